Background: an optimization exercise with open tools, aiming at small area. Do not read the settings as production practice.
In this exercise RTL edits were held to simulation tests only and were not proved equivalent to the original.
The runs stand in the order in which they began. Some may have run side by side, so a run need not build on the results above it, and the first need not be the original design.
Not every run is shown, and edits may drop behaviour that the tests do not exercise.
Power and IR drop assume default switching activity.

## flow/config.mk

```make
export PLATFORM = sky130hd
export DESIGN_NAME = ddk_core
export DESIGN_NICKNAME = ddk_core
export VERILOG_FILES = /design/flow/design.v
export SDC_FILE = /design/flow/constraint.sdc
export NUM_CORES = 4
export LEC_CHECK = 0
export CAP_MARGIN = 20
export CORE_MARGIN = 2
export CORE_UTILIZATION = 40
export PLACE_DENSITY = 0.6
export SLEW_MARGIN = 20
```

## flow/constraint.sdc

```tcl
create_clock -name core_clock -period 6.0 [get_ports {SysClk}]
set_input_delay 1.2000 -clock core_clock [delete_from_list [all_inputs] [get_ports {SysClk}]]
set_output_delay 1.2000 -clock core_clock [all_outputs]
set_load 0.01 [all_outputs]
```

## flow/design.v

```verilog
module edge_detect (input async_sig,
                    input clk,
                    output reg rise,
                    output reg fall);
  reg [1:3] resync;
  always @(posedge clk)
  begin
    rise <= resync[2] & !resync[3];
    fall <= resync[3] & !resync[2];
    resync <= {async_sig , resync[1:2]};
  end
endmodule
module clk_counter(
    input wire          clk_in,
    input wire          rst,
    input wire          start,
    input wire          stop,
    output reg          state,
    output reg [31:0]   count
);
always @ (posedge clk_in)
begin
    if(rst)
    begin
        state <= 1'b0;
        count <= 32'b0;
    end
    else
    begin
        state <= state;
        count <= count;
        case (state)
            1'b0:
            begin
                if (start)
                begin
                    count <= 32'b0;
                    state <= 1'b1;
                end
            end
            1'b1:
            begin
                count <= count + 1;
                if (stop)
                begin
                    state <= 1'b0;
                end
            end
        endcase
    end
end
endmodule
module clk_counter_wb(
    input wire          clk_i,
    input wire          rst_i,
    output reg          ack_o,
    input wire [7:0]    dat_i,
    input wire [3:0]    adr_i,
    output reg [7:0]    dat_o,
    input wire          stb_i,
    input wire          we_i,
    input wire          clk_in,
    input wire [5:0]    ch_in
);
wire ch_start, ch_stop;
assign ch_start = ch_in[0];
assign ch_stop = ch_in[1];
wire start, stop;
edge_detect startedge(
    .clk(clk_in),
    .async_sig(ch_start),
    .fall(start)
);
edge_detect stopedge(
    .clk(clk_in),
    .async_sig(ch_stop),
    .fall(stop)
);
wire [31:0] count;
wire state;
reg force_rst;
wire clk_counter_rst;
assign clk_counter_rst = (rst_i || force_rst);
clk_counter clk_counteri(
    .clk_in(clk_in),
    .rst(clk_counter_rst),
    .start(start),
    .stop(stop),
    .count(count),
    .state(state)
);
always @ (posedge clk_i)
begin
    if(rst_i)
    begin
        force_rst <= 1'b0;
    end
    else
    begin
        ack_o <= 1'b0;
        dat_o <= 8'b0;
        if (stb_i)
        begin
            case(adr_i)
                8'h00:
                begin
                    if (we_i)
                    begin
                        force_rst <= dat_i[0];
                        ack_o <= 1'b1;
                    end
                    else
                    begin
                        dat_o[0] <= clk_counter_rst;
                        ack_o <= 1'b1;
                    end
                end
                8'h01:
                begin
                    begin
                        dat_o[7:0] <= count[07:00];
                        ack_o <= 1'b1;
                    end
                end
                8'h02:
                begin
                    begin
                        dat_o[7:0] <= count[15:08];
                        ack_o <= 1'b1;
                    end
                end
                8'h03:
                begin
                    begin
                        dat_o[7:0] <= count[23:16];
                        ack_o <= 1'b1;
                    end
                end
                8'h04:
                begin
                    begin
                        dat_o[7:0] <= count[31:24];
                        ack_o <= 1'b1;
                    end
                end
            endcase
        end
    end
end
endmodule
module  clk_gen(
    input wire        clk_i,
    input wire        rst_i,
    output reg        ack_o,
    input wire [7:0]  dat_i,
    input wire [3:0]  adr_i,
    output reg [7:0]  dat_o,
    input wire        stb_i,
    input wire        we_i,
    output wire       clk_posedge,
    output wire       clk_out);
reg          en;
reg          div_clk;
reg [7:0]    div;
reg [7:0]    periods;
assign clk_out = div_clk && en;
assign clk_posedge = (periods == 8'd0) && div_clk && en;
always @ (posedge clk_i)
begin
  if(rst_i)
  begin
    div <= 8'd0;
    en <= 1'b0;
    div_clk <= 1'b0;
    periods <= 8'd0;
    dat_o <= 8'd0;
  end
  else
  begin
    en <= en;
    div <= div;
    periods <= (periods + 1);
    div_clk <= div_clk;
    ack_o <= 1'b0;
    dat_o <= 8'd0;
    if(periods == div)
    begin
      periods <= 8'd0;
      div_clk <= ~div_clk;
    end
    if(stb_i)
    begin
      case(adr_i)
        4'h0:
        begin
          if(we_i)  
          begin
            en <= dat_i[0];
            ack_o <= 1'b1;
          end
          else  
          begin
            dat_o[0] <= en;
            ack_o <= 1'b1;
          end
        end
        4'h1:
        begin
          if(we_i)  
          begin
            div <= dat_i;
            periods <= 8'd0;
            ack_o <= 1'b1;
          end
          else  
          begin
            dat_o <= div;
            ack_o <= 1'b1;
          end
        end
      endcase
    end
  end
end
endmodule
module  krake_port(
    input wire        clk_i,
    input wire        rst_i,
    output reg        ack_o,
    input wire [7:0]  dat_i,
    input wire [3:0]  adr_i,
    output reg [7:0]  dat_o,
    input wire        stb_i,
    input wire        we_i,
    input wire [5:0]  ch_in,
    output reg [5:0]  ch_out,
    output reg [5:0]  ch_oe,
    input wire        clka,
    input wire        clkb,
    input wire        clkc,
    input wire        clkd);
reg [4:0] clk_conf [5:0];
reg [5:0] ch_data;
integer i;
always @ (posedge clk_i)
begin
  if(rst_i)
  begin
    ch_data <= 6'd0;
    ch_oe <= 6'd0;
    for(i = 0; i < 6; i = i + 1)
    begin
      clk_conf[i] <= 5'd0;
    end
  end
  else
  begin
    ack_o <= 1'b0;
    dat_o <= 8'd0;
    ch_oe <= ch_oe;
    if(stb_i)
    begin
      case(adr_i)
        4'h0:
        begin
          if(we_i)  
          begin
            ch_data <= dat_i[5:0];
            ack_o <= 1'b1;
          end
          else  
          begin
            dat_o[5:0] <= ch_in;
            ack_o <= 1'b1;
          end
        end
        4'h1:
        begin
          if(we_i)  
          begin
            ch_oe <= dat_i[5:0];
            ack_o <= 1'b1;
          end
          else  
          begin
            dat_o[5:0] <= ch_oe;
            ack_o <= 1'b1;
          end
        end
        4'h2:
        begin
          if(we_i)  
          begin
            clk_conf[0] <= dat_i[4:0];
            ack_o <= 1'b1;
          end
          else  
          begin
            dat_o[4:0] <= clk_conf[0];
            ack_o <= 1'b1;
          end
        end
        4'h3:
        begin
          if(we_i)  
          begin
            clk_conf[1] <= dat_i[4:0];
            ack_o <= 1'b1;
          end
          else  
          begin
            dat_o[4:0] <= clk_conf[1];
            ack_o <= 1'b1;
          end
        end
        4'h4:
        begin
          if(we_i)  
          begin
            clk_conf[2] <= dat_i[4:0];
            ack_o <= 1'b1;
          end
          else  
          begin
            dat_o[4:0] <= clk_conf[2];
            ack_o <= 1'b1;
          end
        end
        4'h5:
        begin
          if(we_i)  
          begin
            clk_conf[3] <= dat_i[4:0];
            ack_o <= 1'b1;
          end
          else  
          begin
            dat_o[4:0] <= clk_conf[3];
            ack_o <= 1'b1;
          end
        end
        4'h6:
        begin
          if(we_i)  
          begin
            clk_conf[4] <= dat_i[4:0];
            ack_o <= 1'b1;
          end
          else  
          begin
            dat_o[4:0] <= clk_conf[4];
            ack_o <= 1'b1;
          end
        end
        4'h7:
        begin
          if(we_i)  
          begin
            clk_conf[5] <= dat_i[4:0];
            ack_o <= 1'b1;
          end
          else  
          begin
            dat_o[4:0] <= clk_conf[5];
            ack_o <= 1'b1;
          end
        end
      endcase
    end
  end
end
always @ (*)
begin
  ch_out <= ch_data;
  for(i = 0; i < 6; i = i + 1)
  begin
    if(clk_conf[i][4] == 1'b1)
      ch_out[i] <= 1'b0;  
    else if(clk_conf[i][3] == 1'b1)
      ch_out[i] <= clkd;
    else if(clk_conf[i][2] == 1'b1)
      ch_out[i] <= clkc;
    else if(clk_conf[i][1] == 1'b1)
      ch_out[i] <= clkb;
    else if(clk_conf[i][0] == 1'b1)
      ch_out[i] <= clka;
  end
end
endmodule
module  uart_tx(
    input wire         clk,
    input wire         rst,
    output reg         dout,
    input wire [7:0]   data_out,
    input wire         en,
    output wire        rdy);
reg  [7:0]  data;
reg [1:0]  state;
reg [2:0] bit_cnt;
reg [8:0]  etu_cnt;
wire etu_full;
assign etu_full = (etu_cnt == (26'd50000000/115200));
assign rdy = (state == 2'b00);
always  @ (posedge clk)
begin
  if (rst)
  begin
    state <= 2'b00;
    dout <= 1'b1;
  end
  else
  begin
    etu_cnt <= (etu_cnt + 1);
    dout <= dout;
    data <= data;
    state <= state;
    bit_cnt <= bit_cnt;
    case(state)
      2'b00:
      begin
        if(en == 1)
        begin
          dout <= 1'b0;
          data <= data_out;
          state <= 2'b01;
          etu_cnt <= 9'd0;
          bit_cnt <= 3'd0;
        end
      end
      2'b01:
      if(etu_full)
      begin
        etu_cnt <= 9'd0;
        bit_cnt <= (bit_cnt + 1);
        dout <= data[0];
        data <= {data[0], data[7:1]};
        if(bit_cnt == 3'd7)
        begin
          state <= 2'b10;
        end
      end
      2'b10:
      if(etu_full)
      begin
        etu_cnt <= 9'd0;
        dout <= 1'b1;
        state <= 2'b11;
      end
      2'b11:
      if(etu_full)
      begin
        etu_cnt <= 9'd0;
        state <= 2'b00;
      end
      default:
        ;  
    endcase
  end
end
endmodule
module  read_ctl(
    input wire        clk_i,
    input wire        rst_i,
    input wire        ack_i,
    input wire [7:0]  dat_i,
    input wire [7:0]  adr_o,
    input wire        stb_o,
    input wire        we_o,
    output reg        valid,
    output reg        read_ack,
    output reg [7:0]  read_adr,
    output reg [7:0]  read_dat);
  reg [7:0] adr;
  reg read;
  always@(posedge clk_i)
  begin
    if(rst_i)
    begin
      valid <= 1'b0;
      read <= 1'b0;
    end  
    else
    begin
      read <= 1'b0;
      valid <= 1'b0;
      adr <= adr_o;  
      if(!we_o && stb_o)
        read <= 1'b1;
      if(read)
      begin
        valid <= 1'b1;
        read_dat <= dat_i;
        read_ack <= ack_i;
        read_adr <= adr;
      end
    end  
  end
endmodule
module p3_fifo #(
    parameter DEPTH_LOG2 = 5
)(
    input  wire [16:0] DATA,
    output reg  [16:0] Q,
    input  wire        WE,
    input  wire        RE,
    input  wire        WCLOCK,
    input  wire        RCLOCK,
    output wire        FULL,
    output wire        EMPTY,
    input  wire        RESET
);
localparam DEPTH = (1 << DEPTH_LOG2);
reg [16:0]         mem [0:DEPTH-1];
reg [DEPTH_LOG2:0] wptr;
reg [DEPTH_LOG2:0] rptr;
assign EMPTY = (wptr == rptr);
assign FULL  = (wptr[DEPTH_LOG2-1:0] == rptr[DEPTH_LOG2-1:0]) &&
               (wptr[DEPTH_LOG2] != rptr[DEPTH_LOG2]);
always @(posedge WCLOCK)
begin
  if(WE && !FULL)
    mem[wptr[DEPTH_LOG2-1:0]] <= DATA;
end
always @(posedge WCLOCK)
begin
  if(RESET)
  begin
    wptr <= 0;
    rptr <= 0;
  end
  else
  begin
    if(WE && !FULL)
      wptr <= wptr + 1'b1;
    if(RE && !EMPTY)
    begin
      rptr <= rptr + 1'b1;
      Q <= mem[rptr[DEPTH_LOG2-1:0]];
    end
  end
end
endmodule
module  read_fifo(
    input wire        clk_i,
    input wire        rst_i,
    input wire        ack_i,
    input wire [7:0]  dat_i,
    input wire [7:0]  adr_o,
    input wire        stb_o,
    input wire        we_o,
    output wire       dout);
reg [1:0] state;
wire       rd_valid;
wire       rd_ack;
wire [7:0] rd_adr;
wire [7:0] rd_dat;
reg       tx_en;
reg [7:0] tx_data;
wire      tx_rdy;
wire        fifo_empty;
wire [16:0] fifo_q;
wire        fifo_re;
wire [16:0] fifo_data;
assign fifo_re = (state == 0 && !fifo_empty);
assign fifo_data = {rd_ack,rd_adr,rd_dat};
wire       ack = fifo_q[16];
wire [7:0] adr = fifo_q[15:8];
wire [7:0] dat = fifo_q[7:0];
read_ctl rdi(
    .clk_i(clk_i),
    .rst_i(rst_i),
    .ack_i(ack_i),
    .dat_i(dat_i),
    .adr_o(adr_o),
    .stb_o(stb_o),
    .we_o(we_o),
    .valid(rd_valid),
    .read_ack(rd_ack),
    .read_adr(rd_adr),
    .read_dat(rd_dat));
p3_fifo fifoi(
    .WCLOCK(clk_i),
    .RCLOCK(clk_i),
    .RESET(rst_i),
    .DATA(fifo_data),
    .WE(rd_valid),
    .Q(fifo_q),
    .RE(fifo_re),
    .FULL(),
    .EMPTY(fifo_empty));
uart_tx txi(
    .clk(clk_i),
    .rst(rst_i),
    .dout(dout),
    .data_out(tx_data),
    .en(tx_en),
    .rdy(tx_rdy));
always @(posedge clk_i)
begin
  if(rst_i)
  begin
    state <= 0;
    tx_en <= 1'b0;
  end
  else
  begin
    state <= state;
    tx_data <= tx_data;
    tx_en <= 1'b0;
    case(state)
      0:
      begin
        if(fifo_re)
        begin
          state <= 1;
        end
      end
      1:
      begin
        if(!tx_en && tx_rdy)
        begin
          tx_data <= {7'd0, ack};
          tx_en <= 1'b1;
          state <= 2;
        end
      end
      2:
      begin
        if(!tx_en && tx_rdy)
        begin
          tx_data <= adr;
          tx_en <= 1'b1;
          state <= 3;
        end
      end
      3:
      begin
        if(!tx_en && tx_rdy)
        begin
          tx_data <= dat;
          tx_en <= 1'b1;
          state <= 0;
        end
      end
    endcase
  end
end
endmodule
module  krake_bus(
      input wire         clk_i,     
      input wire         rst_i,     
      input wire [15:0]  data,      
      input wire         data_clk,  
      input wire         we,        
      output reg         stb_o,     
      output reg [7:0]   adr_o,     
      output reg [7:0]   dat_o,     
      output reg         we_o);     
reg  clean;  
reg  dirty;  
always  @ (posedge clk_i)
begin
  stb_o <= 1'b0;
  dirty <= data_clk;
  clean <= dirty;
  we_o <= we;  
  adr_o <= data[15:8];  
  dat_o <= data[7:0];  
  if(clean ^ dirty)
    stb_o <= 1'b1;
end
endmodule
module ddk_core(
        input   wire  SysClk,             
        input   wire  SysRst,             
        output  wire  RX1,                
        input   wire  DataClk,            
        input   wire  DataWe,             
        input   wire  [15:0]  DATA,       
        input   wire  [5:0]    CH3_IN,    
        output  wire  [5:0]    CH3_OUT,   
        output  wire  [5:0]    CH3_OE,    
        input   wire  [5:0]    CH4_IN,    
        output  wire  [5:0]    CH4_OUT,   
        output  wire  [5:0]    CH4_OE,    
        input   wire  [5:0]    CH5_IN,    
        output  wire  [5:0]    CH5_OUT,   
        output  wire  [5:0]    CH5_OE,    
        input   wire  [5:0]    CH6_IN,    
        output  wire  [5:0]    CH6_OUT,   
        output  wire  [5:0]    CH6_OE,    
        input   wire  [5:0]    CH7_IN,    
        output  wire  [5:0]    CH7_OUT,   
        output  wire  [5:0]    CH7_OE,    
        input   wire  [5:0]    CH8_IN);   
wire         clk_o;
wire         rst_o;
wire         stb_o;
wire         we_o;
wire [7:0]   adr_o;
wire [7:0]   dat_o;
reg  [7:0]   dat_i;
reg          ack_i;
assign clk_o = SysClk;
assign rst_o = SysRst;
wire         ch1_stb_i;  
wire [7:0]   ch1_dat_o;  
wire         ch1_ack_o;  
wire         ch2_stb_i;  
wire [7:0]   ch2_dat_o;  
wire         ch2_ack_o;  
wire         ch3_stb_i;  
wire [7:0]   ch3_dat_o;  
wire         ch3_ack_o;  
wire         ch4_stb_i;  
wire [7:0]   ch4_dat_o;  
wire         ch4_ack_o;  
wire         ch5_stb_i;  
wire [7:0]   ch5_dat_o;  
wire         ch5_ack_o;  
wire         ch6_stb_i;  
wire [7:0]   ch6_dat_o;  
wire         ch6_ack_o;  
wire         ch7_stb_i;  
wire [7:0]   ch7_dat_o;  
wire         ch7_ack_o;  
wire         ch8_stb_i;  
wire [7:0]   ch8_dat_o;  
wire         ch8_ack_o;  
wire         clka_stb_i;  
wire [7:0]   clka_dat_o;  
wire         clka_ack_o;  
wire         clkb_stb_i;  
wire [7:0]   clkb_dat_o;  
wire         clkb_ack_o;  
wire         clkc_stb_i;  
wire [7:0]   clkc_dat_o;  
wire         clkc_ack_o;  
wire         clkd_stb_i;  
wire [7:0]   clkd_dat_o;  
wire         clkd_ack_o;  
wire clka_posedge;
wire clka;
wire clkb_posedge;
wire clkb;
wire clkc_posedge;
wire clkc;
wire clkd_posedge;
wire clkd;
krake_bus ext_bus(
    .clk_i(clk_o),
    .rst_i(rst_o),
    .data(DATA),
    .data_clk(DataClk),
    .we(DataWe),
    .stb_o(stb_o),
    .adr_o(adr_o),
    .dat_o(dat_o),
    .we_o(we_o));
read_fifo fifoi(
    .clk_i(clk_o),
    .rst_i(rst_o),
    .ack_i(ack_i),
    .dat_i(dat_i),
    .adr_o(adr_o),
    .stb_o(stb_o),
    .we_o(we_o),
    .dout(RX1));
assign ch1_dat_o  = 8'd0;
assign ch1_ack_o  = 1'b0;
assign ch2_dat_o  = 8'd0;
assign ch2_ack_o  = 1'b0;
assign clkb_dat_o = 8'd0;
assign clkb_ack_o = 1'b0;
assign clkc_dat_o = 8'd0;
assign clkc_ack_o = 1'b0;
assign clkd_dat_o = 8'd0;
assign clkd_ack_o = 1'b0;
assign clkb = 1'b0;
assign clkc = 1'b0;
assign clkd = 1'b0;
krake_port ch3(
    .clk_i(clk_o),
    .rst_i(rst_o),
    .ack_o(ch3_ack_o),
    .dat_i(dat_o),
    .adr_i(adr_o[3:0]),
    .dat_o(ch3_dat_o),
    .stb_i(ch3_stb_i),
    .we_i(we_o),
    .ch_in(CH3_IN),
    .ch_out(CH3_OUT),
    .ch_oe(CH3_OE),
    .clka(clka),
    .clkb(clkb),
    .clkc(clkc),
    .clkd(clkd));
krake_port ch4(
    .clk_i(clk_o),
    .rst_i(rst_o),
    .ack_o(ch4_ack_o),
    .dat_i(dat_o),
    .adr_i(adr_o[3:0]),
    .dat_o(ch4_dat_o),
    .stb_i(ch4_stb_i),
    .we_i(we_o),
    .ch_in(CH4_IN),
    .ch_out(CH4_OUT),
    .ch_oe(CH4_OE),
    .clka(clka),
    .clkb(clkb),
    .clkc(clkc),
    .clkd(clkd));
krake_port ch5(
    .clk_i(clk_o),
    .rst_i(rst_o),
    .ack_o(ch5_ack_o),
    .dat_i(dat_o),
    .adr_i(adr_o[3:0]),
    .dat_o(ch5_dat_o),
    .stb_i(ch5_stb_i),
    .we_i(we_o),
    .ch_in(CH5_IN),
    .ch_out(CH5_OUT),
    .ch_oe(CH5_OE),
    .clka(clka),
    .clkb(clkb),
    .clkc(clkc),
    .clkd(clkd));
krake_port ch6(
    .clk_i(clk_o),
    .rst_i(rst_o),
    .ack_o(ch6_ack_o),
    .dat_i(dat_o),
    .adr_i(adr_o[3:0]),
    .dat_o(ch6_dat_o),
    .stb_i(ch6_stb_i),
    .we_i(we_o),
    .ch_in(CH6_IN),
    .ch_out(CH6_OUT),
    .ch_oe(CH6_OE),
    .clka(clka),
    .clkb(clkb),
    .clkc(clkc),
    .clkd(clkd));
krake_port ch7(
    .clk_i(clk_o),
    .rst_i(rst_o),
    .ack_o(ch7_ack_o),
    .dat_i(dat_o),
    .adr_i(adr_o[3:0]),
    .dat_o(ch7_dat_o),
    .stb_i(ch7_stb_i),
    .we_i(we_o),
    .ch_in(CH7_IN),
    .ch_out(CH7_OUT),
    .ch_oe(CH7_OE),
    .clka(clka),
    .clkb(clkb),
    .clkc(clkc),
    .clkd(clkd));
clk_counter_wb ci(
    .clk_i(clk_o),
    .rst_i(rst_o),
    .ack_o(ch8_ack_o),
    .dat_i(dat_o),
    .adr_i(adr_o[3:0]),
    .dat_o(ch8_dat_o),
    .stb_i(ch8_stb_i),
    .we_i(we_o),
    .clk_in(clk_o),
    .ch_in(CH8_IN)
);
clk_gen clk_gena(
    .clk_i(clk_o),
    .rst_i(rst_o),
    .ack_o(clka_ack_o),
    .dat_i(dat_o),
    .adr_i(adr_o[3:0]),
    .dat_o(clka_dat_o),
    .stb_i(clka_stb_i),
    .we_i(we_o),
    .clk_posedge(clka_posedge),
    .clk_out(clka));
assign ch1_stb_i  = (stb_o && (adr_o[7:4] == 4'h0));
assign ch2_stb_i  = (stb_o && (adr_o[7:4] == 4'h1));
assign ch3_stb_i  = (stb_o && (adr_o[7:4] == 4'h2));
assign ch4_stb_i  = (stb_o && (adr_o[7:4] == 4'h3));
assign ch5_stb_i  = (stb_o && (adr_o[7:4] == 4'h4));
assign ch6_stb_i  = (stb_o && (adr_o[7:4] == 4'h5));
assign ch7_stb_i  = (stb_o && (adr_o[7:4] == 4'h6));
assign ch8_stb_i  = (stb_o && (adr_o[7:4] == 4'h7));
assign clka_stb_i = (stb_o && (adr_o[7:4] == 4'h8));
assign clkb_stb_i = (stb_o && (adr_o[7:4] == 4'h9));
assign clkc_stb_i = (stb_o && (adr_o[7:4] == 4'hA));
assign clkd_stb_i = (stb_o && (adr_o[7:4] == 4'hB));
always @ (
  adr_o or
  ch1_dat_o    or ch1_ack_o or
  ch2_dat_o    or ch2_ack_o or
  ch3_dat_o    or ch3_ack_o or
  ch4_dat_o    or ch4_ack_o or
  ch5_dat_o    or ch5_ack_o or
  ch6_dat_o    or ch6_ack_o or
  ch7_dat_o    or ch7_ack_o or
  ch8_dat_o    or ch8_ack_o or
  clka_dat_o   or clka_ack_o or
  clkb_dat_o   or clkb_ack_o or
  clkc_dat_o   or clkc_ack_o or
  clkd_dat_o   or clkd_ack_o)
begin
  dat_i <= ch1_dat_o;
  ack_i <= ch1_ack_o;
  case(adr_o[7:4])
    4'h1:
    begin
      dat_i <= ch2_dat_o;
      ack_i <= ch2_ack_o;
    end
    4'h2:
    begin
      dat_i <= ch3_dat_o;
      ack_i <= ch3_ack_o;
    end
    4'h3:
    begin
      dat_i <= ch4_dat_o;
      ack_i <= ch4_ack_o;
    end
    4'h4:
    begin
      dat_i <= ch5_dat_o;
      ack_i <= ch5_ack_o;
    end
    4'h5:
    begin
      dat_i <= ch6_dat_o;
      ack_i <= ch6_ack_o;
    end
    4'h6:
    begin
      dat_i <= ch7_dat_o;
      ack_i <= ch7_ack_o;
    end
    4'h7:
    begin
      dat_i <= ch8_dat_o;
      ack_i <= ch8_ack_o;
    end
    4'h8:
    begin
      dat_i <= clka_dat_o;
      ack_i <= clka_ack_o;
    end
    4'h9:
    begin
      dat_i <= clkb_dat_o;
      ack_i <= clkb_ack_o;
    end
    4'hA:
    begin
      dat_i <= clkc_dat_o;
      ack_i <= clkc_ack_o;
    end
    4'hB:
    begin
      dat_i <= clkd_dat_o;
      ack_i <= clkd_ack_o;
    end
  endcase
end
endmodule
```

## flow/run.sh

```bash
#!/bin/bash
# synth_recipe.tcl (not shown) runs the flow's synth.tcl, then flattens the netlist and writes it again
# the make line also repeats each setting of config.mk as NAME=value (left out here)
make -C /OpenROAD-flow-scripts/flow DESIGN_CONFIG=/design/flow/config.mk WORK_HOME=/design/flow/orfs CLKGATE_MAP_FILE= SYNTH_SCRIPT=/design/flow/synth_recipe.tcl finish
```

==> results of run 1 <==
flip-flops by register name, indices dropped and copies added (netlist names), 9 cells and up:
signal	cells
ch3.clk_conf	30
ch4.clk_conf	30
ch5.clk_conf	30
ch6.clk_conf	30
ch7.clk_conf	30
ci.clk_counteri.count	32
fifoi.fifoi.Q	17
fifoi.fifoi.mem	544
fifoi.txi.etu_cnt	9
cell type report:
cell class	instances	area, µm²
Inverter	17	63.81
Sequential cell	977	26170
Clock inverter	53	615.6
Tap cell	1276	1597
Multi-Input combinational cell	1554	12170
Timing Repair Buffer	186	1788
Clock buffer	135	2779
Fill cell	8301	51670
synth_stat cells (22+ instances only):
| master | number | share of area, % |
|---|---|---|
| edfxtp_1 | 659 | 51 |
| nor2_1 | 353 | 3.4 |
| dfxtp_1 | 318 | 16 |
| mux2i_1 | 306 | 7.8 |
| a22oi_1 | 113 | 2.2 |
| clkbuf_1 | 105 | 1.0 |
| mux4_2 | 103 | 5.9 |
| a21oi_1 | 75 | 0.96 |
| nand2_1 | 68 | 0.65 |
| o22ai_1 | 51 | 0.82 |
| nand3_1 | 49 | 0.63 |
| buf_2 | 40 | 0.51 |
| a22o_1 | 33 | 0.74 |
| or4_1 | 31 | 0.59 |
| a221oi_1 | 28 | 0.63 |
| a31oi_1 | 26 | 0.42 |
| xnor2_1 | 24 | 0.54 |
| ha_1 | 22 | 0.70 |
worst max path at each step:
stage	startpoint	to	slack (ns)	cells after the start
floorplan	SysRst	fifoi.fifoi.Q[0]	2.32	3
global placement	clk_gena.en	CH7_OUT[3]	2.63	4
detailed placement	clk_gena.en	CH7_OUT[3]	2.57	4
CTS	clk_gena.en	CH7_OUT[3]	1.86	4
global route	clk_gena.div_clk	CH7_OUT[3]	1.86	4
finish	clk_gena.en	CH7_OUT[0]	1.97	4
through the flow:
| stage | hold slack [ns] | instance area [µm²] | worst slack, ns |
|---|---|---|---|
| after global routing | 0.3355 | 45180 | 1.864 |
| after global placement | 0.3145 | 41650 | 2.625 |
| final | 0.3253 | 45180 | 1.969 |
| after floorplan | 0.3096 | 39110 | 2.322 |
| after detailed placement | 0.3121 | 41690 | 2.566 |
| after CTS | 0.3263 | 45080 | 1.863 |
metal layers:
metal  part of all wire (%)  global-route usage, %
met1                     42                  26.49
met2                     49                  33.70
met3                    5.7                  2.909
met4                    2.9                  6.132
met5                      0                      0
kinds of logic after synthesis:
logic type,count (synthesis)
fa+ha+maj,22
flops,977
mux,427
compound gates,382
xor+xnor,41
simple gates,682
buf+inv,195
power by group:
group / internal (mW) / total (mW) / leakage [nW] / switching (mW)
logic: 0.774 / 1.63 / 4.78 / 0.857
clock network: 3.67 / 6.31 / 1.66 / 2.64
registers: 7.32 / 7.45 / 8.57 / 0.127
total: 11.8 / 15.4 / 15.0 / 3.63
worst reg2reg max path: stages, from the launching register on:
cell and delay, ns:
dfxtp_1 0.69, nor2b_1 0.64, nand3_1 0.55, nor2_2 0.64, mux2i_1 0.26, nor2_1 0.06
==> summary.txt, run 1 <==
Placed design
The detailed-placement wirelength estimate is 62670 µm. Including well taps, the total number of placed cells is 4005. The congestion estimate from routability-driven global placement came to 0.8732. The count of input and output buffers is 112.

Final layout
The most common cell after layout, fill and taps aside is edfxtp_1. Cells fill 46.65% of the core in the end. Relative to the synthesized area, the layout overhead comes to 15.52%.

At the end of the flow, the number of nets in the layout was 2913. The number of diodes added for antenna fixing is 0. Leaving out filler cells and counting taps, the final layout contains 4198. The library cells used most frequently in the layout, excluding fill and tap cells, are edfxtp_1, nor2_1, dfxtp_1. Cells with a size suffix above 1 make up 14.03% of the layout.

Floorplan
The region available for standard cell placement spans 0.09685 mm². The die covers 0.1003 mm². The floorplan step set the die height to 316.7 µm. In this run the core area contains 114 standard-cell rows.

117 I/O pins were placed. The horizontal extent of the die is 316.7 µm. For this configuration, the core starts out at a cell density of 40.39%.

Drt
The first detailed-routing pass ran for 6 iterations. The via-per-instance ratio is 5.638. The per-cell routed wire length is 23.93 µm.

The number of vias after detailed routing is 23670. The post-detailed-route DRC marker count is 0. For this block, the routed nets add up to 100400 µm of wire. For this block, the initial DRC count from the detailed router was 2049. The number of routed nets with antenna violations is 0.

Clocking
The library cell used as clock root buffer is clkbuf_16. TritonCTS built the clock tree. The clock latency reported for the late side of the worst-skew pair is 0.68 ns.

The number of clock buffers inserted by TritonCTS is 99. Gates resized during post-CTS repair numbered 0. The count of H-tree levels built during CTS is 3. Buffers added to address setup during post-CTS repair amount to 0. The register clock-pin slew on the reported worst setup and hold paths is 0.06 ns. The number of buffers on the longest clock path is 3. The TritonCTS sink count is 977.

The hold-fix buffer count after cts is 0.

Timing
For the pin with the worst max-slew slack, the measured transition is 1.043 ns. The worst relative slew slack is 30.45%. For the final database, setup skew stands at 0.04233 ns. The final count of pins violating max slew is 0. After routing, the total negative slack on setup checks comes to 0 ns. The post-route minimum period is 4.031 ns. The number of setup violations in the final report is 0. The share of the clock period used by the worst path after layout is 67.19%.

Setup repair after global routing left no endpoint under its margin. The number of hold violations in the final report came to 0. Derived from the worst setup path, the maximum achievable clock frequency is 0.2481 GHz.

Run status
The flow ran to the end and the layout has no timing, DRC or antenna violations.

Setup path
The signal on the critical path passes through and2_2, mux2i_1, nor2_1, clkdlybuf4s50_1. The number of cells on the worst reg-to-reg path is 5. STA classifies the critical path startpoint as a flip-flop. The cell type group with the largest total delay on the critical path is simple AND/OR/NAND/NOR gates.

The worst register-to-register path begins at ext_bus.adr_o[6]. The worst setup path is of the flip-flop to output port kind. The reg-to-reg setup timing slack is 3.04 ns. The maximum fanout count along the critical path is 30. The data arrival time of the worst path is 2.83 ns.

The worst flop-to-flop path endpoint is ch5.ch_data[1]. The cell at the slowest stage of the critical path is and2_2. The capturing element type of the critical path is an output port. Together, buffers and inverters on the worst path number 1. The largest single stage delay on the critical path is 0.73 ns. At the worst endpoint, the required time is 4.80 ns.

Global routing
Global routing used 19.89% of the available tracks. After global routing the overflow that remains totals 0. The initial antenna violation count is 3. Entering global routing, the biggest net connects 211 pins.

The first global-routing pass estimated 150200 µm of wire. The number of global-route vias before repair is 23830.

Yosys
The most used flip-flop cell after synthesis is edfxtp_1. The synthesized design contains 977 register bits. The share of synthesized registers carrying an async set or reset is 0%. Summing the sequential cell areas from Yosys gives 66.87% of the chip area. The combinational family with the most area after synthesis is multiplexers.

In this run the mean area of a mapped cell was 14.35 µm². The count of cell types in the netlist is 68. The simple-gate share of the synthesized area is 8.323%. The total number of yosys warnings is 12. The count of mapped cells out of synthesis is 2726.

The multiplexer share of the synthesized area is 14.28%. The total nets after synthesis is 2804. Summing the areas of all compound-gate instances in the mapped netlist gives 6.737% of the synthesized area. The count of flip-flops with a built-in enable after synthesis is 659. The post-synthesis xor/xnor area fraction is 0.9181%. After Yosys synthesis, full adders, half adders and majority gates account for 0.7038% of the synthesized area.

The synthesized area is 0.03911 mm².

Job
The tool flagged a number of max-cap violations equal to 0.

Pwr
The leakage power summed over all cells is 15.01 nW. The ratio of total power to cell area is 340.6 mW/mm². The design draws 15.39 mW.

VDD sags by at most 344.4 µV.

Worst hold path
The startpoint of the tightest hold check path is ci.startedge.resync[1]. The tightest min-delay check is of the flip-flop to flip-flop type. The worst-case hold path end point is ci.startedge.resync[2]. The worst hold path was traced through 0 stages.
==> run 2: changes to the inputs <==
==> flow/design.v (replaced) <==
module ddk_core(
        input   wire  SysClk,
        input   wire  SysRst,
        output  reg   RX1,
        input   wire  DataClk,
        input   wire  DataWe,
        input   wire  [15:0]  DATA,
        input   wire  [5:0]    CH3_IN,
        output  wire  [5:0]    CH3_OUT,
        output  wire  [5:0]    CH3_OE,
        input   wire  [5:0]    CH4_IN,
        output  wire  [5:0]    CH4_OUT,
        output  wire  [5:0]    CH4_OE,
        input   wire  [5:0]    CH5_IN,
        output  wire  [5:0]    CH5_OUT,
        output  wire  [5:0]    CH5_OE,
        input   wire  [5:0]    CH6_IN,
        output  wire  [5:0]    CH6_OUT,
        output  wire  [5:0]    CH6_OE,
        input   wire  [5:0]    CH7_IN,
        output  wire  [5:0]    CH7_OUT,
        output  wire  [5:0]    CH7_OE,
        input   wire  [5:0]    CH8_IN);
reg dirty, clean, stb;
always @(posedge SysClk) begin
  dirty <= DataClk;
  clean <= dirty;
  stb   <= clean ^ dirty;
end
wire [7:0] adr  = DATA[15:8];
wire [7:0] wdat = DATA[7:0];
wire [3:0] hi   = adr[7:4];
wire [3:0] lo   = adr[3:0];
wire       wr   = stb & DataWe;
reg rd1, valid;
always @(posedge SysClk) begin
  if (SysRst) begin
    rd1   <= 1'b0;
    valid <= 1'b0;
  end else begin
    rd1   <= stb & ~DataWe;
    valid <= rd1;
  end
end
reg       cg_en;
reg       div_clk;
reg [7:0] div;
reg [7:0] periods;
wire      clka = div_clk & cg_en;
always @(posedge SysClk) begin
  if (SysRst) begin
    div     <= 8'd0;
    cg_en   <= 1'b0;
    div_clk <= 1'b0;
    periods <= 8'd0;
  end else begin
    periods <= periods + 1'b1;
    if (periods == div) begin
      periods <= 8'd0;
      div_clk <= ~div_clk;
    end
    if (wr && hi == 4'h8 && lo == 4'h0)
      cg_en <= wdat[0];
    if (wr && hi == 4'h8 && lo == 4'h1) begin
      div     <= wdat;
      periods <= 8'd0;
    end
  end
end
reg  [29:0]  ch_data;
reg  [29:0]  ch_oe;
reg  [149:0] conf;
wire [29:0]  ch_in  = {CH7_IN, CH6_IN, CH5_IN, CH4_IN, CH3_IN};
wire [29:0]  ch_out;
genvar p, q;
generate
  for (p = 0; p < 5; p = p + 1) begin : g_port
    wire sel = wr && hi == (p + 2);
    always @(posedge SysClk) begin
      if (SysRst) begin
        ch_data[p*6 +: 6]  <= 6'd0;
        ch_oe[p*6 +: 6]    <= 6'd0;
        conf[p*30 +: 30]   <= 30'd0;
      end else if (sel) begin
        if (lo == 4'h0) ch_data[p*6 +: 6] <= wdat[5:0];
        if (lo == 4'h1) ch_oe[p*6 +: 6]   <= wdat[5:0];
        if (lo == 4'h2) conf[p*30 +  0 +: 5] <= wdat[4:0];
        if (lo == 4'h3) conf[p*30 +  5 +: 5] <= wdat[4:0];
        if (lo == 4'h4) conf[p*30 + 10 +: 5] <= wdat[4:0];
        if (lo == 4'h5) conf[p*30 + 15 +: 5] <= wdat[4:0];
        if (lo == 4'h6) conf[p*30 + 20 +: 5] <= wdat[4:0];
        if (lo == 4'h7) conf[p*30 + 25 +: 5] <= wdat[4:0];
      end
    end
    for (q = 0; q < 6; q = q + 1) begin : g_pin
      wire [4:0] c = conf[p*30 + q*5 +: 5];
      assign ch_out[p*6 + q] = (c[4:1] != 4'd0) ? 1'b0 :
                               c[0] ? clka : ch_data[p*6 + q];
    end
  end
endgenerate
assign {CH7_OUT, CH6_OUT, CH5_OUT, CH4_OUT, CH3_OUT} = ch_out;
assign {CH7_OE,  CH6_OE,  CH5_OE,  CH4_OE,  CH3_OE}  = ch_oe;
reg  [1:3] rs_start, rs_stop;
reg        start, stop;
reg        force_rst;
reg        cnt_state;
reg [31:0] count;
wire       cnt_rst = SysRst | force_rst;
always @(posedge SysClk) begin
  start    <= rs_start[3] & ~rs_start[2];
  stop     <= rs_stop[3]  & ~rs_stop[2];
  rs_start <= {CH8_IN[0], rs_start[1:2]};
  rs_stop  <= {CH8_IN[1], rs_stop[1:2]};
end
always @(posedge SysClk) begin
  if (SysRst)
    force_rst <= 1'b0;
  else if (wr && hi == 4'h7 && lo == 4'h0)
    force_rst <= wdat[0];
end
always @(posedge SysClk) begin
  if (cnt_rst) begin
    cnt_state <= 1'b0;
    count     <= 32'd0;
  end else if (!cnt_state) begin
    if (start) begin
      count     <= 32'd0;
      cnt_state <= 1'b1;
    end
  end else begin
    count <= count + 1'b1;
    if (stop)
      cnt_state <= 1'b0;
  end
end
reg [7:0] rdat;
integer k;
always @(*) begin
  rdat = 8'd0;
  for (k = 0; k < 5; k = k + 1) begin
    if (hi == k + 2 && !lo[3]) begin
      case (lo[2:0])
        3'd0: rdat[5:0] = ch_in[k*6 +: 6];
        3'd1: rdat[5:0] = ch_oe[k*6 +: 6];
        3'd2: rdat[4:0] = conf[k*30 +  0 +: 5];
        3'd3: rdat[4:0] = conf[k*30 +  5 +: 5];
        3'd4: rdat[4:0] = conf[k*30 + 10 +: 5];
        3'd5: rdat[4:0] = conf[k*30 + 15 +: 5];
        3'd6: rdat[4:0] = conf[k*30 + 20 +: 5];
        default: rdat[4:0] = conf[k*30 + 25 +: 5];
      endcase
    end
  end
  if (hi == 4'h7) begin
    case (lo)
      4'h0: rdat[0] = cnt_rst;
      4'h1: rdat = count[7:0];
      4'h2: rdat = count[15:8];
      4'h3: rdat = count[23:16];
      4'h4: rdat = count[31:24];
      default: rdat = 8'd0;
    endcase
  end
  if (hi == 4'h8) begin
    if (lo == 4'h0) rdat[0] = cg_en;
    if (lo == 4'h1) rdat = div;
  end
end
function [11:0] enc;
  input [7:0] a;
  input [7:0] d;
  reg [3:0] h, l;
  begin
    h = a[7:4];
    l = a[3:0];
    if (h >= 4'h2 && h <= 4'h6 && !l[3]) begin
      if (l[2:1] == 2'b00)
        enc = {2'b10, h[2:0], l[0], d[5:0]};
      else if (h == 4'h6)
        enc = {2'b11, l[2:1], 2'b00, l[0], d[4:0]};
      else
        enc = {2'b11, h[2], h[0], l[2:0], d[4:0]};
    end else if (h == 4'h7 && l <= 4'h4)
      enc = {1'b0, l[2:0], d};
    else if (h == 4'h8 && l[3:1] == 3'b000)
      enc = {1'b0, 2'b11, l[0], d};
    else
      enc = {1'b0, 3'b101, a};
  end
endfunction
function [16:0] dec;    
  input [11:0] e;
  reg [4:0] c;
  begin
    c = e[9:5];
    if (e[11:10] == 2'b11) begin
      if (c[2:1] == 2'b00)
        dec = {1'b1, 4'h6, 1'b0, c[4:3], c[0], 3'b000, e[4:0]};
      else
        dec = {1'b1, 1'b0, c[4], ~c[4], c[3], 1'b0, c[2:0], 3'b000, e[4:0]};
    end else if (e[11:10] == 2'b10)
      dec = {1'b1, 1'b0, e[9:7], 3'b000, e[6], 2'b00, e[5:0]};
    else if (e[10:8] == 3'b101)
      dec = {1'b0, e[7:0], 8'd0};
    else if (e[10:9] == 2'b11)
      dec = {1'b1, 4'h8, 3'b000, e[8], e[7:0]};
    else
      dec = {1'b1, 4'h7, 1'b0, e[10:8], e[7:0]};
  end
endfunction
reg [11:0] mem [0:31];
reg [5:0]  wptr, rptr;
reg [11:0] qe;
reg [1:0]  rf_state;
wire empty = (wptr == rptr);
wire full  = (wptr[4:0] == rptr[4:0]) && (wptr[5] != rptr[5]);
wire fifo_re = (rf_state == 2'd0) && !empty;
wire fifo_we = valid && !full;
reg [11:0] rd_e;
always @(posedge SysClk)
  if (stb)
    rd_e <= enc(adr, rdat);
always @(posedge SysClk)
  if (fifo_we)
    mem[wptr[4:0]] <= rd_e;
always @(posedge SysClk) begin
  if (SysRst) begin
    wptr <= 6'd0;
    rptr <= 6'd0;
  end else begin
    if (fifo_we)
      wptr <= wptr + 1'b1;
    if (fifo_re) begin
      rptr <= rptr + 1'b1;
      qe   <= mem[rptr[4:0]];
    end
  end
end
wire [16:0] qd = dec(qe);
reg  tx_en;
wire tx_rdy;
always @(posedge SysClk) begin
  if (SysRst) begin
    rf_state <= 2'd0;
    tx_en    <= 1'b0;
  end else begin
    tx_en <= 1'b0;
    case (rf_state)
      2'd0: if (fifo_re) rf_state <= 2'd1;
      default:
        if (!tx_en && tx_rdy) begin
          tx_en    <= 1'b1;
          rf_state <= rf_state + 1'b1;
        end
    endcase
  end
end
wire [7:0] tx_byte = (rf_state == 2'd2) ? {7'd0, qd[16]} :
                     (rf_state == 2'd3) ? qd[15:8] : qd[7:0];
reg [7:0] tx_sh;
reg [1:0] u_state;
reg [2:0] bit_cnt;
reg [8:0] etu_cnt;
wire      etu_full = (etu_cnt == 9'd434);
assign    tx_rdy = (u_state == 2'd0);
always @(posedge SysClk) begin
  if (SysRst) begin
    u_state <= 2'd0;
    RX1     <= 1'b1;
  end else begin
    etu_cnt <= etu_cnt + 1'b1;
    case (u_state)
      2'd0:
        if (tx_en) begin
          RX1     <= 1'b0;
          tx_sh   <= tx_byte;
          u_state <= 2'd1;
          etu_cnt <= 9'd0;
          bit_cnt <= 3'd0;
        end
      2'd1:
        if (etu_full) begin
          etu_cnt <= 9'd0;
          bit_cnt <= bit_cnt + 1'b1;
          RX1     <= tx_sh[0];
          tx_sh   <= {tx_sh[0], tx_sh[7:1]};
          if (bit_cnt == 3'd7)
            u_state <= 2'd2;
        end
      2'd2:
        if (etu_full) begin
          etu_cnt <= 9'd0;
          RX1     <= 1'b1;
          u_state <= 2'd3;
        end
      default:
        if (etu_full) begin
          etu_cnt <= 9'd0;
          u_state <= 2'd0;
        end
    endcase
  end
end
endmodule
==> run 2 against run 1 <==
  * Via count decreased by 9.9%
  * Critical path depth rose by 1
  * Setup slack worse by 0.41 ns
  * Synthesized cell count decreased by 5.8%
  * Final area decreased by 20%
  * Clock-buffer cell count decreased by 22
  * Power is 22% lower
  * Utilization hardly changed
  * Wire length is 17% lower
  * Flip-flop and latch count decreased by 256
  * Maximum frequency shrank 9.2%
  * Non-clock buffer count is 17 lower
==> summary.txt, run 2 <==
Run status
Run status: timing/DRC/antenna clean (unchanged).

Yosys
Synth top cells by count: edfxtp_1, dfxtp_1, nand2_1 (was edfxtp_1, nor2_1, dfxtp_1). Leading cell types by total area after synthesis: edfxtp_1, dfxtp_1, mux4_2 (was edfxtp_1, dfxtp_1, mux2i_1). The synthesized area was 0.03141 mm² (was 0.03911 mm²). The fraction of post-synthesis cell area in the top cell type by area is 40.92% (was 50.59%). The total of flip-flops plus latches after synthesis is 721 (was 977). The most used flip-flop cell after synthesis is edfxtp_1 (unchanged). The count of mapped cells out of synthesis came to 2569 (was 2726). The most common cell in the synthesized netlist was edfxtp_1 (unchanged). The total nets after synthesis is 2644 (was 2804).

The count of flip-flops with a built-in enable after synthesis is 428 (was 659). The share of synthesized registers carrying an async set or reset is 0% (unchanged). The most area-hungry cell type in the Yosys netlist is edfxtp_1 (unchanged).

The average footprint of a synthesized cell is 12.23 µm² (was 14.35 µm²). The count of cell types in the netlist came to 76 (was 68). The total number of yosys warnings was 1 (was 12). The part of the Yosys area used for sequential elements is 59.60% (was 66.87%).

Drt
The per-cell routed wire length came to 22.27 µm (was 23.93 µm). The number of vias after detailed routing is 21330 (was 23670). The first-pass detailed-route iteration total is 6 (unchanged). The number of routed nets with antenna violations is 0 (unchanged). The number of DRC markers after the initial detailed-route iteration is 1986 (was 2049). The routed wire length is 83060 µm (was 100400 µm). The via-per-instance ratio is 5.718 (was 5.638). The post-detailed-route DRC marker count is 0 (unchanged).

Placed design
The instance count after placement with tap cells included came to 3574 (was 4005). The routability congestion estimate is 0.9238 (was 0.8732). The detailed-placement wirelength estimate is 52950 µm (was 62670 µm). The count of input and output buffers is 112 (unchanged).

Timing
The worst relative slew slack is 21.61% (was 30.45%). The final-layout worst hold slack is 0.3254 ns (was 0.3253 ns). The share of the clock period used by the worst path after layout was 74.00% (was 67.19%). Setup repair after global routing missed its margin: no (unchanged). The number of setup violations in the final report was 0 (unchanged). The final clock skew was 0.03907 ns (was 0.04233 ns). The aggregate negative setup slack came to 0 ns (unchanged). The final count of pins violating max slew is 0 (unchanged). The highest clock frequency the design can meet is 0.2252 GHz (was 0.2481 GHz). The transition time at the pin with the least slew margin is 1.176 ns (was 1.043 ns). The post-route minimum period is 4.440 ns (was 4.031 ns). The number of hold violations in the final report came to 0 (unchanged).

Setup path
The critical path startpoint is cg_en (was clk_gena.en). The data arrival time of the worst path is 3.24 ns (was 2.83 ns). The startpoint of the worst register-to-register path is rptr[0] (was ext_bus.adr_o[6]).

The capturing element type of the critical path is an output port (unchanged). The maximum fanout count along the critical path was 19 (was 30). The end point of the critical path is CH7_OUT[4] (was CH7_OUT[0]).

The worst flop-to-flop path endpoint is mem[29][5] (was ch5.ch_data[1]). The required time of the critical path is 4.80 ns (about the same). The number of cells on the worst reg-to-reg path was 5 (unchanged). The reg-to-reg setup timing slack is 2.65 ns (was 3.04 ns).

The classification of the worst setup path is flip-flop to output port (unchanged). The nature of the critical path startpoint was a flip-flop (unchanged).

Final layout
The most common cell after layout, fill and taps aside is edfxtp_1 (unchanged). The flip-flop count of the largest register after layout was 384 (was 544). The fraction of final layout cells with drive strength greater than 1 came to 15.43% (was 14.03%). The final core utilization is 46.67% (was 46.65%).

The relative area change from synthesis to final layout is 15.31% (was 15.52%). The count of nets after finishing was 2701 (was 2913). The area taken by flip-flops and latches is 0.01873 mm² (was 0.02617 mm²). The post-route non-filler standard cell count came to 3730 (was 4198). Commonest cells after routing, fill and taps aside: edfxtp_1, dfxtp_1, nand2_1 (was edfxtp_1, nor2_1, dfxtp_1).

The area used by multi-input combinational logic was 0.01189 mm² (was 0.01217 mm²). The number of fill cells in the layout was 6970 (was 8301).

Clocking
The clock tree from TritonCTS is done (unchanged). The register clock-pin slew on the reported worst setup and hold paths is 0.06 ns (about the same). The number of buffers on the longest clock path is 3 (unchanged). The number of clock buffers inserted by TritonCTS came to 78 (was 99). The count of buffers added by post-CTS timing repair for setup is 0 (unchanged). The number of instances resized during post-cts repair is 0 (unchanged). The hold-fix buffer count after cts is 0 (unchanged). The count of H-tree levels built during CTS came to 3 (unchanged). The library cell used as clock root buffer was clkbuf_16 (unchanged). The TritonCTS sink count is 721 (was 977). The clock latency reported for the late side of the worst-skew pair is 0.64 ns (was 0.68 ns).

Pwr
The overall power is 12.01 mW (was 15.39 mW). The ratio of total power to cell area is 331.6 mW/mm² (was 340.6 mW/mm²). The leakage power summed over all cells came to 11.34 nW (was 15.01 nW). The peak supply drop is 209.1 µV (was 344.4 µV).

Floorplan
The die outline area came to 0.08077 mm² (was 0.1003 mm²). The site row count is 102 (was 114). The die span in y is 284.2 µm (was 316.7 µm). The initial standard-cell utilization of the core is 40.48% (was 40.39%). The horizontal extent of the die is 284.2 µm (was 316.7 µm).

The total I/O pin count is 117 (unchanged). The area inside the core boundary is 0.07759 mm² (was 0.09685 mm²).

Job
The max-capacitance violation count is 0 (unchanged).

Global routing
The total congestion overflow was 0 (unchanged). The total track usage was 20.25% (was 19.89%). The largest net degree at the start of global routing is 87 (was 211). The global-route wire length before repair is 126400 µm (was 150200 µm). The initial antenna violation count came to 3 (unchanged). The number of global-route vias before repair is 20880 (was 23830).

Worst hold path
The worst hold path class is flip-flop to flip-flop (unchanged).
-- run 2: how the worst min path moves through the flow --
stage           startpoint           to  slack [ns]  depth (start not counted)
6_report       rs_start[1]  rs_start[2]        0.33                          0
5_1_grt        rs_start[1]  rs_start[2]        0.33                          0
4_1_cts        rs_start[1]  rs_start[2]        0.33                          0
3_5_place_dp   rs_start[1]  rs_start[2]        0.31                          0
3_3_place_gp    rs_stop[1]   rs_stop[2]        0.32                          0
2_1_floorplan  rs_start[1]  rs_start[2]        0.31                          0
-- run 2: where the power goes --
part | total (mW) | internal (mW) | switching [mW]
sequential | 5.64 | 5.41 | 0.223
clock | 4.82 | 2.85 | 1.97
combinational | 1.55 | 0.756 | 0.792
total | 12.0 | 9.02 | 2.99
-- run 2: through the flow --
stage / setup slack (ns) / cell area, µm²
finish: 1.560 / 36210
global route: 1.476 / 36210
CTS: 1.539 / 36000
detailed placement: 1.594 / 33430
global placement: 1.751 / 33330
floorplan: 3.004 / 31410
-- run 2: worst max-delay path, stage by stage (launching register included) --
cell and delay (ns):
dfxtp_1 0.36, and2_1 0.92, buf_4 0.37, mux2i_1 0.12
nor2_1 0.26, clkdlybuf4s50_1 0.60
-- run 2: layout make-up --
cell class | count | share of cell area [%]
Antenna cell | 1 | 0.006910
Clock buffer | 113 | 6.029
Clock inverter | 30 | 1.081
Inverter | 19 | 0.1969
Multi-Input combinational cell | 1637 | 32.84
Sequential cell | 721 | 51.71
Tap cell | 1040 | 3.593
Timing Repair Buffer | 169 | 4.547
-- run 2: routing by layer --
layer,track usage (%),wire length (µm),up-vias
met5,0,16,-
li1,-,-,9750
met4,7.368,2800,2
met3,3.981,5186,174
met2,32.59,39510,757
met1,27.23,35540,10640
-- run 2: cell families after synthesis --
family / count (synthesis) / share of synthesized area [%]
fa+ha+maj: 19 / 0.7569
simple gates: 860 / 13.11
buf+inv: 211 / 2.848
flops: 721 / 59.60
mux: 273 / 14.05
compound gates: 443 / 8.462
xor+xnor: 42 / 1.171
==> run 3: changes to the inputs <==
--- a/flow/design.v
+++ b/flow/design.v
@@ -211,3 +211,2 @@
 endfunction
-reg [11:0] mem [0:31];
 reg [5:0]  wptr, rptr;
@@ -215,2 +214,4 @@
 reg [1:0]  rf_state;
+reg [1:0]  rot;
+reg        pw, pr;
 wire empty = (wptr == rptr);
@@ -219,2 +220,7 @@
 wire fifo_we = valid && !full;
+wire [4:0] ws = wptr[4:0] - 1'b1;    
+wire [4:0] rs = rptr[4:0] - 1'b1;    
+wire ins    = pw && (rot + ws[4:3] == 2'd3);
+wire ld     = pr && (rot + rs[4:3] == 2'd3);
+wire bypass = pw && (ws == rptr[4:0]);
 reg [11:0] rd_e;
@@ -223,5 +229,17 @@
     rd_e <= enc(adr, rdat);
+reg [95:0] r0, r1, r2, r3;
+genvar b;
+generate
+  for (b = 0; b < 8; b = b + 1) begin : g_bank
+    always @(posedge SysClk) begin
+      r0[b*12 +: 12] <= (ins && ws[2:0] == b) ? rd_e : r3[b*12 +: 12];
+      r1[b*12 +: 12] <= r0[b*12 +: 12];
+      r2[b*12 +: 12] <= r1[b*12 +: 12];
+      r3[b*12 +: 12] <= r2[b*12 +: 12];
+    end
+  end
+endgenerate
+wire [11:0] tap = r3[rs[2:0]*12 +: 12];
 always @(posedge SysClk)
-  if (fifo_we)
-    mem[wptr[4:0]] <= rd_e;
+  rot <= rot + 1'b1;
 always @(posedge SysClk) begin
@@ -230,8 +248,21 @@
     rptr <= 6'd0;
+    pw   <= 1'b0;
+    pr   <= 1'b0;
   end else begin
-    if (fifo_we)
+    if (ins)
+      pw <= 1'b0;
+    if (fifo_we) begin
       wptr <= wptr + 1'b1;
+      pw   <= 1'b1;
+    end
+    if (ld) begin
+      pr <= 1'b0;
+      qe <= tap;
+    end
     if (fifo_re) begin
       rptr <= rptr + 1'b1;
-      qe   <= mem[rptr[4:0]];
+      if (bypass)
+        qe <= rd_e;
+      else
+        pr <= 1'b1;
     end
@@ -258,3 +289,3 @@
 end
-wire [7:0] tx_byte = (rf_state == 2'd2) ? {7'd0, qd[16]} :
+wire [7:0] tx_byte = (rf_state == 2'd2) ? 8'd0 :
                      (rf_state == 2'd3) ? qd[15:8] : qd[7:0];
@@ -285,3 +316,3 @@
           bit_cnt <= bit_cnt + 1'b1;
-          RX1     <= tx_sh[0];
+          RX1     <= (rf_state == 2'd2 && bit_cnt == 3'd0) ? qd[16] : tx_sh[0];
           tx_sh   <= {tx_sh[0], tx_sh[7:1]};
==> run 3 against run 2 <==
  * Maximum frequency grew 19%
  * Clock power shrank 7.7%
  * Still clean
  * Via count shrank 6.5%
  * Utilization grew 0.19 points
  * Final area shrank 14%
  * Power shrank 11%
  * Sequential share of layout area shrank 3.4 points
  * Critical endpoint is now CH3_OUT[4]
==> summary.txt, run 3 <==
Run status
Run status: timing/DRC/antenna clean (unchanged).

Final layout
The number of fill cells in the layout is 6096 (was 6970). The fraction of final layout cells with drive strength greater than 1 is 13.48% (was 15.43%). Commonest cells after routing, fill and taps aside: dfxtp_1, nand2_1, a21oi_1 (was edfxtp_1, dfxtp_1, nand2_1).

The count of nets after finishing came to 2766 (was 2701). The relative area change from synthesis to final layout is 15.43% (was 15.31%). The flip-flop count of the largest register after layout is 150 (was 384). The most common cell after layout, fill and taps aside is dfxtp_1 (was edfxtp_1).

Drt
The via-per-instance ratio is 5.526 (was 5.718). The number of routed nets with antenna violations came to 0 (unchanged). The per-cell routed wire length is 20.37 µm (was 22.27 µm). The routed wire length is 73530 µm (was 83060 µm).

The number of DRC markers after the initial detailed-route iteration came to 1321 (was 1986). The number of vias after detailed routing is 19950 (was 21330). The first-pass detailed-route iteration total was 5 (was 6). The post-detailed-route DRC marker count is 0 (unchanged).

Pwr
The leakage power summed over all cells came to 11.26 nW (was 11.34 nW). The switching share of power is 25.38% (was 24.90%). The ratio of total power to cell area is 343.4 mW/mm² (was 331.6 mW/mm²). The overall power is 10.64 mW (was 12.01 mW). The logic gate share of total power is 9.3% (was 12.9%). The peak supply drop was 222.4 µV (was 209.1 µV). The internal power came to 7.936 mW (was 9.018 mW).

The part of the total power dissipated in the clock network is 41.8% (was 40.2%). The power spent charging and discharging nets is 2.700 mW (was 2.990 mW). The sequential power share is 48.8% (was 46.9%).

Global routing
The largest net degree at the start of global routing was 113 (was 87). The total congestion overflow was 0 (unchanged). The total track usage is 20.75% (was 20.25%).

The initial antenna violation count is 5 (was 3). The number of global-route vias before repair is 19730 (was 20880). The global-route wire length before repair is 113600 µm (was 126400 µm).

Setup path
The data arrival time of the worst path was 2.54 ns (was 3.24 ns). The reg-to-reg setup timing slack is 2.61 ns (was 2.65 ns). The classification of the worst setup path is flip-flop to output port (unchanged). The maximum fanout count along the critical path is 30 (was 19). The required time of the critical path is 4.80 ns (about the same). The nature of the critical path startpoint is a flip-flop (unchanged). The capturing element type of the critical path is an output port (unchanged).

Clocking
The number of instances resized during post-cts repair was 0 (unchanged). The number of clock buffers inserted by TritonCTS is 73 (was 78). The hold-fix buffer count after cts is 0 (unchanged). The clock latency reported for the late side of the worst-skew pair came to 0.63 ns (was 0.64 ns). The count of H-tree levels built during CTS is 3 (unchanged).

The library cell used as clock root buffer is clkbuf_16 (unchanged). The count of buffers added by post-CTS timing repair for setup is 0 (unchanged). The register clock-pin slew on the reported worst setup and hold paths is 0.06 ns (about the same). The TritonCTS sink count was 725 (was 721).

The clock tree from TritonCTS is done (unchanged). The number of buffers on the longest clock path is 3 (unchanged).

Yosys
The share of synthesized registers carrying an async set or reset came to 0% (unchanged). The part of the Yosys area used for sequential elements is 55.73% (was 59.60%). The synthesized area was 0.02683 mm² (was 0.03141 mm²). The most area-hungry cell type in the Yosys netlist is dfxtp_1 (was edfxtp_1). The total of flip-flops plus latches after synthesis is 725 (was 721). The total number of yosys warnings is 1 (unchanged). The count of flip-flops with a built-in enable after synthesis is 44 (was 428). Synth top cells by count: dfxtp_1, nand2_1, a21oi_1 (was edfxtp_1, dfxtp_1, nand2_1). The most used flip-flop cell after synthesis is dfxtp_1 (was edfxtp_1). The count of mapped cells out of synthesis is 2642 (was 2569). The most common cell in the synthesized netlist is dfxtp_1 (was edfxtp_1). The count of cell types in the netlist was 71 (was 76). The fraction of post-synthesis cell area in the top cell type by area came to 50.81% (was 40.92%). The average footprint of a synthesized cell came to 10.16 µm² (was 12.23 µm²). Leading cell types by total area after synthesis: dfxtp_1, mux2_2, edfxtp_1 (was edfxtp_1, dfxtp_1, mux4_2).

The total nets after synthesis is 2722 (was 2644).

Timing
The share of the clock period used by the worst path after layout was 62.41% (was 74.00%). The transition time at the pin with the least slew margin is 1.214 ns (was 1.176 ns). The final clock skew is 0.02331 ns (was 0.03907 ns). The number of hold violations in the final report is 0 (unchanged). Setup repair after global routing missed its margin: no (unchanged). The worst relative slew slack came to 19.08% (was 21.61%). The highest clock frequency the design can meet is 0.2671 GHz (was 0.2252 GHz). The final count of pins violating max slew came to 0 (unchanged).

The number of setup violations in the final report is 0 (unchanged). The aggregate negative setup slack is 0 ns (unchanged). The post-route minimum period is 3.744 ns (was 4.440 ns).

Floorplan
The horizontal extent of the die was 263.0 µm (was 284.2 µm). The area inside the core boundary is 0.06610 mm² (was 0.07759 mm²). The initial standard-cell utilization of the core is 40.60% (was 40.48%). The die outline area came to 0.06917 mm² (was 0.08077 mm²).

The total I/O pin count is 117 (unchanged). The die span in y is 263.0 µm (was 284.2 µm). The site row count came to 94 (was 102).

Job
The max-capacitance violation count came to 0 (unchanged).

Placed design
The detailed-placement wirelength estimate came to 47310 µm (was 52950 µm). The count of input and output buffers came to 112 (unchanged). The routability congestion estimate came to 0.8965 (was 0.9238).

Worst hold path
The worst hold path class is flip-flop to flip-flop (unchanged).
run 3: changes by cell type after synthesis, sizes merged, moves of 12 or more:
cell	change
xor2	+12
mux2	+112
buf	-15
or3	-14
dfxtp	+388
mux4	-103
o21ai	+48
edfxtp	-384
a21oi	+23
nand3	-29
run 3: cells by family (layout without fill, tap and decap cells):
logic type                 Yosys count  count (layout)  share of synthesized area, %
AOI/OAI and AO/OA                  521             521                         11.46
xor gates and xnor gates            56              56                         1.879
adders and majority gates           24              24                         1.119
buffers and inverters              212             315                         3.185
DFF                                725             725                         55.73
muxes                              281             281                         12.46
other                                0               1                             0
and+or+nand+nor                    823             823                         14.16
run 3: area by class of cell:
class                           instances  area, µm²  area share, %
Sequential cell                       725      14960          48.28
Multi-Input combinational cell       1705      11050          35.67
Clock buffer                          106       2052          6.625
Timing Repair Buffer                  151       1408          4.544
Tap cell                              864       1081          3.490
Clock inverter                         28      314.1          1.014
Inverter                               30      112.6         0.3635
Antenna cell                            1      2.502       0.008079
run 3: metrics by stage:
step                      utilization, %  worst slack (ns)  hold WS [ns]  cells  instance area [µm²]
after global placement             43.22             1.834        0.3100   3474                28570
after global routing               46.86             2.159        0.3243   3610                30970
final                              46.86             2.256        0.3124   3610                30970
after CTS                          46.80             2.248        0.3159   3608                30940
after floorplan                        -             2.571        0.3096   2642                26830
after detailed placement           43.23             1.772        0.3121   3474                28570
run 3: metal layers:
| layer | up-vias | GRT usage (%) | wire (µm) |
|---|---|---|---|
| met4 | 8 | 8.278 | 2293 |
| met3 | 175 | 4.116 | 4664 |
| li1 | 9422 | - | - |
| met5 | - | 0 | 44 |
| met1 | 9681 | 26.43 | 31460 |
| met2 | 664 | 34.56 | 35070 |
run 3: critical path, cell delays in order (launching register included):
cell,delay (ns)
dfxtp_1,0.35
and2_1,0.13
buf_4,0.43
mux2i_1,0.15
nor2_1,0.23
clkdlybuf4s50_1,0.59
run 3: worst paths after layout:
path / start / end / cells past startpoint
setup reg to reg: wptr[0] / r0[72] / 9
setup / recovery: cg_en / CH3_OUT[4] / 5
hold / removal: r0[21] / r1[21] / 0
hold reg to reg: r0[21] / r1[21] / 0
run 3: power by group through the flow:
stage                     Combinational (mW)  Sequential [mW]  Clock, mW
final                                  0.994             5.19       4.45
after global routing                    1.08             5.21       4.75
after CTS                              0.994             5.20       4.54
after detailed placement               0.991             5.30          0
after global placement                 0.971             5.29          0
after floorplan                        0.715             5.23          0
==> run 4: changes to the inputs <==
--- a/flow/config.mk
+++ b/flow/config.mk
@@ -10,2 +10,3 @@
 export CORE_UTILIZATION = 40
+export CTS_BUF_LIST = sky130_fd_sc_hd__clkbuf_4
 export PLACE_DENSITY = 0.6
==> run 4 against run 3 <==
  * Power is 3.5% lower
  * Non-clock buffer count stayed put
  * Hold slack worse by 0.034 ns
  * Flip-flop and latch count stayed put
  * Synthesized area stayed put
  * Clock power is 8.3% lower
  * Global-route usage is 0.47 points higher
  * Wire length is 2.0% higher
  * Critical path depth stayed put
  * Critical endpoint is now CH3_OUT[5]
  * Largest power group unchanged
==> summary.txt, run 4 <==
Clocking
The register clock-pin slew on the reported worst setup and hold paths is 0.07 ns (was 0.06 ns). The clock tree from TritonCTS is done (unchanged). The library cell used as clock root buffer is clkbuf_4 (was clkbuf_16). The number of instances resized during post-cts repair is 0 (unchanged). The number of clock buffers inserted by TritonCTS is 181 (was 73).

The number of buffers on the longest clock path is 3 (unchanged). The clock latency reported for the late side of the worst-skew pair came to 1.03 ns (was 0.63 ns). The hold-fix buffer count after cts came to 0 (unchanged).

The TritonCTS sink count is 725 (unchanged). The count of H-tree levels built during CTS is 4 (was 3). The count of buffers added by post-CTS timing repair for setup is 0 (unchanged).

Yosys
The multiplexer share of the synthesized area is 12.46% (unchanged). The total number of yosys warnings is 1 (unchanged). The total of flip-flops plus latches after synthesis is 725 (unchanged).

Synth top cells by count: dfxtp_1, nand2_1, a21oi_1 (unchanged). The count of flip-flops with a built-in enable after synthesis is 44 (unchanged). The part of the Yosys area used for sequential elements was 55.73% (unchanged). The most common cell in the synthesized netlist is dfxtp_1 (unchanged). The count of cell types in the netlist is 71 (unchanged).

The most area-hungry cell type in the Yosys netlist was dfxtp_1 (unchanged). The count of mapped cells out of synthesis was 2642 (unchanged). The share of the synthesized area in compound gates (AO/OA/AOI/OAI) was 11.46% (unchanged). The most used flip-flop cell after synthesis is dfxtp_1 (unchanged). The total nets after synthesis came to 2722 (unchanged). The share of synthesized registers carrying an async set or reset is 0% (unchanged). The adder and majority gate portion of the synthesized area was 1.119% (unchanged).

The average footprint of a synthesized cell is 10.16 µm² (unchanged). The simple-gate share of the synthesized area is 14.16% (unchanged). The synthesized area came to 0.02683 mm² (unchanged). The combinational family with the most area after synthesis is simple AND/OR/NAND/NOR gates (unchanged).

The fraction of post-synthesis cell area in the top cell type by area is 50.81% (unchanged). Leading cell types by total area after synthesis: dfxtp_1, mux2_2, edfxtp_1 (unchanged). The post-synthesis xor/xnor area fraction is 1.879% (unchanged).

Final layout
The most common cell after layout, fill and taps aside is dfxtp_1 (unchanged). The fraction of final layout cells with drive strength greater than 1 is 18.89% (was 13.48%). The relative area change from synthesis to final layout is 15.17% (was 15.43%).

The post-route non-filler standard cell count was 3798 (was 3610). The area used by multi-input combinational logic was 0.01105 mm² (unchanged). The flip-flop count of the largest register after layout was 150 (unchanged). The final instance area is 0.03090 mm² (was 0.03097 mm²). The area taken by flip-flops and latches is 0.01496 mm² (unchanged). Commonest cells after routing, fill and taps aside: dfxtp_1, nand2_1, clkbuf_4 (was dfxtp_1, nand2_1, a21oi_1). The final core utilization is 46.76% (was 46.86%).

The count of nets after finishing is 2874 (was 2766). The number of fill cells in the layout is 6228 (was 6096).

Timing
The highest clock frequency the design can meet is 0.2399 GHz (was 0.2671 GHz). The share of the clock period used by the worst path after layout is 69.48% (was 62.41%). Setup repair after global routing missed its margin: no (unchanged). The final count of pins violating max slew is 0 (unchanged).

The post-route minimum period is 4.169 ns (was 3.744 ns). The number of hold violations in the final report is 0 (unchanged). The number of setup violations in the final report came to 0 (unchanged). The transition time at the pin with the least slew margin is 1.247 ns (was 1.214 ns). The aggregate negative setup slack is 0 ns (unchanged). The worst relative slew slack was 16.88% (was 19.08%). The final clock skew is 0.05992 ns (was 0.02331 ns).

Setup path
The number of cells on the worst reg-to-reg path is 9 (unchanged). The nature of the critical path startpoint is a flip-flop (unchanged). The capturing element type of the critical path is an output port (unchanged). The required time of the critical path is 4.80 ns (about the same). The data arrival time of the worst path is 2.97 ns (was 2.54 ns). The maximum fanout count along the critical path was 30 (unchanged).

The classification of the worst setup path was flip-flop to output port (unchanged).

Pwr
The overall power is 10.27 mW (was 10.64 mW). The leakage power summed over all cells came to 11.47 nW (was 11.26 nW). The peak supply drop is 179.0 µV (was 222.4 µV). The ratio of total power to cell area is 332.2 mW/mm² (was 343.4 mW/mm²).

Drt
The via-per-instance ratio was 5.458 (was 5.526). The number of routed nets with antenna violations came to 0 (unchanged). The first-pass detailed-route iteration total is 5 (unchanged).

The per-cell routed wire length is 19.76 µm (was 20.37 µm). The routed wire length came to 75040 µm (was 73530 µm). The number of DRC markers after the initial detailed-route iteration is 1271 (was 1321). The post-detailed-route DRC marker count is 0 (unchanged).

The number of vias after detailed routing is 20730 (was 19950).

Global routing
The initial antenna violation count is 7 (was 5). The global-route wire length before repair came to 115600 µm (was 113600 µm). The met3 track demand over resource came to 5.238% (was 4.116%). The met1 routing resource usage after global routing is 26.24% (was 26.43%).

The largest net degree at the start of global routing is 113 (unchanged). The total track usage was 21.21% (was 20.75%). The total congestion overflow was 0 (unchanged). The number of global-route vias before repair is 20630 (was 19730). The met2 usage is 34.70% (was 34.56%). The peak-usage layer in the global routing report is met2 (unchanged).

Floorplan
The total I/O pin count was 117 (unchanged). The horizontal extent of the die is 263.0 µm (unchanged). The site row count is 94 (unchanged). The die span in y is 263.0 µm (unchanged).

The initial standard-cell utilization of the core is 40.60% (unchanged). The die outline area is 0.06917 mm² (unchanged). The area inside the core boundary is 0.06610 mm² (unchanged).

Run status
Run status: timing/DRC/antenna clean (unchanged).

Placed design
The count of input and output buffers is 112 (unchanged). The instance count after placement with tap cells included was 3474 (unchanged). The area after detailed placement is 0.02857 mm² (unchanged). The routability congestion estimate came to 0.8965 (unchanged). The detailed-placement wirelength estimate came to 47310 µm (unchanged).

Job
The max-capacitance violation count is 0 (unchanged).

Worst hold path
The worst hold path cell count is 0 (unchanged). The worst hold path class is flip-flop to flip-flop (unchanged).
run 4: cell counts after synthesis:
No cell type changed its count.
run 4: layer usage:
metal  part of all wire [%]  routed length (µm)  vias up
li1                       -                   -     9773
met1                     42               31790     9987
met2                     47               35640      781
met3                    6.9                5196      182
met4                    3.1                2351        8
met5                  0.071                  53        -
run 4: final timing paths:
| path | from | endpoint | slack, ns |
|---|---|---|---|
| max | div_clk | CH3_OUT[5] | 1.83 |
| min | r0[14] | r1[14] | 0.28 |
| max reg2reg | wptr[0] | r0[48] | 2.62 |
| min reg2reg | r0[14] | r1[14] | 0.28 |
run 4: logic make-up (layout without fill, tap and decap cells):
kind of cell,count (synthesis),in the layout
AOI/OAI and AO/OA,521,521
xor gates and xnor gates,56,56
adders and majority gates,24,24
buffers and inverters,212,497
DFF,725,725
muxes,281,281
other,0,7
and+or+nand+nor,823,823
run 4: critical path, stage by stage, from the launching register on:
cell             delay (ns)
dfxtp_1                0.34
and2_1                 0.12
buf_4                  0.45
mux2i_1                0.14
nor2_1                 0.27
clkdlybuf4s50_1        0.60
run 4: cell type report:
cell class	count	share of cell area, %
multi-input combinational	1705	35.75
clock buffer	272	6.607
inverter	30	0.3644
timing repair buffer	151	4.555
tap	864	3.498
clock inverter	44	0.7733
sequential	725	48.39
antenna	7	0.05668
run 4: through the flow:
step | hold slack (ns) | setup WS, ns
finish | 0.2779 | 1.831
CTS | 0.2675 | 1.806
detailed placement | 0.3121 | 1.772
global placement | 0.3100 | 1.834
global route | 0.2695 | 1.730
floorplan | 0.3096 | 2.571
run 4: report_power, final:
part | switching, mW | internal [mW] | leakage (nW) | total, mW
Combinational | 0.594 | 0.402 | 4.18 | 0.997
Sequential | 0.138 | 5.06 | 5.92 | 5.19
Clock | 1.99 | 2.08 | 1.37 | 4.08
==> run 5: changes to the inputs <==
--- a/flow/config.mk
+++ b/flow/config.mk
@@ -10,3 +10,4 @@
 export CORE_UTILIZATION = 40
-export CTS_BUF_LIST = sky130_fd_sc_hd__clkbuf_4
+export CTS_BUF_LIST = sky130_fd_sc_hd__clkbuf_8
+export CTS_CLUSTER_SIZE = 20
 export PLACE_DENSITY = 0.6
==> run 5 against run 4 <==
  * Critical path type unchanged
  * Largest cell class unchanged
  * Final area is 0.14% lower
  * Critical path depth did not move
  * Synthesized cell count unchanged
  * First-iteration DRC count barely moved
  * Clock-buffer cell count shrank 132
  * Via count down 2.7%
  * Setup slack better by 0.34 ns
  * Sequential power about the same
  * Clock skew fell by 0.020 ns
  * Non-clock buffer count did not move
  * Global-route usage shrank 0.44 points
  * Clock power hardly changed
==> summary.txt, run 5 <==
Run status
Run status: timing/DRC/antenna clean (unchanged).

Pwr
The internal power came to 7.646 mW (was 7.540 mW). The power spent charging and discharging nets is 2.627 mW (was 2.727 mW). The peak supply drop is 209.8 µV (was 179.0 µV). The leakage power summed over all cells was 11.40 nW (was 11.47 nW).

The ratio of total power to cell area is 332.9 mW/mm² (was 332.2 mW/mm²). The overall power was 10.27 mW (about the same). The sequential power share is 50.6% (about the same).

The part of the total power dissipated in the clock network is 39.8% (was 39.7%). The logic gate share of total power is 9.7% (about the same). The switching share of power is 25.57% (was 26.56%).

Setup path
The nature of the critical path startpoint is a flip-flop (unchanged). The reg-to-reg setup timing slack is 2.63 ns (was 2.62 ns). The data arrival time of the worst path is 2.63 ns (was 2.97 ns). The maximum fanout count along the critical path is 30 (unchanged). The classification of the worst setup path is flip-flop to output port (unchanged). The required time of the critical path is 4.80 ns (about the same). The capturing element type of the critical path is an output port (unchanged).

The number of cells on the worst reg-to-reg path came to 9 (unchanged).

Clocking
The TritonCTS sink count is 725 (unchanged). The number of clock buffers inserted by TritonCTS came to 111 (was 181). The clock latency reported for the late side of the worst-skew pair is 0.73 ns (was 1.03 ns). The library cell used as clock root buffer is clkbuf_8 (was clkbuf_4). The register clock-pin slew on the reported worst setup and hold paths is 0.06 ns (was 0.07 ns). The number of buffers on the longest clock path was 3 (unchanged). The clock tree from TritonCTS is done (unchanged). The hold-fix buffer count after cts is 0 (unchanged).

The count of buffers added by post-CTS timing repair for setup came to 0 (unchanged). The number of instances resized during post-cts repair is 0 (unchanged). The count of H-tree levels built during CTS was 3 (was 4).

Drt
The per-cell routed wire length is 20.07 µm (was 19.76 µm). The via-per-instance ratio is 5.494 (was 5.458). The first-pass detailed-route iteration total is 6 (was 5).

The number of DRC markers after the initial detailed-route iteration is 1272 (was 1271). The post-detailed-route DRC marker count was 0 (unchanged). The number of routed nets with antenna violations is 0 (unchanged). The number of vias after detailed routing came to 20170 (was 20730). The routed wire length is 73690 µm (was 75040 µm).

Floorplan
The horizontal extent of the die is 263.0 µm (unchanged). The area inside the core boundary was 0.06610 mm² (unchanged). The site row count is 94 (unchanged). The total I/O pin count came to 117 (unchanged). The die span in y came to 263.0 µm (unchanged). The initial standard-cell utilization of the core is 40.60% (unchanged). The die outline area was 0.06917 mm² (unchanged).

Timing
The aggregate negative setup slack is 0 ns (unchanged). The post-route minimum period is 3.833 ns (was 4.169 ns). The final-layout worst hold slack is 0.3172 ns (was 0.2779 ns).

The share of the clock period used by the worst path after layout is 63.88% (was 69.48%). The transition time at the pin with the least slew margin is 1.242 ns (was 1.247 ns). Setup repair after global routing missed its margin: no (unchanged). The number of setup violations in the final report is 0 (unchanged).

The minimum setup slack in the final design is 2.167 ns (was 1.831 ns). The worst relative slew slack is 17.19% (was 16.88%). The number of hold violations in the final report is 0 (unchanged).

The final clock skew is 0.04029 ns (was 0.05992 ns). The final count of pins violating max slew is 0 (unchanged). The highest clock frequency the design can meet is 0.2609 GHz (was 0.2399 GHz).

Worst hold path
The worst hold path cell count came to 0 (unchanged). The worst hold path class was flip-flop to flip-flop (unchanged).

Yosys
The most common cell in the synthesized netlist is dfxtp_1 (unchanged). The count of mapped cells out of synthesis came to 2642 (unchanged). The count of flip-flops with a built-in enable after synthesis came to 44 (unchanged). The part of the Yosys area used for sequential elements is 55.73% (unchanged). The total nets after synthesis came to 2722 (unchanged). The synthesized area was 0.02683 mm² (unchanged). Leading cell types by total area after synthesis: dfxtp_1, mux2_2, edfxtp_1 (unchanged). The share of synthesized registers carrying an async set or reset was 0% (unchanged). Synth top cells by count: dfxtp_1, nand2_1, a21oi_1 (unchanged).

The most used flip-flop cell after synthesis is dfxtp_1 (unchanged). The total number of yosys warnings is 1 (unchanged). The fraction of post-synthesis cell area in the top cell type by area is 50.81% (unchanged). The average footprint of a synthesized cell is 10.16 µm² (unchanged).

The count of cell types in the netlist came to 71 (unchanged). The total of flip-flops plus latches after synthesis is 725 (unchanged). The most area-hungry cell type in the Yosys netlist is dfxtp_1 (unchanged).

Global routing
The total congestion overflow came to 0 (unchanged). The initial antenna violation count is 5 (was 7). The global-route wire length before repair is 114100 µm (was 115600 µm). The number of global-route vias before repair is 20070 (was 20630). The total track usage came to 20.77% (was 21.21%). The largest net degree at the start of global routing is 113 (unchanged).

Final layout
The count of nets after finishing is 2804 (was 2874). The area used by multi-input combinational logic is 0.01105 mm² (unchanged). The area taken by flip-flops and latches is 0.01496 mm² (unchanged). The relative area change from synthesis to final layout is 15.01% (was 15.17%). The final core utilization came to 46.69% (was 46.76%). The most common cell after layout, fill and taps aside is dfxtp_1 (unchanged). The fraction of final layout cells with drive strength greater than 1 is 14.93% (was 18.89%).

The number of fill cells in the layout is 6170 (was 6228). Commonest cells after routing, fill and taps aside: dfxtp_1, nand2_1, a21oi_1 (was dfxtp_1, nand2_1, clkbuf_4). The flip-flop count of the largest register after layout is 150 (unchanged).

Placed design
The minimum setup slack after placement is 1.772 ns (unchanged). The detailed-placement wirelength estimate is 47310 µm (unchanged). The routability congestion estimate was 0.8965 (unchanged).

The count of input and output buffers is 112 (unchanged).

Job
The max-capacitance violation count is 0 (unchanged).
[run 5: changes by cell type in the layout (fill, tap and decap cells not counted), sizes merged]
cell / previous run / this run
bufinv: 0 / 2
clkbuf: 272 / 140
inv: 37 / 69
clkinvlp: 3 / 2
clkinv: 34 / 12
diode: 7 / 1
[run 5: per-layer routing]
| metal | vias to the layer above | share of wire, % | global-route usage (%) |
|---|---|---|---|
| li1 | 9505 | - | - |
| met1 | 9688 | 43 | 26.40 |
| met2 | 749 | 47 | 34.33 |
| met3 | 217 | 6.8 | 4.275 |
| met4 | 8 | 3.6 | 8.788 |
| met5 | - | 0.066 | 0 |
[run 5: logic make-up after synthesis]
kind of cell	count (synthesis)	share of synthesized area, %
flops	725	55.73
mux	281	12.46
simple gates	823	14.16
xor+xnor	56	1.879
fa+ha+maj	24	1.119
compound gates	521	11.46
buf+inv	212	3.185
[run 5: final cells by class]
| class | count | area share, % |
|---|---|---|
| Tap cell | 864 | 3.503 |
| Antenna cell | 1 | 0.008108 |
| Sequential cell | 725 | 48.46 |
| Multi-Input combinational cell | 1705 | 35.80 |
| Clock inverter | 55 | 1.058 |
| Clock buffer | 140 | 6.243 |
| Inverter | 30 | 0.3649 |
| Timing Repair Buffer | 151 | 4.561 |
[run 5: power groups by stage]
stage                     combinational (mW)  sequential [mW]  clock, mW
after floorplan                        0.715             5.23          0
after global placement                 0.971             5.29          0
after detailed placement               0.991             5.30          0
after CTS                              0.993             5.20       4.18
after global routing                    1.08             5.22       4.41
final                                  0.992             5.20       4.08
[run 5: critical path, stage by stage, from the launching register on]
cell and delay [ns]:
dfxtp_1 0.35, and2_1 0.13, buf_4 0.45, mux2i_1 0.14, nor2_1 0.25, clkdlybuf4s50_1 0.60
[run 5: through the flow]
step	instances	area, µm²
4_1_cts	3669	30820
3_3_place_gp	3474	28570
3_5_place_dp	3474	28570
5_1_grt	3671	30860
6_report	3671	30860
2_1_floorplan	2642	26830
[run 5: worst paths after layout]
check,startpoint,to
max,cg_en,CH3_OUT[5]
min,r2[15],r3[15]
max reg2reg,wptr[0],r0[48]
min reg2reg,r2[15],r3[15]
==> run 6: changes to the inputs <==
--- a/flow/config.mk
+++ b/flow/config.mk
@@ -10,4 +10,4 @@
 export CORE_UTILIZATION = 40
-export CTS_BUF_LIST = sky130_fd_sc_hd__clkbuf_8
-export CTS_CLUSTER_SIZE = 20
+export CTS_BUF_LIST = sky130_fd_sc_hd__clkbuf_16
+export CTS_CLUSTER_SIZE = 30
 export PLACE_DENSITY = 0.6
==> run 6 against run 5 <==
  * Global-route usage about the same
  * Clock power is 5.6% higher
  * Flip-flop and latch count unchanged
  * Setup slack improved by 0.079 ns
  * Clock skew shrank 0.016 ns
  * Sequential power is essentially flat
  * Wire length down 0.34%
  * Clock-buffer cell count decreased by 66
  * Critical path depth unchanged
  * Largest cell class unchanged
  * Maximum frequency is 2.1% higher
  * Die area stayed put
  * Largest power group unchanged
==> summary.txt, run 6 <==
Run status
Run status: timing/DRC/antenna clean (unchanged).

Yosys
The simple-gate share of the synthesized area is 14.16% (unchanged). Leading cell types by total area after synthesis: dfxtp_1, mux2_2, edfxtp_1 (unchanged). Synth top cells by count: dfxtp_1, nand2_1, a21oi_1 (unchanged).

The share of the synthesized area in compound gates (AO/OA/AOI/OAI) is 11.46% (unchanged). The combinational family with the most area after synthesis is simple AND/OR/NAND/NOR gates (unchanged). The count of cell types in the netlist is 71 (unchanged). The most area-hungry cell type in the Yosys netlist was dfxtp_1 (unchanged). The fraction of post-synthesis cell area in the top cell type by area came to 50.81% (unchanged). The total number of yosys warnings is 1 (unchanged). The part of the Yosys area used for sequential elements is 55.73% (unchanged). The count of mapped cells out of synthesis came to 2642 (unchanged). The post-synthesis xor/xnor area fraction was 1.879% (unchanged). The most used flip-flop cell after synthesis was dfxtp_1 (unchanged). The total of flip-flops plus latches after synthesis is 725 (unchanged). The total nets after synthesis is 2722 (unchanged). The share of synthesized registers carrying an async set or reset is 0% (unchanged). The adder and majority gate portion of the synthesized area came to 1.119% (unchanged).

The synthesized area is 0.02683 mm² (unchanged). The multiplexer share of the synthesized area is 12.46% (unchanged). The count of flip-flops with a built-in enable after synthesis is 44 (unchanged). The most common cell in the synthesized netlist is dfxtp_1 (unchanged). The average footprint of a synthesized cell was 10.16 µm² (unchanged).

Floorplan
The horizontal extent of the die is 263.0 µm (unchanged). The initial standard-cell utilization of the core was 40.60% (unchanged). The die span in y came to 263.0 µm (unchanged). The total I/O pin count is 117 (unchanged). The site row count is 94 (unchanged). The die outline area is 0.06917 mm² (unchanged). The area inside the core boundary came to 0.06610 mm² (unchanged).

Pwr
The peak supply drop is 221.6 µV (was 209.8 µV). The part of the total power dissipated in the clock network was 41.0% (was 39.8%). The internal power is 7.792 mW (was 7.646 mW). The sequential power share is 49.5% (was 50.6%).

The power spent charging and discharging nets was 2.701 mW (was 2.627 mW). The overall power is 10.49 mW (was 10.27 mW). The leakage power summed over all cells came to 11.31 nW (was 11.40 nW). The switching share of power is 25.74% (was 25.57%). The logic gate share of total power is 9.5% (was 9.7%). The ratio of total power to cell area is 339.7 mW/mm² (was 332.9 mW/mm²).

Placed design
The count of input and output buffers is 112 (unchanged). The instance count after placement with tap cells included is 3474 (unchanged). The routability congestion estimate is 0.8965 (unchanged). The detailed-placement wirelength estimate was 47310 µm (unchanged). The area after detailed placement is 0.02857 mm² (unchanged).

The minimum setup slack after placement was 1.772 ns (unchanged).

Timing
The final clock skew is 0.02432 ns (was 0.04029 ns). The share of the clock period used by the worst path after layout is 62.57% (was 63.88%). The minimum setup slack in the final design is 2.246 ns (was 2.167 ns). The transition time at the pin with the least slew margin is 1.240 ns (was 1.242 ns). The aggregate negative setup slack is 0 ns (unchanged). The number of setup violations in the final report is 0 (unchanged). The post-route minimum period is 3.754 ns (was 3.833 ns).

The highest clock frequency the design can meet is 0.2664 GHz (was 0.2609 GHz). The number of hold violations in the final report is 0 (unchanged). The final-layout worst hold slack is 0.3142 ns (was 0.3172 ns). The final count of pins violating max slew came to 0 (unchanged). Setup repair after global routing missed its margin: no (unchanged). The worst relative slew slack is 17.36% (was 17.19%).

Global routing
The largest net degree at the start of global routing was 113 (unchanged). The total congestion overflow is 0 (unchanged). The global-route wire length before repair came to 113500 µm (was 114100 µm).

The number of global-route vias before repair is 19690 (was 20070). The initial antenna violation count was 5 (unchanged). The total track usage is 20.73% (was 20.77%).

Setup path
The data arrival time of the worst path is 2.55 ns (was 2.63 ns). The required time of the critical path is 4.80 ns (about the same). The classification of the worst setup path was flip-flop to output port (unchanged). The maximum fanout count along the critical path is 30 (unchanged). The capturing element type of the critical path is an output port (unchanged). The nature of the critical path startpoint is a flip-flop (unchanged).

Clocking
The count of H-tree levels built during CTS is 3 (unchanged). The library cell used as clock root buffer was clkbuf_16 (was clkbuf_8). The register clock-pin slew on the reported worst setup and hold paths is 0.06 ns (about the same). The number of instances resized during post-cts repair came to 0 (unchanged). The TritonCTS sink count is 725 (unchanged). The number of buffers on the longest clock path is 3 (unchanged). The count of buffers added by post-CTS timing repair for setup is 0 (unchanged). The hold-fix buffer count after cts is 0 (unchanged). The number of clock buffers inserted by TritonCTS is 73 (was 111). The clock latency reported for the late side of the worst-skew pair is 0.64 ns (was 0.73 ns).

The clock tree from TritonCTS is done (unchanged).

Final layout
The flip-flop count of the largest register after layout was 150 (unchanged). The final instance area is 0.03089 mm² (was 0.03086 mm²). The final core utilization is 46.74% (was 46.69%). The most common cell after layout, fill and taps aside was dfxtp_1 (unchanged). The post-route non-filler standard cell count is 3610 (was 3671). Commonest cells after routing, fill and taps aside: dfxtp_1, nand2_1, a21oi_1 (unchanged). The count of nets after finishing is 2766 (was 2804).

The fraction of final layout cells with drive strength greater than 1 is 13.19% (was 14.93%). The relative area change from synthesis to final layout is 15.14% (was 15.01%).

Drt
The number of routed nets with antenna violations was 0 (unchanged). The via-per-instance ratio is 5.539 (was 5.494). The number of DRC markers after the initial detailed-route iteration is 1388 (was 1272).

The first-pass detailed-route iteration total is 5 (was 6). The number of vias after detailed routing came to 20000 (was 20170). The post-detailed-route DRC marker count is 0 (unchanged). The routed wire length is 73440 µm (was 73690 µm).

The per-cell routed wire length is 20.34 µm (was 20.07 µm).

Job
The max-capacitance violation count is 0 (unchanged).

Worst hold path
The worst hold path class is flip-flop to flip-flop (unchanged).
==> run 6: cell counts after synthesis <==
No cell type changed its count.
==> run 6: cell families (layout without fill, tap and decap cells) <==
group                      after synthesis  in the layout
muxes                                  281            281
xor gates and xnor gates                56             56
and+or+nand+nor                        823            823
adders and majority gates               24             24
buffers and inverters                  212            315
other                                    0              1
DFF                                    725            725
AOI/OAI and AO/OA                      521            521
==> run 6: worst paths after layout <==
check	to	startpoint	depth (start not counted)	slack, ns
min	r1[21]	r0[21]	0	0.31
min reg2reg	r1[21]	r0[21]	0	0.31
max reg2reg	r0[72]	wptr[0]	9	2.62
max	CH3_OUT[5]	cg_en	5	2.25
==> run 6: power by group through the flow <==
stage / sequential [mW] / combinational, mW / clock (mW)
after global routing: 5.21 / 1.08 / 4.61
after detailed placement: 5.30 / 0.991 / 0
final: 5.19 / 0.995 / 4.31
after CTS: 5.20 / 0.994 / 4.40
after floorplan: 5.23 / 0.715 / 0
after global placement: 5.29 / 0.971 / 0
==> run 6: per-layer routing <==
metal | track usage, % | up-vias | part of all wire, %
li1 | - | 9434 | -
met3 | 4.181 | 175 | 6.4
met5 | 0 | - | 0.060
met4 | 8.154 | 8 | 3.1
met2 | 34.53 | 679 | 48
met1 | 26.40 | 9699 | 43
==> run 6: worst max-delay path, stage by stage, from the launching register on <==
cell,delay [ns]
dfxtp_1,0.35
and2_1,0.13
buf_4,0.43
mux2i_1,0.14
nor2_1,0.27
clkdlybuf4s50_1,0.61
==> run 6: layout make-up <==
| class | instances | area, µm² |
|---|---|---|
| inverter | 30 | 112.6 |
| tap | 864 | 1081 |
| clock buffer | 74 | 1852 |
| clock inverter | 60 | 434.2 |
| sequential | 725 | 14960 |
| timing repair buffer | 151 | 1408 |
| fill | 6113 | 35200 |
| antenna | 1 | 2.502 |
| multi-input combinational | 1705 | 11050 |
==> run 7: changes to the inputs <==
--- a/flow/config.mk
+++ b/flow/config.mk
@@ -11,2 +11,3 @@
 export CTS_BUF_LIST = sky130_fd_sc_hd__clkbuf_16
+export CTS_CLUSTER_DIAMETER = 100
 export CTS_CLUSTER_SIZE = 30
==> run 7 against run 6 <==
  * Still clean
  * Sequential power about the same
  * Flip-flop and latch count unchanged
  * First-iteration DRC count down 0.58%
  * Clock power down 42%
  * Via count down 1.6%
  * Synthesized cell count unchanged
  * Clock skew up 0.0014 ns
  * Wire length down 1.6%
  * Synthesized area unchanged
  * Final area down 4.4%
  * Non-clock buffer count unchanged
==> summary.txt, run 7 <==
Run status
Run status: timing/DRC/antenna clean (unchanged).

Floorplan
The initial standard-cell utilization of the core was 40.60% (unchanged). The die span in y was 263.0 µm (unchanged). The site row count is 94 (unchanged).

The area inside the core boundary is 0.06610 mm² (unchanged). The horizontal extent of the die is 263.0 µm (unchanged). The total I/O pin count is 117 (unchanged).

The die outline area is 0.06917 mm² (unchanged).

Setup path
The cell type group with the largest total delay on the critical path is buffers and inverters (unchanged). The buffer and inverter count on the worst path is 2 (unchanged). Critical Path, Cell by Cell: and2_1, buf_4, mux2i_1, nor2_1, clkdlybuf4s50_1 (unchanged). The data arrival time of the worst path is 2.62 ns (was 2.55 ns). The nature of the critical path startpoint was a flip-flop (unchanged). The capturing element type of the critical path is an output port (unchanged). The reg-to-reg setup timing slack was 2.64 ns (was 2.62 ns). The startpoint of the worst register-to-register path is wptr[0] (unchanged). The worst flop-to-flop path endpoint is r0[59] (was r0[72]). The classification of the worst setup path was flip-flop to output port (unchanged). The required time of the critical path is 4.80 ns (about the same). The cell at the slowest stage of the critical path was clkdlybuf4s50_1 (unchanged).

The maximum fanout count along the critical path came to 30 (unchanged). The stage delay of the slowest cell on the critical path was 0.59 ns (was 0.61 ns). The depth of the critical timing path with buffers and inverters included was 5 (unchanged). The number of cells on the worst reg-to-reg path is 9 (unchanged).

Yosys
The average footprint of a synthesized cell is 10.16 µm² (unchanged). Synth top cells by count: dfxtp_1, nand2_1, a21oi_1 (unchanged). The adder and majority gate portion of the synthesized area came to 1.119% (unchanged). The share of the synthesized area in compound gates (AO/OA/AOI/OAI) is 11.46% (unchanged). The post-synthesis xor/xnor area fraction was 1.879% (unchanged).

The count of flip-flops with a built-in enable after synthesis is 44 (unchanged). The part of the Yosys area used for sequential elements came to 55.73% (unchanged). The share of synthesized registers carrying an async set or reset is 0% (unchanged). The most common cell in the synthesized netlist is dfxtp_1 (unchanged). The most area-hungry cell type in the Yosys netlist was dfxtp_1 (unchanged). Leading cell types by total area after synthesis: dfxtp_1, mux2_2, edfxtp_1 (unchanged). The fraction of post-synthesis cell area in the top cell type by area was 50.81% (unchanged). The combinational family with the most area after synthesis was simple AND/OR/NAND/NOR gates (unchanged).

The total of flip-flops plus latches after synthesis is 725 (unchanged). The count of cell types in the netlist was 71 (unchanged). The synthesized area is 0.02683 mm² (unchanged). The count of mapped cells out of synthesis came to 2642 (unchanged).

The total number of yosys warnings is 1 (unchanged). The most used flip-flop cell after synthesis is dfxtp_1 (unchanged). The multiplexer share of the synthesized area is 12.46% (unchanged).

The simple-gate share of the synthesized area came to 14.16% (unchanged). The total nets after synthesis is 2722 (unchanged).

Final layout
The count of nets after finishing was 2723 (was 2766). The number of fill cells in the layout was 6241 (was 6113). Commonest cells after routing, fill and taps aside: dfxtp_1, nand2_1, a21oi_1 (unchanged).

The most common cell after layout, fill and taps aside is dfxtp_1 (unchanged). The flip-flop count of the largest register after layout is 150 (unchanged). The post-route non-filler standard cell count is 3523 (was 3610).

The final core utilization is 44.67% (was 46.74%). The final instance area came to 0.02952 mm² (was 0.03089 mm²). The fraction of final layout cells with drive strength greater than 1 is 11.25% (was 13.19%). The area taken by flip-flops and latches was 0.01496 mm² (unchanged). The relative area change from synthesis to final layout is 10.03% (was 15.14%). The area used by multi-input combinational logic is 0.01105 mm² (unchanged).

Clocking
The library cell used as clock root buffer is clkbuf_16 (unchanged). The number of buffers on the longest clock path is 3 (unchanged). The count of H-tree levels built during CTS came to 1 (was 3). The TritonCTS sink count is 725 (unchanged). The clock tree from TritonCTS is done (unchanged). The number of clock buffers inserted by TritonCTS is 30 (was 73).

The register clock-pin slew on the reported worst setup and hold paths is 0.12 ns (was 0.06 ns). The clock latency reported for the late side of the worst-skew pair is 0.65 ns (was 0.64 ns). The number of instances resized during post-cts repair came to 0 (unchanged). The count of buffers added by post-CTS timing repair for setup is 0 (unchanged). The hold-fix buffer count after cts is 0 (unchanged).

Worst hold path
The worst-case hold path end point is r1[88] (was r1[21]). The worst hold path class is flip-flop to flip-flop (unchanged). The startpoint of the tightest hold check path was r0[88] (was r0[21]). The worst hold path cell count was 0 (unchanged).

Timing
The transition time at the pin with the least slew margin is 1.239 ns (was 1.240 ns). The final-layout worst hold slack was 0.3245 ns (was 0.3142 ns). The highest clock frequency the design can meet is 0.2615 GHz (was 0.2664 GHz).

The post-route minimum period is 3.823 ns (was 3.754 ns). The share of the clock period used by the worst path after layout is 63.72% (was 62.57%). The number of hold violations in the final report is 0 (unchanged). The final clock skew was 0.02573 ns (was 0.02432 ns). The minimum setup slack in the final design is 2.177 ns (was 2.246 ns). The aggregate negative setup slack was 0 ns (unchanged).

The number of setup violations in the final report is 0 (unchanged). The final count of pins violating max slew is 0 (unchanged). Setup repair after global routing missed its margin: no (unchanged). The worst relative slew slack is 17.43% (was 17.36%).

Global routing
The peak-usage layer in the global routing report is met2 (unchanged). The global-route wire length before repair is 111300 µm (was 113500 µm). The met1 routing resource usage after global routing came to 26.36% (was 26.40%). The total congestion overflow is 0 (unchanged). The largest net degree at the start of global routing came to 113 (unchanged). The initial antenna violation count is 5 (unchanged). The total track usage is 20.09% (was 20.73%).

The met3 track demand over resource is 2.881% (was 4.181%). The met2 usage is 34.13% (was 34.53%). The number of global-route vias before repair is 19120 (was 19690).

Placed design
The instance count after placement with tap cells included is 3474 (unchanged). The count of input and output buffers was 112 (unchanged). The area after detailed placement came to 0.02857 mm² (unchanged). The routability congestion estimate came to 0.8965 (unchanged). The detailed-placement wirelength estimate is 47310 µm (unchanged).

The minimum setup slack after placement is 1.772 ns (unchanged).

Drt
The routed wire length is 72290 µm (was 73440 µm). The post-detailed-route DRC marker count is 0 (unchanged). The per-cell routed wire length came to 20.52 µm (was 20.34 µm). The via-per-instance ratio is 5.586 (was 5.539).

The number of DRC markers after the initial detailed-route iteration is 1380 (was 1388). The number of vias after detailed routing came to 19680 (was 20000). The number of routed nets with antenna violations is 0 (unchanged). The first-pass detailed-route iteration total is 5 (unchanged).

Pwr
The peak supply drop is 235.2 µV (was 221.6 µV). The leakage power summed over all cells is 10.58 nW (was 11.31 nW). The overall power is 8.697 mW (was 10.49 mW). The ratio of total power to cell area is 294.6 mW/mm² (was 339.7 mW/mm²).

Job
The max-capacitance violation count was 0 (unchanged).
==> run 7: area by class of cell <==
cell class,instances,share of cell area (%)
Antenna cell,1,0.008476
Clock buffer,30,2.543
Multi-Input combinational cell,1705,37.43
Inverter,30,0.3814
Clock inverter,17,0.5552
Tap cell,864,3.662
Sequential cell,725,50.66
Timing Repair Buffer,151,4.768
==> run 7: metal layers <==
layer	vias up	share of wire, %
met3	139	6.0
li1	9289	-
met4	8	3.0
met5	-	0.061
met1	9585	43
met2	660	47
==> run 7: worst max path at each step <==
stage	start	endpoint	slack, ns
after floorplan	rptr[0]	qe[1]	2.57
after global placement	DATA[14]	periods[4]	1.83
after detailed placement	DATA[14]	periods[5]	1.77
after CTS	cg_en	CH3_OUT[2]	2.20
after global routing	cg_en	CH3_OUT[2]	2.12
final	cg_en	CH3_OUT[4]	2.18
==> run 7: kinds of logic (layout without fill, tap and decap cells) <==
logic type               after synthesis  in the layout
multiplexers                         281            281
XOR/XNOR                              56             56
AO/OA/AOI/OAI                        521            521
other                                  0              1
adder cells (fa/ha/maj)               24             24
AND/OR/NAND/NOR                      823            823
flip-flops                           725            725
buffers and inverters                212            228
==> run 7: report_power, final <==
part           internal [mW]  switching (mW)
Combinational          0.402           0.591
Sequential              5.05           0.137
Clock                  0.959            1.55
Total                   6.41            2.28
==> run 8: changes to the inputs <==
==> flow/flow/run.sh (new file) <==
#!/bin/bash
# Standard ORFS layout, with the combinational logic of the standard synthesis re-mapped
# by ABC for area (registers untouched) and the smallest buffer on the ports.
set -euo pipefail
W=$(pwd)
R=$W/orfs/results/$FLOW_PLATFORM/ddk_core/base
export LIB=$FLOW_HOME/platforms/$FLOW_PLATFORM/lib/sky130_fd_sc_hd__tt_025C_1v80.lib

# 1. standard synthesis
bash standard.sh synth > $W/1_synth_standard.log 2>&1
cp $R/1_2_yosys.v $W/1_2_yosys_standard.v

# 2. area re-mapping of the combinational logic
python3 flow/comb_lib.py $LIB $W/comb.lib > $W/comb_lib.log 2>&1
export COMB_LIB=$W/comb.lib NETLIST_IN=$W/1_2_yosys_standard.v NETLIST_OUT=$W/1_2_yosys_remap.v STAT_OUT=$W/remap_stat.txt
DU=""
for c in $(sed -n '/DONT_USE_CELLS/,/^$/p' $FLOW_HOME/platforms/$FLOW_PLATFORM/config.mk | grep -o 'sky130_fd_sc_hd__[a-z0-9_]*'); do DU="$DU -dont_use $c"; done
export DONT_USE_ARGS="$DU"
yosys -c flow/remap.tcl > $W/remap.log 2>&1
cp $W/1_2_yosys_remap.v $R/1_2_yosys.v
touch $R/1_2_yosys.v

# 3. the rest of the standard flow on the re-mapped netlist
export BUFFER_PORTS_ARGS="-buffer_cell sky130_fd_sc_hd__buf_1"
bash standard.sh finish > $W/2_to_6_standard.log 2>&1
==> flow/flow/comb_lib.py (new file) <==
# Writes a copy of a liberty file with only its combinational cells (no ff, latch or
# statetable groups), so Yosys can read their functions while flip-flops stay black boxes.
import re, sys
lib = open(sys.argv[1]).read()
parts = re.split(r'(\n\s*cell\s*\()', lib)
keep = [parts[0]]
for i in range(1, len(parts), 2):
    c = parts[i] + parts[i + 1]
    if not re.search(r'\bff\s*\(|\blatch\s*\(|statetable', c):
        keep.append(c)
txt = ''.join(keep)
txt += '}\n' * (txt.count('{') - txt.count('}'))
open(sys.argv[2], 'w').write(txt)
==> flow/flow/remap.tcl (new file) <==
# Re-map the combinational logic of the standard synthesis netlist for area. Flip-flops are
# black boxes here, so every register keeps its instance name, cell type and connections.
yosys read_liberty -lib $::env(LIB)
yosys read_liberty -overwrite -ignore_miss_func $::env(COMB_LIB)
yosys read_verilog $::env(NETLIST_IN)
yosys hierarchy -top $::env(FLOW_TOP)
yosys flatten
yosys opt_clean
yosys abc -liberty $::env(LIB) {*}$::env(DONT_USE_ARGS) -script "+strash;dch;map -a;topo"
yosys read_liberty -lib -overwrite $::env(LIB)
yosys opt_clean -purge
yosys setundef -zero
yosys splitnets
yosys opt_clean -purge
yosys hilomap -singleton -hicell sky130_fd_sc_hd__conb_1 HI -locell sky130_fd_sc_hd__conb_1 LO
yosys insbuf -buf sky130_fd_sc_hd__buf_4 A X
yosys check -assert -mapped
yosys tee -o $::env(STAT_OUT) stat -liberty $::env(LIB)
yosys write_verilog -noattr -nohex -nodec $::env(NETLIST_OUT)
==> flow/standard.sh (new file) <==
#!/bin/bash
# synth_recipe.tcl (not shown) runs the flow's synth.tcl, then flattens the netlist and writes it again
# the make line also repeats each setting of config.mk as NAME=value (left out here)
make -C /OpenROAD-flow-scripts/flow DESIGN_CONFIG=/design/flow/config.mk WORK_HOME=/design/flow/orfs CLKGATE_MAP_FILE= SYNTH_SCRIPT=/design/flow/synth_recipe.tcl "${@:-finish}"
--- a/flow/config.mk
+++ b/flow/config.mk
@@ -10,5 +10,2 @@
 export CORE_UTILIZATION = 40
-export CTS_BUF_LIST = sky130_fd_sc_hd__clkbuf_16
-export CTS_CLUSTER_DIAMETER = 100
-export CTS_CLUSTER_SIZE = 30
 export PLACE_DENSITY = 0.6
removed: flow/run.sh
==> run 8 against run 7 <==
  * Flip-flop and latch count stayed put
  * Utilization is 2.3 points higher
  * Setup slack worse by 0.72 ns
  * Clock skew is 0.0047 ns higher
  * Sequential share of layout area is 0.90 points higher
==> summary.txt, run 8 <==
Floorplan
The horizontal extent of the die is 254.0 µm (was 263.0 µm). The die span in y is 254.0 µm (was 263.0 µm). The total I/O pin count is 117 (unchanged). The initial standard-cell utilization of the core was 40.51% (was 40.60%).

The site row count came to 91 (was 94). The area inside the core boundary is 0.06171 mm² (was 0.06610 mm²). The die outline area was 0.06451 mm² (was 0.06917 mm²).

Final layout
The number of fill cells in the layout is 5893 (was 6241). The area taken by flip-flops and latches was 0.01495 mm² (was 0.01496 mm²). The count of nets after finishing came to 2970 (was 2723).

The fraction of final layout cells with drive strength greater than 1 is 6.218% (was 11.25%). The relative area change from synthesis to final layout was 16.04% (was 10.03%). The area used by multi-input combinational logic is 0.008463 mm² (was 0.01105 mm²).

The flip-flop count of the largest register after layout is 150 (unchanged). The most common cell after layout, fill and taps aside is dfxtp_1 (unchanged). The post-route non-filler standard cell count was 3814 (was 3523). Commonest cells after routing, fill and taps aside: dfxtp_1, nor2_1, o21ai_0 (was dfxtp_1, nand2_1, a21oi_1).

Setup path
The data arrival time of the worst path was 5.03 ns (was 2.62 ns). The worst flop-to-flop path endpoint is count[25] (was r0[59]). The nature of the critical path startpoint is an input port (was flip-flop). The required time of the critical path is 6.49 ns (was 4.80 ns). The number of cells on the worst reg-to-reg path came to 16 (was 9).

The capturing element type of the critical path is a flip-flop (was output port). The maximum fanout count along the critical path is 13 (was 30). The classification of the worst setup path was input port to flip-flop (was flip-flop to output port). The reg-to-reg setup timing slack is 2.63 ns (was 2.64 ns). The startpoint of the worst register-to-register path is cnt_state (was wptr[0]).

Pwr
The switching share of power is 25.45% (was 26.25%). The peak supply drop came to 250.6 µV (was 235.2 µV). The internal power is 8.122 mW (was 6.413 mW). The ratio of total power to cell area is 375.6 mW/mm² (was 294.6 mW/mm²). The sequential power share is 47.7% (was 59.7%). The logic gate share of total power is 8.1% (was 11.4%). The part of the total power dissipated in the clock network is 44.2% (was 28.9%). The leakage power summed over all cells was 10.08 nW (was 10.58 nW). The power spent charging and discharging nets was 2.773 mW (was 2.283 mW).

Drt
The per-cell routed wire length came to 20.42 µm (was 20.52 µm). The via-per-instance ratio came to 5.433 (was 5.586). The number of vias after detailed routing is 20720 (was 19680). The number of routed nets with antenna violations is 0 (unchanged). The first-pass detailed-route iteration total came to 6 (was 5). The routed wire length is 77880 µm (was 72290 µm).

The post-detailed-route DRC marker count is 0 (unchanged). The number of DRC markers after the initial detailed-route iteration is 1874 (was 1380).

Job
The max-capacitance violation count is 0 (unchanged).

Global routing
The global-route wire length before repair is 117400 µm (was 111300 µm). The total track usage is 23.91% (was 20.09%). The number of global-route vias before repair was 19850 (was 19120). The largest net degree at the start of global routing is 123 (was 113). The total congestion overflow is 0 (unchanged). The initial antenna violation count is 3 (was 5).

Timing
The highest clock frequency the design can meet was 0.2203 GHz (was 0.2615 GHz). The worst relative slew slack is 19.60% (was 17.43%). The transition time at the pin with the least slew margin is 1.206 ns (was 1.239 ns). The post-route minimum period was 4.540 ns (was 3.823 ns). The aggregate negative setup slack is 0 ns (unchanged). The final count of pins violating max slew is 0 (unchanged). Setup repair after global routing missed its margin: no (unchanged). The number of hold violations in the final report is 0 (unchanged). The final clock skew is 0.03044 ns (was 0.02573 ns). The share of the clock period used by the worst path after layout is 75.66% (was 63.72%). The number of setup violations in the final report is 0 (unchanged).

Run status
Run status: timing/DRC/antenna clean (unchanged).

Clocking
The count of H-tree levels built during CTS came to 3 (was 1). The hold-fix buffer count after cts is 0 (unchanged). The number of instances resized during post-cts repair is 0 (unchanged). The library cell used as clock root buffer is clkbuf_16 (unchanged). The clock tree from TritonCTS is done (unchanged). The number of clock buffers inserted by TritonCTS came to 75 (was 30).

The count of buffers added by post-CTS timing repair for setup is 0 (unchanged). The TritonCTS sink count is 725 (unchanged). The register clock-pin slew on the reported worst setup and hold paths is 0.06 ns (was 0.12 ns). The clock latency reported for the late side of the worst-skew pair is 0.64 ns (was 0.65 ns). The number of buffers on the longest clock path is 3 (unchanged).

Placed design
The count of input and output buffers came to 112 (unchanged). The routability congestion estimate is 0.9724 (was 0.8965). The instance count after placement with tap cells included is 3674 (was 3474).

The detailed-placement wirelength estimate was 51200 µm (was 47310 µm).

Yosys
The total nets after synthesis came to 2800 (was 2722). The synthesized area is 0.02500 mm² (was 0.02683 mm²). The total number of yosys warnings is 1 (unchanged). The count of mapped cells out of synthesis was 2744 (was 2642). The average footprint of a synthesized cell is 9.110 µm² (was 10.16 µm²).

Worst hold path
The worst hold path class is flip-flop to flip-flop (unchanged). The startpoint of the tightest hold check path is r1[77] (was r0[88]). The worst hold path cell count is 0 (unchanged). The worst-case hold path end point is r2[77] (was r1[88]).
[run 8: area by class of cell]
cell class	count	share of cell area (%)
sequential	725	51.55
timing repair buffer	153	2.562
antenna	2	0.01725
clock inverter	28	1.216
clock buffer	110	7.833
tap	837	3.610
inverter	311	4.033
multi-input combinational	1648	29.18
[run 8: metal layers]
layer  wire length, µm  track usage (%)
met1             33190            31.02
met2             35060            38.26
met3              5689            4.271
met4              3917            12.02
met5                25                0
[run 8: worst max-delay path by stage]
stage / startpoint / end / slack [ns] / cells after the start
after floorplan: SysRst / etu_cnt[0] / 1.62 / 1
after global placement: DATA[8] / periods[6] / 1.19 / 13
after detailed placement: DATA[8] / periods[6] / 1.02 / 13
after CTS: DATA[8] / periods[6] / 1.65 / 13
after global routing: DATA[8] / periods[7] / 1.34 / 13
final: DATA[8] / periods[7] / 1.46 / 13
[run 8: power groups by stage]
| stage | sequential [mW] | combinational [mW] | clock, mW |
|---|---|---|---|
| 2_1_floorplan | 5.26 | 0.518 | 0 |
| 3_3_place_gp | 5.30 | 0.859 | 0 |
| 3_5_place_dp | 5.31 | 0.876 | 0 |
| 4_1_cts | 5.20 | 0.879 | 4.90 |
| 5_1_grt | 5.22 | 0.973 | 5.09 |
| 6_report | 5.20 | 0.884 | 4.81 |
[run 8: critical path, cell delays in order]
cell and delay [ns]:
buf_1 0.15, clkinv_1 0.44, buf_4 0.38, nor2_1 0.15, clkinv_1 0.11, nor2_1 0.20
clkinv_1 0.46, nor2_1 0.51, clkinv_1 0.29, nor2_1 0.35, clkinv_1 0.37, nand2_1 0.32
nor2_1 0.09
[run 8: stage by stage]
step	cell area, µm²	power, mW	setup slack, ns	utilization [%]	hold WS, ns
finish	29010	10.90	1.460	47.01	0.3089
global route	29000	11.29	1.335	47.00	0.3107
CTS	29000	10.98	1.651	46.99	0.3079
detailed placement	26370	6.181	1.016	42.73	0.3121
global placement	26360	6.160	1.187	42.71	0.3096
floorplan	25000	5.776	1.618	-	0.3096
==> run 9: changes to the inputs <==
--- a/flow/design.v
+++ b/flow/design.v
@@ -23,2 +23,14 @@
         input   wire  [5:0]    CH8_IN);
+function [31:0] inc32;
+  input [31:0] v;
+  integer i;
+  reg c;
+  begin
+    c = 1'b1;
+    for (i = 0; i < 32; i = i + 1) begin
+      inc32[i] = v[i] ^ c;
+      c = c & v[i];
+    end
+  end
+endfunction
 reg dirty, clean, stb;
@@ -56,3 +68,3 @@
   end else begin
-    periods <= periods + 1'b1;
+    periods <= inc32({24'd0, periods});
     if (periods == div) begin
@@ -131,3 +143,3 @@
   end else begin
-    count <= count + 1'b1;
+    count <= inc32(count);
     if (stop)
--- a/flow/flow/run.sh
+++ b/flow/flow/run.sh
@@ -2,3 +2,4 @@
 # Standard ORFS layout, with the combinational logic of the standard synthesis re-mapped
-# by ABC for area (registers untouched) and the smallest buffer on the ports.
+# by ABC for area (registers untouched; the smallest of a few ABC scripts is kept) and the
+# smallest buffer on the ports.
 set -euo pipefail
@@ -14,9 +15,27 @@
 python3 flow/comb_lib.py $LIB $W/comb.lib > $W/comb_lib.log 2>&1
-export COMB_LIB=$W/comb.lib NETLIST_IN=$W/1_2_yosys_standard.v NETLIST_OUT=$W/1_2_yosys_remap.v STAT_OUT=$W/remap_stat.txt
 DU=""
 for c in $(sed -n '/DONT_USE_CELLS/,/^$/p' $FLOW_HOME/platforms/$FLOW_PLATFORM/config.mk | grep -o 'sky130_fd_sc_hd__[a-z0-9_]*'); do DU="$DU -dont_use $c"; done
-export DONT_USE_ARGS="$DU"
-yosys -c flow/remap.tcl > $W/remap.log 2>&1
-cp $W/1_2_yosys_remap.v $R/1_2_yosys.v
+export DONT_USE_ARGS="$DU" COMB_LIB=$W/comb.lib NETLIST_IN=$W/1_2_yosys_standard.v
+SCRIPTS=(
+  "strash;dch;map -a;topo"
+  "strash;dch;map -a;strash;dch;map -a"
+  "strash;dch;map -a;strash;dch;map -a;strash;dch;map -a"
+  "strash;dc2;dc2;dc2;dch -f;map -a"
+  "strash;dch -f;amap"
+)
+best=""; best_area=""
+for i in "${!SCRIPTS[@]}"; do
+  export ABC_SCRIPT="${SCRIPTS[$i]}" NETLIST_OUT=$W/remap_$i.v STAT_OUT=$W/remap_stat_$i.txt
+  if yosys -c flow/remap.tcl > $W/remap_$i.log 2>&1; then
+    a=$(grep -i "chip area" $STAT_OUT | grep -o '[0-9.]*$')
+    echo "script $i ($ABC_SCRIPT): $a" >> $W/remap_choice.log
+    if [[ -z "$best" ]] || python3 -c "import sys; sys.exit(0 if $a < $best_area else 1)"; then
+      best=$i; best_area=$a
+    fi
+  fi
+done
+echo "chosen: $best ($best_area)" >> $W/remap_choice.log
+cp $W/remap_$best.v $R/1_2_yosys.v
 touch $R/1_2_yosys.v
+rm -f $W/comb.lib
 
--- a/flow/flow/remap.tcl
+++ b/flow/flow/remap.tcl
@@ -7,4 +7,6 @@
 yosys flatten
+# names made from the flattened cells' pins are internal, so nets keep their netlist names
+yosys rename -hide w:*.*
 yosys opt_clean
-yosys abc -liberty $::env(LIB) {*}$::env(DONT_USE_ARGS) -script "+strash;dch;map -a;topo"
+yosys abc -liberty $::env(LIB) {*}$::env(DONT_USE_ARGS) -script "+$::env(ABC_SCRIPT)"
 yosys read_liberty -lib -overwrite $::env(LIB)
--- a/flow/config.mk
+++ b/flow/config.mk
@@ -10,2 +10,5 @@
 export CORE_UTILIZATION = 40
+export CTS_BUF_LIST = sky130_fd_sc_hd__clkbuf_16
+export CTS_CLUSTER_DIAMETER = 100
+export CTS_CLUSTER_SIZE = 24
 export PLACE_DENSITY = 0.6
==> run 9 against run 8 <==
  * Critical path depth down 1
  * Synthesized cell count down 8.9%
  * Flip-flop and latch count unchanged
  * Clock power down 45%
  * Largest cell class unchanged
==> summary.txt, run 9 <==
Drt
The via-per-instance ratio was 5.607 (was 5.433). The first-pass detailed-route iteration total is 5 (was 6). The number of DRC markers after the initial detailed-route iteration is 1937 (was 1874). The post-detailed-route DRC marker count is 0 (unchanged). The per-cell routed wire length is 20.87 µm (was 20.42 µm).

The number of vias after detailed routing is 19570 (was 20720). The routed wire length is 72850 µm (was 77880 µm). The number of routed nets with antenna violations is 0 (unchanged).

Final layout
The relative area change from synthesis to final layout came to 11.87% (was 16.04%). The area used by multi-input combinational logic was 0.008294 mm² (was 0.008463 mm²). The flip-flop count of the largest register after layout was 150 (unchanged). The fraction of final layout cells with drive strength greater than 1 was 4.713% (was 6.218%). The final core utilization came to 45.26% (was 47.01%). Commonest cells after routing, fill and taps aside: dfxtp_1, o21ai_0, a21oi_1 (was dfxtp_1, nor2_1, o21ai_0).

The most common cell after layout, fill and taps aside is dfxtp_1 (unchanged). The count of nets after finishing is 2760 (was 2970). The post-route non-filler standard cell count is 3490 (was 3814). The number of fill cells in the layout is 5629 (was 5893).

The area taken by flip-flops and latches is 0.01495 mm² (unchanged).

Timing
The final count of pins violating max slew came to 0 (unchanged). The aggregate negative setup slack came to 0 ns (unchanged). The share of the clock period used by the worst path after layout is 67.33% (was 75.66%).

The worst relative slew slack is 30.42% (was 19.60%). Setup repair after global routing missed its margin: no (unchanged). The final clock skew is 0.02463 ns (was 0.03044 ns).

The number of hold violations in the final report was 0 (unchanged). The highest clock frequency the design can meet is 0.2475 GHz (was 0.2203 GHz). The number of setup violations in the final report came to 0 (unchanged). The transition time at the pin with the least slew margin is 1.040 ns (was 1.206 ns).

The post-route minimum period is 4.040 ns (was 4.540 ns).

Yosys
The total number of yosys warnings is 1 (unchanged). The total nets after synthesis was 2556 (was 2800). The average footprint of a synthesized cell is 9.532 µm² (was 9.110 µm²). The synthesized area is 0.02383 mm² (was 0.02500 mm²). The count of mapped cells out of synthesis is 2500 (was 2744).

Floorplan
The initial standard-cell utilization of the core is 40.45% (was 40.51%). The total I/O pin count came to 117 (unchanged). The site row count is 89 (was 91). The die outline area is 0.06154 mm² (was 0.06451 mm²). The horizontal extent of the die is 248.1 µm (was 254.0 µm).

The area inside the core boundary is 0.05891 mm² (was 0.06171 mm²). The die span in y is 248.1 µm (was 254.0 µm).

Global routing
The initial antenna violation count came to 1 (was 3). The total congestion overflow is 0 (unchanged). The global-route wire length before repair is 110700 µm (was 117400 µm). The number of global-route vias before repair is 18790 (was 19850).

The largest net degree at the start of global routing is 154 (was 123). The total track usage is 23.42% (was 23.91%).

Clocking
The register clock-pin slew on the reported worst setup and hold paths is 0.10 ns (was 0.06 ns). The number of instances resized during post-cts repair is 0 (unchanged). The TritonCTS sink count came to 725 (unchanged). The number of buffers on the longest clock path is 3 (unchanged). The library cell used as clock root buffer was clkbuf_16 (unchanged). The number of clock buffers inserted by TritonCTS is 36 (was 75).

The count of H-tree levels built during CTS is 2 (was 3). The count of buffers added by post-CTS timing repair for setup is 0 (unchanged). The clock latency reported for the late side of the worst-skew pair is 0.60 ns (was 0.64 ns).

The clock tree from TritonCTS was done (unchanged). The hold-fix buffer count after cts is 0 (unchanged).

Worst hold path
The worst hold path class is flip-flop to flip-flop (unchanged). The worst hold path cell count was 0 (unchanged).

Setup path
The maximum fanout count along the critical path is 11 (was 13). The required time of the critical path is 6.53 ns (was 6.49 ns). The data arrival time of the worst path is 4.57 ns (was 5.03 ns). The capturing element type of the critical path is a flip-flop (unchanged).

The nature of the critical path startpoint is an input port (unchanged). The number of cells on the worst reg-to-reg path is 13 (was 16). The classification of the worst setup path is input port to flip-flop (unchanged).

Pwr
The logic gate share of total power is 9.6% (was 8.1%). The internal power came to 6.300 mW (was 8.122 mW). The switching share of power is 26.05% (was 25.45%). The overall power is 8.519 mW (was 10.90 mW). The part of the total power dissipated in the clock network came to 31.2% (was 44.2%). The ratio of total power to cell area is 319.6 mW/mm² (was 375.6 mW/mm²).

The leakage power summed over all cells is 9.431 nW (was 10.08 nW). The power spent charging and discharging nets is 2.219 mW (was 2.773 mW). The peak supply drop is 348.4 µV (was 250.6 µV). The sequential power share came to 59.3% (was 47.7%).

Run status
Run status: timing/DRC/antenna clean (unchanged).

Placed design
The count of input and output buffers is 112 (unchanged). The routability congestion estimate is 0.9693 (was 0.9724). The instance count after placement with tap cells included is 3438 (was 3674). The detailed-placement wirelength estimate is 47590 µm (was 51200 µm).

Job
The max-capacitance violation count came to 0 (unchanged).
==> run 9: power by group through the flow <==
stage / Combinational (mW) / Sequential (mW) / Clock [mW]
finish: 0.814 / 5.05 / 2.66
global route: 0.891 / 5.06 / 2.89
CTS: 0.809 / 5.05 / 2.72
detailed placement: 0.805 / 5.16 / 0
global placement: 0.793 / 5.16 / 0
floorplan: 0.468 / 5.14 / 0
==> run 9: per-layer routing <==
metal  vias up  wire length, µm  GRT usage [%]
met4         0             3570          11.13
li1       9319                -              -
met5         -                0              0
met2       801            33000          38.10
met1      9258            30810          30.23
met3       190             5470          4.072
==> run 9: worst paths after layout <==
check / start / to / slack, ns
worst max-delay path: DATA[10] / conf[42] / 1.96
worst min-delay path: r0[82] / r1[82] / 0.32
worst max register to register: count[0] / count[31] / 2.66
worst min register to register: r0[82] / r1[82] / 0.32
==> run 9: layout make-up <==
cell class	instances	share of cell area [%]
flip-flops and latches	725	56.09
repair buffers	166	3.088
inverters	163	2.314
well taps	773	3.628
diodes	1	0.009387
clock inverters	14	0.3755
multi-input cells	1612	31.11
clock buffers	36	3.379
==> run 9: stage by stage <==
stage	setup slack [ns]	hold WS, ns	cell area, µm²
final	1.960	0.3189	26660
after detailed placement	1.551	0.3121	25650
after CTS	2.172	0.3243	26650
after floorplan	0.9768	0.3096	23830
after global placement	1.634	0.3096	25650
after global routing	1.760	0.3262	26660
==> run 9: critical path, cell delays in order <==
cell and delay, ns:
buf_1 0.11, clkinv_1 0.06, buf_4 0.20, nor2_1 0.15
clkinv_1 0.28, nor2_1 0.67, clkinv_1 0.14, nor2_1 0.21
clkinv_1 0.55, nor2_1 0.66, o21ai_0 0.15, a21oi_1 0.17
==> run 10: changes to the inputs <==
--- a/flow/config.mk
+++ b/flow/config.mk
@@ -9,3 +9,3 @@
 export CORE_MARGIN = 2
-export CORE_UTILIZATION = 40
+export CORE_UTILIZATION = 60
 export CTS_BUF_LIST = sky130_fd_sc_hd__clkbuf_16
@@ -13,3 +13,3 @@
 export CTS_CLUSTER_SIZE = 24
-export PLACE_DENSITY = 0.6
+export PLACE_DENSITY = 0.75
 export SLEW_MARGIN = 20
==> run 10 against run 9 <==
  * Still clean
  * Wire length decreased by 4.3%
  * Non-clock buffer count shrank 7
  * Synthesized area stayed put
  * Utilization rose by 22 points
  * Sequential share of layout area increased by 0.62 points
  * Clock power is 3% higher
  * Maximum frequency decreased by 2.1%
  * Power increased by 0.57%
  * Flip-flop and latch count unchanged
  * Clock skew rose by 0.0085 ns
  * Largest cell class unchanged
  * Largest power group unchanged
  * Highest routed layer unchanged
==> summary.txt, run 10 <==
Clocking
The clock tree from TritonCTS is done (unchanged). The number of instances resized during post-cts repair is 0 (unchanged). The library cell used as clock root buffer was clkbuf_16 (unchanged). The count of buffers added by post-CTS timing repair for setup is 0 (unchanged). The hold-fix buffer count after cts came to 0 (unchanged). The number of buffers on the longest clock path is 3 (unchanged). The count of H-tree levels built during CTS was 2 (unchanged).

The TritonCTS sink count is 725 (unchanged). The register clock-pin slew on the reported worst setup and hold paths is 0.10 ns (about the same). The clock latency reported for the late side of the worst-skew pair is 0.60 ns (about the same).

The number of clock buffers inserted by TritonCTS was 36 (unchanged).

Setup path
The nature of the critical path startpoint is a flip-flop (was input port). The classification of the worst setup path is flip-flop to output port (was input port to flip-flop). The number of cells on the worst reg-to-reg path is 11 (was 13). The end point of the critical path was CH3_OUT[4] (was conf[42]). The required time of the critical path was 4.80 ns (was 6.53 ns). The reg-to-reg setup timing slack is 2.18 ns (was 2.66 ns). The startpoint of the worst register-to-register path is wptr[1] (was count[0]). The data arrival time of the worst path was 2.93 ns (was 4.57 ns). The maximum fanout count along the critical path is 16 (was 11). The capturing element type of the critical path is an output port (was flip-flop). The worst flop-to-flop path endpoint is r0[91] (was count[31]). The critical path startpoint is div_clk (was DATA[10]).

Yosys
The average footprint of a synthesized cell was 9.532 µm² (unchanged). The total number of yosys warnings is 1 (unchanged). The total nets after synthesis is 2556 (unchanged). The synthesized area is 0.02383 mm² (unchanged). The count of mapped cells out of synthesis is 2500 (unchanged).

Pwr
The part of the total power dissipated in the clock network is 31.8% (was 31.2%). The ratio of total power to cell area is 324.9 mW/mm² (was 319.6 mW/mm²). The switching share of power was 25.57% (was 26.05%).

The internal power is 6.377 mW (was 6.300 mW). The power spent charging and discharging nets is 2.191 mW (was 2.219 mW). The leakage power summed over all cells came to 9.439 nW (was 9.431 nW). The sequential power share is 58.8% (was 59.3%). The logic gate share of total power was 9.4% (was 9.6%). The peak supply drop is 193.0 µV (was 348.4 µV). The overall power is 8.568 mW (was 8.519 mW).

Global routing
The largest net degree at the start of global routing came to 110 (was 154). The initial antenna violation count came to 1 (unchanged). The global-route wire length before repair came to 106800 µm (was 110700 µm).

The number of global-route vias before repair was 19040 (was 18790). The total track usage was 33.22% (was 23.42%). The total congestion overflow is 0 (unchanged).

Placed design
The count of input and output buffers is 112 (unchanged). The detailed-placement wirelength estimate is 45530 µm (was 47590 µm). The routability congestion estimate came to 0.9904 (was 0.9693). The area after detailed placement was 0.02530 mm² (was 0.02565 mm²).

Timing
The final count of pins violating max slew came to 0 (unchanged). The post-route minimum period is 4.128 ns (was 4.040 ns). The share of the clock period used by the worst path after layout is 68.81% (was 67.33%). The worst relative slew slack is 19.64% (was 30.42%). The transition time at the pin with the least slew margin is 1.202 ns (was 1.040 ns). The aggregate negative setup slack is 0 ns (unchanged). The number of hold violations in the final report is 0 (unchanged). Setup repair after global routing missed its margin: no (unchanged). The highest clock frequency the design can meet came to 0.2422 GHz (was 0.2475 GHz). The final clock skew came to 0.03315 ns (was 0.02463 ns). The number of setup violations in the final report came to 0 (unchanged).

Drt
The first-pass detailed-route iteration total is 7 (was 5). The per-cell routed wire length was 21.51 µm (was 20.87 µm). The routed wire length is 69690 µm (was 72850 µm).

The number of vias after detailed routing is 19780 (was 19570). The via-per-instance ratio is 6.104 (was 5.607). The number of DRC markers after the initial detailed-route iteration is 1822 (was 1937).

The post-detailed-route DRC marker count was 0 (unchanged). The number of routed nets with antenna violations is 0 (unchanged).

Run status
Run status: timing/DRC/antenna clean (unchanged).

Job
The max-capacitance violation count is 0 (unchanged).

Final layout
The area used by multi-input combinational logic is 0.008299 mm² (was 0.008294 mm²). The final core utilization is 66.83% (was 45.26%). The flip-flop count of the largest register after layout is 150 (unchanged). The final instance area was 0.02637 mm² (was 0.02666 mm²). The count of nets after finishing is 2753 (was 2760). Commonest cells after routing, fill and taps aside: dfxtp_1, o21ai_0, a21oi_1 (unchanged). The area taken by flip-flops and latches is 0.01495 mm² (unchanged). The most common cell after layout, fill and taps aside is dfxtp_1 (unchanged). The number of fill cells in the layout was 3267 (was 5629). The fraction of final layout cells with drive strength greater than 1 was 4.679% (was 4.713%).

The relative area change from synthesis to final layout came to 10.65% (was 11.87%).

Worst hold path
The worst hold path class is flip-flop to flip-flop (unchanged).

Floorplan
The area inside the core boundary is 0.03946 mm² (was 0.05891 mm²). The horizontal extent of the die is 203.3 µm (was 248.1 µm). The site row count is 73 (was 89).

The initial standard-cell utilization of the core is 60.39% (was 40.45%). The die span in y is 203.3 µm (was 248.1 µm). The total I/O pin count is 117 (unchanged). The die outline area was 0.04133 mm² (was 0.06154 mm²).
[run 10: cell count changes in the layout (fill, tap and decap cells not counted), sizes merged]
cell	delta
bufinv	+1
inv	+3
buf	-7
clkbuf	+1
[run 10: power by group through the flow]
stage,registers (mW),logic (mW),clock network (mW)
global placement,5.15,0.769,0
finish,5.04,0.801,2.73
CTS,5.04,0.788,2.75
detailed placement,5.15,0.786,0
global route,5.05,0.871,2.92
floorplan,5.14,0.468,0
[run 10: worst min-delay path by stage]
| stage | to | from | slack, ns | cells past startpoint |
|---|---|---|---|---|
| finish | r3[22] | r2[22] | 0.32 | 0 |
| global route | r3[22] | r2[22] | 0.33 | 0 |
| CTS | r3[22] | r2[22] | 0.32 | 0 |
| detailed placement | r1[46] | r0[46] | 0.31 | 0 |
| global placement | r1[75] | r0[75] | 0.31 | 0 |
| floorplan | r1[0] | r0[0] | 0.31 | 0 |
[run 10: cell type report]
type                            instances  area share (%)
Antenna cell                            1        0.009490
Clock buffer                           37           3.511
Clock inverter                         18          0.5314
Inverter                              163           2.339
Multi-Input combinational cell       1612           31.47
Sequential cell                       725           56.71
Tap cell                              525           2.491
Timing Repair Buffer                  159           2.932
[run 10: stage by stage]
step           instances  hold slack, ns  setup slack (ns)
3_3_place_gp        3184          0.3095             1.617
5_1_grt             3239          0.3268             1.836
3_5_place_dp        3184          0.3121             1.577
2_1_floorplan       2500          0.3096            0.9768
6_report            3240          0.3240             1.872
4_1_cts             3239          0.3226             1.988
[run 10: critical path, stage by stage, from the launching register on]
cell       delay, ns
dfxtp_1         0.39
nand2_1         0.54
buf_4           0.47
a2111oi_0       0.72
buf_1           0.22
[run 10: layer usage]
layer	GRT usage, %	vias to the layer above	share of wire (%)
met1	41.79	9272	40
met2	53.78	948	45
met4	17.36	0	5.5
met3	7.335	236	8.7
li1	-	9321	-
met5	0	-	0
==> run 11: changes to the inputs <==
--- a/flow/config.mk
+++ b/flow/config.mk
@@ -7,5 +7,5 @@
 export LEC_CHECK = 0
-export CAP_MARGIN = 20
+export CAP_MARGIN = 0
 export CORE_MARGIN = 2
-export CORE_UTILIZATION = 60
+export CORE_UTILIZATION = 40
 export CTS_BUF_LIST = sky130_fd_sc_hd__clkbuf_16
@@ -13,3 +13,3 @@
 export CTS_CLUSTER_SIZE = 24
-export PLACE_DENSITY = 0.75
-export SLEW_MARGIN = 20
+export PLACE_DENSITY = 0.6
+export SLEW_MARGIN = 0
==> run 11 against run 10 <==
  * Combinational power rose by 2%
  * Synthesized cell count stayed put
  * Critical path depth is 8 higher
  * Critical path type is now input port to flip-flop
  * Die area is 49% higher
  * Final area rose by 1.1%
  * Largest cell class unchanged
==> summary.txt, run 11 <==
Yosys
The average footprint of a synthesized cell is 9.532 µm² (unchanged). The synthesized area came to 0.02383 mm² (unchanged). The total number of yosys warnings is 1 (unchanged). The count of mapped cells out of synthesis was 2500 (unchanged). The total nets after synthesis is 2556 (unchanged).

Timing
The aggregate negative setup slack came to 0 ns (unchanged). The post-route minimum period is 4.004 ns (was 4.128 ns). Setup repair after global routing missed its margin: no (unchanged). The final count of pins violating max slew is 0 (unchanged).

The transition time at the pin with the least slew margin came to 1.131 ns (was 1.202 ns). The share of the clock period used by the worst path after layout is 66.73% (was 68.81%). The number of hold violations in the final report was 0 (unchanged). The number of setup violations in the final report was 0 (unchanged).

The final clock skew came to 0.02635 ns (was 0.03315 ns). The worst relative slew slack is 24.61% (was 19.64%). The highest clock frequency the design can meet came to 0.2498 GHz (was 0.2422 GHz).

Clocking
The count of H-tree levels built during CTS is 2 (unchanged). The TritonCTS sink count was 725 (unchanged). The hold-fix buffer count after cts came to 0 (unchanged). The register clock-pin slew on the reported worst setup and hold paths is 0.10 ns (about the same). The library cell used as clock root buffer is clkbuf_16 (unchanged).

The clock tree from TritonCTS is done (unchanged). The number of buffers on the longest clock path is 3 (unchanged). The clock latency reported for the late side of the worst-skew pair was 0.60 ns (about the same). The number of clock buffers inserted by TritonCTS was 36 (unchanged).

The number of instances resized during post-cts repair is 0 (unchanged). The count of buffers added by post-CTS timing repair for setup is 0 (unchanged).

Setup path
The capturing element type of the critical path is a flip-flop (was output port). The maximum fanout count along the critical path came to 11 (was 16). The number of cells on the worst reg-to-reg path was 13 (was 11). The cell at the slowest stage of the critical path is nor2_1 (was a2111oi_0).

The end point of the critical path is conf[40] (was CH3_OUT[4]). The stage delay of the slowest cell on the critical path is 0.65 ns (was 0.72 ns). The classification of the worst setup path is input port to flip-flop (was flip-flop to output port). Critical Path, Cell by Cell: buf_1, clkinv_1, buf_4, nor2_1, clkinv_1, nor2_1, clkinv_1, nor2_1, clkinv_1, nor2_1, o21ai_0, a21oi_1 (was nand2_1, buf_4, a2111oi_0, buf_1). The worst flop-to-flop path endpoint is count[31] (was r0[91]). The nature of the critical path startpoint is an input port (was flip-flop).

The data arrival time of the worst path is 4.53 ns (was 2.93 ns). The startpoint of the worst register-to-register path is count[0] (was wptr[1]). The required time of the critical path was 6.53 ns (was 4.80 ns). The critical path startpoint was DATA[10] (was div_clk). The reg-to-reg setup timing slack is 2.65 ns (was 2.18 ns).

Pwr
The ratio of total power to cell area was 319.9 mW/mm² (was 324.9 mW/mm²). The part of the total power dissipated in the clock network is 31.2% (was 31.8%). The overall power is 8.526 mW (was 8.568 mW).

The sequential power share is 59.2% (was 58.8%). The leakage power summed over all cells was 9.425 nW (was 9.439 nW). The peak supply drop is 348.3 µV (was 193.0 µV). The logic gate share of total power is 9.5% (was 9.4%).

The internal power came to 6.299 mW (was 6.377 mW). The power spent charging and discharging nets is 2.227 mW (was 2.191 mW). The switching share of power is 26.12% (was 25.57%).

Final layout
The flip-flop count of the largest register after layout came to 150 (unchanged). Commonest cells after routing, fill and taps aside: dfxtp_1, o21ai_0, a21oi_1 (unchanged). The fraction of final layout cells with drive strength greater than 1 was 4.678% (was 4.679%). The relative area change from synthesis to final layout is 11.85% (was 10.65%). The count of nets after finishing is 2759 (was 2753). The final core utilization is 45.25% (was 66.83%). The most common cell after layout, fill and taps aside is dfxtp_1 (unchanged).

Placed design
The detailed-placement wirelength estimate is 47590 µm (was 45530 µm). The count of input and output buffers is 112 (unchanged). The routability congestion estimate was 0.9693 (was 0.9904).

Floorplan
The area inside the core boundary is 0.05891 mm² (was 0.03946 mm²). The horizontal extent of the die was 248.1 µm (was 203.3 µm). The site row count is 89 (was 73). The total I/O pin count came to 117 (unchanged). The initial standard-cell utilization of the core came to 40.45% (was 60.39%). The die outline area was 0.06154 mm² (was 0.04133 mm²).

The die span in y is 248.1 µm (was 203.3 µm).

Run status
Run status: timing/DRC/antenna clean (unchanged).

Drt
The routed wire length is 72950 µm (was 69690 µm). The number of vias after detailed routing was 19590 (was 19780). The top metal layer carrying routed signals is met4 (unchanged). The per-cell routed wire length is 20.91 µm (was 21.51 µm).

The first-pass detailed-route iteration total is 5 (was 7). The number of DRC markers after the initial detailed-route iteration is 1961 (was 1822). The via-per-instance ratio is 5.615 (was 6.104). The length of routed wiring on met1 came to 31150 µm (was 28220 µm). The routed length on met2 came to 32970 µm (was 31560 µm).

The number of routed nets with antenna violations came to 0 (unchanged). The routed wire length on met3 was 5287 µm (was 6045 µm). The post-detailed-route DRC marker count is 0 (unchanged).

Global routing
The number of global-route vias before repair is 18790 (was 19040). The total track usage was 23.42% (was 33.22%). The largest net degree at the start of global routing is 154 (was 110). The global-route wire length before repair was 110700 µm (was 106800 µm). The initial antenna violation count is 1 (unchanged).

The total congestion overflow is 0 (unchanged).

Worst hold path
The worst hold path class is flip-flop to flip-flop (unchanged).

Job
The max-capacitance violation count is 0 (unchanged).
## run 11: power groups by stage
stage                     Clock [mW]  Sequential, mW  Combinational [mW]
after floorplan                    0            5.14               0.468
after CTS                       2.72            5.05               0.809
after global placement             0            5.16               0.793
after global routing            2.89            5.06               0.888
after detailed placement           0            5.16               0.805
final                           2.66            5.05               0.814
## run 11: worst max-delay path: cells and delay by family
family	cells	cell delay, ns
AOI/OAI and AO/OA	2	0.32
and+or+nand+nor	4	1.66
buffers and inverters	6	1.36
## run 11: layer usage
metal / up-vias / GRT usage, %
met2: 802 / 38.10
met4: 0 / 11.13
met3: 191 / 4.072
li1: 9325 / -
met1: 9271 / 30.23
met5: - / 0
## run 11: layout make-up
class / count / area [µm²]
Inverter: 163 / 616.8
Clock buffer: 36 / 900.9
Sequential cell: 725 / 14950
Antenna cell: 1 / 2.502
Timing Repair Buffer: 165 / 818.3
Clock inverter: 14 / 100.1
Multi-Input combinational cell: 1612 / 8294
Tap cell: 773 / 967.2
Fill cell: 5629 / 32250
## run 11: worst min-delay path by stage
stage	startpoint	endpoint	slack (ns)	cells past startpoint
global placement	r0[51]	r1[51]	0.31	0
detailed placement	r2[75]	r3[75]	0.31	0
finish	r0[82]	r1[82]	0.32	0
CTS	r2[20]	r3[20]	0.32	0
global route	r0[82]	r1[82]	0.33	0
floorplan	r0[0]	r1[0]	0.31	0
## run 11: stage by stage
step	instance area, µm²	hold WS (ns)	instances	setup slack, ns
after floorplan	23830	0.3096	2500	0.9768
after global placement	25650	0.3096	3438	1.634
after detailed placement	25650	0.3121	3438	1.551
after CTS	26650	0.3243	3488	2.172
after global routing	26650	0.3262	3489	1.760
final	26650	0.3171	3489	1.996
==> run 12: changes to the inputs <==
--- a/flow/config.mk
+++ b/flow/config.mk
@@ -7,6 +7,6 @@
 export LEC_CHECK = 0
-export CAP_MARGIN = 0
+export CAP_MARGIN = 20
 export CORE_MARGIN = 2
 export CORE_UTILIZATION = 40
-export CTS_BUF_LIST = sky130_fd_sc_hd__clkbuf_16
+export CTS_BUF_LIST = sky130_fd_sc_hd__clkbuf_16 sky130_fd_sc_hd__clkbuf_8
 export CTS_CLUSTER_DIAMETER = 100
@@ -14,2 +14,2 @@
 export PLACE_DENSITY = 0.6
-export SLEW_MARGIN = 0
+export SLEW_MARGIN = 20
==> run 12 against run 11 <==
  * Cell count hardly changed
  * Register-to-register slack hardly changed
  * Still clean on timing, DRC and antenna
  * Sequential share of layout area barely moved
  * Synthesized area stayed put
  * Hold slack better by 0.0018 ns
  * Largest cell class unchanged
  * Die area unchanged
==> summary.txt, run 12 <==
Run status
Run status: timing/DRC/antenna clean (unchanged).

Global routing
The global-route wire length before repair was 110700 µm (unchanged). The peak-usage layer in the global routing report is met2 (unchanged). The total congestion overflow was 0 (unchanged).

The met1 routing resource usage after global routing was 30.23% (unchanged). The total track usage is 23.42% (unchanged). The met3 track demand over resource is 4.072% (unchanged). The initial antenna violation count was 1 (unchanged).

The number of global-route vias before repair is 18790 (unchanged). The met2 usage is 38.10% (unchanged). The largest net degree at the start of global routing is 154 (unchanged).

Clocking
The TritonCTS sink count is 725 (unchanged). The hold-fix buffer count after cts is 0 (unchanged). The library cell used as clock root buffer is clkbuf_16 (unchanged). The number of clock buffers inserted by TritonCTS is 36 (unchanged).

The number of buffers on the longest clock path is 3 (unchanged). The clock latency reported for the late side of the worst-skew pair is 0.60 ns (about the same). The clock tree from TritonCTS is done (unchanged). The register clock-pin slew on the reported worst setup and hold paths is 0.10 ns (about the same).

The count of buffers added by post-CTS timing repair for setup was 0 (unchanged). The count of H-tree levels built during CTS was 2 (unchanged). The number of instances resized during post-cts repair came to 0 (unchanged).

Floorplan
The total I/O pin count is 117 (unchanged). The area inside the core boundary was 0.05891 mm² (unchanged). The die span in y came to 248.1 µm (unchanged).

The horizontal extent of the die is 248.1 µm (unchanged). The site row count is 89 (unchanged). The initial standard-cell utilization of the core is 40.45% (unchanged).

The die outline area is 0.06154 mm² (unchanged).

Yosys
The total number of yosys warnings came to 1 (unchanged). The total nets after synthesis is 2556 (unchanged). The count of mapped cells out of synthesis was 2500 (unchanged). The synthesized area is 0.02383 mm² (unchanged). The average footprint of a synthesized cell is 9.532 µm² (unchanged).

Timing
The aggregate negative setup slack came to 0 ns (unchanged). Setup repair after global routing missed its margin: no (unchanged). The minimum setup slack in the final design is 1.960 ns (was 1.996 ns). The share of the clock period used by the worst path after layout is 67.33% (was 66.73%). The final count of pins violating max slew is 0 (unchanged).

The number of hold violations in the final report is 0 (unchanged). The final clock skew came to 0.02463 ns (was 0.02635 ns). The number of setup violations in the final report is 0 (unchanged). The transition time at the pin with the least slew margin is 1.040 ns (was 1.131 ns). The worst relative slew slack is 30.42% (was 24.61%). The highest clock frequency the design can meet came to 0.2475 GHz (was 0.2498 GHz). The post-route minimum period was 4.040 ns (was 4.004 ns).

Worst hold path
The worst hold path cell count is 0 (unchanged). The startpoint of the tightest hold check path is r0[82] (unchanged). The worst hold path class is flip-flop to flip-flop (unchanged).

The worst-case hold path end point was r1[82] (unchanged).

Drt
The number of vias after detailed routing came to 19570 (was 19590). The routed wire length is 72850 µm (was 72950 µm). The post-detailed-route DRC marker count is 0 (unchanged). The number of routed nets with antenna violations came to 0 (unchanged).

The via-per-instance ratio is 5.607 (was 5.615). The first-pass detailed-route iteration total is 5 (unchanged). The number of DRC markers after the initial detailed-route iteration is 1937 (was 1961). The per-cell routed wire length came to 20.87 µm (was 20.91 µm).

Placed design
The routability congestion estimate is 0.9693 (unchanged). The area after detailed placement is 0.02565 mm² (unchanged). The detailed-placement wirelength estimate is 47590 µm (unchanged). The minimum setup slack after placement is 1.551 ns (unchanged).

The count of input and output buffers was 112 (unchanged).

Setup path
The capturing element type of the critical path is a flip-flop (unchanged). The worst flop-to-flop path endpoint is count[31] (unchanged). The nature of the critical path startpoint is an input port (unchanged). The startpoint of the worst register-to-register path is count[0] (unchanged). The critical path startpoint was DATA[10] (unchanged). The reg-to-reg setup timing slack is 2.66 ns (was 2.65 ns). The required time of the critical path is 6.53 ns (about the same). The number of cells on the worst reg-to-reg path is 13 (unchanged). The maximum fanout count along the critical path was 11 (unchanged).

The classification of the worst setup path is input port to flip-flop (unchanged). The data arrival time of the worst path is 4.57 ns (was 4.53 ns).

Final layout
The count of nets after finishing is 2760 (was 2759). The most common cell after layout, fill and taps aside is dfxtp_1 (unchanged). The fraction of final layout cells with drive strength greater than 1 is 4.713% (was 4.678%). The relative area change from synthesis to final layout came to 11.87% (was 11.85%). Commonest cells after routing, fill and taps aside: dfxtp_1, o21ai_0, a21oi_1 (unchanged). The flip-flop count of the largest register after layout is 150 (unchanged). The final instance area is 0.02666 mm² (was 0.02665 mm²).

Pwr
The peak supply drop is 348.4 µV (was 348.3 µV). The leakage power summed over all cells was 9.431 nW (was 9.425 nW). The ratio of total power to cell area was 319.6 mW/mm² (was 319.9 mW/mm²).

Job
The max-capacitance violation count is 0 (unchanged).
run 12: worst max-delay path by stage:
stage          slack, ns  cells after the start          to
5_1_grt             1.76                     12    conf[44]
6_report            1.96                     12    conf[42]
2_1_floorplan       0.98                      1  etu_cnt[0]
4_1_cts             2.17                     12   conf[104]
3_3_place_gp        1.63                     12    conf[71]
3_5_place_dp        1.55                     12   conf[104]
run 12: layer usage:
layer	share of wire, %	vias up
li1	-	9319
met1	42	9258
met2	45	801
met3	7.5	190
met4	4.9	0
met5	0	-
run 12: metrics by stage:
step | hold slack, ns | util (%) | cells | power (mW)
after floorplan | 0.3096 | - | 2500 | 5.603
after global placement | 0.3096 | 43.54 | 3438 | 5.953
after detailed placement | 0.3121 | 43.54 | 3438 | 5.967
after CTS | 0.3243 | 45.24 | 3488 | 8.577
after global routing | 0.3262 | 45.26 | 3490 | 8.843
final | 0.3189 | 45.26 | 3490 | 8.519
run 12: final cells by class:
| type | instances | area, µm² |
|---|---|---|
| Fill cell | 5629 | 32250 |
| Sequential cell | 725 | 14950 |
| Multi-Input combinational cell | 1612 | 8294 |
| Tap cell | 773 | 967.2 |
| Clock buffer | 36 | 900.9 |
| Timing Repair Buffer | 166 | 823.3 |
| Inverter | 163 | 616.8 |
| Clock inverter | 14 | 100.1 |
| Antenna cell | 1 | 2.502 |
run 12: worst max-delay path, cell delays in order:
cell and delay [ns]:
buf_1 0.11, clkinv_1 0.06, buf_4 0.20, nor2_1 0.15
clkinv_1 0.28, nor2_1 0.67, clkinv_1 0.14, nor2_1 0.21
clkinv_1 0.55, nor2_1 0.66, o21ai_0 0.15, a21oi_1 0.17
run 12: power breakdown:
part	leakage (nW)	internal (mW)	switching [mW]	total, mW
combinational	2.99	0.208	0.606	0.814
clock	0.524	1.11	1.54	2.66
sequential	5.92	4.98	0.0705	5.05
==> run 13: changes to the inputs <==
--- a/flow/config.mk
+++ b/flow/config.mk
@@ -9,7 +9,8 @@
 export CORE_MARGIN = 2
-export CORE_UTILIZATION = 40
-export CTS_BUF_LIST = sky130_fd_sc_hd__clkbuf_16 sky130_fd_sc_hd__clkbuf_8
+export CORE_UTILIZATION = 50
+export CTS_BUF_LIST = sky130_fd_sc_hd__clkbuf_16
 export CTS_CLUSTER_DIAMETER = 100
-export CTS_CLUSTER_SIZE = 24
-export PLACE_DENSITY = 0.6
+export CTS_CLUSTER_SIZE = 28
+export GPL_TIMING_DRIVEN = 0
+export PLACE_DENSITY = 0.7
 export SLEW_MARGIN = 20
==> run 13 against run 12 <==
  * Sequential power hardly changed
  * Maximum frequency is 31% lower
  * First-iteration DRC count decreased by 3.9%
  * Critical path depth down 3
  * Synthesized area is the same
  * Die area down 20%
  * Power decreased by 2.2%
  * Critical path type unchanged
==> summary.txt, run 13 <==
Timing
The share of the clock period used by the worst path after layout is 97.54% (was 67.33%). Setup repair after global routing missed its margin: no (unchanged). The minimum setup slack in the final design is 0.1478 ns (was 1.960 ns). The final clock skew is 0.03170 ns (was 0.02463 ns). The worst relative slew slack came to 18.50% (was 30.42%). The post-route minimum period was 5.852 ns (was 4.040 ns). The highest clock frequency the design can meet was 0.1709 GHz (was 0.2475 GHz).

The number of hold violations in the final report is 0 (unchanged). The transition time at the pin with the least slew margin came to 1.213 ns (was 1.040 ns). The final count of pins violating max slew is 0 (unchanged). The number of setup violations in the final report is 0 (unchanged).

Final layout
The number of diodes added for antenna fixing is 0 (was 1). The count of nets after finishing is 2721 (was 2760). Commonest cells after routing, fill and taps aside: dfxtp_1, o21ai_0, a21oi_1 (unchanged). The fraction of final layout cells with drive strength greater than 1 is 3.960% (was 4.713%). The most common cell after layout, fill and taps aside is dfxtp_1 (unchanged). The flip-flop count of the largest register after layout was 150 (unchanged). The final instance area is 0.02636 mm² (was 0.02666 mm²).

The relative area change from synthesis to final layout is 10.61% (was 11.87%).

Worst hold path
The worst hold path class is flip-flop to flip-flop (unchanged). The worst hold path cell count is 0 (unchanged).

Pwr
The ratio of total power to cell area is 316.1 mW/mm² (was 319.6 mW/mm²). The peak supply drop is 196.1 µV (was 348.4 µV). The leakage power summed over all cells is 9.304 nW (was 9.431 nW).

Drt
The via-per-instance ratio is 5.978 (was 5.607). The number of vias after detailed routing is 19630 (was 19570). The post-detailed-route DRC marker count was 0 (unchanged). The routed wire length came to 69300 µm (was 72850 µm). The number of routed nets with antenna violations is 0 (unchanged). The first-pass detailed-route iteration total came to 6 (was 5). The number of DRC markers after the initial detailed-route iteration came to 1861 (was 1937).

The per-cell routed wire length came to 21.10 µm (was 20.87 µm).

Global routing
The largest net degree at the start of global routing is 113 (was 154). The number of global-route vias before repair came to 18550 (was 18790). The total congestion overflow is 0 (unchanged). The total track usage is 27.13% (was 23.42%). The global-route wire length before repair came to 105600 µm (was 110700 µm). The initial antenna violation count was 0 (was 1).

Placed design
The detailed-placement wirelength estimate is 46440 µm (was 47590 µm). The routability congestion estimate is 0.9757 (was 0.9693). The count of input and output buffers is 112 (unchanged).

The minimum setup slack after placement was -0.8419 ns (was 1.551 ns). The area after detailed placement is 0.02546 mm² (was 0.02565 mm²).

Yosys
The total nets after synthesis came to 2556 (unchanged). The count of mapped cells out of synthesis is 2500 (unchanged). The synthesized area is 0.02383 mm² (unchanged). The average footprint of a synthesized cell is 9.532 µm² (unchanged). The total number of yosys warnings is 1 (unchanged).

Clocking
The register clock-pin slew on the reported worst setup and hold paths came to 0.12 ns (was 0.10 ns). The clock tree from TritonCTS is done (unchanged). The number of instances resized during post-cts repair came to 1 (was 0). The number of clock buffers inserted by TritonCTS was 30 (was 36). The count of buffers added by post-CTS timing repair for setup is 0 (unchanged). The library cell used as clock root buffer is clkbuf_16 (unchanged). The hold-fix buffer count after cts came to 0 (unchanged). The clock latency reported for the late side of the worst-skew pair is 0.66 ns (was 0.60 ns).

The TritonCTS sink count is 725 (unchanged). The number of buffers on the longest clock path was 3 (unchanged). The count of H-tree levels built during CTS is 1 (was 2).

Setup path
The required time of the critical path is 6.58 ns (was 6.53 ns). The depth of the critical timing path with buffers and inverters included was 9 (was 12). The data arrival time of the worst path is 6.43 ns (was 4.57 ns).

The stage delay of the slowest cell on the critical path is 0.95 ns (was 0.67 ns). Critical Path, Cell by Cell: buf_1, clkinv_1, nor2_1, clkinv_1, nor2_1, clkinv_1, nor2_1, o21ai_0, a21oi_1 (was buf_1, clkinv_1, buf_4, nor2_1, clkinv_1, nor2_1, clkinv_1, nor2_1, clkinv_1, nor2_1, o21ai_0, a21oi_1). The cell type group with the largest total delay on the critical path is buffers and inverters (was simple AND/OR/NAND/NOR gates). The buffer and inverter count on the worst path came to 4 (was 6).

The number of cells on the worst reg-to-reg path is 11 (was 13). The nature of the critical path startpoint was an input port (unchanged). The capturing element type of the critical path is a flip-flop (unchanged).

The maximum fanout count along the critical path is 14 (was 11). The cell at the slowest stage of the critical path is nor2_1 (unchanged). The classification of the worst setup path is input port to flip-flop (unchanged).

Floorplan
The die span in y was 222.3 µm (was 248.1 µm). The area inside the core boundary is 0.04675 mm² (was 0.05891 mm²). The site row count was 79 (was 89).

The total I/O pin count is 117 (unchanged). The initial standard-cell utilization of the core is 50.97% (was 40.45%). The die outline area came to 0.04942 mm² (was 0.06154 mm²). The horizontal extent of the die is 222.3 µm (was 248.1 µm).

Job
The max-capacitance violation count is 0 (unchanged).

Run status
Run status: timing/DRC/antenna clean (unchanged).
-- run 13: stage by stage --
| step | hold WS [ns] | std cells | power, mW | utilization (%) | setup TNS [ns] |
|---|---|---|---|---|---|
| finish | 0.3192 | 3284 | 8.331 | 56.38 | 0 |
| global route | 0.3208 | 3284 | 8.607 | 56.38 | 0 |
| CTS | 0.3235 | 3281 | 8.357 | 56.28 | 0 |
| detailed placement | 0.3121 | 3237 | 6.008 | 54.45 | -20.96 |
| global placement | 0.3098 | 3219 | 5.898 | 53.49 | -551.08 |
| floorplan | 0.3096 | 2500 | 5.603 | - | 0 |
-- run 13: layout make-up --
class                           count  area (µm²)
Sequential cell                   725       14950
Timing Repair Buffer              133       837.1
Clock buffer                       30       750.7
Inverter                          163       623.1
Clock inverter                     14       103.9
Multi-Input combinational cell   1612        8329
Tap cell                          607       759.5
Fill cell                        4209       20400
-- run 13: worst paths after layout --
kind | start | endpoint | slack (ns)
min reg2reg | r0[31] | r1[31] | 0.32
max | DATA[8] | ch_oe[29] | 0.15
min | r0[31] | r1[31] | 0.32
max reg2reg | wptr[1] | r0[67] | 2.26
-- run 13: report_power, final --
group / internal [mW] / switching, mW / total, mW
sequential: 4.98 / 0.0703 / 5.05
clock: 0.929 / 1.49 / 2.42
combinational: 0.253 / 0.607 / 0.860
-- run 13: layer usage --
| layer | up-vias | part of all wire (%) | GRT usage, % |
|---|---|---|---|
| met3 | 224 | 7.9 | 3.584 |
| met2 | 936 | 45 | 44.41 |
| met1 | 9221 | 41 | 35.18 |
| li1 | 9252 | - | - |
| met4 | 0 | 5.7 | 14.17 |
| met5 | - | 0 | 0 |
-- run 13: worst reg2reg max path: cells and delay by family (launching register included) --
family          cells  cell delay [ns]
simple gates        4             1.51
flops               1             0.37
compound gates      4             1.38
buf+inv             3             0.37
==> run 14: changes to the inputs <==
--- a/flow/design.v
+++ b/flow/design.v
@@ -226,3 +226,3 @@
 reg [1:0]  rf_state;
-reg [1:0]  rot;
+reg [4:0]  rot;
 reg        pw, pr;
@@ -234,4 +234,5 @@
 wire [4:0] rs = rptr[4:0] - 1'b1;    
-wire ins    = pw && (rot + ws[4:3] == 2'd3);
-wire ld     = pr && (rot + rs[4:3] == 2'd3);
+wire [4:0] wpos = ws + rot + 1'b1;   
+wire ld     = pr && (rs == ~rot);    
+wire ins    = pw && (wpos[1:0] == 2'd0) && !(pr && rs == ws && !ld);
 wire bypass = pw && (ws == rptr[4:0]);
@@ -239,13 +240,15 @@
 always @(posedge SysClk)
-  if (stb)
+  if (stb && (!pw || ins))
     rd_e <= enc(adr, rdat);
-reg [95:0] r0, r1, r2, r3;
+reg [383:0] ring;
 genvar b;
 generate
-  for (b = 0; b < 8; b = b + 1) begin : g_bank
-    always @(posedge SysClk) begin
-      r0[b*12 +: 12] <= (ins && ws[2:0] == b) ? rd_e : r3[b*12 +: 12];
-      r1[b*12 +: 12] <= r0[b*12 +: 12];
-      r2[b*12 +: 12] <= r1[b*12 +: 12];
-      r3[b*12 +: 12] <= r2[b*12 +: 12];
+  for (b = 0; b < 32; b = b + 1) begin : g_ring
+    if (b % 4 == 0) begin : g_ins
+      always @(posedge SysClk)
+        ring[b*12 +: 12] <= (ins && wpos[4:2] == b / 4) ? rd_e
+                                                        : ring[((b + 31) % 32)*12 +: 12];
+    end else begin : g_sh
+      always @(posedge SysClk)
+        ring[b*12 +: 12] <= ring[(b - 1)*12 +: 12];
     end
@@ -253,3 +256,2 @@
 endgenerate
-wire [11:0] tap = r3[rs[2:0]*12 +: 12];
 always @(posedge SysClk)
@@ -271,3 +273,3 @@
       pr <= 1'b0;
-      qe <= tap;
+      qe <= ring[31*12 +: 12];
     end
--- a/flow/flow/run.sh
+++ b/flow/flow/run.sh
@@ -18,15 +18,22 @@
 export DONT_USE_ARGS="$DU" COMB_LIB=$W/comb.lib NETLIST_IN=$W/1_2_yosys_standard.v
-SCRIPTS=(
-  "strash;dch;map -a;topo"
-  "strash;dch;map -a;strash;dch;map -a"
-  "strash;dch;map -a;strash;dch;map -a;strash;dch;map -a"
-  "strash;dc2;dc2;dc2;dch -f;map -a"
-  "strash;dch -f;amap"
-)
+P="strash;dch;map -a;strash;dch;map -a;strash;&get -n"
+SCRIPTS=()
+for s in 0 42 7 13 21 77 3 99; do
+  SCRIPTS+=("$P;&deepsyn -S $s -T 60;&put;dch;map -a")
+done
+SCRIPTS+=("strash;dch;map -a;strash;dch;map -a")
+# run the candidates 4 at a time
+for i in "${!SCRIPTS[@]}"; do
+  (
+    export ABC_SCRIPT="${SCRIPTS[$i]}" NETLIST_OUT=$W/remap_$i.v STAT_OUT=$W/remap_stat_$i.txt
+    yosys -c flow/remap.tcl > $W/remap_$i.log 2>&1 || true
+  ) &
+  if (( i % 4 == 3 )); then wait; fi
+done
+wait
 best=""; best_area=""
 for i in "${!SCRIPTS[@]}"; do
-  export ABC_SCRIPT="${SCRIPTS[$i]}" NETLIST_OUT=$W/remap_$i.v STAT_OUT=$W/remap_stat_$i.txt
-  if yosys -c flow/remap.tcl > $W/remap_$i.log 2>&1; then
-    a=$(grep -i "chip area" $STAT_OUT | grep -o '[0-9.]*$')
-    echo "script $i ($ABC_SCRIPT): $a" >> $W/remap_choice.log
+  if [[ -s $W/remap_$i.v && -s $W/remap_stat_$i.txt ]]; then
+    a=$(grep -i "chip area" $W/remap_stat_$i.txt | grep -o '[0-9.]*$')
+    echo "script $i (${SCRIPTS[$i]}): $a" >> $W/remap_choice.log
     if [[ -z "$best" ]] || python3 -c "import sys; sys.exit(0 if $a < $best_area else 1)"; then
--- a/flow/config.mk
+++ b/flow/config.mk
@@ -9,8 +9,7 @@
 export CORE_MARGIN = 2
-export CORE_UTILIZATION = 50
+export CORE_UTILIZATION = 40
 export CTS_BUF_LIST = sky130_fd_sc_hd__clkbuf_16
 export CTS_CLUSTER_DIAMETER = 100
-export CTS_CLUSTER_SIZE = 28
-export GPL_TIMING_DRIVEN = 0
-export PLACE_DENSITY = 0.7
+export CTS_CLUSTER_SIZE = 24
+export PLACE_DENSITY = 0.6
 export SLEW_MARGIN = 20
==> run 14 against run 13 <==
  * Still clean
  * Combinational power rose by 2.6%
  * Cell count rose by 1.3%
  * Critical endpoint is now count[31]
  * Highest routed layer unchanged
  * Flip-flop and latch count rose by 3
==> summary.txt, run 14 <==
Run status
Run status: timing/DRC/antenna clean (unchanged).

Clocking
The count of H-tree levels built during CTS is 2 (was 1). The number of instances resized during post-cts repair was 0 (was 1). The count of buffers added by post-CTS timing repair for setup is 0 (unchanged). The number of buffers on the longest clock path was 3 (unchanged). The clock latency reported for the late side of the worst-skew pair is 0.62 ns (was 0.66 ns). The number of clock buffers inserted by TritonCTS is 36 (was 30). The TritonCTS sink count came to 728 (was 725). The library cell used as clock root buffer was clkbuf_16 (unchanged).

The hold-fix buffer count after cts is 0 (unchanged). The register clock-pin slew on the reported worst setup and hold paths is 0.10 ns (was 0.12 ns). The clock tree from TritonCTS is done (unchanged).

Yosys
The average footprint of a synthesized cell is 9.610 µm² (was 9.532 µm²). The count of mapped cells out of synthesis is 2373 (was 2500). The total number of yosys warnings was 1 (unchanged). The total nets after synthesis is 2429 (was 2556). The synthesized area is 0.02281 mm² (was 0.02383 mm²).

Final layout
The flip-flop count of the largest register after layout is 384 (was 150). The fraction of final layout cells with drive strength greater than 1 came to 3.737% (was 3.960%). The count of nets after finishing is 2612 (was 2721). Commonest cells after routing, fill and taps aside: dfxtp_1, nand2_1, o21ai_0 (was dfxtp_1, o21ai_0, a21oi_1). The most common cell after layout, fill and taps aside is dfxtp_1 (unchanged). The number of fill cells in the layout is 5504 (was 4209). The relative area change from synthesis to final layout came to 11.56% (was 10.61%).

Setup path
The nature of the critical path startpoint is a flip-flop (was input port). The data arrival time of the worst path is 5.58 ns (was 6.43 ns). By instance count, the cell type seen most on the critical path is nand2_1. The maximum fanout count along the critical path was 4 (was 14). The capturing element type of the critical path is a flip-flop (unchanged). The stage delay of the slowest cell on the critical path came to 0.40 ns (was 0.95 ns). The cell at the slowest stage of the critical path is dfxtp_1 (was nor2_1).

The classification of the worst setup path is flip-flop to flip-flop (was input port to flip-flop). The required time of the critical path came to 6.50 ns (was 6.58 ns).

Timing
The minimum setup slack in the final design was 0.9232 ns (was 0.1478 ns). The aggregate negative setup slack is 0 ns (unchanged). The post-route minimum period came to 5.077 ns (was 5.852 ns). The transition time at the pin with the least slew margin was 1.188 ns (was 1.213 ns). The worst relative slew slack came to 20.61% (was 18.50%). The share of the clock period used by the worst path after layout is 84.61% (was 97.54%).

The final clock skew is 0.04455 ns (was 0.03170 ns). The highest clock frequency the design can meet is 0.1970 GHz (was 0.1709 GHz). Setup repair after global routing missed its margin: no (unchanged). The number of hold violations in the final report is 0 (unchanged).

The number of setup violations in the final report is 0 (unchanged). The final count of pins violating max slew was 0 (unchanged).

Drt
The per-cell routed wire length is 19.61 µm (was 21.10 µm). The first-pass detailed-route iteration total is 5 (was 6). The via-per-instance ratio came to 5.293 (was 5.978).

The routed wire length is 65220 µm (was 69300 µm). The number of routed nets with antenna violations is 0 (unchanged). The number of vias after detailed routing is 17600 (was 19630). The number of DRC markers after the initial detailed-route iteration came to 1605 (was 1861).

The post-detailed-route DRC marker count is 0 (unchanged).

Placed design
The count of input and output buffers is 112 (unchanged). The detailed-placement wirelength estimate is 44710 µm (was 46440 µm). The routability congestion estimate is 0.9957 (was 0.9757). The minimum setup slack after placement is 0.7467 ns (was -0.8419 ns).

Floorplan
The initial standard-cell utilization of the core is 40.45% (was 50.97%). The total I/O pin count was 117 (unchanged). The die outline area is 0.05894 mm² (was 0.04942 mm²). The area inside the core boundary is 0.05639 mm² (was 0.04675 mm²).

The horizontal extent of the die was 242.8 µm (was 222.3 µm). The site row count is 87 (was 79). The die span in y is 242.8 µm (was 222.3 µm).

Pwr
The ratio of total power to cell area is 355.2 mW/mm² (was 316.1 mW/mm²). The leakage power summed over all cells was 9.195 nW (was 9.304 nW). The peak supply drop is 242.9 µV (was 196.1 µV).

The overall power was 9.037 mW (was 8.331 mW).

Global routing
The largest net degree at the start of global routing is 41 (was 113). The total congestion overflow is 0 (unchanged). The number of global-route vias before repair is 16720 (was 18550). The global-route wire length before repair was 98690 µm (was 105600 µm). The initial antenna violation count is 1 (was 0). The total track usage was 21.69% (was 27.13%).

Job
The max-capacitance violation count was 0 (unchanged).

Worst hold path
The worst hold path class is flip-flop to flip-flop (unchanged).
[run 14: per-stage QoR]
stage,instances,utilization (%),hold WS (ns),cell area (µm²)
after floorplan,2373,-,0.3096,22810
after global placement,3273,43.29,0.3108,24410
after detailed placement,3273,43.30,0.3121,24420
after CTS,3324,45.08,0.3296,25420
after global routing,3326,45.12,0.3321,25440
final,3326,45.12,0.3184,25440
[run 14: power breakdown]
| group | total (mW) | internal, mW | switching, mW |
|---|---|---|---|
| sequential | 5.50 | 5.26 | 0.243 |
| combinational | 0.882 | 0.281 | 0.600 |
| clock | 2.65 | 1.11 | 1.54 |
[run 14: cell type report]
| class | instances | area, µm² | share of cell area [%] |
|---|---|---|---|
| Clock inverter | 15 | 102.6 | 0.4033 |
| Multi-Input combinational cell | 1487 | 7217 | 28.37 |
| Inverter | 158 | 593.1 | 2.331 |
| Timing Repair Buffer | 145 | 665.6 | 2.616 |
| Tap cell | 756 | 945.9 | 3.718 |
| Sequential cell | 728 | 15010 | 59.01 |
| Clock buffer | 36 | 900.9 | 3.541 |
| Antenna cell | 1 | 2.502 | 0.009836 |
[run 14: worst paths after layout]
check | to | depth (start not counted) | startpoint | slack, ns
worst min-delay path | ring[125] | 0 | ring[113] | 0.32
worst min register to register | ring[125] | 0 | ring[113] | 0.32
worst max register to register | count[31] | 37 | cnt_state | 0.92
worst max-delay path | count[31] | 37 | cnt_state | 0.92
[run 14: per-layer routing]
layer | part of all wire [%] | wire length (µm) | GRT usage (%)
met1 | 42 | 27180 | 27.50
met4 | 5.0 | 3261 | 10.86
met3 | 7.9 | 5160 | 4.401
met5 | 0 | 0 | 0
met2 | 45 | 29620 | 35.18
[run 14: critical path: cells and delay by family (launching register included)]
family                 cells  cell delay, ns
buffers and inverters      7            0.67
AO/OA/AOI/OAI              2            0.22
AND/OR/NAND/NOR           28            3.66
flip-flops                 1            0.40
==> run 15: changes to the inputs <==
--- a/flow/config.mk
+++ b/flow/config.mk
@@ -12,3 +12,3 @@
 export CTS_CLUSTER_DIAMETER = 100
-export CTS_CLUSTER_SIZE = 24
+export CTS_CLUSTER_SIZE = 20
 export PLACE_DENSITY = 0.6
==> run 15 against run 14 <==
  * First-iteration DRC count decreased by 6.0%
  * Clock skew down 0.0042 ns
  * Via count hardly changed
  * Sequential share of layout area fell by 0.41 points
  * Synthesized area is the same
  * Largest cell class unchanged
  * Hold slack got worse by 0.0014 ns
  * Die area unchanged
  * Clock-buffer cell count up 6
  * Flip-flop and latch count is the same
  * Largest power group unchanged
  * Still clean on timing, DRC and antenna
==> summary.txt, run 15 <==
Yosys
The average footprint of a synthesized cell is 9.610 µm² (unchanged). The synthesized area was 0.02281 mm² (unchanged). The total nets after synthesis is 2429 (unchanged). The total number of yosys warnings came to 1 (unchanged). The count of mapped cells out of synthesis was 2373 (unchanged).

Timing
Setup repair after global routing missed its margin: no (unchanged). The highest clock frequency the design can meet was 0.1983 GHz (was 0.1970 GHz). The minimum setup slack in the final design is 0.9560 ns (was 0.9232 ns).

The number of setup violations in the final report is 0 (unchanged). The worst relative slew slack is 23.25% (was 20.61%). The final-layout worst hold slack came to 0.3170 ns (was 0.3184 ns). The final clock skew is 0.04030 ns (was 0.04455 ns). The post-route minimum period is 5.044 ns (was 5.077 ns). The number of hold violations in the final report is 0 (unchanged). The aggregate negative setup slack was 0 ns (unchanged). The share of the clock period used by the worst path after layout is 84.07% (was 84.61%). The final count of pins violating max slew is 0 (unchanged).

The transition time at the pin with the least slew margin is 1.149 ns (was 1.188 ns).

Clocking
The clock latency reported for the late side of the worst-skew pair is 0.63 ns (was 0.62 ns). The register clock-pin slew on the reported worst setup and hold paths is 0.09 ns (was 0.10 ns). The clock tree from TritonCTS is done (unchanged). The TritonCTS sink count is 728 (unchanged).

The count of H-tree levels built during CTS is 2 (unchanged). The number of buffers on the longest clock path is 3 (unchanged). The number of clock buffers inserted by TritonCTS is 42 (was 36). The hold-fix buffer count after cts is 0 (unchanged).

The library cell used as clock root buffer is clkbuf_16 (unchanged).

Drt
The routed wire length was 65260 µm (was 65220 µm). The number of routed nets with antenna violations is 0 (unchanged). The number of vias after detailed routing is 17620 (was 17600). The first-pass detailed-route iteration total is 8 (was 5). The number of DRC markers after the initial detailed-route iteration is 1509 (was 1605). The per-cell routed wire length is 19.59 µm (was 19.61 µm). The post-detailed-route DRC marker count is 0 (unchanged). The via-per-instance ratio is 5.288 (was 5.293).

Job
The max-capacitance violation count was 0 (unchanged).

Global routing
The total track usage is 21.78% (was 21.69%). The number of global-route vias before repair is 16860 (was 16720). The initial antenna violation count was 1 (unchanged).

The global-route wire length before repair was 99440 µm (was 98690 µm). The largest net degree at the start of global routing is 41 (unchanged). The total congestion overflow came to 0 (unchanged).

Run status
Run status: timing/DRC/antenna clean (unchanged).

Worst hold path
The startpoint of the tightest hold check path is ring[147] (was ring[113]). The worst hold path class is flip-flop to flip-flop (unchanged). The worst hold path cell count is 0 (unchanged).

Setup path
The critical path startpoint is cnt_state (unchanged). The data arrival time of the worst path is 5.54 ns (was 5.58 ns). The classification of the worst setup path is flip-flop to flip-flop (unchanged). The maximum fanout count along the critical path is 4 (unchanged). The most repeated library cell on the critical path was nand2_1 (unchanged).

The number of cells on the worst reg-to-reg path is 37 (unchanged). The cell at the slowest stage of the critical path is dfxtp_1 (unchanged). The required time of the critical path is 6.50 ns (about the same). The nature of the critical path startpoint is a flip-flop (unchanged).

The capturing element type of the critical path is a flip-flop (unchanged). The startpoint of the worst register-to-register path was cnt_state (unchanged). The stage delay of the slowest cell on the critical path is 0.39 ns (was 0.40 ns).

Final layout
The relative area change from synthesis to final layout came to 12.34% (was 11.56%). The most common cell after layout, fill and taps aside is dfxtp_1 (unchanged). Commonest cells after routing, fill and taps aside: dfxtp_1, nand2_1, o21ai_0 (unchanged). The fraction of final layout cells with drive strength greater than 1 came to 4.002% (was 3.737%). The post-route non-filler standard cell count was 3331 (was 3326). The flip-flop count of the largest register after layout came to 384 (unchanged). The final core utilization is 45.44% (was 45.12%). The count of nets after finishing came to 2618 (was 2612).

Pwr
The leakage power summed over all cells came to 9.267 nW (was 9.195 nW). The ratio of total power to cell area was 361.8 mW/mm² (was 355.2 mW/mm²). The peak supply drop is 230.7 µV (was 242.9 µV).

Floorplan
The total I/O pin count is 117 (unchanged). The horizontal extent of the die came to 242.8 µm (unchanged). The area inside the core boundary is 0.05639 mm² (unchanged). The site row count came to 87 (unchanged). The die span in y came to 242.8 µm (unchanged).

The die outline area is 0.05894 mm² (unchanged). The initial standard-cell utilization of the core came to 40.45% (unchanged).

Placed design
The minimum setup slack after placement came to 0.7467 ns (unchanged). The routability congestion estimate is 0.9957 (unchanged). The detailed-placement wirelength estimate was 44710 µm (unchanged). The count of input and output buffers is 112 (unchanged). The instance count after placement with tap cells included was 3273 (unchanged).
-- run 15: power by group --
part           internal, mW  leakage, nW  total (mW)  switching (mW)
clock                  1.29        0.603        2.89            1.60
combinational         0.281         2.65       0.884           0.602
sequential             5.26         6.01        5.50           0.242
-- run 15: final cells by class --
cell class	count	area (µm²)
flip-flops and latches	728	15010
repair buffers	145	665.6
multi-input cells	1487	7217
clock inverters	14	130.1
well taps	756	945.9
clock buffers	42	1051
inverters	158	593.1
diodes	1	2.502
fillers	5467	30770
-- run 15: critical path, delay by kind of cell (launching register included) --
family | cells | cell delay, ns
AND/OR/NAND/NOR | 28 | 3.67
buffers and inverters | 7 | 0.66
flip-flops | 1 | 0.39
AO/OA/AOI/OAI | 2 | 0.22
-- run 15: what timing repair did --
action / CTS / global route
endpoints found under the setup margin: 0 / 2
endpoints found under the hold margin: 0 / 0
setup buffers: 0 / 0
gates resized for setup: 0 / 3
-- run 15: stage by stage --
| step | power [mW] | cell area, µm² |
|---|---|---|
| 6_report | 9.270 | 25620 |
| 5_1_grt | 9.661 | 25620 |
| 4_1_cts | 9.332 | 25600 |
| 3_5_place_dp | 6.480 | 24420 |
| 3_3_place_gp | 6.452 | 24410 |
| 2_1_floorplan | 6.082 | 22810 |
-- run 15: layer usage --
layer  GRT usage [%]  wire length [µm]
met1           27.88             27040
met2           35.34             29590
met3           4.124              5322
met4           10.74              3308
met5               0                 0
-- run 15: path summary, 6_finish.rpt --
check / to / slack (ns)
hold reg to reg: ring[159] / 0.32
hold / removal: ring[159] / 0.32
setup reg to reg: count[31] / 0.96
setup / recovery: count[31] / 0.96
==> run 16: changes to the inputs <==
--- a/flow/flow/run.sh
+++ b/flow/flow/run.sh
@@ -20,3 +20,3 @@
 SCRIPTS=()
-for s in 0 42 7 13 21 77 3 99; do
+for s in 0 42 7 13 21 77 3 99 5 11 17 29 31 55 63 88; do
   SCRIPTS+=("$P;&deepsyn -S $s -T 60;&put;dch;map -a")
--- a/flow/config.mk
+++ b/flow/config.mk
@@ -9,7 +9,7 @@
 export CORE_MARGIN = 2
-export CORE_UTILIZATION = 40
+export CORE_UTILIZATION = 55
 export CTS_BUF_LIST = sky130_fd_sc_hd__clkbuf_16
-export CTS_CLUSTER_DIAMETER = 100
-export CTS_CLUSTER_SIZE = 20
-export PLACE_DENSITY = 0.6
+export CTS_CLUSTER_DIAMETER = 60
+export CTS_CLUSTER_SIZE = 24
+export PLACE_DENSITY = 0.7
 export SLEW_MARGIN = 20
==> run 16 against run 15 <==
  * Hold slack better by 0.0064 ns
  * Cell count is 6.4% lower
  * Sequential share of layout area grew 0.24 points
  * Register-to-register slack got worse by 0.02 ns
  * Clock skew decreased by 0.022 ns
  * Clock-buffer cell count rose by 1
  * Sequential power hardly changed
==> summary.txt, run 16 <==
Pwr
The ratio of total power to cell area is 368.1 mW/mm² (was 361.8 mW/mm²). The leakage power summed over all cells was 9.365 nW (was 9.267 nW). The overall power is 9.390 mW (was 9.270 mW). The peak supply drop came to 221.3 µV (was 230.7 µV).

Clocking
The clock tree from TritonCTS is done (unchanged). The count of H-tree levels built during CTS is 2 (unchanged). The library cell used as clock root buffer was clkbuf_16 (unchanged).

The number of buffers on the longest clock path is 3 (unchanged). The clock latency reported for the late side of the worst-skew pair is 0.61 ns (was 0.63 ns). The TritonCTS sink count is 728 (unchanged). The hold-fix buffer count after cts was 0 (unchanged). The number of clock buffers inserted by TritonCTS is 42 (unchanged). The number of instances resized during post-cts repair is 0 (unchanged). The count of buffers added by post-CTS timing repair for setup is 0 (unchanged).

The register clock-pin slew on the reported worst setup and hold paths was 0.09 ns (about the same).

Setup path
The capturing element type of the critical path was a flip-flop (unchanged). The data arrival time of the worst path is 5.61 ns (was 5.54 ns). The required time of the critical path is 6.54 ns (was 6.50 ns). The cell at the slowest stage of the critical path is dfxtp_1 (unchanged). The end point of the critical path is count[31] (unchanged). The maximum fanout count along the critical path is 4 (unchanged). The reg-to-reg setup timing slack came to 0.94 ns (was 0.96 ns). The worst flop-to-flop path endpoint is count[31] (unchanged). The startpoint of the worst register-to-register path is cnt_state (unchanged). The stage delay of the slowest cell on the critical path is 0.39 ns (about the same). The buffer and inverter count on the worst path is 11 (was 7). The depth of the critical timing path with buffers and inverters included came to 43 (was 37).

The classification of the worst setup path is flip-flop to flip-flop (unchanged). The most repeated library cell on the critical path is nand2_1 (unchanged). The number of cells on the worst reg-to-reg path is 43 (was 37).

The cell type group with the largest total delay on the critical path is simple AND/OR/NAND/NOR gates (unchanged). The nature of the critical path startpoint is a flip-flop (unchanged). The critical path startpoint is cnt_state (unchanged).

Worst hold path
The worst hold path class is flip-flop to flip-flop (unchanged). The startpoint of the tightest hold check path is ring[121] (was ring[147]).

Final layout
The most common cell after layout, fill and taps aside is dfxtp_1 (unchanged). The relative area change from synthesis to final layout is 12.03% (was 12.34%). The final core utilization came to 62.48% (was 45.44%).

Commonest cells after routing, fill and taps aside: dfxtp_1, nand2_1, o21ai_0 (unchanged). The area taken by flip-flops and latches is 0.01501 mm² (unchanged). The fraction of final layout cells with drive strength greater than 1 is 4.563% (was 4.002%).

The area used by multi-input combinational logic came to 0.007153 mm² (was 0.007217 mm²). The number of fill cells in the layout is 3530 (was 5467). The post-route non-filler standard cell count is 3119 (was 3331). The count of nets after finishing is 2615 (was 2618). The flip-flop count of the largest register after layout is 384 (unchanged).

Placed design
The count of input and output buffers is 112 (unchanged). The routability congestion estimate came to 0.9887 (was 0.9957). The detailed-placement wirelength estimate is 41310 µm (was 44710 µm).

The instance count after placement with tap cells included is 3047 (was 3273).

Global routing
The total congestion overflow is 0 (unchanged). The global-route wire length before repair was 95130 µm (was 99440 µm). The number of global-route vias before repair is 16950 (was 16860). The total track usage came to 28.15% (was 21.78%). The largest net degree at the start of global routing is 43 (was 41). The initial antenna violation count is 4 (was 1).

Floorplan
The total I/O pin count is 117 (unchanged). The horizontal extent of the die is 207.5 µm (was 242.8 µm). The die outline area is 0.04305 mm² (was 0.05894 mm²). The initial standard-cell utilization of the core is 55.77% (was 40.45%). The die span in y is 207.5 µm (was 242.8 µm). The area inside the core boundary is 0.04083 mm² (was 0.05639 mm²). The site row count is 74 (was 87).

Timing
The transition time at the pin with the least slew margin is 1.103 ns (was 1.149 ns). The worst relative slew slack is 25.81% (was 23.25%). The final clock skew is 0.01825 ns (was 0.04030 ns). The share of the clock period used by the worst path after layout is 84.36% (was 84.07%).

The number of setup violations in the final report is 0 (unchanged). Setup repair after global routing missed its margin: no (unchanged). The final count of pins violating max slew was 0 (unchanged). The highest clock frequency the design can meet is 0.1976 GHz (was 0.1983 GHz). The number of hold violations in the final report came to 0 (unchanged). The post-route minimum period is 5.062 ns (was 5.044 ns).

The aggregate negative setup slack is 0 ns (unchanged).

Yosys
The count of mapped cells out of synthesis was 2368 (was 2373). The average footprint of a synthesized cell is 9.617 µm² (was 9.610 µm²). The total nets after synthesis came to 2424 (was 2429). The synthesized area is 0.02277 mm² (was 0.02281 mm²). The total number of yosys warnings came to 1 (unchanged).

Drt
The via-per-instance ratio is 5.659 (was 5.288). The number of vias after detailed routing was 17650 (was 17620). The routed wire length came to 61210 µm (was 65260 µm). The first-pass detailed-route iteration total came to 6 (was 8). The number of routed nets with antenna violations is 0 (unchanged).

The per-cell routed wire length came to 19.62 µm (was 19.59 µm). The number of DRC markers after the initial detailed-route iteration is 1622 (was 1509). The post-detailed-route DRC marker count is 0 (unchanged).

Job
The max-capacitance violation count is 0 (unchanged).

Run status
Run status: timing/DRC/antenna clean (unchanged).
## run 16: worst reg2reg max path, delay by kind of cell, from the launching register on
kind | cells | cell delay, ns
compound gates | 2 | 0.24
simple gates | 30 | 3.52
flops | 1 | 0.39
buf+inv | 11 | 0.86
## run 16: worst min-delay path by stage
| stage | slack [ns] | depth (start not counted) | to |
|---|---|---|---|
| floorplan | 0.31 | 0 | ring[108] |
| global placement | 0.31 | 0 | ring[128] |
| detailed placement | 0.31 | 0 | ring[374] |
| CTS | 0.32 | 0 | ring[133] |
| global route | 0.33 | 0 | ring[133] |
| finish | 0.32 | 0 | ring[133] |
## run 16: layout make-up
type,instances,area share (%)
multi-input cells,1476,28.04
well taps,532,2.609
diodes,1,0.009808
inverters,164,2.413
flip-flops and latches,728,58.85
clock buffers,43,4.218
repair buffers,147,2.678
clock inverters,28,1.187
## run 16: stage by stage
| stage | hold slack (ns) | worst slack [ns] | instance area, µm² |
|---|---|---|---|
| 5_1_grt | 0.3269 | 0.1127 | 25510 |
| 3_5_place_dp | 0.3121 | 1.027 | 24130 |
| 2_1_floorplan | 0.3096 | 1.779 | 22770 |
| 4_1_cts | 0.3235 | 0.9869 | 25510 |
| 3_3_place_gp | 0.3105 | 1.193 | 24130 |
| 6_report | 0.3234 | 0.9382 | 25510 |
## run 16: routing by layer
layer  vias up  share of wire, %  track usage [%]
met5         -             0.039                0
met4         4               4.9            12.98
met3       185               7.4            5.643
met2       692                46            46.34
met1      8211                41            35.84
li1       8557                 -                -
## run 16: report_power, final
group          internal [mW]  switching (mW)
clock network           1.42            1.68
registers               5.24           0.228
logic                  0.269           0.549
total                   6.93            2.46
==> run 17: changes to the inputs <==
--- a/flow/design.v
+++ b/flow/design.v
@@ -224,6 +224,8 @@
 reg [5:0]  wptr, rptr;
-reg [11:0] qe;
 reg [1:0]  rf_state;
 reg [4:0]  rot;
-reg        pw, pr;
+reg        pw;       
+reg        acc;      
+reg        prot;     
+reg        cur_w;    
 wire empty = (wptr == rptr);
@@ -232,8 +234,10 @@
 wire fifo_we = valid && !full;
-wire [4:0] ws = wptr[4:0] - 1'b1;    
-wire [4:0] rs = rptr[4:0] - 1'b1;    
-wire [4:0] wpos = ws + rot + 1'b1;   
-wire ld     = pr && (rs == ~rot);    
-wire ins    = pw && (wpos[1:0] == 2'd0) && !(pr && rs == ws && !ld);
-wire bypass = pw && (ws == rptr[4:0]);
+wire [4:0] ws = acc ? wptr[4:0] - 1'b1 : wptr[4:0];   
+wire [4:0] cs = rptr[4:0] - 1'b1;                      
+wire [4:0] wpos = ws + rot + 1'b1;                     
+wire       at_ins = (wpos == 5'd0) || (wpos == 5'd6) || (wpos == 5'd12) ||
+                    (wpos == 5'd18) || (wpos == 5'd24) || (wpos == 5'd30);
+wire ins    = pw && at_ins && (acc || !full) && !(prot && !cur_w && ws == cs);
+wire bypass = pw && acc && (ws == rptr[4:0]);          
+wire tap_ok = prot && !cur_w && (cs == ~rot);           
 reg [11:0] rd_e;
@@ -246,6 +250,6 @@
   for (b = 0; b < 32; b = b + 1) begin : g_ring
-    if (b % 4 == 0) begin : g_ins
+    if (b % 6 == 0) begin : g_ins
       always @(posedge SysClk)
-        ring[b*12 +: 12] <= (ins && wpos[4:2] == b / 4) ? rd_e
-                                                        : ring[((b + 31) % 32)*12 +: 12];
+        ring[b*12 +: 12] <= (ins && wpos == b) ? rd_e
+                                               : ring[((b + 31) % 32)*12 +: 12];
     end else begin : g_sh
@@ -258,25 +262,37 @@
   rot <= rot + 1'b1;
+wire dat_ld;    
 always @(posedge SysClk) begin
   if (SysRst) begin
-    wptr <= 6'd0;
-    rptr <= 6'd0;
-    pw   <= 1'b0;
-    pr   <= 1'b0;
+    wptr  <= 6'd0;
+    rptr  <= 6'd0;
+    pw    <= 1'b0;
+    acc   <= 1'b0;
+    prot  <= 1'b0;
+    cur_w <= 1'b0;
   end else begin
-    if (ins)
-      pw <= 1'b0;
-    if (fifo_we) begin
-      wptr <= wptr + 1'b1;
-      pw   <= 1'b1;
+    if (ins) begin
+      pw  <= 1'b0;
+      acc <= 1'b0;
     end
-    if (ld) begin
-      pr <= 1'b0;
-      qe <= ring[31*12 +: 12];
+    if (stb && !DataWe && (!pw || ins)) begin
+      pw  <= 1'b1;
+      acc <= 1'b0;
     end
+    if (valid) begin
+      if (fifo_we) begin
+        wptr <= wptr + 1'b1;
+        if (!ins)
+          acc <= 1'b1;
+      end else if (!acc) begin
+        pw <= 1'b0;           
+      end
+    end
+    if (dat_ld)
+      prot <= 1'b0;
     if (fifo_re) begin
-      rptr <= rptr + 1'b1;
-      if (bypass)
-        qe <= rd_e;
-      else
-        pr <= 1'b1;
+      rptr  <= rptr + 1'b1;
+      prot  <= 1'b1;
+      cur_w <= bypass && !ins;
+    end else if (ins) begin
+      cur_w <= 1'b0;
     end
@@ -284,3 +300,3 @@
 end
-wire [16:0] qd = dec(qe);
+wire [16:0] td = dec(ring[31*12 +: 12]);
 reg  tx_en;
@@ -303,4 +319,2 @@
 end
-wire [7:0] tx_byte = (rf_state == 2'd2) ? 8'd0 :
-                     (rf_state == 2'd3) ? qd[15:8] : qd[7:0];
 reg [7:0] tx_sh;
@@ -311,2 +325,15 @@
 assign    tx_rdy = (u_state == 2'd0);
+wire start_bit = (u_state == 2'd1) && (bit_cnt == 3'd0) && !etu_full;
+wire ack_ld    = tap_ok && start_bit && (rf_state == 2'd2);
+wire adr_ld    = tap_ok && start_bit && (rf_state == 2'd3);
+assign dat_ld  = tap_ok && u_state[1] && (rf_state == 2'd3);
+always @(posedge SysClk)
+  if (ack_ld)
+    tx_sh <= {7'd0, td[16]};
+  else if (adr_ld)
+    tx_sh <= td[15:8];
+  else if (dat_ld)
+    tx_sh <= td[7:0];
+  else if (u_state == 2'd1 && etu_full)
+    tx_sh <= {tx_sh[0], tx_sh[7:1]};
 always @(posedge SysClk) begin
@@ -321,3 +348,2 @@
           RX1     <= 1'b0;
-          tx_sh   <= tx_byte;
           u_state <= 2'd1;
@@ -330,4 +356,3 @@
           bit_cnt <= bit_cnt + 1'b1;
-          RX1     <= (rf_state == 2'd2 && bit_cnt == 3'd0) ? qd[16] : tx_sh[0];
-          tx_sh   <= {tx_sh[0], tx_sh[7:1]};
+          RX1     <= tx_sh[0];
           if (bit_cnt == 3'd7)
--- a/flow/flow/run.sh
+++ b/flow/flow/run.sh
@@ -20,3 +20,3 @@
 SCRIPTS=()
-for s in 0 42 7 13 21 77 3 99 5 11 17 29 31 55 63 88; do
+for s in 0 42 7 13 21 77 3 99 5 11 17 29; do
   SCRIPTS+=("$P;&deepsyn -S $s -T 60;&put;dch;map -a")
--- a/flow/config.mk
+++ b/flow/config.mk
@@ -9,7 +9,7 @@
 export CORE_MARGIN = 2
-export CORE_UTILIZATION = 55
+export CORE_UTILIZATION = 40
 export CTS_BUF_LIST = sky130_fd_sc_hd__clkbuf_16
-export CTS_CLUSTER_DIAMETER = 60
+export CTS_CLUSTER_DIAMETER = 100
 export CTS_CLUSTER_SIZE = 24
-export PLACE_DENSITY = 0.7
+export PLACE_DENSITY = 0.6
 export SLEW_MARGIN = 20
==> run 17 against run 16 <==
  * Critical path type unchanged
  * Highest routed layer unchanged
  * Wire length rose by 5.0%
  * Synthesized cell count rose by 1.5%
  * First-iteration DRC count fell by 4.7%
  * Largest cell class unchanged
==> summary.txt, run 17 <==
Run status
Run status: timing/DRC/antenna clean (unchanged).

Setup path
The nature of the critical path startpoint is a flip-flop (unchanged). The buffer and inverter count on the worst path is 14 (was 11). The classification of the worst setup path is flip-flop to flip-flop (unchanged). The maximum fanout count along the critical path is 4 (unchanged).

The required time of the critical path was 6.54 ns (about the same). The cell type group with the largest total delay on the critical path is simple AND/OR/NAND/NOR gates (unchanged). The stage delay of the slowest cell on the critical path is 0.35 ns (was 0.39 ns). The critical path startpoint is count[0] (was cnt_state). The most repeated library cell on the critical path is nand2_1 (unchanged).

The data arrival time of the worst path was 5.30 ns (was 5.61 ns). The capturing element type of the critical path is a flip-flop (unchanged). The startpoint of the worst register-to-register path is count[0] (was cnt_state). The cell at the slowest stage of the critical path is dfxtp_1 (unchanged).

Drt
The number of routed nets with antenna violations is 0 (unchanged). The number of vias after detailed routing is 17630 (was 17650). The post-detailed-route DRC marker count is 0 (unchanged). The routed wire length is 64270 µm (was 61210 µm). The first-pass detailed-route iteration total came to 6 (unchanged). The number of DRC markers after the initial detailed-route iteration came to 1545 (was 1622). The per-cell routed wire length is 19.17 µm (was 19.62 µm). The via-per-instance ratio was 5.259 (was 5.659).

Final layout
The number of fill cells in the layout is 5373 (was 3530). The relative area change from synthesis to final layout is 12.22% (was 12.03%). The most common cell after layout, fill and taps aside is dfxtp_1 (unchanged). The area used by multi-input combinational logic is 0.007116 mm² (was 0.007153 mm²). The number of diodes added for antenna fixing was 0 (was 1). The flip-flop count of the largest register after layout is 384 (unchanged). Commonest cells after routing, fill and taps aside: dfxtp_1, nand2_1, nor2_1 (was dfxtp_1, nand2_1, o21ai_0). The area taken by flip-flops and latches is 0.01462 mm² (was 0.01501 mm²).

The final core utilization was 45.59% (was 62.48%). The count of nets after finishing came to 2647 (was 2615). The fraction of final layout cells with drive strength greater than 1 came to 3.879% (was 4.563%).

Global routing
The global-route wire length before repair is 97640 µm (was 95130 µm). The number of global-route vias before repair is 16750 (was 16950). The total congestion overflow is 0 (unchanged). The initial antenna violation count is 3 (was 4). The largest net degree at the start of global routing is 34 (was 43). The total track usage is 22.03% (was 28.15%).

Floorplan
The die span in y is 241.2 µm (was 207.5 µm). The total I/O pin count is 117 (unchanged). The area inside the core boundary is 0.05542 mm² (was 0.04083 mm²). The die outline area was 0.05820 mm² (was 0.04305 mm²). The initial standard-cell utilization of the core came to 40.63% (was 55.77%). The horizontal extent of the die is 241.2 µm (was 207.5 µm). The site row count is 86 (was 74).

Pwr
The ratio of total power to cell area was 348.7 mW/mm² (was 368.1 mW/mm²). The overall power was 8.811 mW (was 9.390 mW). The peak supply drop is 301.0 µV (was 221.3 µV).

The leakage power summed over all cells is 9.198 nW (was 9.365 nW).

Clocking
The clock latency reported for the late side of the worst-skew pair is 0.60 ns (was 0.61 ns). The clock tree from TritonCTS is done (unchanged). The library cell used as clock root buffer is clkbuf_16 (unchanged). The TritonCTS sink count was 718 (was 728).

The hold-fix buffer count after cts was 0 (unchanged). The register clock-pin slew on the reported worst setup and hold paths was 0.10 ns (was 0.09 ns). The number of instances resized during post-cts repair is 0 (unchanged). The number of buffers on the longest clock path is 3 (unchanged). The count of buffers added by post-CTS timing repair for setup is 0 (unchanged). The number of clock buffers inserted by TritonCTS was 37 (was 42).

The count of H-tree levels built during CTS came to 2 (unchanged).

Timing
Setup repair after global routing missed its margin: no (unchanged). The highest clock frequency the design can meet came to 0.2102 GHz (was 0.1976 GHz). The post-route minimum period is 4.758 ns (was 5.062 ns). The share of the clock period used by the worst path after layout came to 79.30% (was 84.36%). The number of setup violations in the final report was 0 (unchanged). The final-layout worst hold slack is 0.3036 ns (was 0.3234 ns). The aggregate negative setup slack was 0 ns (unchanged). The worst relative slew slack is 31.65% (was 25.81%).

The final clock skew came to 0.03767 ns (was 0.01825 ns). The number of hold violations in the final report came to 0 (unchanged). The final count of pins violating max slew is 0 (unchanged).

The transition time at the pin with the least slew margin is 0.9994 ns (was 1.103 ns).

Yosys
The total nets after synthesis is 2459 (was 2424). The count of mapped cells out of synthesis came to 2403 (was 2368). The average footprint of a synthesized cell is 9.369 µm² (was 9.617 µm²).

The synthesized area was 0.02251 mm² (was 0.02277 mm²). The total number of yosys warnings was 1 (unchanged).

Worst hold path
The startpoint of the tightest hold check path is ring[51] (was ring[121]). The worst hold path class is flip-flop to flip-flop (unchanged).

Job
The max-capacitance violation count came to 0 (unchanged).

Placed design
The count of input and output buffers came to 112 (unchanged). The detailed-placement wirelength estimate is 45180 µm (was 41310 µm). The routability congestion estimate is 0.9877 (was 0.9887).
run 17: final cells by class:
class | count | share of cell area, %
Sequential cell | 718 | 57.88
Multi-Input combinational cell | 1475 | 28.16
Tap cell | 748 | 3.704
Clock buffer | 37 | 3.665
Inverter | 210 | 3.120
Timing Repair Buffer | 149 | 2.763
Clock inverter | 15 | 0.6983
run 17: worst paths after layout:
kind / slack (ns) / to / depth (start not counted)
max: 1.24 / count[31] / 46
min: 0.30 / ring[63] / 0
max reg2reg: 1.24 / count[31] / 46
min reg2reg: 0.30 / ring[63] / 0
run 17: power breakdown:
group          leakage (nW)  internal, mW  switching, mW
clock                 0.560          1.20           1.56
combinational          2.73         0.252          0.533
sequential             5.91          5.05          0.210
total                  9.20          6.51           2.30
run 17: stage by stage:
stage / cells / instance area (µm²) / setup WS, ns
finish: 3352 / 25260 / 1.242
global route: 3352 / 25260 / 0.4411
CTS: 3352 / 25260 / 1.269
detailed placement: 3300 / 24160 / 1.263
global placement: 3300 / 24160 / 1.285
floorplan: 2403 / 22510 / 1.878
run 17: worst reg2reg max path: cells and delay by family (launching register included):
family,cells,cell delay [ns]
AOI/OAI and AO/OA,2,0.22
buffers and inverters,14,1.01
DFF,1,0.35
and+or+nand+nor,30,3.12
run 17: layer usage:
layer / wire [µm] / part of all wire [%] / global-route usage [%] / vias to the layer above
li1: - / - / - / 8559
met3: 4678 / 7.3 / 4.205 / 171
met2: 29390 / 46 / 36.89 / 645
met1: 27550 / 43 / 28.11 / 8248
met5: 39 / 0.061 / 0 / -
met4: 2606 / 4.1 / 8.623 / 6
==> run 18: changes to the inputs <==
--- a/flow/design.v
+++ b/flow/design.v
@@ -261,3 +261,6 @@
 always @(posedge SysClk)
-  rot <= rot + 1'b1;
+  if (SysRst)
+    rot <= 5'd0;
+  else
+    rot <= rot + 1'b1;
 wire dat_ld;    
==> run 18 against run 17 <==
  * Final area decreased by 0.30%
  * Still clean on timing, DRC and antenna
  * Setup slack got worse by 0.51 ns
  * Wire length decreased by 1.7%
  * Highest routed layer unchanged
  * Synthesized cell count decreased by 0.67%
  * Flip-flop and latch count unchanged
  * Sequential power increased by 2%
  * Clock-buffer cell count decreased by 1
==> summary.txt, run 18 <==
Floorplan
The area inside the core boundary is 0.05531 mm² (was 0.05542 mm²). The horizontal extent of the die was 241.0 µm (was 241.2 µm). The site row count is 86 (unchanged). The initial standard-cell utilization of the core came to 40.64% (was 40.63%). The die outline area came to 0.05810 mm² (was 0.05820 mm²). The total I/O pin count was 117 (unchanged). The die span in y is 241.0 µm (was 241.2 µm).

Clocking
The register clock-pin slew on the reported worst setup and hold paths was 0.10 ns (about the same). The TritonCTS sink count was 718 (unchanged). The number of clock buffers inserted by TritonCTS is 36 (was 37). The number of buffers on the longest clock path came to 3 (unchanged). The count of buffers added by post-CTS timing repair for setup is 0 (unchanged). The library cell used as clock root buffer is clkbuf_16 (unchanged). The clock latency reported for the late side of the worst-skew pair came to 0.58 ns (was 0.60 ns). The clock tree from TritonCTS was done (unchanged). The count of H-tree levels built during CTS came to 2 (unchanged).

Placed design
The minimum setup slack after placement is 0.1850 ns (was 1.263 ns). The detailed-placement wirelength estimate was 43280 µm (was 45180 µm). The count of input and output buffers came to 112 (unchanged). The routability congestion estimate was 0.9614 (was 0.9877).

Drt
The via-per-instance ratio is 5.269 (was 5.259). The per-cell routed wire length is 18.92 µm (was 19.17 µm). The post-detailed-route DRC marker count is 0 (unchanged). The number of routed nets with antenna violations is 0 (unchanged). The number of vias after detailed routing was 17590 (was 17630).

The number of DRC markers after the initial detailed-route iteration is 1638 (was 1545). The routed wire length came to 63150 µm (was 64270 µm). The first-pass detailed-route iteration total is 6 (unchanged).

Setup path
The startpoint of the worst register-to-register path is count[0] (unchanged). The reg-to-reg setup timing slack was 0.73 ns (was 1.24 ns). The most repeated library cell on the critical path is clkinv_1 (was nand2_1). The required time of the critical path is 6.47 ns (was 6.54 ns).

The classification of the worst setup path is flip-flop to flip-flop (unchanged). The maximum fanout count along the critical path is 3 (was 4). The buffer and inverter count on the worst path is 13 (was 14). The stage delay of the slowest cell on the critical path is 0.38 ns (was 0.35 ns). The critical path startpoint was count[0] (unchanged).

The worst flop-to-flop path endpoint is count[31] (unchanged). The number of cells on the worst reg-to-reg path is 44 (was 46). The capturing element type of the critical path was a flip-flop (unchanged). The nature of the critical path startpoint is a flip-flop (unchanged). The cell at the slowest stage of the critical path is dfxtp_1 (unchanged). The data arrival time of the worst path was 5.74 ns (was 5.30 ns).

The cell type group with the largest total delay on the critical path is simple AND/OR/NAND/NOR gates (unchanged).

Yosys
The total nets after synthesis is 2443 (was 2459). The count of mapped cells out of synthesis is 2387 (was 2403). The synthesized area was 0.02248 mm² (was 0.02251 mm²). The total number of yosys warnings is 1 (unchanged).

The average footprint of a synthesized cell is 9.416 µm² (was 9.369 µm²).

Worst hold path
The worst hold path cell count was 0 (unchanged). The startpoint of the tightest hold check path is ring[146] (was ring[51]). The worst hold path class is flip-flop to flip-flop (unchanged). The worst-case hold path end point is ring[158] (was ring[63]).

Timing
The final count of pins violating max slew is 0 (unchanged). The worst relative slew slack is 28.11% (was 31.65%). The aggregate negative setup slack is 0 ns (unchanged).

The number of setup violations in the final report is 0 (unchanged). The final clock skew is 0.02742 ns (was 0.03767 ns). The share of the clock period used by the worst path after layout came to 87.83% (was 79.30%). The number of hold violations in the final report came to 0 (unchanged). Setup repair after global routing missed its margin: no (unchanged). The post-route minimum period is 5.270 ns (was 4.758 ns). The transition time at the pin with the least slew margin is 1.067 ns (was 0.9994 ns). The highest clock frequency the design can meet was 0.1898 GHz (was 0.2102 GHz). The minimum setup slack in the final design was 0.7300 ns (was 1.242 ns).

Job
The max-capacitance violation count is 0 (unchanged).

Pwr
The ratio of total power to cell area is 346.3 mW/mm² (was 348.7 mW/mm²). The peak supply drop is 245.2 µV (was 301.0 µV). The leakage power summed over all cells came to 9.091 nW (was 9.198 nW).

Global routing
The total congestion overflow came to 0 (unchanged). The largest net degree at the start of global routing is 43 (was 34). The total track usage was 21.51% (was 22.03%). The global-route wire length before repair is 95950 µm (was 97640 µm). The number of global-route vias before repair is 16370 (was 16750). The initial antenna violation count is 4 (was 3).

Run status
Run status: timing/DRC/antenna clean (unchanged).

Final layout
The most common cell after layout, fill and taps aside is dfxtp_1 (unchanged). The relative area change from synthesis to final layout is 12.07% (was 12.22%). The number of diodes added for antenna fixing is 0 (unchanged).

The number of fill cells in the layout came to 5364 (was 5373). The flip-flop count of the largest register after layout is 384 (unchanged). Commonest cells after routing, fill and taps aside: dfxtp_1, nand2_1, o21ai_0 (was dfxtp_1, nand2_1, nor2_1). The count of nets after finishing is 2637 (was 2647). The fraction of final layout cells with drive strength greater than 1 is 4.363% (was 3.879%).
## run 18: stage by stage
stage	instances	hold WS, ns	instance area (µm²)	total power, mW	util (%)
2_1_floorplan	2387	0.3096	22480	5.866	-
4_1_cts	3338	0.3172	25150	8.793	45.47
6_report	3338	0.3143	25190	8.722	45.54
3_5_place_dp	3291	0.3121	24170	6.223	43.70
5_1_grt	3338	0.3224	25190	9.094	45.54
3_3_place_gp	3291	0.3116	24170	6.197	43.70
## run 18: report_power, final
group | total (mW) | switching, mW | internal [mW]
registers | 5.38 | 0.233 | 5.15
clock network | 2.59 | 1.48 | 1.11
logic | 0.754 | 0.506 | 0.248
total | 8.72 | 2.22 | 6.50
## run 18: per-layer routing
metal / wire length, µm / GRT usage, %
met1: 27500 / 28.85
met2: 27970 / 34.33
met5: 57 / 0
met4: 2728 / 9.072
met3: 4895 / 3.637
## run 18: how the worst max path moves through the flow
stage / to / depth (start not counted)
finish: count[31] / 44
floorplan: count[31] / 44
global route: count[31] / 44
detailed placement: count[31] / 44
CTS: count[31] / 44
global placement: count[31] / 44
## run 18: area by class of cell
| type | instances | area (µm²) | share of cell area (%) |
|---|---|---|---|
| Clock inverter | 11 | 81.33 | 0.3229 |
| Inverter | 198 | 743.2 | 2.951 |
| Timing Repair Buffer | 156 | 752.0 | 2.985 |
| Clock buffer | 36 | 900.9 | 3.577 |
| Multi-Input combinational cell | 1471 | 7151 | 28.39 |
| Sequential cell | 718 | 14620 | 58.06 |
| Tap cell | 748 | 935.9 | 3.716 |
## run 18: timing repair
action	CTS	global route
hold buffers	0	0
gates resized for setup	0	12
setup endpoints to repair	0	7
==> run 19: changes to the inputs <==
--- a/flow/config.mk
+++ b/flow/config.mk
@@ -12,3 +12,3 @@
 export CTS_CLUSTER_DIAMETER = 100
-export CTS_CLUSTER_SIZE = 24
+export CTS_CLUSTER_SIZE = 28
 export PLACE_DENSITY = 0.6
==> run 19 against run 18 <==
  * Still clean
  * Synthesized cell count did not move
  * First-iteration DRC count grew 5.1%
  * Clock-buffer cell count fell by 4
  * Hold slack better by 0.0043 ns
  * Largest cell class unchanged
  * Highest routed layer unchanged
==> summary.txt, run 19 <==
Run status
Run status: timing/DRC/antenna clean (unchanged).

Clocking
The number of buffers on the longest clock path is 3 (unchanged). The count of H-tree levels built during CTS came to 1 (was 2). The hold-fix buffer count after cts came to 0 (unchanged).

The TritonCTS sink count is 718 (unchanged). The register clock-pin slew on the reported worst setup and hold paths is 0.11 ns (was 0.10 ns). The number of clock buffers inserted by TritonCTS came to 31 (was 36). The library cell used as clock root buffer is clkbuf_16 (unchanged).

The clock latency reported for the late side of the worst-skew pair is 0.65 ns (was 0.58 ns). The clock tree from TritonCTS was done (unchanged).

Placed design
The routability congestion estimate was 0.9614 (unchanged). The count of input and output buffers is 112 (unchanged). The detailed-placement wirelength estimate is 43280 µm (unchanged). The minimum setup slack after placement was 0.1850 ns (unchanged).

Global routing
The number of global-route vias before repair is 16380 (was 16370). The peak-usage layer in the global routing report is met2 (unchanged). The largest net degree at the start of global routing is 43 (unchanged). The total track usage is 21.26% (was 21.51%). The met1 routing resource usage after global routing was 28.73% (was 28.85%). The global-route wire length before repair was 95530 µm (was 95950 µm). The met3 track demand over resource is 3.294% (was 3.637%). The total congestion overflow came to 0 (unchanged).

The met2 usage came to 34.06% (was 34.33%). The initial antenna violation count is 5 (was 4).

Final layout
The most common cell after layout, fill and taps aside is dfxtp_1 (unchanged). The count of nets after finishing is 2632 (was 2637). The fraction of final layout cells with drive strength greater than 1 is 4.292% (was 4.363%).

The relative area change from synthesis to final layout was 11.79% (was 12.07%). Commonest cells after routing, fill and taps aside: dfxtp_1, nand2_1, o21ai_0 (unchanged). The flip-flop count of the largest register after layout is 384 (unchanged).

Pwr
The power spent charging and discharging nets was 2.223 mW (about the same). The ratio of total power to cell area is 342.7 mW/mm² (was 346.3 mW/mm²). The part of the total power dissipated in the clock network came to 28.8% (was 29.7%).

The peak supply drop is 249.9 µV (was 245.2 µV). The switching share of power is 25.82% (was 25.48%). The sequential power share came to 62.5% (was 61.7%). The logic gate share of total power came to 8.8% (was 8.6%). The internal power is 6.388 mW (was 6.499 mW). The leakage power summed over all cells is 9.059 nW (was 9.091 nW).

Timing
The final clock skew was 0.03309 ns (was 0.02742 ns). The post-route minimum period is 5.288 ns (was 5.270 ns). Setup repair after global routing missed its margin: no (unchanged).

The final count of pins violating max slew is 0 (unchanged). The minimum setup slack in the final design is 0.7121 ns (was 0.7300 ns). The transition time at the pin with the least slew margin came to 1.056 ns (was 1.067 ns).

The final-layout worst hold slack is 0.3185 ns (was 0.3143 ns). The worst relative slew slack is 28.88% (was 28.11%). The aggregate negative setup slack came to 0 ns (unchanged).

The share of the clock period used by the worst path after layout is 88.13% (was 87.83%). The number of setup violations in the final report came to 0 (unchanged). The highest clock frequency the design can meet is 0.1891 GHz (was 0.1898 GHz). The number of hold violations in the final report came to 0 (unchanged).

Yosys
The total number of yosys warnings is 1 (unchanged). The average footprint of a synthesized cell is 9.416 µm² (unchanged). The total nets after synthesis is 2443 (unchanged). The count of mapped cells out of synthesis is 2387 (unchanged). The synthesized area is 0.02248 mm² (unchanged).

Setup path
The most repeated library cell on the critical path is clkinv_1 (unchanged). The number of cells on the worst reg-to-reg path is 44 (unchanged). The critical path startpoint is count[0] (unchanged). The stage delay of the slowest cell on the critical path is 0.38 ns (about the same). The buffer and inverter count on the worst path is 13 (unchanged). The classification of the worst setup path is flip-flop to flip-flop (unchanged).

The required time of the critical path is 6.52 ns (was 6.47 ns). The reg-to-reg setup timing slack came to 0.71 ns (was 0.73 ns). The capturing element type of the critical path is a flip-flop (unchanged). The worst flop-to-flop path endpoint is count[31] (unchanged). The end point of the critical path was count[31] (unchanged). The maximum fanout count along the critical path is 3 (unchanged). The startpoint of the worst register-to-register path is count[0] (unchanged). The cell at the slowest stage of the critical path is dfxtp_1 (unchanged).

The data arrival time of the worst path is 5.81 ns (was 5.74 ns). The depth of the critical timing path with buffers and inverters included was 44 (unchanged). The cell type group with the largest total delay on the critical path was simple AND/OR/NAND/NOR gates (unchanged).

The nature of the critical path startpoint is a flip-flop (unchanged).

Floorplan
The initial standard-cell utilization of the core was 40.64% (unchanged). The site row count is 86 (unchanged). The area inside the core boundary is 0.05531 mm² (unchanged). The total I/O pin count is 117 (unchanged). The horizontal extent of the die is 241.0 µm (unchanged).

The die span in y is 241.0 µm (unchanged). The die outline area was 0.05810 mm² (unchanged).

Worst hold path
The worst hold path class was flip-flop to flip-flop (unchanged).

Drt
The number of vias after detailed routing is 17700 (was 17590). The routed wire length is 62760 µm (was 63150 µm). The number of routed nets with antenna violations was 0 (unchanged). The per-cell routed wire length was 18.82 µm (was 18.92 µm). The number of DRC markers after the initial detailed-route iteration came to 1721 (was 1638). The via-per-instance ratio is 5.306 (was 5.269). The post-detailed-route DRC marker count is 0 (unchanged). The first-pass detailed-route iteration total is 8 (was 6).

Job
The max-capacitance violation count is 0 (unchanged).
[run 19: changes by cell type in the layout (fill, tap and decap cells not counted), sizes merged]
cell	change
clkinv	-1
clkinvlp	+1
diode	+1
clkbuf	-4
[run 19: final cells by class]
type	instances	area [µm²]
fill	5386	30180
sequential	718	14620
multi-input combinational	1471	7157
tap	748	935.9
clock buffer	32	800.8
timing repair buffer	156	752.0
inverter	198	743.2
clock inverter	11	108.9
antenna	1	2.502
[run 19: per-layer routing]
| layer | part of all wire [%] | routed length, µm | vias up |
|---|---|---|---|
| met1 | 44 | 27660 | 8258 |
| met3 | 6.9 | 4352 | 171 |
| li1 | - | - | 8534 |
| met5 | 0.096 | 60 | - |
| met4 | 4.4 | 2744 | 8 |
| met2 | 45 | 27940 | 726 |
[run 19: how the worst min path moves through the flow]
stage | end | startpoint | depth (start not counted)
2_1_floorplan | ring[100] | ring[88] | 0
3_3_place_gp | ring[167] | ring[155] | 0
3_5_place_dp | ring[161] | ring[149] | 0
4_1_cts | ring[259] | ring[247] | 0
5_1_grt | ring[315] | ring[303] | 0
6_report | ring[315] | ring[303] | 0
[run 19: repair_timing]
| item | CTS | global route |
|---|---|---|
| endpoints found under the setup margin | 0 | 7 |
| hold endpoints to repair | 0 | 0 |
| setup buffers | 0 | 0 |
| gates resized for setup | 0 | 13 |
[run 19: stage by stage]
stage          power, mW  std cells  cell area, µm²  util (%)
2_1_floorplan      5.866       2387           22480         -
6_report           8.611       3335           25120     45.43
3_5_place_dp       6.223       3291           24170     43.70
4_1_cts            8.674       3334           25080     45.34
3_3_place_gp       6.197       3291           24170     43.70
5_1_grt            8.963       3334           25120     45.42
[run 19: power groups by stage]
stage / Combinational, mW / Sequential (mW) / Clock (mW)
3_5_place_dp: 0.742 / 5.48 / 0
2_1_floorplan: 0.459 / 5.41 / 0
3_3_place_gp: 0.723 / 5.47 / 0
5_1_grt: 0.841 / 5.42 / 2.70
6_report: 0.754 / 5.38 / 2.48
4_1_cts: 0.745 / 5.37 / 2.55
==> run 20: changes to the inputs <==
--- a/flow/design.v
+++ b/flow/design.v
@@ -86,2 +86,3 @@
 wire [29:0]  ch_out;
+wire [5:0] wd = wdat[5:0] & {6{~SysRst}};
 genvar p, q;
@@ -89,18 +90,10 @@
   for (p = 0; p < 5; p = p + 1) begin : g_port
-    wire sel = wr && hi == (p + 2);
+    wire       sel = wr && hi == (p + 2);
+    wire [7:0] ld;
+    for (q = 0; q < 8; q = q + 1) begin : g_ld
+      assign ld[q] = (sel && lo == q) || SysRst;
+    end
     always @(posedge SysClk) begin
-      if (SysRst) begin
-        ch_data[p*6 +: 6]  <= 6'd0;
-        ch_oe[p*6 +: 6]    <= 6'd0;
-        conf[p*30 +: 30]   <= 30'd0;
-      end else if (sel) begin
-        if (lo == 4'h0) ch_data[p*6 +: 6] <= wdat[5:0];
-        if (lo == 4'h1) ch_oe[p*6 +: 6]   <= wdat[5:0];
-        if (lo == 4'h2) conf[p*30 +  0 +: 5] <= wdat[4:0];
-        if (lo == 4'h3) conf[p*30 +  5 +: 5] <= wdat[4:0];
-        if (lo == 4'h4) conf[p*30 + 10 +: 5] <= wdat[4:0];
-        if (lo == 4'h5) conf[p*30 + 15 +: 5] <= wdat[4:0];
-        if (lo == 4'h6) conf[p*30 + 20 +: 5] <= wdat[4:0];
-        if (lo == 4'h7) conf[p*30 + 25 +: 5] <= wdat[4:0];
-      end
+      ch_data[p*6 +: 6] <= ({6{ld[0]}} & wd) | ({6{~ld[0]}} & ch_data[p*6 +: 6]);
+      ch_oe[p*6 +: 6]   <= ({6{ld[1]}} & wd) | ({6{~ld[1]}} & ch_oe[p*6 +: 6]);
     end
@@ -108,2 +101,4 @@
       wire [4:0] c = conf[p*30 + q*5 +: 5];
+      always @(posedge SysClk)
+        conf[p*30 + q*5 +: 5] <= ({5{ld[q+2]}} & wd[4:0]) | ({5{~ld[q+2]}} & c);
       assign ch_out[p*6 + q] = (c[4:1] != 4'd0) ? 1'b0 :
==> run 20 against run 19 <==
  * Synthesized cell count fell by 21%
  * Largest cell class unchanged
  * Sequential share of layout area rose by 8.4 points
  * Cell count fell by 15%
  * Critical endpoint unchanged
  * Wire length fell by 7.4%
  * Global-route usage fell by 1.5 points
  * Die area barely moved
  * Via count fell by 15%
  * Non-clock buffer count rose by 2
  * Utilization fell by 0.057 points
  * Still clean
==> summary.txt, run 20 <==
Clocking
The number of instances resized during post-cts repair is 0 (unchanged). The count of buffers added by post-CTS timing repair for setup is 0 (unchanged). The register clock-pin slew on the reported worst setup and hold paths was 0.11 ns (about the same).

The number of clock buffers inserted by TritonCTS is 30 (was 31). The clock latency reported for the late side of the worst-skew pair came to 0.64 ns (was 0.65 ns). The hold-fix buffer count after cts is 0 (unchanged). The library cell used as clock root buffer is clkbuf_16 (unchanged). The clock tree from TritonCTS is done (unchanged).

The count of H-tree levels built during CTS was 1 (unchanged). The TritonCTS sink count came to 718 (unchanged). The number of buffers on the longest clock path came to 3 (unchanged).

Floorplan
The total I/O pin count is 117 (unchanged). The site row count came to 86 (unchanged). The area inside the core boundary was 0.05531 mm² (unchanged). The horizontal extent of the die is 241.0 µm (about the same). The die span in y is 241.0 µm (about the same). The initial standard-cell utilization of the core is 40.63% (was 40.64%). The die outline area is 0.05809 mm² (was 0.05810 mm²).

Setup path
The number of cells on the worst reg-to-reg path is 42 (was 44). The most repeated library cell on the critical path is nand2_1 (was clkinv_1). The worst flop-to-flop path endpoint was count[31] (unchanged). The nature of the critical path startpoint is a flip-flop (unchanged). The buffer and inverter count on the worst path is 10 (was 13). The critical path startpoint is count[0] (unchanged). The reg-to-reg setup timing slack is 1.33 ns (was 0.71 ns). The data arrival time of the worst path is 5.24 ns (was 5.81 ns).

The cell at the slowest stage of the critical path is dfxtp_1 (unchanged). The end point of the critical path was count[31] (unchanged). The capturing element type of the critical path is a flip-flop (unchanged).

The cell type group with the largest total delay on the critical path is simple AND/OR/NAND/NOR gates (unchanged). The depth of the critical timing path with buffers and inverters included is 42 (was 44). The classification of the worst setup path is flip-flop to flip-flop (unchanged).

The startpoint of the worst register-to-register path is count[0] (unchanged). The stage delay of the slowest cell on the critical path was 0.43 ns (was 0.38 ns). The required time of the critical path is 6.58 ns (was 6.52 ns). The maximum fanout count along the critical path is 5 (was 3).

Drt
The number of DRC markers after the initial detailed-route iteration is 1545 (was 1721). The number of vias after detailed routing is 15040 (was 17700). The number of routed nets with antenna violations is 0 (unchanged). The first-pass detailed-route iteration total is 5 (was 8). The per-cell routed wire length is 20.40 µm (was 18.82 µm).

The routed wire length is 58130 µm (was 62760 µm). The post-detailed-route DRC marker count is 0 (unchanged). The via-per-instance ratio is 5.279 (was 5.306).

Global routing
The initial antenna violation count came to 4 (was 5). The number of global-route vias before repair is 14330 (was 16380). The total track usage is 19.74% (was 21.26%). The total congestion overflow is 0 (unchanged).

The global-route wire length before repair is 86530 µm (was 95530 µm). The largest net degree at the start of global routing is 43 (unchanged).

Pwr
The part of the total power dissipated in the clock network is 28.5% (was 28.8%). The power spent charging and discharging nets was 1.981 mW (was 2.223 mW). The overall power is 8.495 mW (was 8.611 mW). The logic gate share of total power is 6.2% (was 8.8%).

The sequential power share was 65.2% (was 62.5%). The internal power is 6.514 mW (was 6.388 mW). The ratio of total power to cell area is 338.5 mW/mm² (was 342.7 mW/mm²). The peak supply drop was 276.4 µV (was 249.9 µV).

The leakage power summed over all cells is 8.661 nW (was 9.059 nW). The switching share of power is 23.32% (was 25.82%).

Timing
The transition time at the pin with the least slew margin is 1.060 ns (was 1.056 ns). The final count of pins violating max slew is 0 (unchanged). The final clock skew is 0.02069 ns (was 0.03309 ns).

The worst relative slew slack is 29.09% (was 28.88%). The number of hold violations in the final report was 0 (unchanged). The final-layout worst hold slack came to 0.3284 ns (was 0.3185 ns).

The highest clock frequency the design can meet came to 0.2143 GHz (was 0.1891 GHz). The number of setup violations in the final report is 0 (unchanged). The share of the clock period used by the worst path after layout is 77.79% (was 88.13%). The aggregate negative setup slack was 0 ns (unchanged). Setup repair after global routing missed its margin: no (unchanged). The post-route minimum period is 4.667 ns (was 5.288 ns). The minimum setup slack in the final design is 1.333 ns (was 0.7121 ns).

Final layout
The count of nets after finishing is 2143 (was 2632). The post-route non-filler standard cell count is 2849 (was 3335). The most common cell after layout, fill and taps aside is dfxtp_1 (unchanged). The final instance area was 0.02509 mm² (was 0.02512 mm²). The final core utilization is 45.37% (was 45.43%).

Commonest cells after routing, fill and taps aside: dfxtp_1, edfxtp_1, nor2_1 (was dfxtp_1, nand2_1, o21ai_0). The fraction of final layout cells with drive strength greater than 1 came to 4.810% (was 4.292%). The relative area change from synthesis to final layout came to 11.66% (was 11.79%).

Placed design
The routability congestion estimate is 0.9484 (was 0.9614). The detailed-placement wirelength estimate is 40020 µm (was 43280 µm). The count of input and output buffers is 112 (unchanged). The minimum setup slack after placement is 1.415 ns (was 0.1850 ns). The instance count after placement with tap cells included is 2803 (was 3291). The area after detailed placement came to 0.02420 mm² (was 0.02417 mm²).

Job
The max-capacitance violation count is 0 (unchanged).

Yosys
The total number of yosys warnings is 1 (unchanged). The average footprint of a synthesized cell is 11.85 µm² (was 9.416 µm²). The total nets after synthesis came to 1953 (was 2443). The synthesized area is 0.02247 mm² (was 0.02248 mm²). The count of mapped cells out of synthesis is 1897 (was 2387).

Run status
Run status: timing/DRC/antenna clean (unchanged).

Worst hold path
The worst hold path class is flip-flop to flip-flop (unchanged).
[run 20: layout make-up]
class,instances,area (µm²)
multi-input cells,1010,5140
diodes,1,2.502
inverters,169,634.4
well taps,748,935.9
flip-flops and latches,718,16730
clock buffers,30,750.7
clock inverters,15,137.6
fillers,5156,30220
repair buffers,158,765.7
[run 20: metal layers]
layer / wire, µm / GRT usage, %
met1: 24770 / 26.91
met3: 5012 / 3.397
met2: 26410 / 32.17
met4: 1906 / 6.098
met5: 35 / 0
[run 20: power by group through the flow]
stage	clock network, mW	logic, mW	registers [mW]
floorplan	0	0.296	5.59
global placement	0	0.519	5.64
detailed placement	0	0.525	5.65
CTS	2.49	0.528	5.54
global route	2.64	0.584	5.58
finish	2.43	0.530	5.54
[run 20: how the worst min path moves through the flow]
stage | start | end | slack (ns) | depth (start not counted)
final | ring[360] | ring[372] | 0.33 | 0
after detailed placement | ring[324] | ring[336] | 0.31 | 0
after CTS | ring[24] | ring[36] | 0.33 | 0
after global placement | ring[172] | ring[184] | 0.31 | 0
after global routing | rs_start[2] | rs_start[3] | 0.34 | 0
after floorplan | ring[88] | ring[100] | 0.31 | 0
==> run 21: changes to the inputs <==
--- a/flow/config.mk
+++ b/flow/config.mk
@@ -9,3 +9,3 @@
 export CORE_MARGIN = 2
-export CORE_UTILIZATION = 40
+export CORE_UTILIZATION = 45
 export CTS_BUF_LIST = sky130_fd_sc_hd__clkbuf_16
@@ -13,3 +13,3 @@
 export CTS_CLUSTER_SIZE = 28
-export PLACE_DENSITY = 0.6
+export PLACE_DENSITY = 0.65
 export SLEW_MARGIN = 20
==> run 21 against run 20 <==
  * Sequential share of layout area increased by 0.35 points
  * Clock-buffer cell count unchanged
  * Largest power group unchanged
  * Clock power about the same
  * Sequential power is essentially flat
  * Global-route usage is 2.5 points higher
  * Combinational power shrank 1%
  * Power hardly changed
==> summary.txt, run 21 <==
Clocking
The count of buffers added by post-CTS timing repair for setup came to 0 (unchanged). The hold-fix buffer count after cts is 0 (unchanged). The clock latency reported for the late side of the worst-skew pair is 0.64 ns (about the same). The number of clock buffers inserted by TritonCTS was 30 (unchanged).

The library cell used as clock root buffer was clkbuf_16 (unchanged). The count of H-tree levels built during CTS came to 1 (unchanged). The number of buffers on the longest clock path is 3 (unchanged). The clock tree from TritonCTS is done (unchanged). The number of instances resized during post-cts repair came to 0 (unchanged). The TritonCTS sink count was 718 (unchanged). The register clock-pin slew on the reported worst setup and hold paths is 0.11 ns (about the same).

Final layout
The area taken by flip-flops and latches is 0.01673 mm² (unchanged). The fraction of final layout cells with drive strength greater than 1 is 4.578% (was 4.810%). The number of fill cells in the layout is 4334 (was 5156). The area used by multi-input combinational logic is 0.005137 mm² (was 0.005140 mm²).

The count of nets after finishing is 2139 (was 2143). The relative area change from synthesis to final layout came to 11.07% (was 11.66%). Commonest cells after routing, fill and taps aside: dfxtp_1, edfxtp_1, nor2_1 (unchanged). The most common cell after layout, fill and taps aside is dfxtp_1 (unchanged).

The final instance area is 0.02496 mm² (was 0.02509 mm²).

Floorplan
The initial standard-cell utilization of the core was 45.72% (was 40.63%). The area inside the core boundary is 0.04915 mm² (was 0.05531 mm²). The site row count came to 81 (was 86). The die outline area was 0.05174 mm² (was 0.05809 mm²). The total I/O pin count is 117 (unchanged). The die span in y was 227.5 µm (was 241.0 µm).

The horizontal extent of the die is 227.5 µm (was 241.0 µm).

Timing
The final count of pins violating max slew is 0 (unchanged). The highest clock frequency the design can meet is 0.2130 GHz (was 0.2143 GHz). The post-route minimum period came to 4.696 ns (was 4.667 ns). The number of setup violations in the final report is 0 (unchanged).

The final clock skew is 0.02550 ns (was 0.02069 ns). The aggregate negative setup slack is 0 ns (unchanged). Setup repair after global routing missed its margin: no (unchanged).

The number of hold violations in the final report is 0 (unchanged). The share of the clock period used by the worst path after layout is 78.27% (was 77.79%). The worst relative slew slack is 28.00% (was 29.09%). The transition time at the pin with the least slew margin was 1.079 ns (was 1.060 ns).

Pwr
The part of the total power dissipated in the clock network came to 28.5% (about the same). The logic gate share of total power is 6.2% (about the same). The switching share of power is 23.28% (was 23.32%). The overall power is 8.489 mW (was 8.495 mW). The internal power came to 6.513 mW (was 6.514 mW).

The sequential power share is 65.3% (was 65.2%). The ratio of total power to cell area is 340.1 mW/mm² (was 338.5 mW/mm²). The leakage power summed over all cells is 8.651 nW (was 8.661 nW). The power spent charging and discharging nets was 1.977 mW (was 1.981 mW). The peak supply drop is 219.6 µV (was 276.4 µV).

Setup path
The maximum fanout count along the critical path is 9 (was 5). The most repeated library cell on the critical path is clkinv_1 (was nand2_1). The cell at the slowest stage of the critical path is nor2_1 (was dfxtp_1). The number of cells on the worst reg-to-reg path is 42 (unchanged). The depth of the critical timing path with buffers and inverters included was 7 (was 42). The capturing element type of the critical path is a flip-flop (unchanged).

The data arrival time of the worst path came to 4.97 ns (was 5.24 ns). Traced cell by cell, the critical path runs through buf_1, clkinv_1, nor2_1, clkinv_1, nor2_1, clkinv_1, o21ai_0. The nature of the critical path startpoint is an input port (was flip-flop).

The required time of the critical path is 6.28 ns (was 6.58 ns). The buffer and inverter count on the worst path was 4 (was 10). The classification of the worst setup path is input port to flip-flop (was flip-flop to flip-flop).

The stage delay of the slowest cell on the critical path is 0.87 ns (was 0.43 ns). The cell type group with the largest total delay on the critical path is buffers and inverters (was simple AND/OR/NAND/NOR gates).

Drt
The number of routed nets with antenna violations is 0 (unchanged). The per-cell routed wire length came to 20.87 µm (was 20.40 µm). The post-detailed-route DRC marker count is 0 (unchanged).

The number of vias after detailed routing was 15220 (was 15040). The first-pass detailed-route iteration total is 6 (was 5). The via-per-instance ratio is 5.512 (was 5.279). The routed wire length is 57650 µm (was 58130 µm). The number of DRC markers after the initial detailed-route iteration is 1665 (was 1545).

Yosys
The average footprint of a synthesized cell is 11.85 µm² (unchanged). The total number of yosys warnings was 1 (unchanged). The total nets after synthesis is 1953 (unchanged). The count of mapped cells out of synthesis is 1897 (unchanged). The synthesized area is 0.02247 mm² (unchanged).

Placed design
The detailed-placement wirelength estimate is 39130 µm (was 40020 µm). The count of input and output buffers was 112 (unchanged). The routability congestion estimate is 0.9378 (was 0.9484).

The area after detailed placement is 0.02406 mm² (was 0.02420 mm²).

Job
The max-capacitance violation count is 0 (unchanged).

Global routing
The initial antenna violation count is 4 (unchanged). The number of global-route vias before repair was 14750 (was 14330). The total track usage was 22.27% (was 19.74%).

The total congestion overflow came to 0 (unchanged). The global-route wire length before repair is 87270 µm (was 86530 µm). The largest net degree at the start of global routing was 44 (was 43).

Run status
Run status: timing/DRC/antenna clean (unchanged).

Worst hold path
The worst hold path class was flip-flop to flip-flop (unchanged). The worst hold path cell count is 0 (unchanged).
==> run 21: cell type report <==
cell class / instances / area share (%)
multi-input combinational: 1010 / 20.58
tap: 664 / 3.328
inverter: 169 / 2.541
sequential: 718 / 67.01
clock buffer: 30 / 3.008
antenna: 1 / 0.01003
timing repair buffer: 154 / 2.947
clock inverter: 16 / 0.5764
==> run 21: through the flow <==
step / cells / setup WS [ns] / util (%) / hold slack [ns]
6_report: 2762 / 1.304 / 50.78 / 0.3226
5_1_grt: 2761 / 0.5354 / 50.78 / 0.3261
4_1_cts: 2761 / 1.367 / 50.77 / 0.3213
3_5_place_dp: 2715 / 0.9178 / 48.95 / 0.3121
3_3_place_gp: 2715 / 1.039 / 48.95 / 0.3102
2_1_floorplan: 1897 / 2.193 / - / 0.3096
==> run 21: routing by layer <==
| metal | up-vias | track usage [%] | routed length, µm |
|---|---|---|---|
| li1 | 7068 | - | - |
| met1 | 7248 | 30.26 | 24460 |
| met2 | 745 | 35.93 | 25880 |
| met3 | 157 | 4.517 | 5198 |
| met4 | 6 | 7.021 | 2063 |
| met5 | - | 0 | 41 |
==> run 21: power groups by stage <==
stage               Clock (mW)  Combinational, mW  Sequential [mW]
finish                    2.42              0.523             5.55
global route              2.64              0.578             5.58
CTS                       2.48              0.517             5.55
detailed placement           0              0.514             5.65
global placement             0              0.506             5.65
floorplan                    0              0.296             5.59
==> run 21: final timing paths <==
path / start / to / slack [ns]
hold / removal: ring[325] / ring[337] / 0.32
setup reg to reg: count[0] / count[31] / 1.33
hold reg to reg: ring[325] / ring[337] / 0.32
setup / recovery: DATA[9] / flip-flop / 1.30
==> run 21: worst reg2reg max path, delay by kind of cell, from the launching register on <==
kind,cells,cell delay [ns]
AOI/OAI and AO/OA,2,0.25
DFF,1,0.43
buffers and inverters,10,0.72
and+or+nand+nor,30,3.24
==> run 22: changes to the inputs <==
--- a/flow/flow/run.sh
+++ b/flow/flow/run.sh
@@ -20,3 +20,3 @@
 SCRIPTS=()
-for s in 0 42 7 13 21 77 3 99 5 11 17 29; do
+for s in 0 42 7 13 21 77 3 99 5 11 17 29 31 55 63 88 2 9 37 71; do
   SCRIPTS+=("$P;&deepsyn -S $s -T 60;&put;dch;map -a")
==> run 22 against run 21 <==
  * Critical path depth did not move
  * Clock power barely moved
  * First-iteration DRC count did not move
  * Power did not move
  * Non-clock buffer count did not move
  * Critical path type unchanged
  * Via count did not move
  * Flip-flop and latch count did not move
  * Synthesized area did not move
  * Sequential power barely moved
  * Clock-buffer cell count did not move
==> summary.txt, run 22 <==
Run status
Run status: timing/DRC/antenna clean (unchanged).

Pwr
The leakage power summed over all cells was 8.651 nW (unchanged). The ratio of total power to cell area is 340.1 mW/mm² (unchanged). The overall power is 8.489 mW (unchanged). The peak supply drop is 219.6 µV (unchanged).

Clocking
The count of buffers added by post-CTS timing repair for setup is 0 (unchanged). The hold-fix buffer count after cts is 0 (unchanged). The clock latency reported for the late side of the worst-skew pair is 0.64 ns (about the same). The register clock-pin slew on the reported worst setup and hold paths is 0.11 ns (about the same).

The count of H-tree levels built during CTS is 1 (unchanged). The number of instances resized during post-cts repair was 0 (unchanged). The number of buffers on the longest clock path is 3 (unchanged). The clock tree from TritonCTS is done (unchanged). The library cell used as clock root buffer is clkbuf_16 (unchanged). The TritonCTS sink count is 718 (unchanged). The number of clock buffers inserted by TritonCTS is 30 (unchanged).

Setup path
The stage delay of the slowest cell on the critical path came to 0.87 ns (about the same). The capturing element type of the critical path is a flip-flop (unchanged). The maximum fanout count along the critical path is 9 (unchanged). The nature of the critical path startpoint was an input port (unchanged). The startpoint of the worst register-to-register path is count[0] (unchanged). The data arrival time of the worst path is 4.97 ns (about the same).

The reg-to-reg setup timing slack came to 1.33 ns (about the same). The required time of the critical path is 6.28 ns (about the same). The cell at the slowest stage of the critical path is nor2_1 (unchanged). The number of cells on the worst reg-to-reg path came to 42 (unchanged). The most repeated library cell on the critical path is clkinv_1 (unchanged). The worst flop-to-flop path endpoint is count[31] (unchanged). The classification of the worst setup path is input port to flip-flop (unchanged). Critical Path, Cell by Cell: buf_1, clkinv_1, nor2_1, clkinv_1, nor2_1, clkinv_1, o21ai_0 (unchanged).

Final layout
The post-route non-filler standard cell count is 2762 (unchanged). The most common cell after layout, fill and taps aside was dfxtp_1 (unchanged). The relative area change from synthesis to final layout came to 11.07% (unchanged). The fraction of final layout cells with drive strength greater than 1 is 4.578% (unchanged). Commonest cells after routing, fill and taps aside: dfxtp_1, edfxtp_1, nor2_1 (unchanged). The number of fill cells in the layout is 4334 (unchanged).

The count of nets after finishing is 2139 (unchanged).

Timing
Setup repair after global routing missed its margin: no (unchanged). The final count of pins violating max slew is 0 (unchanged). The transition time at the pin with the least slew margin is 1.079 ns (unchanged). The final clock skew is 0.02550 ns (unchanged). The share of the clock period used by the worst path after layout came to 78.27% (unchanged). The aggregate negative setup slack is 0 ns (unchanged). The worst relative slew slack is 28.00% (unchanged). The final-layout worst hold slack was 0.3226 ns (unchanged). The number of setup violations in the final report is 0 (unchanged). The highest clock frequency the design can meet was 0.2130 GHz (unchanged).

The post-route minimum period is 4.696 ns (unchanged). The number of hold violations in the final report is 0 (unchanged).

Global routing
The total track usage is 22.27% (unchanged). The largest net degree at the start of global routing is 44 (unchanged). The initial antenna violation count was 4 (unchanged). The number of global-route vias before repair is 14750 (unchanged). The total congestion overflow is 0 (unchanged).

The global-route wire length before repair came to 87270 µm (unchanged).

Worst hold path
The worst hold path cell count is 0 (unchanged). The worst-case hold path end point was ring[337] (unchanged). The startpoint of the tightest hold check path is ring[325] (unchanged). The worst hold path class is flip-flop to flip-flop (unchanged).

Floorplan
The horizontal extent of the die came to 227.5 µm (unchanged). The total I/O pin count is 117 (unchanged). The die span in y came to 227.5 µm (unchanged). The initial standard-cell utilization of the core is 45.72% (unchanged). The area inside the core boundary is 0.04915 mm² (unchanged). The site row count is 81 (unchanged). The die outline area is 0.05174 mm² (unchanged).

Job
The max-capacitance violation count is 0 (unchanged).

Placed design
The instance count after placement with tap cells included was 2715 (unchanged). The count of input and output buffers was 112 (unchanged). The routability congestion estimate is 0.9378 (unchanged).

The detailed-placement wirelength estimate is 39130 µm (unchanged).

Yosys
The count of mapped cells out of synthesis came to 1897 (unchanged). The average footprint of a synthesized cell is 11.85 µm² (unchanged). The synthesized area came to 0.02247 mm² (unchanged).

The total nets after synthesis is 1953 (unchanged). The total number of yosys warnings is 1 (unchanged).

Drt
The number of DRC markers after the initial detailed-route iteration is 1665 (unchanged). The number of vias after detailed routing is 15220 (unchanged). The first-pass detailed-route iteration total was 6 (unchanged). The routed wire length is 57650 µm (unchanged). The post-detailed-route DRC marker count came to 0 (unchanged). The via-per-instance ratio came to 5.512 (unchanged). The number of routed nets with antenna violations is 0 (unchanged). The per-cell routed wire length is 20.87 µm (unchanged).
## run 22: stage by stage
| stage | worst slack, ns | area [µm²] | utilization [%] |
|---|---|---|---|
| finish | 1.304 | 24960 | 50.78 |
| global route | 0.5354 | 24960 | 50.78 |
| CTS | 1.367 | 24950 | 50.77 |
| detailed placement | 0.9178 | 24060 | 48.95 |
| global placement | 1.039 | 24060 | 48.95 |
| floorplan | 2.193 | 22470 | - |
## run 22: how the worst max path moves through the flow
stage / from / slack, ns / depth (start not counted) / endpoint
2_1_floorplan: DATA[9] / 2.19 / 6 / flip-flop
3_3_place_gp: DATA[9] / 1.04 / 7 / flip-flop
3_5_place_dp: DATA[9] / 0.92 / 7 / flip-flop
4_1_cts: count[0] / 1.37 / 42 / count[31]
5_1_grt: count[0] / 0.54 / 42 / count[31]
6_report: DATA[9] / 1.30 / 7 / flip-flop
## run 22: layout make-up
cell class | count | area [µm²] | share of cell area (%)
Inverter | 169 | 634.4 | 2.541
Clock inverter | 16 | 143.9 | 0.5764
Tap cell | 664 | 830.8 | 3.328
Sequential cell | 718 | 16730 | 67.01
Multi-Input combinational cell | 1010 | 5137 | 20.58
Antenna cell | 1 | 2.502 | 0.01003
Timing Repair Buffer | 154 | 735.7 | 2.947
Clock buffer | 30 | 750.7 | 3.008
## run 22: metal layers
layer	track usage, %	vias up	share of wire [%]
met5	0	-	0.071
met4	7.021	6	3.6
met3	4.517	157	9.0
met2	35.93	745	45
met1	30.26	7248	42
li1	-	7068	-
## run 22: report_power, final
part           total, mW  switching [mW]  internal, mW
clock               2.42            1.44         0.975
sequential          5.55           0.165          5.38
combinational      0.523           0.367         0.156
## run 22: worst max-delay path, delay by kind of cell
kind / cells / cell delay, ns
simple gates: 2 / 1.25
buf+inv: 4 / 1.73
compound gates: 1 / 0.79
==> run 23: changes to the inputs <==
--- a/flow/flow/run.sh
+++ b/flow/flow/run.sh
@@ -20,4 +20,4 @@
 SCRIPTS=()
-for s in 0 42 7 13 21 77 3 99 5 11 17 29 31 55 63 88 2 9 37 71; do
-  SCRIPTS+=("$P;&deepsyn -S $s -T 60;&put;dch;map -a")
+for s in 0 42 7 13 21 77 3 99; do
+  SCRIPTS+=("$P;&deepsyn -S $s -T 150;&put;dch;map -a")
 done
==> run 23 against run 22 <==
  * Still clean
  * Clock power about the same
  * Synthesized area about the same
  * Wire length decreased by 4.1%
  * Die area about the same
  * Non-clock buffer count decreased by 5
  * Cell count unchanged
  * Sequential power decreased by 2%
  * Largest power group unchanged
==> summary.txt, run 23 <==
Floorplan
The initial standard-cell utilization of the core is 45.78% (was 45.72%). The area inside the core boundary is 0.04905 mm² (was 0.04915 mm²). The die span in y is 227.4 µm (was 227.5 µm).

The die outline area was 0.05171 mm² (was 0.05174 mm²). The total I/O pin count came to 117 (unchanged). The horizontal extent of the die is 227.4 µm (was 227.5 µm). The site row count is 81 (unchanged).

Yosys
The total number of yosys warnings is 1 (unchanged). The total nets after synthesis is 1957 (was 1953). The average footprint of a synthesized cell is 11.81 µm² (was 11.85 µm²). The synthesized area is 0.02246 mm² (was 0.02247 mm²). The count of mapped cells out of synthesis came to 1901 (was 1897).

Final layout
The final instance area is 0.02492 mm² (was 0.02496 mm²). Commonest cells after routing, fill and taps aside: dfxtp_1, edfxtp_1, nor2_1 (unchanged). The most common cell after layout, fill and taps aside is dfxtp_1 (unchanged). The final core utilization is 50.80% (was 50.78%). The number of fill cells in the layout is 4364 (was 4334).

The count of nets after finishing is 2139 (unchanged). The post-route non-filler standard cell count came to 2762 (unchanged). The relative area change from synthesis to final layout came to 10.97% (was 11.07%). The number of diodes added for antenna fixing was 0 (was 1). The fraction of final layout cells with drive strength greater than 1 is 4.385% (was 4.578%).

Drt
The number of vias after detailed routing is 15010 (was 15220). The per-cell routed wire length is 20.02 µm (was 20.87 µm). The post-detailed-route DRC marker count is 0 (unchanged).

The first-pass detailed-route iteration total is 7 (was 6). The via-per-instance ratio is 5.434 (was 5.512). The routed wire length was 55280 µm (was 57650 µm). The number of routed nets with antenna violations was 0 (unchanged). The number of DRC markers after the initial detailed-route iteration was 1432 (was 1665).

Job
The max-capacitance violation count is 0 (unchanged).

Timing
The highest clock frequency the design can meet was 0.2045 GHz (was 0.2130 GHz). The final count of pins violating max slew was 0 (unchanged). The post-route minimum period came to 4.890 ns (was 4.696 ns).

The aggregate negative setup slack was 0 ns (unchanged). Setup repair after global routing missed its margin: no (unchanged). The worst relative slew slack is 27.87% (was 28.00%).

The share of the clock period used by the worst path after layout is 81.50% (was 78.27%). The final-layout worst hold slack was 0.3236 ns (was 0.3226 ns). The transition time at the pin with the least slew margin is 1.071 ns (was 1.079 ns). The number of hold violations in the final report is 0 (unchanged).

The final clock skew is 0.02905 ns (was 0.02550 ns). The number of setup violations in the final report is 0 (unchanged).

Setup path
The startpoint of the worst register-to-register path is count[0] (unchanged). The data arrival time of the worst path was 5.46 ns (was 4.97 ns). The nature of the critical path startpoint is a flip-flop (was input port). The worst flop-to-flop path endpoint was count[31] (unchanged).

The classification of the worst setup path is flip-flop to flip-flop (was input port to flip-flop). The required time of the critical path is 6.57 ns (was 6.28 ns). The capturing element type of the critical path was a flip-flop (unchanged). The maximum fanout count along the critical path is 4 (was 9).

The cell at the slowest stage of the critical path is dfxtp_1 (was nor2_1). The number of cells on the worst reg-to-reg path was 39 (was 42). The reg-to-reg setup timing slack is 1.11 ns (was 1.33 ns). The most repeated library cell on the critical path is nand2_1 (was clkinv_1). The stage delay of the slowest cell on the critical path is 0.41 ns (was 0.87 ns).

Clocking
The count of buffers added by post-CTS timing repair for setup is 0 (unchanged). The count of H-tree levels built during CTS was 1 (unchanged). The register clock-pin slew on the reported worst setup and hold paths is 0.10 ns (was 0.11 ns). The library cell used as clock root buffer is clkbuf_16 (unchanged). The clock tree from TritonCTS is done (unchanged). The number of instances resized during post-cts repair was 0 (unchanged). The number of clock buffers inserted by TritonCTS is 31 (was 30).

The number of buffers on the longest clock path is 3 (unchanged). The hold-fix buffer count after cts was 0 (unchanged). The clock latency reported for the late side of the worst-skew pair was 0.64 ns (about the same). The TritonCTS sink count is 718 (unchanged).

Pwr
The leakage power summed over all cells is 8.596 nW (was 8.651 nW). The peak supply drop is 220.2 µV (was 219.6 µV). The ratio of total power to cell area is 338.0 mW/mm² (was 340.1 mW/mm²).

Placed design
The instance count after placement with tap cells included is 2712 (was 2715). The area after detailed placement was 0.02399 mm² (was 0.02406 mm²). The detailed-placement wirelength estimate came to 38100 µm (was 39130 µm). The routability congestion estimate came to 0.9664 (was 0.9378). The count of input and output buffers was 112 (unchanged).

Global routing
The global-route wire length before repair is 84490 µm (was 87270 µm). The largest net degree at the start of global routing was 41 (was 44). The initial antenna violation count is 0 (was 4). The total track usage was 21.44% (was 22.27%).

The total congestion overflow came to 0 (unchanged). The number of global-route vias before repair is 14550 (was 14750).

Worst hold path
The worst hold path class is flip-flop to flip-flop (unchanged). The worst hold path cell count is 0 (unchanged). The startpoint of the tightest hold check path was ring[26] (was ring[325]). The worst-case hold path end point was ring[38] (was ring[337]).

Run status
Run status: timing/DRC/antenna clean (unchanged).
-- run 23: power breakdown --
| part | internal [mW] | switching, mW |
|---|---|---|
| clock network | 0.972 | 1.47 |
| logic | 0.167 | 0.387 |
| registers | 5.28 | 0.145 |
-- run 23: layer usage --
metal / GRT usage, % / part of all wire (%) / up-vias
li1: - / - / 7079
met1: 29.22 / 42 / 7090
met2: 34.65 / 45 / 716
met3: 3.498 / 8.6 / 125
met4: 7.864 / 4.1 / 0
met5: 0 / 0 / -
-- run 23: layout make-up --
cell class              instances  area, µm²  area share, %
well taps                     664      830.8          3.334
multi-input cells            1010       5109          20.50
flip-flops and latches        718      16730          67.12
clock buffers                  31      775.7          3.113
inverters                     173      649.4          2.606
clock inverters                17      135.1         0.5423
repair buffers                149      693.2          2.782
-- run 23: per-stage QoR --
stage	power, mW	worst slack [ns]
global placement	6.062	1.297
CTS	8.470	1.145
global route	8.709	0.2458
finish	8.423	1.110
detailed placement	6.079	1.200
floorplan	5.814	1.923
-- run 23: how the worst max path moves through the flow --
| stage | slack (ns) | depth (start not counted) | start | to |
|---|---|---|---|---|
| after floorplan | 1.92 | 39 | cnt_state | count[31] |
| after global placement | 1.30 | 11 | DATA[8] | rd_e[3] |
| final | 1.11 | 39 | count[0] | count[31] |
| after global routing | 0.25 | 39 | count[0] | count[31] |
| after CTS | 1.15 | 39 | count[0] | count[31] |
| after detailed placement | 1.20 | 39 | count[0] | count[31] |
-- run 23: critical path: cells and delay by family, from the launching register on --
kind	cells	cell delay (ns)
and+or+nand+nor	29	3.61
DFF	1	0.41
buffers and inverters	8	0.58
AOI/OAI and AO/OA	2	0.23
==> run 24: changes to the inputs <==
--- a/flow/flow/run.sh
+++ b/flow/flow/run.sh
@@ -21,3 +21,3 @@
 for s in 0 42 7 13 21 77 3 99; do
-  SCRIPTS+=("$P;&deepsyn -S $s -T 150;&put;dch;map -a")
+  SCRIPTS+=("$P;&deepsyn -S $s -T 60;&put;dch;map -a;strash;&get -n;&deepsyn -S $s -T 60;&put;dch;map -a")
 done
==> run 24 against run 23 <==
  * Utilization decreased by 0.16 points
  * Clock skew rose by 0.0046 ns
  * Cell count hardly changed
  * Flip-flop and latch count is the same
  * Non-clock buffer count increased by 4
  * Setup slack improved by 0.28 ns
  * Die area up 0.11%
  * Highest routed layer is now met5
==> summary.txt, run 24 <==
Run status
Run status: timing/DRC/antenna clean (unchanged).

Pwr
The overall power is 8.583 mW (was 8.423 mW). The ratio of total power to cell area is 344.8 mW/mm² (was 338.0 mW/mm²). The peak supply drop is 255.0 µV (was 220.2 µV). The leakage power summed over all cells is 8.638 nW (was 8.596 nW).

Global routing
The initial antenna violation count is 2 (was 0). The number of global-route vias before repair is 14870 (was 14550). The global-route wire length before repair was 87900 µm (was 84490 µm). The largest net degree at the start of global routing is 45 (was 41). The total congestion overflow is 0 (unchanged). The total track usage was 22.71% (was 21.44%).

Setup path
The most repeated library cell on the critical path is nand2_1 (unchanged). The stage delay of the slowest cell on the critical path came to 0.44 ns (was 0.41 ns). The cell type group with the largest total delay on the critical path is simple AND/OR/NAND/NOR gates (unchanged). The buffer and inverter count on the worst path is 12 (was 8).

The classification of the worst setup path is flip-flop to flip-flop (unchanged). The capturing element type of the critical path is a flip-flop (unchanged). The nature of the critical path startpoint is a flip-flop (unchanged). The maximum fanout count along the critical path is 5 (was 4).

The required time of the critical path is 6.57 ns (about the same). The cell at the slowest stage of the critical path is dfxtp_1 (unchanged). The data arrival time of the worst path is 5.18 ns (was 5.46 ns).

Timing
The final count of pins violating max slew is 0 (unchanged). The aggregate negative setup slack is 0 ns (unchanged). The highest clock frequency the design can meet is 0.2167 GHz (was 0.2045 GHz). The post-route minimum period is 4.614 ns (was 4.890 ns). The number of setup violations in the final report is 0 (unchanged). Setup repair after global routing missed its margin: no (unchanged).

The share of the clock period used by the worst path after layout was 76.90% (was 81.50%). The final clock skew was 0.03361 ns (was 0.02905 ns). The worst relative slew slack is 26.87% (was 27.87%). The transition time at the pin with the least slew margin is 1.085 ns (was 1.071 ns). The number of hold violations in the final report is 0 (unchanged).

Clocking
The count of buffers added by post-CTS timing repair for setup is 0 (unchanged). The TritonCTS sink count is 718 (unchanged). The hold-fix buffer count after cts is 0 (unchanged). The register clock-pin slew on the reported worst setup and hold paths came to 0.11 ns (was 0.10 ns).

The number of instances resized during post-cts repair was 0 (unchanged). The library cell used as clock root buffer is clkbuf_16 (unchanged). The count of H-tree levels built during CTS is 1 (unchanged). The number of clock buffers inserted by TritonCTS was 29 (was 31).

The clock tree from TritonCTS is done (unchanged). The number of buffers on the longest clock path is 3 (unchanged). The clock latency reported for the late side of the worst-skew pair is 0.64 ns (about the same).

Worst hold path
The worst hold path class was flip-flop to flip-flop (unchanged).

Final layout
The count of nets after finishing is 2139 (unchanged). The final core utilization is 50.64% (was 50.80%). The relative area change from synthesis to final layout is 10.72% (was 10.97%). The post-route non-filler standard cell count came to 2761 (was 2762).

Commonest cells after routing, fill and taps aside: dfxtp_1, edfxtp_1, nor2_1 (unchanged). The fraction of final layout cells with drive strength greater than 1 is 4.342% (was 4.385%). The number of fill cells in the layout is 4372 (was 4364). The most common cell after layout, fill and taps aside was dfxtp_1 (unchanged).

Yosys
The average footprint of a synthesized cell is 11.84 µm² (was 11.81 µm²). The count of mapped cells out of synthesis was 1899 (was 1901). The total number of yosys warnings is 1 (unchanged). The total nets after synthesis is 1955 (was 1957). The synthesized area is 0.02248 mm² (was 0.02246 mm²).

Floorplan
The die outline area is 0.05176 mm² (was 0.05171 mm²). The total I/O pin count is 117 (unchanged). The die span in y is 227.5 µm (was 227.4 µm). The horizontal extent of the die is 227.5 µm (was 227.4 µm). The initial standard-cell utilization of the core was 45.74% (was 45.78%). The site row count is 81 (unchanged). The area inside the core boundary came to 0.04915 mm² (was 0.04905 mm²).

Drt
The via-per-instance ratio is 5.452 (was 5.434). The per-cell routed wire length is 21.18 µm (was 20.02 µm). The routed wire length is 58470 µm (was 55280 µm).

The first-pass detailed-route iteration total is 6 (was 7). The number of vias after detailed routing is 15050 (was 15010). The number of routed nets with antenna violations came to 0 (unchanged).

The number of DRC markers after the initial detailed-route iteration came to 1453 (was 1432). The post-detailed-route DRC marker count was 0 (unchanged).

Placed design
The routability congestion estimate is 0.9593 (was 0.9664). The count of input and output buffers is 112 (unchanged). The instance count after placement with tap cells included was 2716 (was 2712).

The detailed-placement wirelength estimate is 40110 µm (was 38100 µm).

Job
The max-capacitance violation count is 0 (unchanged).
==> run 24: worst register-to-register path: cells and delay by family (launching register included) <==
| family | cells | cell delay (ns) |
|---|---|---|
| buffers and inverters | 12 | 0.87 |
| AOI/OAI and AO/OA | 2 | 0.25 |
| DFF | 1 | 0.44 |
| and+or+nand+nor | 30 | 3.00 |
==> run 24: routing by layer <==
| metal | up-vias | wire length (µm) | GRT usage (%) |
|---|---|---|---|
| li1 | 7078 | - | - |
| met2 | 643 | 27230 | 38.25 |
| met3 | 144 | 4642 | 4.259 |
| met1 | 7186 | 24340 | 29.50 |
| met4 | 2 | 2245 | 7.717 |
| met5 | - | 12 | 0 |
==> run 24: final timing paths <==
kind,end,startpoint,slack (ns),cells after the start
hold / removal,ring[158],ring[146],0.30,0
hold reg to reg,ring[158],ring[146],0.30,0
setup reg to reg,count[31],count[0],1.39,44
setup / recovery,count[31],count[0],1.39,44
==> run 24: final cells by class <==
| cell class | instances | area, µm² | share of cell area, % |
|---|---|---|---|
| sequential | 718 | 16730 | 67.19 |
| multi-input combinational | 1011 | 5142 | 20.66 |
| tap | 664 | 830.8 | 3.338 |
| clock buffer | 30 | 750.7 | 3.016 |
| timing repair buffer | 153 | 728.2 | 2.925 |
| inverter | 170 | 638.1 | 2.563 |
| clock inverter | 14 | 73.82 | 0.2966 |
| antenna | 1 | 2.502 | 0.01005 |
==> run 24: stage by stage <==
stage	hold WS, ns	cell area, µm²	setup slack (ns)
5_1_grt	0.3150	24890	0.6002
4_1_cts	0.3154	24890	1.414
2_1_floorplan	0.3096	22480	1.813
6_report	0.2996	24890	1.386
3_5_place_dp	0.3121	24060	1.359
3_3_place_gp	0.3106	24060	1.479
==> run 24: power breakdown <==
part,switching (mW),internal (mW)
Combinational,0.396,0.173
Sequential,0.192,5.50
Clock,1.41,0.916
Total,1.99,6.59
==> run 25: changes to the inputs <==
--- a/flow/flow/run.sh
+++ b/flow/flow/run.sh
@@ -2,3 +2,3 @@
 # Standard ORFS layout, with the combinational logic of the standard synthesis re-mapped
-# by ABC for area (registers untouched; the smallest of a few ABC scripts is kept) and the
+# by ABC for area (registers untouched; the smallest of a few seeded ABC runs is kept) and the
 # smallest buffer on the ports.
==> run 25 against run 24 <==
  * Sequential power hardly changed
  * Register-to-register slack hardly changed
  * Clock skew stayed put
  * Critical path depth stayed put
  * Die area stayed put
  * Critical endpoint unchanged
  * Still clean on timing, DRC and antenna
  * Setup slack stayed put
  * Synthesized area stayed put
  * Global-route usage stayed put
==> summary.txt, run 25 <==
Placed design
The detailed-placement wirelength estimate is 40110 µm (unchanged). The routability congestion estimate was 0.9593 (unchanged). The count of input and output buffers was 112 (unchanged).

Floorplan
The die outline area is 0.05176 mm² (unchanged). The horizontal extent of the die is 227.5 µm (unchanged). The site row count is 81 (unchanged). The initial standard-cell utilization of the core came to 45.74% (unchanged). The area inside the core boundary is 0.04915 mm² (unchanged). The total I/O pin count is 117 (unchanged).

The die span in y is 227.5 µm (unchanged).

Timing
The number of setup violations in the final report is 0 (unchanged). Setup repair after global routing missed its margin: no (unchanged). The worst relative slew slack is 26.87% (unchanged). The highest clock frequency the design can meet is 0.2167 GHz (unchanged). The share of the clock period used by the worst path after layout is 76.90% (unchanged). The number of hold violations in the final report is 0 (unchanged).

The final count of pins violating max slew was 0 (unchanged). The final-layout worst hold slack is 0.2996 ns (unchanged). The final clock skew is 0.03361 ns (unchanged). The post-route minimum period is 4.614 ns (unchanged). The aggregate negative setup slack came to 0 ns (unchanged). The transition time at the pin with the least slew margin is 1.085 ns (unchanged).

Final layout
Commonest cells after routing, fill and taps aside: dfxtp_1, edfxtp_1, nor2_1 (unchanged). The number of fill cells in the layout is 4372 (unchanged). The most common cell after layout, fill and taps aside is dfxtp_1 (unchanged).

The relative area change from synthesis to final layout is 10.72% (unchanged). The count of nets after finishing is 2139 (unchanged). The fraction of final layout cells with drive strength greater than 1 is 4.342% (unchanged).

Drt
The per-cell routed wire length is 21.18 µm (unchanged). The length of routed wiring on met1 was 24340 µm (unchanged). The first-pass detailed-route iteration total came to 6 (unchanged). The number of DRC markers after the initial detailed-route iteration is 1453 (unchanged). The top metal layer carrying routed signals is met5 (unchanged). The routed length on met2 is 27230 µm (unchanged). The post-detailed-route DRC marker count is 0 (unchanged).

The number of routed nets with antenna violations is 0 (unchanged). The routed wire length on met3 was 4642 µm (unchanged). The number of vias after detailed routing was 15050 (unchanged). The routed wire length is 58470 µm (unchanged). The via-per-instance ratio is 5.452 (unchanged).

Setup path
The data arrival time of the worst path is 5.18 ns (about the same). The capturing element type of the critical path is a flip-flop (unchanged). The critical path startpoint is count[0] (unchanged).

The classification of the worst setup path is flip-flop to flip-flop (unchanged). The nature of the critical path startpoint is a flip-flop (unchanged). The most repeated library cell on the critical path was nand2_1 (unchanged). The cell at the slowest stage of the critical path is dfxtp_1 (unchanged). The required time of the critical path is 6.57 ns (about the same). The maximum fanout count along the critical path is 5 (unchanged). The stage delay of the slowest cell on the critical path is 0.44 ns (about the same). The startpoint of the worst register-to-register path is count[0] (unchanged).

Pwr
The part of the total power dissipated in the clock network is 27.0% (about the same). The logic gate share of total power came to 6.6% (about the same). The ratio of total power to cell area came to 344.8 mW/mm² (unchanged). The switching share of power came to 23.22% (unchanged). The internal power came to 6.590 mW (unchanged). The leakage power summed over all cells was 8.638 nW (unchanged).

The peak supply drop was 255.0 µV (unchanged). The overall power is 8.583 mW (unchanged). The sequential power share came to 66.3% (about the same). The power spent charging and discharging nets is 1.993 mW (unchanged).

Clocking
The register clock-pin slew on the reported worst setup and hold paths is 0.11 ns (about the same). The hold-fix buffer count after cts is 0 (unchanged). The clock latency reported for the late side of the worst-skew pair was 0.64 ns (about the same). The number of buffers on the longest clock path is 3 (unchanged). The number of instances resized during post-cts repair is 0 (unchanged). The clock tree from TritonCTS is done (unchanged). The count of buffers added by post-CTS timing repair for setup is 0 (unchanged). The number of clock buffers inserted by TritonCTS is 29 (unchanged). The count of H-tree levels built during CTS is 1 (unchanged). The TritonCTS sink count is 718 (unchanged).

The library cell used as clock root buffer is clkbuf_16 (unchanged).

Worst hold path
The worst hold path class is flip-flop to flip-flop (unchanged). The startpoint of the tightest hold check path is ring[146] (unchanged).

Run status
Run status: timing/DRC/antenna clean (unchanged).

Global routing
The initial antenna violation count is 2 (unchanged). The number of global-route vias before repair is 14870 (unchanged). The total track usage is 22.71% (unchanged). The global-route wire length before repair is 87900 µm (unchanged). The total congestion overflow is 0 (unchanged).

The largest net degree at the start of global routing is 45 (unchanged).

Yosys
The total nets after synthesis is 1955 (unchanged). The count of mapped cells out of synthesis is 1899 (unchanged). The synthesized area came to 0.02248 mm² (unchanged). The average footprint of a synthesized cell came to 11.84 µm² (unchanged).

The total number of yosys warnings is 1 (unchanged).

Job
The max-capacitance violation count is 0 (unchanged).
## run 25: cell counts in the layout (fill, tap and decap cells not counted)
Identical to the previous run, type by type.
## run 25: per-layer routing
layer / vias up / GRT usage (%)
met2: 643 / 38.25
met1: 7186 / 29.50
met3: 144 / 4.259
met4: 2 / 7.717
met5: - / 0
li1: 7078 / -
## run 25: power by group through the flow
stage | registers [mW] | clock network [mW] | logic (mW)
2_1_floorplan | 5.73 | 0 | 0.335
4_1_cts | 5.70 | 2.38 | 0.563
3_5_place_dp | 5.80 | 0 | 0.560
3_3_place_gp | 5.79 | 0 | 0.551
5_1_grt | 5.74 | 2.55 | 0.630
6_report | 5.69 | 2.32 | 0.568
## run 25: worst paths after layout
kind                            depth (start not counted)  slack, ns   endpoint
worst max-delay path                                   44       1.39  count[31]
worst min-delay path                                    0       0.30  ring[158]
worst max register to register                         44       1.39  count[31]
worst min register to register                          0       0.30  ring[158]
## run 25: area by class of cell
type | count | area, µm² | share of cell area [%]
multi-input cells | 1011 | 5142 | 20.66
flip-flops and latches | 718 | 16730 | 67.19
clock buffers | 30 | 750.7 | 3.016
diodes | 1 | 2.502 | 0.01005
clock inverters | 14 | 73.82 | 0.2966
repair buffers | 153 | 728.2 | 2.925
inverters | 170 | 638.1 | 2.563
well taps | 664 | 830.8 | 3.338
## run 25: metrics by stage
step	cells	worst slack, ns	utilization (%)	instance area, µm²
2_1_floorplan	1899	1.813	-	22480
3_3_place_gp	2716	1.479	48.95	24060
3_5_place_dp	2716	1.359	48.95	24060
4_1_cts	2760	1.414	50.63	24890
5_1_grt	2760	0.6002	50.64	24890
6_report	2761	1.386	50.64	24890
## run 25: critical path, delay by kind of cell, from the launching register on
| family | cells | cell delay [ns] |
|---|---|---|
| buf+inv | 12 | 0.87 |
| compound gates | 2 | 0.25 |
| simple gates | 30 | 3.00 |
| flops | 1 | 0.44 |

[static timing again, ports no longer ideal]
How much do the figures lean on ideal ports? The routed layouts below were timed once more, with nothing changed but the port constraints. Step 1, drivers: a clkbuf_16 drives SysClk and a buf_2 each remaining input, both assumed. Step 2 times the ports against the registers' clock, not the clock port: input delays grow and output delays shrink by t, the midpoint of the rising clock arrivals with the driver on. Three values: ideal ports, drivers, drivers and shift; two values: the first two.
run	t (ns)	setup slack, ns	worst register clock-pin slew, ns	worst data-port slew with drivers (ns)	pins driven straight from the clock port
run 1	0.725	1.969 / 1.901 / 2.626	0.07 / 0.07	0.05	1
run 2	0.688	1.560 / 1.491 / 1.367	0.06 / 0.06	0.09	1
run 3	0.688	2.256 / 2.191 / 1.659	0.07 / 0.07	0.09	1
run 4	1.069	1.831 / 1.771 / 1.628	0.07 / 0.07	0.10	1
run 5	0.771	2.167 / 2.103 / 1.635	0.07 / 0.07	0.10	1
run 6	0.689	2.246 / 2.181 / 1.673	0.07 / 0.07	0.09	1
run 7	0.700	2.177 / 2.114 / 1.677	0.12 / 0.12	0.09	1
run 8	0.686	1.460 / 1.495 / 0.809	0.07 / 0.07	0.11	1
run 9	0.647	1.960 / 1.997 / 1.351	0.10 / 0.10	0.09	1
run 10	0.643	1.872 / 1.811 / 1.430	0.10 / 0.10	0.07	1
run 11	0.647	1.996 / 2.033 / 1.387	0.10 / 0.10	0.09	1
run 12	0.647	1.960 / 1.997 / 1.351	0.10 / 0.10	0.09	1
run 13	0.704	0.148 / 0.182 / -0.522	0.12 / 0.12	0.06	1
run 14	0.657	0.923 / 0.923 / 0.923	0.12 / 0.12	0.09	1
run 15	0.673	0.956 / 0.956 / 0.956	0.10 / 0.10	0.10	1
run 16	0.659	0.938 / 0.938 / 0.938	0.09 / 0.09	0.08	1
run 17	0.641	1.242 / 1.242 / 1.242	0.10 / 0.10	0.10	1
run 18	0.627	0.730 / 0.730 / 0.730	0.10 / 0.10	0.08	1
run 19	0.692	0.712 / 0.712 / 0.712	0.11 / 0.11	0.08	1
run 20	0.695	1.333 / 1.333 / 1.333	0.12 / 0.12	0.11	1
run 21	0.690	1.304 / 1.311 / 0.621	0.12 / 0.12	0.10	1
run 22	0.690	1.304 / 1.311 / 0.621	0.12 / 0.12	0.10	1
run 23	0.683	1.110 / 1.110 / 1.021	0.11 / 0.11	0.06	1
run 24	0.677	1.386 / 1.386 / 1.159	0.12 / 0.12	0.10	1
run 25	0.677	1.386 / 1.386 / 1.159	0.12 / 0.12	0.10	1
Met with ideal ports but missed after step 2: setup timing in run 13.
